This is an optimization exercise on Yosys and OpenROAD, whose aim is small area, not a production implementation.
The RTL was checked by simulation tests, not by an equivalence proof against the original design.
Order is by start time. A run may have started before the one above it ended, and the first run may already hold edits.
Not every run is shown, and edits may drop behaviour that the tests do not exercise.
Power is estimated from default activity; no workload was simulated.

**flow/config.mk**
```make
export PLATFORM = sky130hd
export DESIGN_NAME = FIFO
export DESIGN_NICKNAME = FIFO
export VERILOG_FILES = /design/flow/design.v
export SDC_FILE = /design/flow/constraint.sdc
export NUM_CORES = 4
export LEC_CHECK = 0
export CAP_MARGIN = 20
export CORE_MARGIN = 2
export CORE_UTILIZATION = 40
export SLEW_MARGIN = 20
```
**flow/constraint.sdc**
```tcl
create_clock -name core_clock -period 5.0 [get_ports {clk}]
set_input_delay 1.0000 -clock core_clock [delete_from_list [all_inputs] [get_ports {clk}]]
set_output_delay 1.0000 -clock core_clock [all_outputs]
set_load 0.01 [all_outputs]
```
**flow/design.v**
```verilog
module FIFO (
    output reg [WIDTH-1:0] data_out,     
    output valid,                        
    output [$clog2(DEPTH)-1:0] count,    
    output reg overflow,                 
    output reg underflow,                
    output full,                         
    output near_full,                    
    output near_empty,                   
    output empty,                        
    input [WIDTH-1:0] data_in,           
    input clk,                           
    input wr_en,                         
    input rd_en,                         
    input rst                            
);
parameter WIDTH = 8;          
parameter DEPTH = 32;         
parameter near_e_depth = 2;   
parameter near_f_depth = 2;   
integer i;
reg [WIDTH-1:0] fifo[DEPTH-1:0];
reg [$clog2(DEPTH)-1:0] wr_pos;
reg [$clog2(DEPTH)-1:0] rd_pos;
assign count =      wr_pos - rd_pos;
assign empty =      (count == 0);
assign near_empty = (count <= near_e_depth) && !empty;
assign near_full =  (count >= (DEPTH-1 - near_f_depth)) && !full;
assign full =       (count == DEPTH-1);
assign valid =      (rd_en && !empty);
always @(posedge clk or negedge rst) begin
    if (!rst) begin
        wr_pos = 'b0; rd_pos = 'b0;
        for (i = 0; i < DEPTH; i = i + 1) 
            fifo[i] = 'b0;
        data_out = fifo[rd_pos];
        overflow = 1'b0; 
        underflow = 1'b0;
    end else begin
        if (wr_en && !full) begin
            fifo[wr_pos] = data_in;
            underflow = 1'b0;
            wr_pos = (wr_pos + 1);
        end else if (wr_en && full) 
            overflow = 1'b1;
        if (rd_en && !empty) begin
            data_out = fifo[rd_pos];
            overflow = 1'b0;
            rd_pos = (rd_pos + 1);
        end else if (rd_en && empty) begin
            underflow = 1'b1;
        end
    end
end
endmodule
```
**flow/run.sh**
```bash
#!/bin/bash
# synth_recipe.tcl (not shown) runs the flow's synth.tcl, then flattens the netlist and writes it again
# the make line also repeats each setting of config.mk as NAME=value (left out here)
make -C /OpenROAD-flow-scripts/flow DESIGN_CONFIG=/design/flow/config.mk WORK_HOME=/design/flow/orfs CLKGATE_MAP_FILE= SYNTH_SCRIPT=/design/flow/synth_recipe.tcl finish
```
==> results of run 1 <==
[routing by layer]
| layer | global-route usage (%) | wire, um | vias to the layer above |
|---|---|---|---|
| li1 | - | - | 4140 |
| met1 | 33.19 | 18390 | 4903 |
| met2 | 36.47 | 18630 | 316 |
| met3 | 3.799 | 2379 | 92 |
| met4 | 9.877 | 1701 | 0 |
| met5 | 0 | 0 | - |
[Yosys cell counts, types with 7 or more instances]
cell type  count  share of area, %
dfrtp_1      276                52
mux2_2       250                21
a22oi_1       64               3.6
nand2_1       61               1.7
nor2_1        59               1.7
clkbuf_1      44               1.2
a21oi_1       23              0.87
a32oi_1       23               1.5
inv_1         21              0.59
ha_1          16               1.5
nand4_1       16              0.75
o21ai_0       16              0.60
nor4_2        11               1.0
a221oi_1       9              0.59
a31oi_1        9              0.42
and4_1         9              0.59
buf_2          9              0.34
nand3_1        9              0.34
a22o_1         8              0.53
a32o_1         8              0.60
nand2b_1       8              0.38
xnor2_1        8              0.53
buf_1          7              0.20
nor4_1         7              0.33
o22ai_1        7              0.33
[stage by stage]
step / power [uW] / worst slack (ps) / cell area [um^2]
2_1_floorplan: 8371 / 699.9 / 13300
3_3_place_gp: 10610 / 586.6 / 14360
3_5_place_dp: 10690 / 532.1 / 14360
4_1_cts: 13140 / 430.0 / 15450
5_1_grt: 13890 / 222.8 / 15470
6_report: 13180 / 480.9 / 15470
[path summary, 6_finish.rpt]
kind	from	to	slack [ps]	cells after the start
worst max-delay path	wr_pos[0]$_DFFE_PN0N_	valid	480	11
worst min-delay path	rst	fifo[7][3]$_DFF_PN0_	340	1
worst max register to register	wr_pos[0]$_DFFE_PN0N_	data_out[2]$_DFFE_PN0P_	500	15
worst min register to register	fifo[31][1]$_DFF_PN0_	fifo[31][1]$_DFF_PN0_	490	2
max in group asynchronous	rst	fifo[16][3]$_DFF_PN0_	3400	3
min in group core_clock	fifo[31][1]$_DFF_PN0_	fifo[31][1]$_DFF_PN0_	490	2
[final cells by class]
class / count / area, um^2 / share of cell area, %
sequential: 276 / 6907 / 44.63
multi-input combinational: 710 / 6046 / 39.07
clock buffer: 37 / 848.3 / 5.482
timing repair buffer: 87 / 788.3 / 5.094
tap: 442 / 553.0 / 3.574
clock inverter: 21 / 246.5 / 1.593
inverter: 23 / 86.33 / 0.5579
[flip-flops by register name (all words and copies together), names as in the netlist]
register   flops
fifo         256
overflow       1
underflow      1
wr_pos         5
data_out       8
rd_pos         5
[report_power, final]
group / leakage, uW / switching [uW] / internal [uW]
sequential: 0.00325 / 338 / 3400
combinational: 0.00257 / 3910 / 3120
clock: 0.000546 / 953 / 1470
total: 0.00637 / 5200 / 7980
[logic make-up (layout without fill, tap and decap cells)]
| family | after synthesis | count (layout) | synth area share [%] |
|---|---|---|---|
| adder cells (fa/ha/maj) | 17 | 17 | 1.655 |
| buffers and inverters | 86 | 168 | 2.680 |
| multiplexers | 256 | 256 | 21.77 |
| XOR/XNOR | 11 | 11 | 0.7807 |
| AND/OR/NAND/NOR | 227 | 227 | 9.894 |
| flip-flops | 276 | 276 | 51.91 |
| AO/OA/AOI/OAI | 199 | 199 | 11.30 |
==> flow_metrics.py, run 1 <==
metrics = {
    "sta": {
        "whs_ps": 340.5,
        "max_freq_mhz": 221.3,
        "setup_tns_ps": 0,
        "finalHoldViolCount": 0,
        "skew_ps": 29.24,
        "finalCritPeriodShare_pct": 90.38,
        "tightest_slew_ps": 1164,
        "slew_headroom_pct": 22.09,
        "min_period_ps": 4519,
        "final_max_slew_viol_count": 0,
        "setup_violations": 0,
        "grt_setup_unrepaired": "no",
    },
    "critical_path": {
        "critical-path-top-delay-family": "buffers and inverters",
        "crit_chain": "inv_1 > ha_1 > inv_1 > fa_1 > a21o_1 > a21oi_2 > xor2_2 > nand3_1 > nor3_1 > nor2_1 > clkdlybuf4s50_1",
        "start_kind": "flop",
        "worstSetupPathType": "reg2out",
        "crit_top_cell": "inv_1",
        "crit_path_end_kind": "output pin",
        "cp_slowest_cell": "clkdlybuf4s50_1",
        "path_buf_inv": 3,
        "cp.required_ps": 4000,
        "arrival_ps": 3520,
        "critPathMaxStageDelay_ps": 520,
        "cp_max_fo": 4,
    },
    "detailed_routing": {
        "drt_wl_total_um": 41100,
        "first_iter_violations": 718,
        "routed_via_density": 5.922,
        "drtAntennaViolNets": 0,
        "drc": 0,
        "routedWlPerCell_um": 25.75,
        "drtPass1Iterations": 8,
        "vias": 9451,
    },
    "cts": {
        "cts_tree": "done",
        "htree_levels": 1,
        "clockRootBuffer": "clkbuf_16",
        "cts.sinks": 276,
        "cts-resized-gates": 0,
        "clk_latency_ps": 570,
        "clk_pin_slew_ps": 60,
        "cts_hold_buf": 0,
        "numCtsBuffers": 31,
        "clock_path_buffers": 3,
        "post_cts_buffers": 0,
    },
    "logic_synthesis": {
        "syn_inst": 1072,
        "syn_nets": 1101,
        "ys.flop_type": "dfrtp_1",
        "synth_cell_types": 78,
        "synth_area_per_cell_um2": 12.41,
        "syn_area_mm2": 0.01330,
        "synth_edf_count": 0,
        "yosys_warnings": 2,
        "yosysSeqAreaShare_pct": 51.91,
        "synth-seq-cells": 276,
        "async_flop_share_pct": 100.0,
    },
    "placed_design": {
        "detailed_place_hpwl_um": 27870,
        "placed_cells": 1537,
        "io_buffers": 31,
        "gp_congestion": 0.8900,
    },
    "floorplan": {
        "die_w_um": 186.4,
        "initial_core_util_pct": 40.79,
        "ioPinCount": 32,
        "dieArea_mm2": 0.03474,
        "die_h_um": 186.4,
        "core_mm2": 0.03262,
        "rows": 66,
    },
    "layout": {
        "nets": 1158,
        "fillers": 2933,
        "fin_util_pct": 47.44,
        "antennaDiodeCount": 0,
        "layout_commonest_cell": "dfrtp_1",
        "stdcell_count": 1596,
        "layout_common_cells": "276 x dfrtp_1, 250 x mux2_2, 64 x a22oi_1",
        "area.growth.synth_to_final_pct": 16.32,
        "drive_gt1_share_pct": 35.01,
    },
    "power_and_ir_drop": {
        "power_density_mw_per_mm2": 851.7,
        "vdd_drop_max_uv": 397.5,
        "power.leakage_uw": 0.006368,
    },
    "grt": {
        "grt.total_usage_pct": 23.63,
        "antenna_found_initial": 0,
        "grt_max_degree": 128,
        "grt_pass1_wl_um": 62630,
        "grt_overflow_total": 0,
        "grt_pass1_vias": 9714,
    },
    "flow_run": {
        "maxCapViolations": 0,
    },
    "outcome": {
        "outcome": "timing/DRC/antenna clean",
    },
    "worst_hold_path": {
        "min_path_type": "in2async",
    },
}
==> inputs of run 2 (changes only) <==
==> flow/design.v (replaced) <==
module FIFO (
    output [WIDTH-1:0] data_out,         
    output valid,                        
    output [$clog2(DEPTH)-1:0] count,    
    output reg overflow,                 
    output reg underflow,                
    output full,                         
    output near_full,                    
    output near_empty,                   
    output empty,                        
    input [WIDTH-1:0] data_in,           
    input clk,                           
    input wr_en,                         
    input rd_en,                         
    input rst                            
);
parameter WIDTH = 8;
parameter DEPTH = 32;
parameter near_e_depth = 2;
parameter near_f_depth = 2;
localparam AW = $clog2(DEPTH);
reg [WIDTH-1:0] mem [0:DEPTH-1];
reg [AW-1:0]    n;
assign count      = n;
assign empty      = (n == 0);
assign full       = (n == DEPTH-1);
assign near_empty = (n <= near_e_depth) && !empty;
assign near_full  = (n >= (DEPTH-1 - near_f_depth)) && !full;
assign valid      = rd_en && !empty;
wire wr_ok = wr_en && !full;
wire rd_ok = rd_en && !empty;
wire [DEPTH-1:0] sel = {{(DEPTH-1){1'b0}}, 1'b1} << n;
reg  [WIDTH-1:0] rd_word;
integer k;
always @(*) begin
    rd_word = 'b0;
    for (k = 0; k < DEPTH; k = k + 1)
        rd_word = rd_word | (mem[k] & {WIDTH{sel[k]}});
end
assign data_out = rd_word;
always @(posedge clk or negedge rst) begin
    if (!rst) begin
        n         <= 'b0;
        overflow  <= 1'b0;
        underflow <= 1'b0;
    end else begin
        if (wr_ok && !rd_ok)
            n <= n + 1'b1;
        else if (rd_ok && !wr_ok)
            n <= n - 1'b1;
        if (rd_ok)
            overflow <= 1'b0;
        else if (wr_en && full)
            overflow <= 1'b1;
        if (rd_en && empty)
            underflow <= 1'b1;
        else if (wr_ok)
            underflow <= 1'b0;
    end
end
always @(posedge clk or negedge rst) begin
    if (!rst)
        mem[0] <= 'b0;
    else if (wr_ok)
        mem[0] <= data_in;
end
genvar g;
generate
    for (g = 1; g < DEPTH; g = g + 1) begin : shift
        always @(posedge clk)
            if (wr_ok)
                mem[g] <= mem[g-1];
    end
endgenerate
endmodule
==> run 2 against run 1 <==
  * Sequential power decreased by 18%
  * Final cell count fell by 35%
  * Cell area fell by 22%
  * Non-clock buffer count fell by 32
  * Power shrank 46%
  * Largest cell class unchanged
  * Still clean
  * Synthesized area fell by 21%
  * Count of clock-buffer cells in the layout is 4 lower
  * Critical endpoint is now data_out[5]
  * Clock skew fell by 20 ps
  * Worst hold slack better by 110 ps
  * Die area fell by 21%
==> flow_metrics.py, run 2 <==
metrics = {
    "detailed_routing": {
        "first_iter_violations": 1036,
        "drc": 0,
        "drtAntennaViolNets": 0,
        "vias": 6470,
        "drt_wl_total_um": 28250,
        "routed_via_density": 6.215,
        "drtPass1Iterations": 7,
        "routedWlPerCell_um": 27.14,
    },
    "sta": {
        "finalCritPeriodShare_pct": 95.06,
        "max_freq_mhz": 210.4,
        "skew_ps": 8.922,
        "final_max_slew_viol_count": 0,
        "min_period_ps": 4753,
        "setup_violations": 0,
        "grt_setup_unrepaired": "no",
        "slew_headroom_pct": 22.50,
        "tightest_slew_ps": 1163,
        "finalHoldViolCount": 0,
    },
    "cts": {
        "clockRootBuffer": "clkbuf_16",
        "clk_pin_slew_ps": 60,
        "cts_tree": "done",
        "numCtsBuffers": 28,
        "htree_levels": 1,
        "clock_path_buffers": 3,
        "cts.sinks": 263,
        "post_cts_buffers": 0,
        "clk_latency_ps": 550,
        "cts_hold_buf": 0,
        "cts-resized-gates": 0,
    },
    "critical_path": {
        "cp.required_ps": 4000,
        "arrival_ps": 3750,
        "start_kind": "flop",
        "cp_max_fo": 19,
        "rrSetupSlack_ps": 1470,
        "r2r_start": "n[4]$_DFFE_PN0P_",
        "crit_path_end_kind": "output pin",
        "worstSetupPathType": "reg2out",
        "rr_endpoint": "n[4]$_DFFE_PN0P_",
        "reg2reg_depth": 12,
    },
    "layout": {
        "area.growth.synth_to_final_pct": 15.25,
        "fin_util_pct": 46.66,
        "layout_commonest_cell": "edfxtp_1",
        "nets": 703,
        "layout_common_cells": "248 x edfxtp_1, 31 x a22oi_1, 31 x clkdlybuf4s50_1",
        "drive_gt1_share_pct": 13.03,
        "largest_reg_flops": 256,
        "antennaDiodeCount": 0,
    },
    "power_and_ir_drop": {
        "vdd_drop_max_uv": 336.8,
        "power_density_mw_per_mm2": 587.8,
        "power.leakage_uw": 0.004109,
        "finalPower_uw": 7106,
    },
    "worst_hold_path": {
        "hold_start": "mem[18][2]$_DFFE_PP_",
        "min_to": "mem[19][2]$_DFFE_PP_",
        "min_path_cells": 0,
        "min_path_type": "reg2reg",
    },
    "placed_design": {
        "io_buffers": 31,
        "gp_congestion": 0.9297,
        "detailed_place_hpwl_um": 17790,
    },
    "logic_synthesis": {
        "synth_area_per_cell_um2": 16.31,
        "syn_inst": 643,
        "synth_edf_count": 248,
        "synth-seq-cells": 263,
        "yosys_warnings": 2,
        "synth_cell_types": 61,
        "ys.flop_type": "edfxtp_1",
        "syn_nets": 660,
        "yosysTopAreaCell": "edfxtp_1",
        "syn_area_mm2": 0.01049,
        "yosysSeqAreaShare_pct": 74.57,
        "yosysMostFrequentCell": "edfxtp_1",
        "synth_top_area_share_pct": 70.99,
        "async_flop_share_pct": 5.703,
        "synthTopCellsByCount": "248 x edfxtp_1, 31 x a22oi_1, 29 x nand3_1",
        "synth.area.top_cells": "edfxtp_1 71%, dfrtp_1 3.6%, a22oi_1 2.2%",
    },
    "grt": {
        "grt.total_usage_pct": 19.91,
        "grt_pass1_vias": 6419,
        "antenna_found_initial": 0,
        "grt_overflow_total": 0,
        "grt_pass1_wl_um": 41610,
        "grt_max_degree": 204,
    },
    "floorplan": {
        "rows": 59,
        "die_w_um": 165.9,
        "dieArea_mm2": 0.02754,
        "die_h_um": 165.9,
        "core_mm2": 0.02591,
        "ioPinCount": 32,
        "initial_core_util_pct": 40.48,
    },
    "outcome": {
        "outcome": "timing/DRC/antenna clean",
    },
    "flow_run": {
        "maxCapViolations": 0,
    },
}
[run 2: changes by cell type after synthesis, moves of 12 or more]
cell / previous run / this run
mux2i_1: 1 / 20
nor2_1: 59 / 17
a22oi_1: 64 / 31
dfrtp_1: 276 / 15
inv_1: 21 / 5
ha_1: 16 / 4
nand2_1: 61 / 25
a21oi_1: 23 / 5
mux2_2: 250 / 6
edfxtp_1: 0 / 248
clkbuf_1: 44 / 23
nand3_1: 9 / 29
[run 2: logic make-up after synthesis]
| kind of cell | Yosys count | share of synthesized area, % |
|---|---|---|
| DFF | 263 | 74.57 |
| muxes | 36 | 3.626 |
| adders and majority gates | 5 | 0.6680 |
| and+or+nand+nor | 160 | 8.755 |
| xor gates and xnor gates | 6 | 0.5010 |
| AOI/OAI and AO/OA | 125 | 9.685 |
| buffers and inverters | 48 | 2.195 |
[run 2: how the worst max path moves through the flow]
stage,start,end,slack (ps)
2_1_floorplan,n[0]$_DFFE_PN0P_,n[4]$_DFFE_PN0P_,-1510
3_3_place_gp,n[4]$_DFFE_PN0P_,data_out[5],1060
3_5_place_dp,n[4]$_DFFE_PN0P_,data_out[5],910
4_1_cts,n[4]$_DFFE_PN0P_,data_out[2],320
5_1_grt,n[4]$_DFFE_PN0P_,data_out[4],190
6_report,n[4]$_DFFE_PN0P_,data_out[5],250
[run 2: where the power goes]
part | switching [uW] | total, uW | internal [uW]
registers | 292 | 3050 | 2760
clock network | 848 | 1920 | 1070
logic | 1310 | 2130 | 829
[run 2: per-stage QoR]
step / hold WS [ps] / instances / area (um^2) / TNS, ps / setup slack (ps)
2_1_floorplan: 417.4 / 643 / 10550 / -96720 / -1509
3_3_place_gp: 425.2 / 991 / 11250 / 0 / 1061
3_5_place_dp: 425.3 / 991 / 11250 / 0 / 911.5
4_1_cts: 440.7 / 1041 / 12090 / 0 / 320.0
5_1_grt: 462.1 / 1041 / 12090 / 0 / 189.7
6_report: 446.0 / 1041 / 12090 / 0 / 246.8
[run 2: layer usage]
metal  share of wire, %  wire (um)  vias up  track usage (%)
li1                   -          -     2701                -
met1                 42      11730     3261            29.36
met2                 43      12100      431            28.56
met3                 11       3147       77            4.075
met4                4.5       1265        0            8.885
met5                  0          0        -                0
[run 2: area by class of cell]
| cell class | count | area (um^2) |
|---|---|---|
| Fill cell | 2215 | 13820 |
| Sequential cell | 263 | 7828 |
| Multi-Input combinational cell | 332 | 2481 |
| Clock buffer | 33 | 719.4 |
| Timing Repair Buffer | 55 | 503.0 |
| Tap cell | 335 | 419.2 |
| Clock inverter | 17 | 113.9 |
| Inverter | 6 | 26.28 |
[run 2: worst max-delay path, cell delays in order (launching register included)]
cell,delay [ps]
dfrtp_1,670
buf_4,340
nor3_2,590
and2_1,570
a22o_1,230
nor4_1,70
nand4b_1,170
clkdlybuf4s50_1,570
==> inputs of run 3 (changes only) <==
--- a/flow/design.v
+++ b/flow/design.v
@@ -32,10 +32,20 @@
 wire [DEPTH-1:0] sel = {{(DEPTH-1){1'b0}}, 1'b1} << n;
-reg  [WIDTH-1:0] rd_word;
-integer k;
-always @(*) begin
-    rd_word = 'b0;
-    for (k = 0; k < DEPTH; k = k + 1)
-        rd_word = rd_word | (mem[k] & {WIDTH{sel[k]}});
-end
-assign data_out = rd_word;
+genvar b, j;
+generate
+    for (b = 0; b < WIDTH; b = b + 1) begin : rd
+        wire [10:0] grp_n;
+        for (j = 0; j < 10; j = j + 1) begin : g3
+            FIFO_aoi222 u (
+                .a1(mem[3*j][b]),   .a2(sel[3*j]),
+                .b1(mem[3*j+1][b]), .b2(sel[3*j+1]),
+                .c1(mem[3*j+2][b]), .c2(sel[3*j+2]),
+                .y(grp_n[j]));
+        end
+        FIFO_aoi22 u30 (
+            .a1(mem[30][b]), .a2(sel[30]),
+            .b1(mem[31][b]), .b2(sel[31]),
+            .y(grp_n[10]));
+        assign data_out[b] = ~&grp_n;
+    end
+endgenerate
 always @(posedge clk or negedge rst) begin
@@ -75 +85,7 @@
 endmodule
+module FIFO_aoi222 (input a1, a2, b1, b2, c1, c2, output y);
+    assign y = ~((a1 & a2) | (b1 & b2) | (c1 & c2));
+endmodule
+module FIFO_aoi22 (input a1, a2, b1, b2, output y);
+    assign y = ~((a1 & a2) | (b1 & b2));
+endmodule
--- a/flow/config.mk
+++ b/flow/config.mk
@@ -11 +11,3 @@
 export SLEW_MARGIN = 20
+export SYNTH_HIERARCHICAL = 1
+export SYNTH_MINIMUM_KEEP_SIZE = 0
==> run 3 against run 2 <==
  * Final cell count down 16%
  * Register-to-register slack improved by 370 ps
  * Clock power hardly changed
  * First-iteration DRC count fell by 18%
  * Synthesized cell count shrank 25%
  * Sequential share of layout area up 5.8 points
  * Setup slack improved by 220 ps
  * Synthesized area decreased by 9.2%
  * Count of clock-buffer cells in the layout grew 4
  * Flip-flop and latch count unchanged
==> flow_metrics.py, run 3 <==
metrics = {
    "outcome": {
        "outcome": "timing/DRC/antenna clean",
    },
    "power_and_ir_drop": {
        "p_seq_share_pct": 47.9,
        "vdd_drop_max_uv": 182.0,
        "power.leakage_uw": 0.003628,
        "combPwrFrac_pct": 21.2,
        "p_int_uw": 4398,
        "power_switching_uw": 1726,
        "power_density_mw_per_mm2": 552.5,
        "clockPowerShare_pct": 30.9,
        "sw_frac_of_total_pct": 28.18,
    },
    "cts": {
        "numCtsBuffers": 28,
        "clockRootBuffer": "clkbuf_16",
        "cts_hold_buf": 0,
        "post_cts_buffers": 0,
        "cts.sinks": 263,
        "clk_latency_ps": 530,
        "cts-resized-gates": 0,
        "htree_levels": 1,
        "cts_tree": "done",
        "clk_pin_slew_ps": 60,
        "clock_path_buffers": 3,
    },
    "logic_synthesis": {
        "synth-seq-cells": 263,
        "async_flop_share_pct": 5.703,
        "ys.flop_type": "edfxtp_1",
        "syn_area_mm2": 0.009520,
        "yosysSeqAreaShare_pct": 82.17,
        "synth_edf_count": 248,
        "syn_inst": 482,
        "synth_cell_types": 31,
        "yosys_warnings": 9,
        "synthTopCellsByCount": "248 x edfxtp_1, 80 x a222oi_1, 46 x nor2_1",
        "synth_area_per_cell_um2": 19.75,
        "yosysTopAreaCell": "edfxtp_1",
        "synth_top_area_share_pct": 78.22,
        "syn_nets": 500,
        "synth.area.top_cells": "edfxtp_1 78%, a222oi_1 8.4%, dfrtp_1 3.9%",
        "yosysMostFrequentCell": "edfxtp_1",
    },
    "grt": {
        "grt_pass1_wl_um": 30770,
        "grt_max_degree": 191,
        "grt_overflow_total": 0,
        "grt_pass1_vias": 5313,
        "antenna_found_initial": 0,
        "grt.total_usage_pct": 15.92,
    },
    "placed_design": {
        "detailed_place_hpwl_um": 13040,
        "detailedPlace.worstSlack_ps": 998.8,
        "gp_congestion": 0.9070,
        "placedInstanceArea_mm2": 0.01025,
        "io_buffers": 31,
    },
    "layout": {
        "layout_common_cells": "248 x edfxtp_1, 80 x a222oi_1, 46 x nor2_1",
        "fillers": 1994,
        "multi_input_area_mm2": 0.001670,
        "fin_util_pct": 47.36,
        "layout_commonest_cell": "edfxtp_1",
        "largest_reg_flops": 256,
        "nets": 556,
        "drive_gt1_share_pct": 10.95,
        "fin_area_mm2": 0.01108,
        "antennaDiodeCount": 0,
        "register_area_mm2": 0.007823,
        "area.growth.synth_to_final_pct": 16.41,
    },
    "sta": {
        "skew_ps": 18.89,
        "tightest_slew_ps": 1029,
        "grt_setup_unrepaired": "no",
        "whs_ps": 441.3,
        "max_freq_mhz": 220.5,
        "min_period_ps": 4535,
        "finalCritPeriodShare_pct": 90.69,
        "setup_violations": 0,
        "slew_headroom_pct": 31.38,
        "fin_ws_ps": 465.3,
        "finalHoldViolCount": 0,
        "final_max_slew_viol_count": 0,
    },
    "critical_path": {
        "crit_path_end_kind": "output pin",
        "crit_chain": "inv_1 > nor2_1 > nand2_1 > nor2_1 > a22oi_2 > nand4_1 > nor2_1 > nand4_1 > clkdlybuf4s50_1",
        "critPathMaxStageDelay_ps": 810,
        "arrival_ps": 3530,
        "cp_slowest_cell": "nor2_1",
        "worstSetupPathType": "reg2out",
        "crit_top_cell": "nor2_1",
        "start_kind": "flop",
        "cp_max_fo": 8,
        "cp.required_ps": 4000,
    },
    "detailed_routing": {
        "drtPass1Iterations": 6,
        "routedWlPerCell_um": 22.62,
        "vias": 5220,
        "drtAntennaViolNets": 0,
        "drc": 0,
        "first_iter_violations": 854,
        "drt_wl_total_um": 19810,
        "routed_via_density": 5.959,
    },
    "floorplan": {
        "dieArea_mm2": 0.02505,
        "rows": 56,
        "initial_core_util_pct": 40.68,
        "core_mm2": 0.02340,
        "ioPinCount": 32,
        "die_w_um": 158.3,
        "die_h_um": 158.3,
    },
    "worst_hold_path": {
        "min_path_type": "reg2reg",
    },
    "flow_run": {
        "maxCapViolations": 0,
    },
}
run 3: changes by cell type after synthesis, sizes merged, moves of 19 or more:
cell,change
a222oi,+77
mux2i,-19
clkbuf,-20
a22oi,-23
a32o,-19
nand2,-19
nor2,+27
nand3,-27
run 3: cell families (layout without fill, tap and decap cells):
logic type / count (synthesis) / after routing / share of synthesized area (%)
AOI/OAI and AO/OA: 98 / 98 / 10.29
xor gates and xnor gates: 4 / 4 / 0.3681
adders and majority gates: 6 / 6 / 0.8674
buffers and inverters: 12 / 87 / 0.5913
DFF: 263 / 263 / 82.17
muxes: 9 / 9 / 1.051
and+or+nand+nor: 90 / 90 / 4.666
run 3: layout make-up:
cell class / instances / area share, %
clock inverter: 12 / 0.6774
multi-input combinational: 207 / 15.07
clock buffer: 37 / 6.819
tap: 319 / 3.601
sequential: 263 / 70.58
inverter: 5 / 0.2032
timing repair buffer: 33 / 3.048
run 3: routing by layer:
metal  global-route usage, %  wire length (um)  up-vias
met5                       0                 0        -
met4                   3.904               347        0
met3                   3.457              1701       31
met2                   25.63              9443      241
met1                   22.30              8319     2697
li1                        -                 -     2251
run 3: path summary, 6_finish.rpt:
check	from	cells past startpoint	slack [ps]	to
setup / recovery	n[1]$_DFFE_PN0P_	9	470	data_out[4]
hold / removal	mem[7][0]$_DFFE_PP_	0	440	mem[8][0]$_DFFE_PP_
setup reg to reg	n[3]$_DFFE_PN0P_	5	1840	mem[25][2]$_DFFE_PP_
hold reg to reg	mem[7][0]$_DFFE_PP_	0	440	mem[8][0]$_DFFE_PP_
max in group asynchronous	rst	1	3550	n[2]$_DFFE_PN0P_
min in group asynchronous	rst	1	940	mem[0][1]$_DFFE_PN0P_
run 3: stage by stage:
step | total power, uW | instances | setup TNS (ps)
after floorplan | 3674 | 482 | -83600
after global placement | 4213 | 827 | 0
after detailed placement | 4265 | 827 | 0
after CTS | 6177 | 876 | 0
after global routing | 6402 | 876 | 0
final | 6123 | 876 | 0
run 3: Yosys stat by module (local to each module, per instance):
module	times used	cell area, um^2	cells
FIFO_aoi222	80	10.01	1
FIFO	1	8620	394
FIFO_aoi22	8	12.51	1
run 3: power by group through the flow:
stage                     logic (uW)  clock network, uW  registers [uW]
after detailed placement        1290                  0            2970
after global placement          1260                  0            2950
after CTS                       1300               1940            2940
final                           1300               1890            2930
after global routing            1410               2020            2970
after floorplan                  737                  0            2940
run 3: worst max-delay path, delay by kind of cell (launching register included):
kind	cells	cell delay, ps
simple gates	6	1570
compound gates	1	220
flops	1	500
buf+inv	2	720
==> inputs of run 4 (changes only) <==
==> flow/flow/run.sh (new file) <==
#!/bin/bash
set -euo pipefail
export BUFFER_PORTS_ARGS="-buffer_cell sky130_fd_sc_hd__buf_1"
export CTS_ARGS="-sink_clustering_enable -repair_clock_nets -dont_use_dummy_load -buf_list {sky130_fd_sc_hd__clkbuf_8 sky130_fd_sc_hd__clkbuf_16} -sink_clustering_size 30 -sink_clustering_max_diameter 120"
bash standard.sh > standard.log 2>&1
==> flow/standard.sh (new file) <==
#!/bin/bash
# synth_recipe.tcl (not shown) runs the flow's synth.tcl, then flattens the netlist and writes it again
# the make line also repeats each setting of config.mk as NAME=value (left out here)
make -C /OpenROAD-flow-scripts/flow DESIGN_CONFIG=/design/flow/config.mk WORK_HOME=/design/flow/orfs CLKGATE_MAP_FILE= SYNTH_SCRIPT=/design/flow/synth_recipe.tcl "${@:-finish}"
removed: flow/run.sh
==> run 4 against run 3 <==
  * Worst hold slack improved by 1.7 ps
  * Still clean on timing, DRC and antenna
  * Sequential power barely moved
  * Routed wire length shrank 5.0%
  * Global-route usage decreased by 1.2 points
  * Cell area fell by 6.5%
==> flow_metrics.py, run 4 <==
metrics = {
    "placed_design": {
        "detailed_place_hpwl_um": 12720,
        "io_buffers": 31,
        "gp_congestion": 0.8495,
        "placed_cells": 827,
    },
    "layout": {
        "antennaDiodeCount": 0,
        "nets": 540,
        "stdcell_count": 839,
        "drive_gt1_share_pct": 7.692,
        "area.growth.synth_to_final_pct": 8.806,
        "layout_commonest_cell": "edfxtp_1",
        "largest_reg_flops": 256,
        "layout_common_cells": "248 x edfxtp_1, 80 x a222oi_1, 46 x nor2_1",
    },
    "floorplan": {
        "core_mm2": 0.02340,
        "dieArea_mm2": 0.02505,
        "rows": 56,
        "die_w_um": 158.3,
        "initial_core_util_pct": 40.68,
        "die_h_um": 158.3,
        "ioPinCount": 32,
    },
    "cts": {
        "numCtsBuffers": 12,
        "clk_pin_slew_ps": 110,
        "cts_tree": "done",
        "htree_levels": 1,
        "clk_latency_ps": 480,
        "cts.sinks": 263,
        "clockRootBuffer": "clkbuf_16",
        "post_cts_buffers": 0,
        "clock_path_buffers": 3,
        "cts_hold_buf": 0,
        "cts-resized-gates": 0,
    },
    "logic_synthesis": {
        "yosysMostFrequentCell": "edfxtp_1",
        "yosys_warnings": 9,
        "ys.flop_type": "edfxtp_1",
        "synth_area_per_cell_um2": 19.75,
        "synth_edf_count": 248,
        "synth-seq-cells": 263,
        "synth_top_area_share_pct": 78.22,
        "syn_area_mm2": 0.009520,
        "synthTopCellsByCount": "248 x edfxtp_1, 80 x a222oi_1, 46 x nor2_1",
        "async_flop_share_pct": 5.703,
        "syn_nets": 500,
        "yosysTopAreaCell": "edfxtp_1",
        "syn_inst": 482,
        "synth.area.top_cells": "edfxtp_1 78%, a222oi_1 8.4%, dfrtp_1 3.9%",
        "synth_cell_types": 31,
        "yosysSeqAreaShare_pct": 82.17,
    },
    "grt": {
        "antenna_found_initial": 0,
        "grt.busiest_layer": "met2",
        "grt_use_met3_pct": 2.831,
        "met1_usage_pct": 21.73,
        "grt_pass1_vias": 4848,
        "grt.total_usage_pct": 14.73,
        "use_met2_pct": 23.48,
        "grt_pass1_wl_um": 28280,
        "grt_overflow_total": 0,
        "grt_max_degree": 188,
    },
    "sta": {
        "final_max_slew_viol_count": 0,
        "whs_ps": 443.0,
        "min_period_ps": 4200,
        "slew_headroom_pct": 33.01,
        "max_freq_mhz": 238.1,
        "finalHoldViolCount": 0,
        "skew_ps": 25.76,
        "finalCritPeriodShare_pct": 84.00,
        "tightest_slew_ps": 1005,
        "setup_violations": 0,
        "grt_setup_unrepaired": "no",
    },
    "critical_path": {
        "arrival_ps": 3200,
        "cp_slowest_cell": "dfrtp_1",
        "cp_max_fo": 14,
        "start_kind": "flop",
        "worstSetupPathType": "reg2out",
        "crit_path_end_kind": "output pin",
        "rrSetupSlack_ps": 1830,
        "critPathMaxStageDelay_ps": 680,
        "crit_chain": "or3_1 > nor2_1 > a222oi_1 > nand4_1 > nor2_1 > nand4_1 > buf_1",
        "cp.required_ps": 4000,
    },
    "worst_hold_path": {
        "min_path_type": "reg2reg",
    },
    "detailed_routing": {
        "drc": 0,
        "routed_via_density": 5.977,
        "drt_wl_total_um": 18820,
        "first_iter_violations": 944,
        "routedWlPerCell_um": 22.43,
        "vias": 5015,
        "drtAntennaViolNets": 0,
        "drtPass1Iterations": 6,
    },
    "outcome": {
        "outcome": "timing/DRC/antenna clean",
    },
    "power_and_ir_drop": {
        "vdd_drop_max_uv": 187.1,
        "power.leakage_uw": 0.003290,
        "power_density_mw_per_mm2": 492.4,
    },
    "flow_run": {
        "maxCapViolations": 0,
    },
}
==> run 4: cell counts after synthesis <==
No cell type changed its count.
==> run 4: Yosys stat by module (local to each module, per instance) <==
module,cells inside,copies in the design
FIFO_aoi222,1,80
FIFO_aoi22,1,8
FIFO,394,1
==> run 4: report_power, final <==
group	switching (uW)	internal (uW)	total (uW)
clock	621	436	1060
combinational	742	371	1110
sequential	184	2750	2930
==> run 4: cells by family after synthesis <==
kind of cell | after synthesis | synth area share [%]
adders and majority gates | 6 | 0.8674
muxes | 9 | 1.051
and+or+nand+nor | 90 | 4.666
buffers and inverters | 12 | 0.5913
DFF | 263 | 82.17
AOI/OAI and AO/OA | 98 | 10.29
xor gates and xnor gates | 4 | 0.3681
==> run 4: metal layers <==
metal  wire [um]  part of all wire [%]
met5           0                     0
met4         175                  0.93
met3        1464                   7.8
met2        9145                    49
met1        8035                    43
==> run 4: critical path: cells and delay by family, from the launching register on <==
kind / cells / cell delay, ps
AOI/OAI and AO/OA: 1 / 650
buffers and inverters: 1 / 170
DFF: 1 / 680
and+or+nand+nor: 5 / 1230
==> run 4: final timing paths <==
check                      depth (start not counted)                 start                    end
hold reg to reg                                    0  mem[21][0]$_DFFE_PP_   mem[22][0]$_DFFE_PP_
hold / removal                                     0  mem[21][0]$_DFFE_PP_   mem[22][0]$_DFFE_PP_
setup reg to reg                                   5      n[3]$_DFFE_PN0P_   mem[27][1]$_DFFE_PP_
max in group asynchronous                          1                   rst       n[0]$_DFFE_PN0P_
min in group asynchronous                          1                   rst  mem[0][2]$_DFFE_PN0P_
setup / recovery                                   7      n[2]$_DFFE_PN0P_            data_out[4]
==> run 4: area by class of cell <==
class	count	area, um^2
inverters	5	22.52
multi-input cells	207	1670
clock buffers	12	300.3
well taps	319	399.1
fillers	2054	13040
flip-flops and latches	263	7823
repair buffers	33	143.9
==> run 4: per-stage QoR <==
stage | util, % | TNS, ps | setup WS (ps) | power, uW | area [um^2]
floorplan | - | -83600 | -1629 | 3674 | 9563
finish | 44.26 | 0 | 800.0 | 5100 | 10360
detailed placement | 42.98 | 0 | 1444 | 4079 | 10060
global placement | 42.98 | 0 | 1496 | 4037 | 10060
global route | 44.26 | 0 | 713.5 | 5324 | 10360
CTS | 44.26 | 0 | 916.6 | 5127 | 10360
==> inputs of run 5 (changes only) <==
==> flow/flow/run.sh (replaced) <==
#!/bin/bash
set -euo pipefail
export BUFFER_PORTS_ARGS="-buffer_cell sky130_fd_sc_hd__buf_1"
export CTS_ARGS="-sink_clustering_enable -repair_clock_nets -dont_use_dummy_load -buf_list {sky130_fd_sc_hd__clkbuf_4 sky130_fd_sc_hd__clkbuf_8} -sink_clustering_size 20 -sink_clustering_max_diameter 80"
bash standard.sh > standard.log 2>&1
==> run 5 against run 4 <==
  * Final cell count is 0.60% higher
  * Flip-flop and latch count is the same
  * Synthesized cell count stayed put
  * Worst hold slack got worse by 58 ps
  * Setup slack better by 63 ps
  * First-iteration DRC count fell by 14%
  * Via count is 0.46% higher
  * Non-clock buffer count is the same
  * Cell area is 0.64% lower
  * Synthesized area stayed put
==> flow_metrics.py, run 5 <==
metrics = {
    "sta": {
        "setup_violations": 0,
        "grt_setup_unrepaired": "no",
        "final_max_slew_viol_count": 0,
        "finalCritPeriodShare_pct": 82.75,
        "skew_ps": 57.13,
        "max_freq_mhz": 241.7,
        "finalHoldViolCount": 0,
        "min_period_ps": 4137,
        "fin_ws_ps": 862.5,
        "tightest_slew_ps": 1066,
        "slew_headroom_pct": 28.94,
    },
    "grt": {
        "grt_overflow_total": 0,
        "grt_pass1_vias": 4915,
        "antenna_found_initial": 0,
        "grt_pass1_wl_um": 28420,
        "grt.total_usage_pct": 14.88,
        "grt_max_degree": 188,
    },
    "worst_hold_path": {
        "min_path_type": "reg2reg",
        "min_to": "mem[8][1]$_DFFE_PP_",
        "hold_start": "mem[7][1]$_DFFE_PP_",
        "min_path_cells": 0,
    },
    "critical_path": {
        "worstSetupPathType": "reg2out",
        "reg2reg_depth": 5,
        "arrival_ps": 3140,
        "r2r_start": "n[3]$_DFFE_PN0P_",
        "cp.required_ps": 4000,
        "rr_endpoint": "mem[27][7]$_DFFE_PP_",
        "cp_max_fo": 8,
        "crit_path_end_kind": "output pin",
        "start_kind": "flop",
        "rrSetupSlack_ps": 1810,
        "startpoint": "n[1]$_DFFE_PN0P_",
    },
    "detailed_routing": {
        "routed_via_density": 5.969,
        "first_iter_violations": 814,
        "drt_wl_total_um": 18950,
        "drc": 0,
        "drtPass1Iterations": 6,
        "drtAntennaViolNets": 0,
        "routedWlPerCell_um": 22.46,
        "vias": 5038,
    },
    "placed_design": {
        "detailedPlace.worstSlack_ps": 1444,
        "gp_congestion": 0.8495,
        "io_buffers": 31,
        "detailed_place_hpwl_um": 12720,
        "placed_cells": 827,
    },
    "cts": {
        "cts_hold_buf": 0,
        "cts-resized-gates": 0,
        "cts_tree": "done",
        "cts.sinks": 263,
        "post_cts_buffers": 0,
        "htree_levels": 1,
        "clockRootBuffer": "clkbuf_8",
        "clk_latency_ps": 520,
        "clk_pin_slew_ps": 120,
        "clock_path_buffers": 3,
        "numCtsBuffers": 17,
    },
    "floorplan": {
        "die_h_um": 158.3,
        "core_mm2": 0.02340,
        "die_w_um": 158.3,
        "rows": 56,
        "dieArea_mm2": 0.02505,
        "ioPinCount": 32,
        "initial_core_util_pct": 40.68,
    },
    "logic_synthesis": {
        "yosys_warnings": 9,
        "ys.flop_type": "edfxtp_1",
        "yosysSeqAreaShare_pct": 82.17,
        "synth_top_area_share_pct": 78.22,
        "async_flop_share_pct": 5.703,
        "synth_edf_count": 248,
        "synth-seq-cells": 263,
        "yosysTopAreaCell": "edfxtp_1",
        "synth.area.top_cells": "edfxtp_1 78%, a222oi_1 8.4%, dfrtp_1 3.9%",
        "syn_inst": 482,
        "syn_area_mm2": 0.009520,
        "synthTopCellsByCount": "248 x edfxtp_1, 80 x a222oi_1, 46 x nor2_1",
        "syn_nets": 500,
        "yosysMostFrequentCell": "edfxtp_1",
        "synth_area_per_cell_um2": 19.75,
        "synth_cell_types": 31,
    },
    "layout": {
        "nets": 545,
        "area.growth.synth_to_final_pct": 8.109,
        "drive_gt1_share_pct": 8.571,
        "layout_commonest_cell": "edfxtp_1",
        "largest_reg_flops": 256,
        "antennaDiodeCount": 0,
        "layout_common_cells": "248 x edfxtp_1, 80 x a222oi_1, 46 x nor2_1",
        "stdcell_count": 844,
        "fillers": 2071,
    },
    "power_and_ir_drop": {
        "combPwrFrac_pct": 22.4,
        "vdd_drop_max_uv": 171.7,
        "p_seq_share_pct": 58.9,
        "power_density_mw_per_mm2": 483.2,
        "clockPowerShare_pct": 18.7,
        "power_switching_uw": 1546,
        "sw_frac_of_total_pct": 31.09,
        "p_int_uw": 3427,
        "power.leakage_uw": 0.003265,
    },
    "outcome": {
        "outcome": "timing/DRC/antenna clean",
    },
    "flow_run": {
        "maxCapViolations": 0,
    },
}
==> run 5: cell counts after synthesis <==
No cell type changed its count.
==> run 5: kinds of logic (layout without fill, tap and decap cells) <==
family | count (synthesis) | in the layout | share of synthesized area, %
muxes | 9 | 9 | 1.051
buffers and inverters | 12 | 55 | 0.5913
and+or+nand+nor | 90 | 90 | 4.666
AOI/OAI and AO/OA | 98 | 98 | 10.29
adders and majority gates | 6 | 6 | 0.8674
xor gates and xnor gates | 4 | 4 | 0.3681
DFF | 263 | 263 | 82.17
==> run 5: worst max path at each step <==
stage / endpoint / slack, ps
2_1_floorplan: n[4]$_DFFE_PN0P_ / -1630
3_3_place_gp: data_out[4] / 1500
3_5_place_dp: data_out[1] / 1440
4_1_cts: data_out[1] / 830
5_1_grt: data_out[1] / 630
6_report: data_out[6] / 860
==> run 5: stage by stage <==
stage	utilization, %	instance area, um^2	hold WS, ps	setup TNS, ps	power (uW)
global route	43.98	10290	386.7	0	5201
finish	43.98	10290	385.3	0	4973
global placement	42.98	10060	432.5	0	4037
detailed placement	42.98	10060	435.4	0	4079
CTS	43.98	10290	382.9	0	5004
floorplan	-	9563	426.0	-83600	3674
==> run 5: power groups by stage <==
stage | combinational, uW | clock [uW] | sequential, uW
after floorplan | 737 | 0 | 2940
after global placement | 1090 | 0 | 2950
after detailed placement | 1110 | 0 | 2970
after CTS | 1110 | 965 | 2930
after global routing | 1200 | 1040 | 2960
final | 1120 | 929 | 2930
==> run 5: Yosys stat by module (local to each module, per instance) <==
module	copies in the design	cell area [um^2]	cells inside	flip-flops and latches
FIFO_aoi22	8	12.51	1	0
FIFO	1	8620	394	263
FIFO_aoi222	80	10.01	1	0
==> run 5: area by class of cell <==
type | count | area (um^2) | share of cell area (%)
multi-input combinational | 207 | 1670 | 16.23
sequential | 263 | 7823 | 76.00
inverter | 5 | 22.52 | 0.2188
timing repair buffer | 33 | 143.9 | 1.398
tap | 319 | 399.1 | 3.878
clock buffer | 17 | 234.0 | 2.273
==> run 5: worst max-delay path, cell delays in order, from the launching register on <==
cell and delay, ps:
dfrtp_1 520, inv_1 180, or3_1 530, nor2_1 540, a222oi_1 290, nand4_1 200, nor2_1 70, nand4_1 100
buf_1 170
==> run 5: per-layer routing <==
metal	share of wire (%)	GRT usage [%]	up-vias
li1	-	-	2198
met1	43	21.69	2611
met2	48	23.50	212
met3	8.0	3.348	17
met4	0.96	2.445	0
met5	0	0	-
==> inputs of run 6 (changes only) <==
--- a/flow/config.mk
+++ b/flow/config.mk
@@ -9,3 +9,4 @@
 export CORE_MARGIN = 2
-export CORE_UTILIZATION = 40
+export CORE_UTILIZATION = 65
+export PLACE_DENSITY = 0.75
 export SLEW_MARGIN = 20
==> run 6 against run 5 <==
  * Power shrank 0.93%
  * Critical path type unchanged
  * Routed wire length down 4.7%
  * Still clean on timing, DRC and antenna
  * Sequential power is essentially flat
  * Critical path depth is 1 lower
  * Worst hold slack improved by 14 ps
  * Via count up 1.3%
  * Count of clock-buffer cells in the layout unchanged
  * Final cell count down 16%
  * Sequential share of layout area increased by 1.3 points
  * Setup slack gained 41 ps
  * Clock skew grew 1.5 ps
==> flow_metrics.py, run 6 <==
metrics = {
    "sta": {
        "grt_setup_unrepaired": "no",
        "max_freq_mhz": 244.1,
        "tightest_slew_ps": 1070,
        "slew_headroom_pct": 28.65,
        "setup_violations": 0,
        "skew_ps": 58.65,
        "finalCritPeriodShare_pct": 81.92,
        "finalHoldViolCount": 0,
        "min_period_ps": 4096,
        "final_max_slew_viol_count": 0,
        "fin_ws_ps": 903.9,
    },
    "layout": {
        "fin_util_pct": 70.19,
        "drive_gt1_share_pct": 8.571,
        "antennaDiodeCount": 0,
        "largest_reg_flops": 256,
        "layout_common_cells": "248 x edfxtp_1, 80 x a222oi_1, 46 x nor2_1",
        "area.growth.synth_to_final_pct": 6.335,
        "layout_commonest_cell": "edfxtp_1",
        "fillers": 891,
        "nets": 545,
        "fin_area_mm2": 0.01012,
        "stdcell_count": 709,
    },
    "grt": {
        "grt_overflow_total": 0,
        "grt_pass1_wl_um": 27880,
        "antenna_found_initial": 0,
        "grt.total_usage_pct": 22.90,
        "grt_max_degree": 192,
        "grt_pass1_vias": 4857,
    },
    "logic_synthesis": {
        "synthTopCellsByCount": "248 x edfxtp_1, 80 x a222oi_1, 46 x nor2_1",
        "ys.flop_type": "edfxtp_1",
        "synth-seq-cells": 263,
        "synth_area_per_cell_um2": 19.75,
        "syn_inst": 482,
        "yosysSeqAreaShare_pct": 82.17,
        "synth_cell_types": 31,
        "syn_nets": 500,
        "synth_edf_count": 248,
        "yosys_warnings": 9,
        "async_flop_share_pct": 5.703,
        "yosysTopAreaCell": "edfxtp_1",
        "synth_top_area_share_pct": 78.22,
        "synth.area.top_cells": "edfxtp_1 78%, a222oi_1 8.4%, dfrtp_1 3.9%",
        "yosysMostFrequentCell": "edfxtp_1",
        "syn_area_mm2": 0.009520,
    },
    "floorplan": {
        "die_w_um": 125.0,
        "core_mm2": 0.01442,
        "initial_core_util_pct": 66.00,
        "dieArea_mm2": 0.01563,
        "ioPinCount": 32,
        "die_h_um": 125.0,
        "rows": 44,
    },
    "cts": {
        "htree_levels": 1,
        "clockRootBuffer": "clkbuf_8",
        "cts_hold_buf": 0,
        "post_cts_buffers": 0,
        "cts.sinks": 263,
        "clk_pin_slew_ps": 110,
        "clock_path_buffers": 3,
        "numCtsBuffers": 17,
        "clk_latency_ps": 520,
        "cts-resized-gates": 0,
        "cts_tree": "done",
    },
    "detailed_routing": {
        "drt_wl_total_um": 18060,
        "first_iter_violations": 965,
        "routed_via_density": 7.196,
        "routedWlPerCell_um": 25.48,
        "drtAntennaViolNets": 0,
        "vias": 5102,
        "drc": 0,
        "drtPass1Iterations": 7,
    },
    "critical_path": {
        "cp_slowest_cell": "dfrtp_1",
        "start_kind": "flop",
        "path_buf_inv": 1,
        "worstSetupPathType": "reg2out",
        "cp.depth": 7,
        "rrSetupSlack_ps": 1850,
        "arrival_ps": 3100,
        "cp_max_fo": 14,
        "crit_path_end_kind": "output pin",
        "reg2reg_depth": 5,
        "cp.required_ps": 4000,
        "critPathMaxStageDelay_ps": 660,
        "crit_chain": "or3_1 > nor2_1 > a222oi_1 > nand4_1 > nor2_1 > nand4_1 > buf_1",
        "critical-path-top-delay-family": "simple AND/OR/NAND/NOR gates",
        "rr_endpoint": "mem[12][3]$_DFFE_PP_",
        "r2r_start": "n[3]$_DFFE_PN0P_",
    },
    "outcome": {
        "outcome": "timing/DRC/antenna clean",
    },
    "placed_design": {
        "placed_cells": 692,
        "placedInstanceArea_mm2": 0.009889,
        "detailedPlace.worstSlack_ps": 1517,
        "io_buffers": 31,
        "gp_congestion": 0.8993,
        "detailed_place_hpwl_um": 12020,
    },
    "worst_hold_path": {
        "min_to": "mem[3][2]$_DFFE_PP_",
        "hold_start": "mem[2][2]$_DFFE_PP_",
        "min_path_type": "reg2reg",
        "min_path_cells": 0,
    },
    "flow_run": {
        "maxCapViolations": 0,
    },
    "power_and_ir_drop": {
        "vdd_drop_max_uv": 303.0,
        "power.leakage_uw": 0.003265,
        "power_density_mw_per_mm2": 486.7,
    },
}
[run 6: power breakdown]
| part | internal [uW] | total (uW) | switching, uW | leakage [uW] |
|---|---|---|---|---|
| Sequential | 2750 | 2930 | 186 | 0.00260 |
| Combinational | 371 | 1090 | 722 | 0.000538 |
| Clock | 309 | 901 | 592 | 0.000122 |
[run 6: final cells by class]
type | count | area, um^2 | share of cell area [%]
Timing Repair Buffer | 33 | 143.9 | 1.421
Inverter | 5 | 22.52 | 0.2225
Sequential cell | 263 | 7823 | 77.27
Tap cell | 184 | 230.2 | 2.274
Multi-Input combinational cell | 207 | 1670 | 16.50
Clock buffer | 17 | 234.0 | 2.311
[run 6: metal layers]
metal	track usage [%]	vias to the layer above	wire (um)
met3	4.493	25	1751
met1	34.68	2589	7298
met4	5.229	0	267
met2	35.71	292	8746
met5	0	-	0
li1	-	2196	-
[run 6: worst max path at each step]
stage / from / end / slack, ps
after CTS: n[2]$_DFFE_PN0P_ / data_out[0] / 930
after detailed placement: n[2]$_DFFE_PN0P_ / data_out[0] / 1520
after global routing: n[2]$_DFFE_PN0P_ / data_out[1] / 740
after global placement: n[2]$_DFFE_PN0P_ / data_out[7] / 1610
after floorplan: wr_en / n[4]$_DFFE_PN0P_ / -1630
final: n[2]$_DFFE_PN0P_ / data_out[0] / 900
[run 6: cells by family after synthesis]
family | Yosys count | synth area share (%)
flip-flops | 263 | 82.17
AO/OA/AOI/OAI | 98 | 10.29
buffers and inverters | 12 | 0.5913
XOR/XNOR | 4 | 0.3681
adder cells (fa/ha/maj) | 6 | 0.8674
AND/OR/NAND/NOR | 90 | 4.666
multiplexers | 9 | 1.051
[run 6: Yosys stat by module (local to each module, per instance)]
module       area (um^2)  cells inside  copies in the design  flops+latches
FIFO_aoi222        10.01             1                    80              0
FIFO                8620           394                     1            263
FIFO_aoi22         12.51             1                     8              0
[run 6: worst reg2reg max path: stages (launching register included)]
cell        delay, ps
dfrtp_1           480
nand2_1           430
o21ai_4           210
clkinvlp_4        120
buf_4             570
buf_12            700
[run 6: metrics by stage]
step / setup TNS (ps) / hold slack [ps] / power (uW)
after floorplan: -83600 / 426.0 / 3674
after global placement: 0 / 430.0 / 4000
after detailed placement: 0 / 433.7 / 4053
after CTS: 0 / 398.6 / 4944
after global routing: 0 / 408.6 / 5146
final: 0 / 399.1 / 4927
==> inputs of run 7 (changes only) <==
--- a/flow/config.mk
+++ b/flow/config.mk
@@ -9,4 +9,4 @@
 export CORE_MARGIN = 2
-export CORE_UTILIZATION = 65
-export PLACE_DENSITY = 0.75
+export CORE_UTILIZATION = 75
+export PLACE_DENSITY = 0.85
 export SLEW_MARGIN = 20
==> run 7 against run 6 <==
  * Sequential power barely moved
  * Flip-flop and latch count did not move
  * Synthesized cell count did not move
  * Setup slack improved by 61 ps
  * Core utilization rose by 11 points
  * Via count rose by 1.0%
  * Critical path depth rose by 1
  * Final cell count fell by 1.7%
  * Largest power group unchanged
  * First-iteration DRC count rose by 4.4%
  * Clock power fell by 0.6%
  * Still clean on timing, DRC and antenna
==> flow_metrics.py, run 7 <==
metrics = {
    "outcome": {
        "outcome": "timing/DRC/antenna clean",
    },
    "cts": {
        "post_cts_buffers": 0,
        "htree_levels": 1,
        "numCtsBuffers": 17,
        "clock_path_buffers": 3,
        "cts_tree": "done",
        "cts_hold_buf": 0,
        "cts.sinks": 263,
        "cts-resized-gates": 0,
        "clk_pin_slew_ps": 110,
        "clk_latency_ps": 520,
        "clockRootBuffer": "clkbuf_8",
    },
    "sta": {
        "min_period_ps": 4035,
        "skew_ps": 76.82,
        "tightest_slew_ps": 939.5,
        "grt_setup_unrepaired": "no",
        "setup_violations": 0,
        "setup_tns_ps": 0,
        "finalCritPeriodShare_pct": 80.70,
        "max_freq_mhz": 247.8,
        "finalHoldViolCount": 0,
        "final_max_slew_viol_count": 0,
        "slew_headroom_pct": 37.37,
    },
    "floorplan": {
        "core_mm2": 0.01252,
        "die_h_um": 116.7,
        "ioPinCount": 32,
        "dieArea_mm2": 0.01361,
        "die_w_um": 116.7,
        "rows": 41,
        "initial_core_util_pct": 76.06,
    },
    "logic_synthesis": {
        "synth-seq-cells": 263,
        "synth_area_per_cell_um2": 19.75,
        "synth.area.top_cells": "edfxtp_1 78%, a222oi_1 8.4%, dfrtp_1 3.9%",
        "syn_inst": 482,
        "async_flop_share_pct": 5.703,
        "syn_area_mm2": 0.009520,
        "synth_cell_types": 31,
        "synth_edf_count": 248,
        "yosysSeqAreaShare_pct": 82.17,
        "yosys_warnings": 9,
        "ys.flop_type": "edfxtp_1",
        "synth_top_area_share_pct": 78.22,
        "yosysTopAreaCell": "edfxtp_1",
        "synthTopCellsByCount": "248 x edfxtp_1, 80 x a222oi_1, 46 x nor2_1",
        "syn_nets": 500,
        "yosysMostFrequentCell": "edfxtp_1",
    },
    "grt": {
        "grt_pass1_wl_um": 27630,
        "grt_pass1_vias": 4942,
        "antenna_found_initial": 0,
        "grt_max_degree": 187,
        "grt.total_usage_pct": 27.45,
        "grt_overflow_total": 0,
    },
    "power_and_ir_drop": {
        "power.leakage_uw": 0.003265,
        "vdd_drop_max_uv": 334.5,
        "power_density_mw_per_mm2": 486.5,
        "finalPower_uw": 4918,
    },
    "layout": {
        "antennaDiodeCount": 0,
        "nets": 545,
        "layout_common_cells": "248 x edfxtp_1, 80 x a222oi_1, 46 x nor2_1",
        "area.growth.synth_to_final_pct": 6.176,
        "multi_input_area_mm2": 0.001670,
        "largest_reg_flops": 256,
        "layout_commonest_cell": "edfxtp_1",
        "fillers": 642,
        "fin_area_mm2": 0.01011,
        "register_area_mm2": 0.007823,
        "drive_gt1_share_pct": 8.571,
    },
    "detailed_routing": {
        "first_iter_violations": 1007,
        "drtPass1Iterations": 9,
        "routed_via_density": 7.395,
        "drt_wl_total_um": 17890,
        "drtAntennaViolNets": 0,
        "routedWlPerCell_um": 25.66,
        "vias": 5154,
        "drc": 0,
    },
    "placed_design": {
        "placedInstanceArea_mm2": 0.009874,
        "detailed_place_hpwl_um": 11930,
        "io_buffers": 31,
        "gp_congestion": 0.9281,
    },
    "flow_run": {
        "maxCapViolations": 0,
    },
    "critical_path": {
        "cp.required_ps": 4000,
        "arrival_ps": 3030,
        "cp_max_fo": 8,
        "worstSetupPathType": "reg2out",
        "start_kind": "flop",
        "crit_path_end_kind": "output pin",
    },
    "worst_hold_path": {
        "min_path_type": "reg2reg",
    },
}
[run 7: final timing paths]
check | start | slack [ps] | cells after the start | to
worst max-delay path | n[1]$_DFFE_PN0P_ | 970 | 8 | data_out[1]
worst min-delay path | mem[9][3]$_DFFE_PP_ | 450 | 0 | mem[10][3]$_DFFE_PP_
worst max register to register | n[3]$_DFFE_PN0P_ | 1940 | 5 | mem[31][1]$_DFFE_PP_
worst min register to register | mem[9][3]$_DFFE_PP_ | 450 | 0 | mem[10][3]$_DFFE_PP_
max in group asynchronous | rst | 3820 | 1 | n[2]$_DFFE_PN0P_
min in group asynchronous | rst | 570 | 1 | mem[0][2]$_DFFE_PN0P_
[run 7: area by class of cell]
type                       count  area share, %
clock buffer                  17          2.315
inverter                       5         0.2228
multi-input combinational    207          16.52
sequential                   263          77.39
tap                          172          2.129
timing repair buffer          33          1.423
[run 7: cells by family (layout without fill, tap and decap cells)]
family,Yosys count,in the layout,synth area share (%)
flip-flops,263,263,82.17
multiplexers,9,9,1.051
AND/OR/NAND/NOR,90,90,4.666
AO/OA/AOI/OAI,98,98,10.29
adder cells (fa/ha/maj),6,6,0.8674
buffers and inverters,12,55,0.5913
XOR/XNOR,4,4,0.3681
[run 7: per-layer routing]
metal	part of all wire, %	global-route usage (%)	up-vias
li1	-	-	2202
met1	39	39.48	2564
met2	48	42.48	354
met3	11	7.940	34
met4	2.1	7.765	0
met5	0	0	-
[run 7: worst max-delay path: stages, from the launching register on]
cell and delay (ps):
dfrtp_1 500, inv_1 170, or3_1 520, nor2_1 590
a222oi_1 160, nand4_1 220, nor2_1 90, nand4_1 110
buf_1 160
[run 7: modules after synthesis, one instance, submodules excluded]
module | area [um^2] | flops+latches | copies in the design
FIFO | 8620 | 263 | 1
FIFO_aoi22 | 12.51 | 0 | 8
FIFO_aoi222 | 10.01 | 0 | 80
[run 7: power by group]
| group | total (uW) | leakage, uW | switching [uW] | internal, uW |
|---|---|---|---|---|
| sequential | 2930 | 0.00260 | 186 | 2750 |
| combinational | 1090 | 0.000538 | 719 | 370 |
| clock | 896 | 0.000122 | 587 | 309 |
| total | 4920 | 0.00326 | 1490 | 3430 |
[run 7: stage by stage]
step                instances  worst slack [ps]  util (%)  hold WS (ps)
floorplan                 482             -1629         -         426.0
global placement          680              1647     78.89         429.5
detailed placement        680              1535     78.89         432.0
CTS                       697              1001     80.76         459.4
global route              697             746.5     80.76         468.1
finish                    697             965.1     80.76         453.0
==> inputs of run 8 (changes only) <==
--- a/flow/design.v
+++ b/flow/design.v
@@ -23,2 +23,3 @@
 reg [AW-1:0]    n;
+reg             none_read;
 assign count      = n;
@@ -31,3 +32,42 @@
 wire rd_ok = rd_en && !empty;
-wire [DEPTH-1:0] sel = {{(DEPTH-1){1'b0}}, 1'b1} << n;
+wire cnt_up = wr_ok && !rd_ok;
+wire cnt_dn = rd_ok && !wr_ok;
+reg [AW-1:0] n_tgl;
+integer t;
+always @(*)
+    for (t = 0; t < AW; t = t + 1)
+        n_tgl[t] = (cnt_up && &(n | ({AW{1'b1}} << t))) ||
+                   (cnt_dn && ~|(n & ~({AW{1'b1}} << t)));
+always @(posedge clk or negedge rst) begin
+    if (!rst) begin
+        n         <= 'b0;
+        overflow  <= 1'b0;
+        underflow <= 1'b0;
+        none_read <= 1'b1;
+    end else begin
+        n <= n ^ n_tgl;
+        if (rd_ok)
+            overflow <= 1'b0;
+        else if (wr_en && full)
+            overflow <= 1'b1;
+        if (rd_en && empty)
+            underflow <= 1'b1;
+        else if (wr_ok)
+            underflow <= 1'b0;
+        if (rd_ok)
+            none_read <= 1'b0;
+    end
+end
+always @(posedge clk)
+    if (wr_ok)
+        mem[0] <= data_in;
+genvar g;
+generate
+    for (g = 1; g < DEPTH; g = g + 1) begin : shift
+        always @(posedge clk)
+            if (wr_ok)
+                mem[g] <= mem[g-1];
+    end
+endgenerate
+wire [DEPTH-1:0] sel = {{(DEPTH-1){1'b0}}, !none_read} << n;
 genvar b, j;
@@ -50,36 +90,2 @@
 endgenerate
-always @(posedge clk or negedge rst) begin
-    if (!rst) begin
-        n         <= 'b0;
-        overflow  <= 1'b0;
-        underflow <= 1'b0;
-    end else begin
-        if (wr_ok && !rd_ok)
-            n <= n + 1'b1;
-        else if (rd_ok && !wr_ok)
-            n <= n - 1'b1;
-        if (rd_ok)
-            overflow <= 1'b0;
-        else if (wr_en && full)
-            overflow <= 1'b1;
-        if (rd_en && empty)
-            underflow <= 1'b1;
-        else if (wr_ok)
-            underflow <= 1'b0;
-    end
-end
-always @(posedge clk or negedge rst) begin
-    if (!rst)
-        mem[0] <= 'b0;
-    else if (wr_ok)
-        mem[0] <= data_in;
-end
-genvar g;
-generate
-    for (g = 1; g < DEPTH; g = g + 1) begin : shift
-        always @(posedge clk)
-            if (wr_ok)
-                mem[g] <= mem[g-1];
-    end
-endgenerate
 endmodule
--- a/flow/config.mk
+++ b/flow/config.mk
@@ -9,4 +9,4 @@
 export CORE_MARGIN = 2
-export CORE_UTILIZATION = 75
-export PLACE_DENSITY = 0.85
+export CORE_UTILIZATION = 65
+export PLACE_DENSITY = 0.75
 export SLEW_MARGIN = 20
==> run 8 against run 7 <==
  * Clock skew down 11 ps
  * Cell area decreased by 0.48%
  * Flip-flop and latch count grew 1
  * Routed wire length up 0.26%
  * Still clean
  * Global-route usage shrank 4.4 points
  * Highest routed layer unchanged
  * Power is 0.42% lower
  * Core utilization is 11 points lower
==> flow_metrics.py, run 8 <==
metrics = {
    "placed_design": {
        "io_buffers": 31,
        "detailed_place_hpwl_um": 12140,
        "gp_congestion": 0.8293,
        "detailedPlace.worstSlack_ps": 1355,
        "placedInstanceArea_mm2": 0.009826,
    },
    "power_and_ir_drop": {
        "combPwrFrac_pct": 20.8,
        "p_int_uw": 3415,
        "vdd_drop_max_uv": 263.7,
        "power_switching_uw": 1483,
        "finalPower_uw": 4897,
        "sw_frac_of_total_pct": 30.27,
        "power_density_mw_per_mm2": 486.8,
        "power.leakage_uw": 0.003217,
        "p_seq_share_pct": 60.7,
        "clockPowerShare_pct": 18.5,
    },
    "grt": {
        "antenna_found_initial": 0,
        "grt_max_degree": 129,
        "grt.total_usage_pct": 23.02,
        "grt_pass1_vias": 4907,
        "grt_pass1_wl_um": 27880,
        "grt_overflow_total": 0,
    },
    "logic_synthesis": {
        "yosysMostFrequentCell": "edfxtp_1",
        "synth_cell_types": 32,
        "yosysSeqAreaShare_pct": 83.44,
        "synth-seq-cells": 264,
        "syn_nets": 483,
        "synth_edf_count": 256,
        "synth_top_area_share_pct": 81.31,
        "yosys_warnings": 9,
        "synth_area_per_cell_um2": 20.16,
        "synth.area.top_cells": "edfxtp_1 81%, a222oi_1 8.5%, dfrtp_1 1.9%",
        "syn_area_mm2": 0.009454,
        "synthTopCellsByCount": "256 x edfxtp_1, 80 x a222oi_1, 45 x nor2_1",
        "ys.flop_type": "edfxtp_1",
        "yosysTopAreaCell": "edfxtp_1",
        "async_flop_share_pct": 3.030,
        "syn_inst": 469,
    },
    "floorplan": {
        "dieArea_mm2": 0.01553,
        "die_h_um": 124.6,
        "ioPinCount": 32,
        "rows": 44,
        "initial_core_util_pct": 65.80,
        "core_mm2": 0.01437,
        "die_w_um": 124.6,
    },
    "cts": {
        "cts_hold_buf": 0,
        "clk_pin_slew_ps": 110,
        "post_cts_buffers": 0,
        "cts_tree": "done",
        "clockRootBuffer": "clkbuf_8",
        "clk_latency_ps": 520,
        "numCtsBuffers": 17,
        "cts.sinks": 264,
        "htree_levels": 1,
        "clock_path_buffers": 3,
        "cts-resized-gates": 0,
    },
    "detailed_routing": {
        "drtAntennaViolNets": 0,
        "drt_wl_total_um": 17930,
        "drtPass1Iterations": 9,
        "routed_via_density": 7.248,
        "first_iter_violations": 983,
        "routedWlPerCell_um": 25.69,
        "vias": 5059,
        "drc": 0,
    },
    "outcome": {
        "outcome": "timing/DRC/antenna clean",
    },
    "layout": {
        "layout_commonest_cell": "edfxtp_1",
        "layout_common_cells": "256 x edfxtp_1, 80 x a222oi_1, 45 x nor2_1",
        "antennaDiodeCount": 0,
        "drive_gt1_share_pct": 8.366,
        "fin_area_mm2": 0.01006,
        "nets": 530,
        "fin_util_pct": 70.01,
        "largest_reg_flops": 256,
        "area.growth.synth_to_final_pct": 6.405,
        "fillers": 876,
    },
    "sta": {
        "slew_headroom_pct": 41.24,
        "final_max_slew_viol_count": 0,
        "tightest_slew_ps": 878.1,
        "fin_ws_ps": 748.3,
        "finalCritPeriodShare_pct": 85.03,
        "grt_setup_unrepaired": "no",
        "finalHoldViolCount": 0,
        "setup_violations": 0,
        "min_period_ps": 4252,
        "skew_ps": 66.00,
        "max_freq_mhz": 235.2,
        "whs_ps": 392.2,
    },
    "critical_path": {
        "start_kind": "flop",
        "crit_path_end_kind": "output pin",
        "worstSetupPathType": "reg2out",
        "arrival_ps": 3250,
        "cp_max_fo": 13,
        "cp.required_ps": 4000,
    },
    "worst_hold_path": {
        "min_path_type": "reg2reg",
    },
    "flow_run": {
        "maxCapViolations": 0,
    },
}
## run 8: layout make-up
class | count | area, um^2 | area share, %
Tap cell | 184 | 230.2 | 2.289
Inverter | 3 | 15.01 | 0.1493
Sequential cell | 264 | 7889 | 78.42
Timing Repair Buffer | 36 | 166.4 | 1.654
Multi-Input combinational cell | 194 | 1525 | 15.16
Clock buffer | 17 | 234.0 | 2.326
## run 8: stage by stage
step / TNS [ps] / cells
after floorplan: -82730 / 469
after global placement: 0 / 681
after detailed placement: 0 / 681
after CTS: 0 / 698
after global routing: 0 / 698
final: 0 / 698
## run 8: path summary, 6_finish.rpt
path                                startpoint               endpoint  slack [ps]  depth (start not counted)
setup reg to reg                n[2]$_DFF_PN0_         n[3]$_DFF_PN0_        2120                          7
hold / removal             mem[7][7]$_DFFE_PN_    mem[8][7]$_DFFE_PN_         390                          0
max in group asynchronous                  rst  none_read$_DFFE_PN1P_        4170                          1
hold reg to reg            mem[7][7]$_DFFE_PN_    mem[8][7]$_DFFE_PN_         390                          0
min in group asynchronous                  rst  underflow$_DFFE_PN0P_         400                          1
setup / recovery                n[0]$_DFF_PN0_            data_out[7]         750                          8
## run 8: cells by family (layout without fill, tap and decap cells)
logic type | count (synthesis) | in the layout | share of synthesized area [%]
DFF | 264 | 264 | 83.44
AOI/OAI and AO/OA | 93 | 93 | 10.05
and+or+nand+nor | 91 | 91 | 4.831
buffers and inverters | 11 | 56 | 0.6485
xor gates and xnor gates | 6 | 6 | 0.5560
adders and majority gates | 2 | 2 | 0.2646
muxes | 2 | 2 | 0.2118
## run 8: Yosys stat by module (local to each module, per instance)
module / copies in the design / cell area [um^2] / cells inside
FIFO: 1 / 8553 / 381
FIFO_aoi22: 8 / 12.51 / 1
FIFO_aoi222: 80 / 10.01 / 1
## run 8: power by group through the flow
stage	Combinational (uW)	Sequential, uW	Clock (uW)
after floorplan	718	2940	0
after global placement	972	2990	0
after detailed placement	1000	3020	0
after CTS	1010	2970	931
after global routing	1100	3010	998
final	1020	2970	906
## run 8: per-layer routing
metal / vias up / global-route usage [%] / share of wire (%)
met3: 21 / 3.393 / 7.5
met5: - / 0 / 0
met2: 265 / 36.35 / 49
met1: 2615 / 35.33 / 42
li1: 2158 / - / -
met4: 0 / 4.825 / 1.6
## run 8: worst max-delay path, cell delays in order, from the launching register on
cell      delay, ps
dfrtp_1         680
nand2_1         240
or2_2           430
nor2_1          560
a222oi_1        310
nand4_1         210
nor2_1           80
nand4_1          90
buf_1           160
==> inputs of run 9 (changes only) <==
==> flow/flow/run.sh (replaced) <==
#!/bin/bash
set -euo pipefail
export BUFFER_PORTS_ARGS="-buffer_cell sky130_fd_sc_hd__buf_1"
export CTS_ARGS="-sink_clustering_enable -repair_clock_nets -dont_use_dummy_load -buf_list {sky130_fd_sc_hd__clkbuf_8} -sink_clustering_size 16 -sink_clustering_max_diameter 60"
bash standard.sh > standard.log 2>&1
==> run 9 against run 8 <==
  * Count of clock-buffer cells in the layout grew 3
  * Maximum frequency increased by 0.91%
  * Clock power up 7.8%
  * Synthesized area unchanged
  * Sequential power about the same
  * Sequential share of layout area down 0.32 points
  * First-iteration DRC count grew 1.7%
  * Critical endpoint unchanged
  * Largest cell class unchanged
==> flow_metrics.py, run 9 <==
metrics = {
    "logic_synthesis": {
        "synth_cell_types": 32,
        "yosys_warnings": 9,
        "synth.area.top_cells": "edfxtp_1 81%, a222oi_1 8.5%, dfrtp_1 1.9%",
        "syn_nets": 483,
        "async_flop_share_pct": 3.030,
        "synth_area_per_cell_um2": 20.16,
        "ys.flop_type": "edfxtp_1",
        "syn_inst": 469,
        "yosysTopAreaCell": "edfxtp_1",
        "yosysSeqAreaShare_pct": 83.44,
        "syn_area_mm2": 0.009454,
        "synthTopCellsByCount": "256 x edfxtp_1, 80 x a222oi_1, 45 x nor2_1",
        "synth_edf_count": 256,
        "synth-seq-cells": 264,
        "yosysMostFrequentCell": "edfxtp_1",
        "synth_top_area_share_pct": 81.31,
    },
    "outcome": {
        "outcome": "timing/DRC/antenna clean",
    },
    "grt": {
        "use_met2_pct": 36.35,
        "grt.busiest_layer": "met2",
        "grt_max_degree": 129,
        "grt_pass1_vias": 4911,
        "grt_pass1_wl_um": 27970,
        "grt_use_met3_pct": 3.565,
        "met1_usage_pct": 35.54,
        "grt.total_usage_pct": 23.04,
        "grt_overflow_total": 0,
        "antenna_found_initial": 0,
    },
    "power_and_ir_drop": {
        "vdd_drop_max_uv": 283.8,
        "finalPower_uw": 4966,
        "p_seq_share_pct": 59.9,
        "combPwrFrac_pct": 20.4,
        "power_switching_uw": 1499,
        "clockPowerShare_pct": 19.7,
        "power_density_mw_per_mm2": 491.7,
        "power.leakage_uw": 0.003239,
        "p_int_uw": 3467,
        "sw_frac_of_total_pct": 30.19,
    },
    "sta": {
        "finalCritPeriodShare_pct": 84.27,
        "final_max_slew_viol_count": 0,
        "finalHoldViolCount": 0,
        "skew_ps": 48.33,
        "setup_violations": 0,
        "whs_ps": 417.8,
        "tightest_slew_ps": 858.5,
        "grt_setup_unrepaired": "no",
        "min_period_ps": 4214,
        "max_freq_mhz": 237.3,
        "slew_headroom_pct": 42.56,
    },
    "worst_hold_path": {
        "min_path_type": "in2async",
    },
    "cts": {
        "cts_hold_buf": 0,
        "clockRootBuffer": "clkbuf_8",
        "clk_latency_ps": 520,
        "htree_levels": 1,
        "cts-resized-gates": 0,
        "cts.sinks": 264,
        "cts_tree": "done",
        "post_cts_buffers": 0,
        "numCtsBuffers": 20,
        "clock_path_buffers": 3,
        "clk_pin_slew_ps": 90,
    },
    "detailed_routing": {
        "drc": 0,
        "vias": 5101,
        "routedWlPerCell_um": 25.58,
        "drtAntennaViolNets": 0,
        "drtPass1Iterations": 12,
        "first_iter_violations": 1000,
        "drt_wl_total_um": 17930,
        "routed_via_density": 7.277,
    },
    "critical_path": {
        "crit_chain": "nand2_1 > or2_2 > nor2_1 > a222oi_1 > nand4_1 > nor2_1 > nand4_1 > buf_1",
        "start_kind": "flop",
        "critPathMaxStageDelay_ps": 670,
        "cp_slowest_cell": "dfrtp_1",
        "arrival_ps": 3210,
        "crit_path_end_kind": "output pin",
        "worstSetupPathType": "reg2out",
        "critical-path-top-delay-family": "simple AND/OR/NAND/NOR gates",
        "path_buf_inv": 1,
        "cp.required_ps": 4000,
        "cp_max_fo": 13,
    },
    "floorplan": {
        "dieArea_mm2": 0.01553,
        "die_w_um": 124.6,
        "rows": 44,
        "initial_core_util_pct": 65.80,
        "ioPinCount": 32,
        "die_h_um": 124.6,
        "core_mm2": 0.01437,
    },
    "layout": {
        "layout_common_cells": "256 x edfxtp_1, 80 x a222oi_1, 45 x nor2_1",
        "drive_gt1_share_pct": 8.897,
        "multi_input_area_mm2": 0.001525,
        "largest_reg_flops": 256,
        "fillers": 873,
        "register_area_mm2": 0.007889,
        "nets": 533,
        "fin_util_pct": 70.30,
        "area.growth.synth_to_final_pct": 6.842,
        "layout_commonest_cell": "edfxtp_1",
        "antennaDiodeCount": 0,
    },
    "placed_design": {
        "io_buffers": 31,
        "gp_congestion": 0.8293,
        "detailed_place_hpwl_um": 12140,
    },
    "flow_run": {
        "maxCapViolations": 0,
    },
}
## run 9: cell types whose count changed in the layout (fill, tap and decap cells not counted)
cell	before	now
clkbuf_8	17	20
## run 9: metrics by stage
| step | setup slack, ps | cells | instance area (um^2) | setup TNS (ps) |
|---|---|---|---|---|
| CTS | 795.5 | 701 | 10100 | 0 |
| finish | 786.5 | 701 | 10100 | 0 |
| floorplan | -803.4 | 469 | 9479 | -82730 |
| global placement | 1468 | 681 | 9826 | 0 |
| detailed placement | 1355 | 681 | 9826 | 0 |
| global route | 627.2 | 701 | 10100 | 0 |
## run 9: power groups by stage
stage / Sequential, uW / Combinational, uW / Clock [uW]
4_1_cts: 2970 / 1010 / 998
5_1_grt: 3010 / 1100 / 1070
6_report: 2970 / 1020 / 977
3_3_place_gp: 2990 / 972 / 0
2_1_floorplan: 2940 / 718 / 0
3_5_place_dp: 3020 / 1000 / 0
## run 9: per-module statistics from Yosys (local to each module, per instance)
module / cell area [um^2] / flops+latches / times used
FIFO: 8553 / 264 / 1
FIFO_aoi22: 12.51 / 0 / 8
FIFO_aoi222: 10.01 / 0 / 80
## run 9: cells by family (layout without fill, tap and decap cells)
| group | after synthesis | in the layout | share of synthesized area (%) |
|---|---|---|---|
| adder cells (fa/ha/maj) | 2 | 2 | 0.2646 |
| multiplexers | 2 | 2 | 0.2118 |
| AND/OR/NAND/NOR | 91 | 91 | 4.831 |
| flip-flops | 264 | 264 | 83.44 |
| XOR/XNOR | 6 | 6 | 0.5560 |
| buffers and inverters | 11 | 59 | 0.6485 |
| AO/OA/AOI/OAI | 93 | 93 | 10.05 |
## run 9: final timing paths
path	startpoint	end	slack (ps)	cells after the start
worst min-delay path	rst	n[3]$_DFF_PN0_	420	1
worst max register to register	n[0]$_DFF_PN0_	n[3]$_DFF_PN0_	2150	7
worst max-delay path	n[0]$_DFF_PN0_	data_out[7]	790	8
min in group core_clock	mem[8][7]$_DFFE_PN_	mem[9][7]$_DFFE_PN_	440	0
max in group asynchronous	rst	none_read$_DFFE_PN1P_	4210	1
worst min register to register	mem[8][7]$_DFFE_PN_	mem[9][7]$_DFFE_PN_	440	0
## run 9: layout make-up
class,count,share of cell area [%]
flip-flops and latches,264,78.10
inverters,3,0.1486
repair buffers,36,1.647
well taps,184,2.279
clock buffers,20,2.725
multi-input cells,194,15.10
## run 9: per-layer routing
metal	part of all wire, %	wire length (um)
met1	42	7503
met2	48	8674
met3	8.3	1491
met4	1.5	263
met5	0	0
==> inputs of run 10 (changes only) <==
==> flow/flow/run.sh (replaced) <==
#!/bin/bash
set -euo pipefail
export BUFFER_PORTS_ARGS="-buffer_cell sky130_fd_sc_hd__buf_1"
export CTS_ARGS="-sink_clustering_enable -repair_clock_nets -dont_use_dummy_load -buf_list {sky130_fd_sc_hd__clkbuf_16} -sink_clustering_size 36 -sink_clustering_max_diameter 80"
bash standard.sh > standard.log 2>&1
==> run 10 against run 9 <==
  * Setup slack improved by 33 ps
  * Maximum frequency increased by 0.79%
  * Still clean on timing, DRC and antenna
  * Count of clock-buffer cells in the layout decreased by 8
  * Cell area increased by 0.25%
  * Core utilization increased by 0.17 points
  * Largest cell class unchanged
  * Clock power increased by 5%
  * First-iteration DRC count increased by 6.2%
==> flow_metrics.py, run 10 <==
metrics = {
    "power_and_ir_drop": {
        "power.leakage_uw": 0.003243,
        "p_seq_share_pct": 59.2,
        "combPwrFrac_pct": 20.3,
        "vdd_drop_max_uv": 275.7,
        "power_density_mw_per_mm2": 495.8,
        "power_switching_uw": 1480,
        "clockPowerShare_pct": 20.5,
        "p_int_uw": 3541,
        "finalPower_uw": 5021,
        "sw_frac_of_total_pct": 29.48,
    },
    "worst_hold_path": {
        "min_to": "mem[6][4]$_DFFE_PN_",
        "min_path_cells": 0,
        "min_path_type": "reg2reg",
        "hold_start": "mem[5][4]$_DFFE_PN_",
    },
    "layout": {
        "layout_common_cells": "256 x edfxtp_1, 80 x a222oi_1, 45 x nor2_1",
        "stdcell_count": 693,
        "largest_reg_flops": 256,
        "fillers": 870,
        "layout_commonest_cell": "edfxtp_1",
        "multi_input_area_mm2": 0.001525,
        "drive_gt1_share_pct": 7.466,
        "area.growth.synth_to_final_pct": 7.107,
        "nets": 525,
        "register_area_mm2": 0.007889,
        "antennaDiodeCount": 0,
    },
    "sta": {
        "slew_headroom_pct": 42.70,
        "grt_setup_unrepaired": "no",
        "min_period_ps": 4181,
        "final_max_slew_viol_count": 0,
        "finalHoldViolCount": 0,
        "setup_violations": 0,
        "tightest_slew_ps": 856.4,
        "max_freq_mhz": 239.2,
        "skew_ps": 61.96,
        "finalCritPeriodShare_pct": 83.61,
        "setup_tns_ps": 0,
    },
    "logic_synthesis": {
        "syn_area_mm2": 0.009454,
        "synth_compound_area_share_pct": 10.04,
        "synth_xor_xnor_area_share_pct": 0.5558,
        "yosysMostFrequentCell": "edfxtp_1",
        "synth_cell_types": 32,
        "synth.area.top_cells": "edfxtp_1 81%, a222oi_1 8.5%, dfrtp_1 1.9%",
        "synthSimpleGateAreaFrac_pct": 4.831,
        "synth_top_area_share_pct": 81.31,
        "synth_area_per_cell_um2": 20.16,
        "syn_nets": 483,
        "ys.flop_type": "edfxtp_1",
        "synthTopCellsByCount": "256 x edfxtp_1, 80 x a222oi_1, 45 x nor2_1",
        "async_flop_share_pct": 3.030,
        "synth-seq-cells": 264,
        "yosys.area_share.adder_pct": 0.2647,
        "yosys_warnings": 9,
        "syn_inst": 469,
        "yosysTopAreaCell": "edfxtp_1",
        "synth_edf_count": 256,
        "synthMuxAreaShare_pct": 0.2118,
        "synth_top_family_by_area": "compound AO/OA/AOI/OAI gates",
        "yosysSeqAreaShare_pct": 83.44,
    },
    "cts": {
        "clk_latency_ps": 490,
        "clock_path_buffers": 3,
        "cts-resized-gates": 0,
        "post_cts_buffers": 0,
        "clk_pin_slew_ps": 120,
        "cts.sinks": 264,
        "clockRootBuffer": "clkbuf_16",
        "cts_hold_buf": 0,
        "htree_levels": 1,
        "numCtsBuffers": 12,
        "cts_tree": "done",
    },
    "floorplan": {
        "initial_core_util_pct": 65.80,
        "rows": 44,
        "dieArea_mm2": 0.01553,
        "die_w_um": 124.6,
        "core_mm2": 0.01437,
        "ioPinCount": 32,
        "die_h_um": 124.6,
    },
    "detailed_routing": {
        "drtPass1Iterations": 9,
        "routed_via_density": 7.206,
        "drtAntennaViolNets": 0,
        "vias": 4994,
        "first_iter_violations": 1062,
        "routedWlPerCell_um": 25.61,
        "drc": 0,
        "drt_wl_total_um": 17750,
    },
    "grt": {
        "grt_pass1_vias": 4833,
        "met1_usage_pct": 35.31,
        "grt.total_usage_pct": 22.69,
        "grt_max_degree": 129,
        "grt.busiest_layer": "met2",
        "use_met2_pct": 36.35,
        "grt_pass1_wl_um": 27610,
        "grt_overflow_total": 0,
        "grt_use_met3_pct": 3.007,
        "antenna_found_initial": 0,
    },
    "placed_design": {
        "io_buffers": 31,
        "placed_cells": 681,
        "gp_congestion": 0.8293,
        "detailed_place_hpwl_um": 12140,
    },
    "critical_path": {
        "r2r_start": "n[0]$_DFF_PN0_",
        "cp.required_ps": 4000,
        "rr_endpoint": "n[3]$_DFF_PN0_",
        "rrSetupSlack_ps": 2140,
        "reg2reg_depth": 7,
        "worstSetupPathType": "reg2out",
        "start_kind": "flop",
        "arrival_ps": 3180,
        "crit_path_end_kind": "output pin",
        "cp_max_fo": 13,
    },
    "flow_run": {
        "maxCapViolations": 0,
    },
    "outcome": {
        "outcome": "timing/DRC/antenna clean",
    },
}
-- run 10: worst max-delay path, cell delays in order (launching register included) --
cell and delay, ps:
dfrtp_1 660, nand2_1 230, or2_2 430, nor2_1 600
a222oi_1 280, nand4_1 210, nor2_1 70, nand4_1 100
buf_1 160
-- run 10: power groups by stage --
| stage | clock network, uW | registers (uW) | logic, uW |
|---|---|---|---|
| 2_1_floorplan | 0 | 2940 | 718 |
| 3_3_place_gp | 0 | 2990 | 972 |
| 3_5_place_dp | 0 | 3020 | 1000 |
| 4_1_cts | 1050 | 2970 | 1010 |
| 5_1_grt | 1120 | 3010 | 1100 |
| 6_report | 1030 | 2970 | 1020 |
-- run 10: worst max path at each step --
stage              startpoint        endpoint  slack (ps)  depth (start not counted)
2_1_floorplan           wr_en  n[4]$_DFF_PN0_        -800                          6
3_3_place_gp   n[0]$_DFF_PN0_     data_out[1]        1470                          8
3_5_place_dp   n[0]$_DFF_PN0_     data_out[7]        1350                          8
4_1_cts        n[0]$_DFF_PN0_     data_out[7]         880                          8
5_1_grt        n[0]$_DFF_PN0_     data_out[7]         700                          8
6_report       n[0]$_DFF_PN0_     data_out[1]         820                          8
-- run 10: cell type report --
cell class,count,share of cell area (%)
repair buffers,36,1.643
clock buffers,12,2.966
well taps,184,2.274
inverters,3,0.1483
multi-input cells,194,15.06
flip-flops and latches,264,77.91
-- run 10: through the flow --
stage          setup WS (ps)  hold WS [ps]  util, %  instance area [um^2]
2_1_floorplan         -803.4         426.0        -                  9479
3_3_place_gp            1468         431.1    68.38                  9826
3_5_place_dp            1355         432.8    68.38                  9826
4_1_cts                875.1         395.0    70.47                 10130
5_1_grt                697.1         394.2    70.47                 10130
6_report               819.5         395.4    70.47                 10130
-- run 10: per-module statistics from Yosys (local to each module, per instance) --
module       flops+latches  cell area [um^2]  times used  cells inside
FIFO_aoi222              0             10.01          80             1
FIFO_aoi22               0             12.51           8             1
FIFO                   264              8553           1           381
-- run 10: cells by family (layout without fill, tap and decap cells) --
family | Yosys count | count (layout)
fa+ha+maj | 2 | 2
mux | 2 | 2
simple gates | 91 | 91
buf+inv | 11 | 51
flops | 264 | 264
compound gates | 93 | 93
xor+xnor | 6 | 6
-- run 10: per-layer routing --
metal / part of all wire (%) / up-vias
met3: 7.2 / 14
met1: 42 / 2600
met2: 50 / 227
met5: 0 / -
met4: 0.85 / 0
li1: - / 2153
==> inputs of run 11 (changes only) <==
==> flow/flow/run.sh (replaced) <==
#!/bin/bash
# The standard layout, with three changes that only shrink the cells:
#  - ports are buffered with buf_1,
#  - the clock tree uses clkbuf_4/clkbuf_8 in clusters of 20 sinks and no
#    dummy loads,
#  - after placement, gates that synthesis upsized are sized back down where
#    timing allows (downsize.tcl), then slew/cap are repaired as usual.
# make's output goes to standard_*.log here and each tool's full log to
# orfs/logs; downsize.tcl's output goes to downsize.log.
set -euo pipefail
export BUFFER_PORTS_ARGS="-buffer_cell sky130_fd_sc_hd__buf_1"
export CTS_ARGS="-sink_clustering_enable -repair_clock_nets -dont_use_dummy_load -buf_list {sky130_fd_sc_hd__clkbuf_8} -sink_clustering_size 20 -sink_clustering_max_diameter 40"
bash standard.sh place > standard_place.log 2>&1
R=orfs/results/${FLOW_PLATFORM:-sky130hd}/FIFO/base
openroad -no_init -exit flow/downsize.tcl -log downsize_tool.log > downsize.log 2>&1 || true
bash standard.sh > standard_finish.log 2>&1
==> flow/flow/downsize.tcl (new file) <==
set P $::env(FLOW_HOME)/platforms/sky130hd
set R orfs/results/sky130hd/FIFO/base
read_lef $P/lef/sky130_fd_sc_hd.tlef
read_lef $P/lef/sky130_fd_sc_hd_merged.lef
read_liberty $P/lib/sky130_fd_sc_hd__tt_025C_1v80.lib
read_db $R/3_place.odb
read_sdc $R/3_place.sdc
source $P/setRC.tcl
set_dont_use [concat [get_lib_cells sky130_fd_sc_hd__probe*] [get_lib_cells sky130_fd_sc_hd__lpflow_*]]
estimate_parasitics -placement
puts "area before [rsz::design_area]"
report_worst_slack -max
# Size every combinational gate down to its smallest drive of the same
# function; repair_design and repair_timing below size back up what needs it.
set n_swapped 0
foreach inst [get_cells *] {
  set m [get_property $inst ref_name]
  if {![regexp {^(sky130_fd_sc_hd__[a-z0-9]+)_([0-9]+)$} $m -> base sz]} { continue }
  if {[regexp {df|dl|clk|tap|fill|decap|conb|probe|lpflow} $base]} { continue }
  foreach s {0 1} {
    if {$s >= $sz} { break }
    set lc [get_lib_cells -quiet ${base}_$s]
    if {[llength $lc]} {
      replace_cell $inst $lc
      incr n_swapped
      break
    }
  }
}
puts "swapped $n_swapped"
estimate_parasitics -placement
repair_design -slew_margin 20 -cap_margin 20 -verbose
repair_timing -setup -verbose
puts "area after [rsz::design_area]"
report_worst_slack -max
detailed_placement
check_placement
write_db $R/3_place.odb
==> run 11 against run 10 <==
  * Register-to-register slack worse by 670 ps
  * Critical path type unchanged
  * Still clean
  * Synthesized cell count stayed put
  * Power is 0.65% higher
  * Highest routed layer unchanged
  * Clock power is 5% higher
  * Core utilization is 0.39 points higher
==> flow_metrics.py, run 11 <==
metrics = {
    "logic_synthesis": {
        "synthTopCellsByCount": "256 x edfxtp_1, 80 x a222oi_1, 45 x nor2_1",
        "yosysTopAreaCell": "edfxtp_1",
        "yosysMostFrequentCell": "edfxtp_1",
        "syn_nets": 483,
        "synth_cell_types": 32,
        "ys.flop_type": "edfxtp_1",
        "yosysSeqAreaShare_pct": 83.44,
        "async_flop_share_pct": 3.030,
        "synth-seq-cells": 264,
        "yosys_warnings": 9,
        "syn_inst": 469,
        "synth_edf_count": 256,
        "synth_top_area_share_pct": 81.31,
        "syn_area_mm2": 0.009454,
        "synth.area.top_cells": "edfxtp_1 81%, a222oi_1 8.5%, dfrtp_1 1.9%",
        "synth_area_per_cell_um2": 20.16,
    },
    "floorplan": {
        "ioPinCount": 32,
        "die_w_um": 124.6,
        "dieArea_mm2": 0.01553,
        "initial_core_util_pct": 65.80,
        "rows": 44,
        "die_h_um": 124.6,
        "core_mm2": 0.01437,
    },
    "critical_path": {
        "start_kind": "flop",
        "reg2reg_depth": 5,
        "rr_endpoint": "mem[28][0]$_DFFE_PN_",
        "crit_path_end_kind": "output pin",
        "critPathMaxStageDelay_ps": 530,
        "cp_slowest_cell": "dfrtp_1",
        "worstSetupPathType": "reg2out",
        "arrival_ps": 3220,
        "rrSetupSlack_ps": 1470,
        "cp_max_fo": 13,
        "crit_chain": "nand2_1 > or2_0 > nor2_1 > a222oi_1 > nand4_1 > nor2_1 > nand4_1 > buf_1",
        "cp.required_ps": 4000,
        "r2r_start": "n[2]$_DFF_PN0_",
    },
    "detailed_routing": {
        "drc": 0,
        "routedWlPerCell_um": 24.95,
        "first_iter_violations": 978,
        "drt_wl_total_um": 17770,
        "drtPass1Iterations": 8,
        "vias": 5130,
        "drtAntennaViolNets": 0,
        "routed_via_density": 7.205,
    },
    "grt": {
        "grt_pass1_vias": 4983,
        "antenna_found_initial": 0,
        "grt_pass1_wl_um": 27830,
        "grt_overflow_total": 0,
        "grt_max_degree": 58,
        "grt.total_usage_pct": 22.92,
    },
    "cts": {
        "cts.sinks": 264,
        "clockRootBuffer": "clkbuf_8",
        "clk_pin_slew_ps": 90,
        "cts_hold_buf": 0,
        "numCtsBuffers": 26,
        "htree_levels": 1,
        "cts-resized-gates": 0,
        "clk_latency_ps": 560,
        "clock_path_buffers": 3,
        "post_cts_buffers": 0,
        "cts_tree": "done",
    },
    "sta": {
        "final_max_slew_viol_count": 0,
        "fin_ws_ps": 783.4,
        "max_freq_mhz": 237.2,
        "grt_setup_unrepaired": "no",
        "setup_violations": 0,
        "finalCritPeriodShare_pct": 84.33,
        "tightest_slew_ps": 743.7,
        "slew_headroom_pct": 50.32,
        "skew_ps": 79.50,
        "finalHoldViolCount": 0,
        "min_period_ps": 4217,
    },
    "flow_run": {
        "maxCapViolations": 0,
    },
    "power_and_ir_drop": {
        "power_density_mw_per_mm2": 496.3,
        "power.leakage_uw": 0.003305,
        "vdd_drop_max_uv": 283.8,
    },
    "layout": {
        "layout_commonest_cell": "edfxtp_1",
        "area.growth.synth_to_final_pct": 7.703,
        "antennaDiodeCount": 0,
        "nets": 544,
        "fillers": 855,
        "fin_util_pct": 70.86,
        "layout_common_cells": "256 x edfxtp_1, 80 x a222oi_1, 45 x nor2_1",
        "largest_reg_flops": 256,
        "drive_gt1_share_pct": 7.008,
    },
    "worst_hold_path": {
        "min_path_type": "in2async",
    },
    "outcome": {
        "outcome": "timing/DRC/antenna clean",
    },
    "placed_design": {
        "io_buffers": 31,
        "detailedPlace.worstSlack_ps": 1355,
        "detailed_place_hpwl_um": 12140,
        "gp_congestion": 0.8293,
    },
}
==> run 11: cell counts after synthesis <==
Identical to the previous run, type by type.
==> run 11: worst max-delay path by stage <==
stage                   start             end  slack, ps  cells past startpoint
6_report       n[0]$_DFF_PN0_     data_out[0]        780                      8
5_1_grt        n[0]$_DFF_PN0_     data_out[3]        580                      8
4_1_cts        n[0]$_DFF_PN0_     data_out[0]        830                      8
3_5_place_dp   n[0]$_DFF_PN0_     data_out[7]       1350                      8
3_3_place_gp   n[0]$_DFF_PN0_     data_out[1]       1470                      8
2_1_floorplan           wr_en  n[4]$_DFF_PN0_       -800                      6
==> run 11: worst max-delay path: cells and delay by family (launching register included) <==
kind,cells,cell delay [ps]
AOI/OAI and AO/OA,1,480
buffers and inverters,1,160
DFF,1,530
and+or+nand+nor,6,1530
==> run 11: routing by layer <==
layer	up-vias	global-route usage [%]	wire (um)
li1	2189	-	-
met1	2652	34.70	7232
met2	260	36.45	8714
met3	29	3.007	1505
met4	0	5.882	314
met5	-	0	0
==> run 11: area by class of cell <==
cell class                      count  area [um^2]  area share, %
Sequential cell                   264         7889          77.48
Multi-Input combinational cell    194         1440          14.14
Clock buffer                       26        357.8          3.514
Timing Repair Buffer               41        250.2          2.458
Tap cell                          184        230.2          2.261
Inverter                            3        15.01         0.1475
==> run 11: Yosys stat by module, one instance, submodules excluded <==
module       flops+latches  cells inside  area (um^2)
FIFO                   264           381         8553
FIFO_aoi22               0             1        12.51
FIFO_aoi222              0             1        10.01
==> run 11: per-stage QoR <==
step	hold WS (ps)	cell area [um^2]	instances	power, uW	setup TNS [ps]
floorplan	426.0	9479	469	3659	-82730
CTS	386.7	10180	712	5064	0
global placement	431.1	9826	681	3961	0
global route	413.1	10180	712	5267	0
detailed placement	432.8	9826	681	4020	0
finish	390.2	10180	712	5054	0
==> run 11: report_power, final <==
group          switching (uW)  leakage, uW  total, uW  internal [uW]
clock network             620     0.000187       1080            462
registers                 194      0.00260       2960           2770
logic                     673     0.000520       1010            337
total                    1490      0.00331       5050           3570
==> run 11: cells by family after synthesis <==
logic type	after synthesis	share of synthesized area, %
mux	2	0.2118
buf+inv	11	0.6485
xor+xnor	6	0.5560
compound gates	93	10.05
fa+ha+maj	2	0.2646
flops	264	83.44
simple gates	91	4.831
==> inputs of run 12 (changes only) <==
--- a/flow/flow/run.sh
+++ b/flow/flow/run.sh
@@ -11,3 +11,3 @@
 export BUFFER_PORTS_ARGS="-buffer_cell sky130_fd_sc_hd__buf_1"
-export CTS_ARGS="-sink_clustering_enable -repair_clock_nets -dont_use_dummy_load -buf_list {sky130_fd_sc_hd__clkbuf_8} -sink_clustering_size 20 -sink_clustering_max_diameter 40"
+export CTS_ARGS="-sink_clustering_enable -repair_clock_nets -dont_use_dummy_load -buf_list {sky130_fd_sc_hd__clkbuf_8} -sink_clustering_size 16 -sink_clustering_max_diameter 60"
 bash standard.sh place > standard_place.log 2>&1
==> run 12 against run 11 <==
  * Maximum frequency is essentially flat
  * Register-to-register slack got worse by 60 ps
  * Global-route usage is essentially flat
  * Non-clock buffer count stayed put
  * Via count down 1.2%
  * Sequential share of layout area rose by 0.63 points
  * Routed wire length up 0.35%
  * Final cell count down 0.84%
  * Flip-flop and latch count did not move
  * Critical path type unchanged
  * Largest power group unchanged
==> flow_metrics.py, run 12 <==
metrics = {
    "critical_path": {
        "path_buf_inv": 1,
        "start_kind": "flop",
        "critPathMaxStageDelay_ps": 550,
        "cp_max_fo": 13,
        "cp_slowest_cell": "a222oi_1",
        "crit_path_end_kind": "output pin",
        "cp.required_ps": 4000,
        "arrival_ps": 3210,
        "crit_chain": "nand2_1 > or2_0 > nor2_1 > a222oi_1 > nand4_1 > nor2_1 > nand4_1 > buf_1",
        "critical-path-top-delay-family": "simple AND/OR/NAND/NOR gates",
        "worstSetupPathType": "reg2out",
    },
    "cts": {
        "cts_hold_buf": 0,
        "clk_pin_slew_ps": 100,
        "htree_levels": 1,
        "cts.sinks": 264,
        "numCtsBuffers": 20,
        "clockRootBuffer": "clkbuf_8",
        "clk_latency_ps": 510,
        "clock_path_buffers": 3,
        "cts-resized-gates": 0,
        "post_cts_buffers": 0,
        "cts_tree": "done",
    },
    "layout": {
        "area.growth.synth_to_final_pct": 6.829,
        "largest_reg_flops": 256,
        "nets": 538,
        "layout_commonest_cell": "edfxtp_1",
        "fillers": 864,
        "multi_input_area_mm2": 0.001440,
        "antennaDiodeCount": 0,
        "register_area_mm2": 0.007889,
        "drive_gt1_share_pct": 5.939,
        "layout_common_cells": "256 x edfxtp_1, 80 x a222oi_1, 45 x nor2_1",
        "fin_util_pct": 70.29,
    },
    "power_and_ir_drop": {
        "vdd_drop_max_uv": 325.3,
        "power.leakage_uw": 0.003262,
        "power_density_mw_per_mm2": 488.2,
    },
    "logic_synthesis": {
        "yosysSeqAreaShare_pct": 83.44,
        "synth.area.top_cells": "edfxtp_1 81%, a222oi_1 8.5%, dfrtp_1 1.9%",
        "yosysMostFrequentCell": "edfxtp_1",
        "synth-seq-cells": 264,
        "syn_area_mm2": 0.009454,
        "yosys_warnings": 9,
        "syn_nets": 483,
        "async_flop_share_pct": 3.030,
        "syn_inst": 469,
        "synth_area_per_cell_um2": 20.16,
        "synth_cell_types": 32,
        "synth_top_area_share_pct": 81.31,
        "synth_edf_count": 256,
        "ys.flop_type": "edfxtp_1",
        "synthTopCellsByCount": "256 x edfxtp_1, 80 x a222oi_1, 45 x nor2_1",
        "yosysTopAreaCell": "edfxtp_1",
    },
    "detailed_routing": {
        "routed_via_density": 7.176,
        "routedWlPerCell_um": 25.25,
        "drtPass1Iterations": 7,
        "drtAntennaViolNets": 0,
        "first_iter_violations": 938,
        "vias": 5066,
        "drc": 0,
        "drt_wl_total_um": 17830,
    },
    "sta": {
        "max_freq_mhz": 237.4,
        "min_period_ps": 4213,
        "finalCritPeriodShare_pct": 84.25,
        "finalHoldViolCount": 0,
        "fin_ws_ps": 787.4,
        "grt_setup_unrepaired": "no",
        "tightest_slew_ps": 754.6,
        "setup_tns_ps": 0,
        "final_max_slew_viol_count": 0,
        "slew_headroom_pct": 49.59,
        "skew_ps": 37.42,
        "setup_violations": 0,
    },
    "floorplan": {
        "ioPinCount": 32,
        "core_mm2": 0.01437,
        "dieArea_mm2": 0.01553,
        "die_w_um": 124.6,
        "initial_core_util_pct": 65.80,
        "die_h_um": 124.6,
        "rows": 44,
    },
    "grt": {
        "antenna_found_initial": 0,
        "grt.total_usage_pct": 22.91,
        "grt_overflow_total": 0,
        "grt_pass1_wl_um": 27730,
        "grt_max_degree": 58,
        "grt_pass1_vias": 4880,
    },
    "outcome": {
        "outcome": "timing/DRC/antenna clean",
    },
    "worst_hold_path": {
        "min_path_type": "in2async",
    },
    "flow_run": {
        "maxCapViolations": 0,
    },
    "placed_design": {
        "gp_congestion": 0.8293,
        "detailedPlace.worstSlack_ps": 1355,
        "detailed_place_hpwl_um": 12140,
        "io_buffers": 31,
    },
}
==> run 12: cell counts after synthesis <==
No cell type changed its count.
==> run 12: kinds of logic (layout without fill, tap and decap cells) <==
family,Yosys count,count (layout),synth area share (%)
simple gates,91,91,4.831
compound gates,93,93,10.05
flops,264,264,83.44
fa+ha+maj,2,2,0.2646
xor+xnor,6,6,0.5560
buf+inv,11,64,0.6485
mux,2,2,0.2118
==> run 12: per-stage QoR <==
step	hold slack (ps)	std cells	cell area [um^2]	power [uW]
3_5_place_dp	432.8	681	9826	4020
2_1_floorplan	426.0	469	9479	3659
3_3_place_gp	431.1	681	9826	3961
5_1_grt	412.8	706	10100	5138
6_report	400.9	706	10100	4931
4_1_cts	406.3	706	10100	4930
==> run 12: modules after synthesis, one instance, submodules excluded <==
module / flip-flops and latches / times used / cells inside / area, um^2
FIFO: 264 / 1 / 381 / 8553
FIFO_aoi22: 0 / 8 / 1 / 12.51
FIFO_aoi222: 0 / 80 / 1 / 10.01
==> run 12: worst paths after layout <==
kind / slack (ps) / end / startpoint / cells past startpoint
hold / removal: 400 / n[3]$_DFF_PN0_ / rst / 1
max in group asynchronous: 4260 / none_read$_DFFE_PN1P_ / rst / 1
setup / recovery: 790 / data_out[7] / n[0]$_DFF_PN0_ / 8
hold reg to reg: 410 / mem[5][7]$_DFFE_PN_ / mem[4][7]$_DFFE_PN_ / 0
min in group core_clock: 410 / mem[5][7]$_DFFE_PN_ / mem[4][7]$_DFFE_PN_ / 0
setup reg to reg: 1410 / mem[28][6]$_DFFE_PN_ / n[2]$_DFF_PN0_ / 5
==> run 12: final cells by class <==
class,count,area share (%)
sequential,264,78.11
multi-input combinational,194,14.26
clock buffer,20,2.725
timing repair buffer,41,2.478
tap,184,2.279
inverter,3,0.1487
==> run 12: routing by layer <==
layer	vias to the layer above	part of all wire [%]	track usage, %
met2	272	49	36.35
li1	2178	-	-
met4	0	1.6	4.693
met1	2583	41	35.07
met3	33	8.5	3.351
met5	-	0	0
==> run 12: where the power goes <==
part / switching (uW) / internal [uW]
Clock: 604 / 361
Sequential: 194 / 2770
Combinational: 670 / 337
==> inputs of run 13 (changes only) <==
--- a/flow/flow/run.sh
+++ b/flow/flow/run.sh
@@ -13,3 +13,3 @@
 bash standard.sh place > standard_place.log 2>&1
-R=orfs/results/${FLOW_PLATFORM:-sky130hd}/FIFO/base
+
 openroad -no_init -exit flow/downsize.tcl -log downsize_tool.log > downsize.log 2>&1 || true
==> flow/flow/downsize.tcl (replaced) <==
# Runs between the standard placement and clock-tree synthesis.
# Synthesis and the floorplan's timing repair (which works from wire-load
# models) leave some gates and buffers larger than the placed design needs.
# Size each combinational gate and buffer down to the smallest drive of the
# same function that keeps setup slack and slews comfortable, then let
# repair_design / repair_timing fix anything that is left.
set P $::env(FLOW_HOME)/platforms/sky130hd
set R orfs/results/sky130hd/FIFO/base
read_lef $P/lef/sky130_fd_sc_hd.tlef
read_lef $P/lef/sky130_fd_sc_hd_merged.lef
read_liberty $P/lib/sky130_fd_sc_hd__tt_025C_1v80.lib
read_db $R/3_place.odb
read_sdc $R/3_place.sdc
source $P/setRC.tcl
set_dont_use [concat [get_lib_cells sky130_fd_sc_hd__probe*] [get_lib_cells sky130_fd_sc_hd__lpflow_*]]
estimate_parasitics -placement
puts "area before [expr {[rsz::design_area] * 1e12}]"
report_worst_slack -max

set slew_cap 0.75e-9
set slack_floor 0.4e-9

proc ok_now {inst} {
  global slew_cap slack_floor
  estimate_parasitics -placement
  if {[sta::max_slew_violation_count] > 0} { return 0 }
  if {[sta::max_capacitance_violation_count] > 0} { return 0 }
  if {[sta::worst_slack_cmd max] < $slack_floor} { return 0 }
  foreach p [get_pins -of_objects $inst -filter "direction==output"] {
    if {[get_property $p slew_max] > $slew_cap * 1e9} { return 0 }
  }
  return 1
}
puts "slack [sta::worst_slack_cmd max] slew viol [sta::max_slew_violation_count]"

proc lib_area {lc} { return [get_property $lc area] }

set cands {}
foreach inst [get_cells *] {
  set m [get_property $inst ref_name]
  if {![regexp {^(sky130_fd_sc_hd__[a-z0-9]+)_([0-9]+)$} $m -> base sz]} { continue }
  if {[regexp {df|dl|clk|tap|fill|decap|conb|probe|lpflow} $base]} { continue }
  lappend cands [list [lib_area [get_lib_cells $m]] $inst $base $m]
}
set saved 0.0
foreach c [lsort -real -decreasing -index 0 $cands] {
  lassign $c a inst base m
  set smaller {}
  foreach lc [get_lib_cells ${base}_*] {
    if {![regexp "^${base}_\[0-9\]+\$" [get_name $lc]]} { continue }
    set la [lib_area $lc]
    if {$la < $a} { lappend smaller [list $la $lc] }
  }
  foreach s [lsort -real -increasing -index 0 $smaller] {
    lassign $s la lc
    replace_cell $inst $lc
    if {[ok_now $inst]} {
      set saved [expr {$saved + $a - $la}]
      puts "downsized [get_full_name $inst] $m -> [get_name $lc]"
      break
    }
    replace_cell $inst [get_lib_cells $m]
  }
}
estimate_parasitics -placement
puts "saved $saved"
repair_design -slew_margin 20 -cap_margin 20 -verbose
repair_timing -setup -verbose
puts "area after [expr {[rsz::design_area] * 1e12}]"
report_worst_slack -max
detailed_placement
check_placement
write_db $R/3_place.odb
==> run 13 against run 12 <==
  * Sequential share of layout area grew 0.72 points
  * First-iteration DRC count grew 0.11%
  * Combinational power is essentially flat
  * Routed wire length shrank 0.27%
  * Final cell count shrank 0.71%
  * Clock skew grew 2.9 ps
  * Setup slack gained 100 ps
  * Highest routed layer unchanged
==> flow_metrics.py, run 13 <==
metrics = {
    "logic_synthesis": {
        "synth_edf_count": 256,
        "syn_nets": 483,
        "ys.flop_type": "edfxtp_1",
        "synth-seq-cells": 264,
        "yosysMostFrequentCell": "edfxtp_1",
        "synthTopCellsByCount": "256 x edfxtp_1, 80 x a222oi_1, 45 x nor2_1",
        "syn_inst": 469,
        "synth_area_per_cell_um2": 20.16,
        "synth_top_area_share_pct": 81.31,
        "synth_cell_types": 32,
        "syn_area_mm2": 0.009454,
        "synth.area.top_cells": "edfxtp_1 81%, a222oi_1 8.5%, dfrtp_1 1.9%",
        "yosysSeqAreaShare_pct": 83.44,
        "async_flop_share_pct": 3.030,
        "yosys_warnings": 9,
        "yosysTopAreaCell": "edfxtp_1",
    },
    "sta": {
        "max_freq_mhz": 243.3,
        "grt_setup_unrepaired": "no",
        "tightest_slew_ps": 764.2,
        "slew_headroom_pct": 48.95,
        "setup_violations": 0,
        "final_max_slew_viol_count": 0,
        "skew_ps": 40.30,
        "finalCritPeriodShare_pct": 82.21,
        "finalHoldViolCount": 0,
        "setup_tns_ps": 0,
        "min_period_ps": 4111,
    },
    "cts": {
        "numCtsBuffers": 20,
        "cts_tree": "done",
        "cts-resized-gates": 0,
        "post_cts_buffers": 0,
        "clk_pin_slew_ps": 100,
        "cts.sinks": 264,
        "cts_hold_buf": 0,
        "clock_path_buffers": 3,
        "htree_levels": 1,
        "clockRootBuffer": "clkbuf_8",
        "clk_latency_ps": 500,
    },
    "layout": {
        "fillers": 879,
        "fin_util_pct": 69.64,
        "largest_reg_flops": 256,
        "fin_area_mm2": 0.01001,
        "drive_gt1_share_pct": 5.996,
        "area.growth.synth_to_final_pct": 5.850,
        "nets": 533,
        "layout_common_cells": "256 x edfxtp_1, 80 x a222oi_1, 45 x nor2_1",
        "layout_commonest_cell": "edfxtp_1",
        "multi_input_area_mm2": 0.001440,
        "register_area_mm2": 0.007889,
        "antennaDiodeCount": 0,
    },
    "floorplan": {
        "die_h_um": 124.6,
        "ioPinCount": 32,
        "dieArea_mm2": 0.01553,
        "initial_core_util_pct": 65.80,
        "rows": 44,
        "die_w_um": 124.6,
        "core_mm2": 0.01437,
    },
    "detailed_routing": {
        "drtAntennaViolNets": 0,
        "drc": 0,
        "routedWlPerCell_um": 25.37,
        "first_iter_violations": 939,
        "drt_wl_total_um": 17780,
        "drtPass1Iterations": 6,
        "vias": 5066,
        "routed_via_density": 7.227,
    },
    "critical_path": {
        "arrival_ps": 3110,
        "r2r_start": "n[2]$_DFF_PN0_",
        "cp_slowest_cell": "dfrtp_1",
        "reg2reg_depth": 7,
        "rrSetupSlack_ps": 1520,
        "crit_chain": "nand2_1 > or2_2 > nor2_1 > a222oi_1 > nand4_1 > nor2_1 > nand4_1 > buf_1",
        "critical-path-top-delay-family": "simple AND/OR/NAND/NOR gates",
        "cp_max_fo": 13,
        "cp.required_ps": 4000,
        "critPathMaxStageDelay_ps": 620,
        "start_kind": "flop",
        "path_buf_inv": 1,
        "worstSetupPathType": "reg2out",
        "rr_endpoint": "n[3]$_DFF_PN0_",
        "crit_path_end_kind": "output pin",
    },
    "power_and_ir_drop": {
        "clockPowerShare_pct": 19.4,
        "p_seq_share_pct": 60.3,
        "p_int_uw": 3455,
        "power.leakage_uw": 0.003220,
        "power_density_mw_per_mm2": 491.2,
        "sw_frac_of_total_pct": 29.71,
        "combPwrFrac_pct": 20.3,
        "vdd_drop_max_uv": 393.3,
        "power_switching_uw": 1460,
    },
    "placed_design": {
        "detailed_place_hpwl_um": 12140,
        "gp_congestion": 0.8293,
        "io_buffers": 31,
        "placedInstanceArea_mm2": 0.009826,
    },
    "grt": {
        "grt.total_usage_pct": 22.68,
        "grt_overflow_total": 0,
        "grt_pass1_wl_um": 27560,
        "antenna_found_initial": 0,
        "grt_pass1_vias": 4870,
        "grt_max_degree": 129,
    },
    "worst_hold_path": {
        "min_path_type": "in2async",
    },
    "outcome": {
        "outcome": "timing/DRC/antenna clean",
    },
    "flow_run": {
        "maxCapViolations": 0,
    },
}
run 13: cell counts after synthesis:
Identical to the previous run, type by type.
run 13: worst register-to-register path, cell delays in order (launching register included):
cell        delay [ps]
dfrtp_1            580
nand3_1            390
o21ai_0            620
clkinvlp_4         830
ha_1               520
nand3_1            140
mux2i_1            120
xor2_1             160
run 13: worst max path at each step:
| stage | start | endpoint | slack [ps] | cells after the start |
|---|---|---|---|---|
| CTS | n[0]$_DFF_PN0_ | data_out[7] | 950 | 8 |
| global placement | n[0]$_DFF_PN0_ | data_out[1] | 1470 | 8 |
| global route | n[0]$_DFF_PN0_ | data_out[7] | 750 | 8 |
| finish | n[0]$_DFF_PN0_ | data_out[7] | 890 | 8 |
| detailed placement | n[0]$_DFF_PN0_ | data_out[7] | 1350 | 8 |
| floorplan | wr_en | n[4]$_DFF_PN0_ | -800 | 6 |
run 13: area by class of cell:
cell class	count	area share, %
Tap cell	184	2.301
Timing Repair Buffer	36	1.575
Clock buffer	20	2.751
Inverter	3	0.1500
Sequential cell	264	78.83
Multi-Input combinational cell	194	14.39
run 13: cells by family after synthesis:
logic type,Yosys count,synth area share (%)
multiplexers,2,0.2118
AND/OR/NAND/NOR,91,4.831
buffers and inverters,11,0.6485
adder cells (fa/ha/maj),2,0.2646
XOR/XNOR,6,0.5560
flip-flops,264,83.44
AO/OA/AOI/OAI,93,10.05
run 13: Yosys stat by module (local to each module, per instance):
module | copies in the design | cells | flip-flops and latches
FIFO_aoi222 | 80 | 1 | 0
FIFO | 1 | 381 | 264
FIFO_aoi22 | 8 | 1 | 0
run 13: routing by layer:
layer	global-route usage, %	vias to the layer above	wire length [um]
li1	-	2166	-
met1	34.99	2612	7477
met2	36.00	263	8662
met3	3.007	25	1418
met4	4.494	0	223
met5	0	-	0
run 13: per-stage QoR:
step	hold slack [ps]	total power, uW	instances	setup WS (ps)
floorplan	426.0	3659	469	-803.4
global placement	431.1	3961	681	1468
detailed placement	432.8	4020	681	1355
CTS	409.7	4916	701	946.1
global route	413.1	5122	701	754.2
finish	405.8	4915	701	889.4
run 13: power by group through the flow:
stage	registers, uW	logic [uW]	clock network, uW
floorplan	2940	718	0
global placement	2990	972	0
detailed placement	3020	1000	0
CTS	2960	985	972
global route	3000	1080	1050
finish	2960	996	956
==> inputs of run 14 (changes only) <==
--- a/flow/flow/run.sh
+++ b/flow/flow/run.sh
@@ -11,3 +11,3 @@
 export BUFFER_PORTS_ARGS="-buffer_cell sky130_fd_sc_hd__buf_1"
-export CTS_ARGS="-sink_clustering_enable -repair_clock_nets -dont_use_dummy_load -buf_list {sky130_fd_sc_hd__clkbuf_8} -sink_clustering_size 16 -sink_clustering_max_diameter 60"
+export CTS_ARGS="-sink_clustering_enable -repair_clock_nets -dont_use_dummy_load -buf_list {sky130_fd_sc_hd__clkbuf_8} -sink_clustering_size 20 -sink_clustering_max_diameter 60"
 bash standard.sh place > standard_place.log 2>&1
--- a/flow/config.mk
+++ b/flow/config.mk
@@ -9,4 +9,4 @@
 export CORE_MARGIN = 2
-export CORE_UTILIZATION = 65
-export PLACE_DENSITY = 0.75
+export CORE_UTILIZATION = 80
+export PLACE_DENSITY = 0.9
 export SLEW_MARGIN = 20
==> run 14 against run 13 <==
  * Die area down 18%
  * Flip-flop and latch count unchanged
  * Cell area down 1.0%
  * Critical endpoint is now data_out[0]
  * Highest routed layer unchanged
==> flow_metrics.py, run 14 <==
metrics = {
    "logic_synthesis": {
        "yosys_warnings": 9,
        "synth.area.top_cells": "edfxtp_1 81%, a222oi_1 8.5%, dfrtp_1 1.9%",
        "yosysMostFrequentCell": "edfxtp_1",
        "ys.flop_type": "edfxtp_1",
        "async_flop_share_pct": 3.030,
        "synth-seq-cells": 264,
        "synth_top_area_share_pct": 81.31,
        "yosysSeqAreaShare_pct": 83.44,
        "syn_area_mm2": 0.009454,
        "syn_nets": 483,
        "synth_area_per_cell_um2": 20.16,
        "syn_inst": 469,
        "synth_cell_types": 32,
        "yosysTopAreaCell": "edfxtp_1",
        "synthTopCellsByCount": "256 x edfxtp_1, 80 x a222oi_1, 45 x nor2_1",
        "synth_edf_count": 256,
    },
    "floorplan": {
        "dieArea_mm2": 0.01270,
        "initial_core_util_pct": 82.44,
        "ioPinCount": 32,
        "rows": 39,
        "die_w_um": 112.7,
        "die_h_um": 112.7,
        "core_mm2": 0.01147,
    },
    "layout": {
        "drive_gt1_share_pct": 5.263,
        "antennaDiodeCount": 0,
        "layout_common_cells": "256 x edfxtp_1, 80 x a222oi_1, 45 x nor2_1",
        "area.growth.synth_to_final_pct": 4.791,
        "layout_commonest_cell": "edfxtp_1",
        "nets": 529,
        "largest_reg_flops": 256,
        "stdcell_count": 656,
    },
    "placed_design": {
        "gp_congestion": 0.9062,
        "detailed_place_hpwl_um": 12860,
        "detailedPlace.worstSlack_ps": 1334,
        "placed_cells": 639,
        "io_buffers": 31,
    },
    "sta": {
        "setup_violations": 0,
        "max_freq_mhz": 244.3,
        "final_max_slew_viol_count": 0,
        "slew_headroom_pct": 41.65,
        "skew_ps": 34.13,
        "tightest_slew_ps": 875.2,
        "grt_setup_unrepaired": "no",
        "finalHoldViolCount": 0,
        "finalCritPeriodShare_pct": 81.85,
        "min_period_ps": 4093,
        "fin_ws_ps": 907.3,
    },
    "critical_path": {
        "cp_max_fo": 13,
        "worstSetupPathType": "reg2out",
        "cp_slowest_cell": "dfrtp_1",
        "start_kind": "flop",
        "critical-path-top-delay-family": "simple AND/OR/NAND/NOR gates",
        "cp.depth": 8,
        "rrSetupSlack_ps": 1430,
        "critPathMaxStageDelay_ps": 610,
        "crit_path_end_kind": "output pin",
        "crit_chain": "nand2_1 > or2_2 > nor2_1 > a222oi_1 > nand4_1 > nor2_1 > nand4_1 > buf_1",
        "cp.required_ps": 4000,
        "reg2reg_depth": 4,
        "arrival_ps": 3090,
        "path_buf_inv": 1,
    },
    "cts": {
        "cts_hold_buf": 0,
        "cts-resized-gates": 0,
        "numCtsBuffers": 17,
        "post_cts_buffers": 0,
        "clk_latency_ps": 510,
        "cts.sinks": 264,
        "cts_tree": "done",
        "clockRootBuffer": "clkbuf_8",
        "htree_levels": 1,
        "clk_pin_slew_ps": 110,
        "clock_path_buffers": 3,
    },
    "power_and_ir_drop": {
        "power.leakage_uw": 0.003194,
        "sw_frac_of_total_pct": 30.05,
        "p_int_uw": 3404,
        "power_density_mw_per_mm2": 491.2,
        "combPwrFrac_pct": 21.0,
        "power_switching_uw": 1462,
        "p_seq_share_pct": 61.1,
        "finalPower_uw": 4867,
        "clockPowerShare_pct": 17.9,
        "vdd_drop_max_uv": 417.2,
    },
    "outcome": {
        "outcome": "timing/DRC/antenna clean",
    },
    "grt": {
        "grt_overflow_total": 0,
        "grt_pass1_vias": 4951,
        "met1_usage_pct": 43.01,
        "grt_max_degree": 166,
        "antenna_found_initial": 0,
        "use_met2_pct": 49.06,
        "grt.busiest_layer": "met2",
        "grt_pass1_wl_um": 28680,
        "grt_use_met3_pct": 5.731,
        "grt.total_usage_pct": 29.96,
    },
    "worst_hold_path": {
        "min_path_type": "in2async",
    },
    "detailed_routing": {
        "first_iter_violations": 1310,
        "drt_wl_total_um": 18720,
        "drtAntennaViolNets": 0,
        "vias": 5244,
        "drtPass1Iterations": 8,
        "routedWlPerCell_um": 28.54,
        "routed_via_density": 7.994,
        "drc": 0,
    },
    "flow_run": {
        "maxCapViolations": 0,
    },
}
==> run 14: changes by cell type in the layout (fill, tap and decap cells not counted) <==
cell	previous run	this run
clkbuf_8	20	17
buf_4	1	0
==> run 14: power by group through the flow <==
stage | clock (uW) | combinational [uW] | sequential (uW)
5_1_grt | 941 | 1080 | 3010
2_1_floorplan | 0 | 718 | 2940
3_3_place_gp | 0 | 947 | 2990
6_report | 871 | 1020 | 2980
3_5_place_dp | 0 | 1020 | 3030
4_1_cts | 878 | 999 | 2970
==> run 14: modules after synthesis (local to each module, per instance) <==
module,cells inside,cell area [um^2],copies in the design,flops+latches
FIFO,381,8553,1,264
FIFO_aoi22,1,12.51,8,0
FIFO_aoi222,1,10.01,80,0
==> run 14: layer usage <==
metal | share of wire [%] | vias to the layer above
li1 | - | 2156
met1 | 36 | 2599
met2 | 50 | 443
met3 | 12 | 46
met4 | 2.5 | 0
met5 | 0 | -
==> run 14: layout make-up <==
type	instances	area (um^2)
Sequential cell	264	7889
Timing Repair Buffer	35	150.1
Tap cell	143	178.9
Clock buffer	17	234.0
Fill cell	467	1560
Multi-Input combinational cell	194	1440
Inverter	3	15.01
==> run 14: kinds of logic (layout without fill, tap and decap cells) <==
| kind of cell | count (synthesis) | in the layout | synth area share [%] |
|---|---|---|---|
| DFF | 264 | 264 | 83.44 |
| buffers and inverters | 11 | 55 | 0.6485 |
| xor gates and xnor gates | 6 | 6 | 0.5560 |
| and+or+nand+nor | 91 | 91 | 4.831 |
| adders and majority gates | 2 | 2 | 0.2646 |
| AOI/OAI and AO/OA | 93 | 93 | 10.05 |
| muxes | 2 | 2 | 0.2118 |
==> run 14: final timing paths <==
path	from	end
min in group core_clock	mem[6][5]$_DFFE_PN_	mem[7][5]$_DFFE_PN_
worst min register to register	mem[6][5]$_DFFE_PN_	mem[7][5]$_DFFE_PN_
worst max register to register	n[2]$_DFF_PN0_	mem[18][7]$_DFFE_PN_
worst min-delay path	rst	n[3]$_DFF_PN0_
worst max-delay path	n[0]$_DFF_PN0_	data_out[0]
max in group asynchronous	rst	none_read$_DFFE_PN1P_
==> run 14: per-stage QoR <==
stage                     area [um^2]  TNS (ps)  hold WS, ps  utilization, %
after CTS                        9907         0        403.2           86.39
after global routing             9907         0        425.2           86.39
after global placement           9767         0        429.1           85.17
after floorplan                  9479    -82730        426.0               -
after detailed placement         9767         0        432.1           85.17
final                            9907         0        392.4           86.39
==> inputs of run 15 (changes only) <==
--- a/flow/config.mk
+++ b/flow/config.mk
@@ -9,4 +9,4 @@
 export CORE_MARGIN = 2
-export CORE_UTILIZATION = 80
-export PLACE_DENSITY = 0.9
+export CORE_UTILIZATION = 85
+export PLACE_DENSITY = 0.92
 export SLEW_MARGIN = 20
==> run 15 against run 14 <==
  * The flow now stops in detailed placement
  * Synthesized area is the same
  * Synthesized cell count is the same
==> flow_metrics.py, run 15 <==
metrics = {
    "outcome": {
        "stop_stage": "detailed placement",
        "outcome": "stopped before the end",
        "stop_error": "[ERROR DPL-0033] detailed placement checks failed during check placement.",
    },
    "logic_synthesis": {
        "synth_area_per_cell_um2": 20.16,
        "yosysMostFrequentCell": "edfxtp_1",
        "syn_nets": 483,
        "synth.area.top_cells": "edfxtp_1 81%, a222oi_1 8.5%, dfrtp_1 1.9%",
        "synth_edf_count": 256,
        "yosysTopAreaCell": "edfxtp_1",
        "ys.flop_type": "edfxtp_1",
        "syn_area_mm2": 0.009454,
        "async_flop_share_pct": 3.030,
        "synth_cell_types": 32,
        "yosys_warnings": 9,
        "synth-seq-cells": 264,
        "synthTopCellsByCount": "256 x edfxtp_1, 80 x a222oi_1, 45 x nor2_1",
        "syn_inst": 469,
        "synth_top_area_share_pct": 81.31,
        "yosysSeqAreaShare_pct": 83.44,
    },
    "placed_design": {
        "io_buffers": 31,
        "gp_congestion": 0.8803,
        "detailed_place_hpwl_um": 16500,
    },
    "floorplan": {
        "die_w_um": 109.5,
        "rows": 38,
        "initial_core_util_pct": 87.21,
        "die_h_um": 109.5,
        "ioPinCount": 32,
    },
}
[run 15: cell counts after synthesis]
No cell type changed its count.
[run 15: metrics by stage]
stage | total power, uW | hold WS (ps) | instances | setup WS (ps) | area, um^2
floorplan | 3659 | 426.0 | 469 | -803.4 | 9479
global placement | 3943 | 429.6 | 636 | 1496 | 9763
[run 15: worst max path at each step]
stage / start / to / slack, ps / cells past startpoint
floorplan: wr_en / n[4]$_DFF_PN0_ / -800 / 6
global placement: n[0]$_DFF_PN0_ / data_out[7] / 1500 / 8
[run 15: logic make-up after synthesis]
logic type | count (synthesis) | share of synthesized area (%)
flip-flops | 264 | 83.44
AO/OA/AOI/OAI | 93 | 10.05
AND/OR/NAND/NOR | 91 | 4.831
buffers and inverters | 11 | 0.6485
XOR/XNOR | 6 | 0.5560
multiplexers | 2 | 0.2118
adder cells (fa/ha/maj) | 2 | 0.2646
[run 15: power groups by stage]
stage	clock, uW	combinational, uW	sequential, uW
after global placement	0	955	2990
after floorplan	0	718	2940
[run 15: modules after synthesis (local to each module, per instance)]
module       cell area [um^2]  cells inside  flip-flops and latches  copies in the design
FIFO                     8553           381                     264                     1
FIFO_aoi222             10.01             1                       0                    80
FIFO_aoi22              12.51             1                       0                     8
==> inputs of run 16 (changes only) <==
--- a/flow/flow/run.sh
+++ b/flow/flow/run.sh
@@ -11,3 +11,3 @@
 export BUFFER_PORTS_ARGS="-buffer_cell sky130_fd_sc_hd__buf_1"
-export CTS_ARGS="-sink_clustering_enable -repair_clock_nets -dont_use_dummy_load -buf_list {sky130_fd_sc_hd__clkbuf_8} -sink_clustering_size 20 -sink_clustering_max_diameter 60"
+export CTS_ARGS="-sink_clustering_enable -repair_clock_nets -dont_use_dummy_load -buf_list {sky130_fd_sc_hd__clkbuf_8} -sink_clustering_size 18 -sink_clustering_max_diameter 50"
 bash standard.sh place > standard_place.log 2>&1
--- a/flow/config.mk
+++ b/flow/config.mk
@@ -9,4 +9,4 @@
 export CORE_MARGIN = 2
-export CORE_UTILIZATION = 85
-export PLACE_DENSITY = 0.92
+export CORE_UTILIZATION = 80
+export PLACE_DENSITY = 0.9
 export SLEW_MARGIN = 20
==> run 16 against run 15 <==
  * Now clean on timing, DRC and antenna
  * Synthesized cell count unchanged
  * Synthesized area unchanged
==> flow_metrics.py, run 16 <==
metrics = {
    "outcome": {
        "outcome": "timing/DRC/antenna clean",
    },
    "floorplan": {
        "core_mm2": 0.01147,
        "dieArea_mm2": 0.01270,
        "rows": 39,
        "ioPinCount": 32,
        "die_h_um": 112.7,
        "initial_core_util_pct": 82.44,
        "die_w_um": 112.7,
    },
    "logic_synthesis": {
        "yosysTopAreaCell": "edfxtp_1",
        "synth_edf_count": 256,
        "synth_cell_types": 32,
        "synth_area_per_cell_um2": 20.16,
        "synth.area.top_cells": "edfxtp_1 81%, a222oi_1 8.5%, dfrtp_1 1.9%",
        "syn_inst": 469,
        "async_flop_share_pct": 3.030,
        "ys.flop_type": "edfxtp_1",
        "synth-seq-cells": 264,
        "syn_area_mm2": 0.009454,
        "yosys_warnings": 9,
        "synthTopCellsByCount": "256 x edfxtp_1, 80 x a222oi_1, 45 x nor2_1",
        "yosysMostFrequentCell": "edfxtp_1",
        "yosysSeqAreaShare_pct": 83.44,
        "synth_top_area_share_pct": 81.31,
        "syn_nets": 483,
    },
    "detailed_routing": {
        "topRoutingLayerUsed": "met4",
        "vias": 5273,
        "wl_met3_um": 2205,
        "drt_wl_total_um": 18860,
        "wl_met1_um": 6737,
        "routedWlPerCell_um": 28.67,
        "routed_via_density": 8.014,
        "first_iter_violations": 1255,
        "dr_wl_met2_um": 9530,
        "drtAntennaViolNets": 0,
        "drtPass1Iterations": 9,
        "drc": 0,
    },
    "layout": {
        "area.growth.synth_to_final_pct": 5.082,
        "nets": 531,
        "largest_reg_flops": 256,
        "layout_commonest_cell": "edfxtp_1",
        "drive_gt1_share_pct": 5.631,
        "layout_common_cells": "256 x edfxtp_1, 80 x a222oi_1, 45 x nor2_1",
        "antennaDiodeCount": 0,
        "fin_area_mm2": 0.009935,
    },
    "power_and_ir_drop": {
        "power_switching_uw": 1480,
        "p_seq_share_pct": 60.5,
        "vdd_drop_max_uv": 439.8,
        "p_int_uw": 3439,
        "power.leakage_uw": 0.003208,
        "sw_frac_of_total_pct": 30.09,
        "power_density_mw_per_mm2": 495.1,
        "clockPowerShare_pct": 18.7,
        "finalPower_uw": 4919,
        "combPwrFrac_pct": 20.8,
    },
    "critical_path": {
        "critPathMaxStageDelay_ps": 620,
        "crit_top_cell": "nor2_1",
        "crit_path_end_kind": "output pin",
        "worstSetupPathType": "reg2out",
        "cp_slowest_cell": "dfrtp_1",
        "path_buf_inv": 1,
        "crit_chain": "nor2_1 > nand2_1 > nor2_1 > a222oi_1 > nand4_1 > nor2_1 > nand4_1 > buf_1",
        "arrival_ps": 3100,
        "start_kind": "flop",
        "critical-path-top-delay-family": "simple AND/OR/NAND/NOR gates",
        "cp.required_ps": 4000,
        "cp_max_fo": 13,
    },
    "placed_design": {
        "detailed_place_hpwl_um": 12860,
        "placedInstanceArea_mm2": 0.009767,
        "detailedPlace.worstSlack_ps": 1334,
        "io_buffers": 31,
        "gp_congestion": 0.9062,
    },
    "grt": {
        "grt_overflow_total": 0,
        "grt.total_usage_pct": 30.06,
        "grt_pass1_wl_um": 28790,
        "grt_max_degree": 166,
        "grt_pass1_vias": 5058,
        "antenna_found_initial": 0,
    },
    "cts": {
        "cts_hold_buf": 0,
        "clk_latency_ps": 500,
        "post_cts_buffers": 0,
        "cts-resized-gates": 0,
        "clock_path_buffers": 3,
        "clockRootBuffer": "clkbuf_8",
        "cts_tree": "done",
        "cts.sinks": 264,
        "clk_pin_slew_ps": 100,
        "numCtsBuffers": 19,
        "htree_levels": 1,
    },
    "sta": {
        "grt_setup_unrepaired": "no",
        "fin_ws_ps": 904.5,
        "finalHoldViolCount": 0,
        "max_freq_mhz": 244.2,
        "final_max_slew_viol_count": 0,
        "skew_ps": 39.34,
        "setup_violations": 0,
        "whs_ps": 408.9,
        "tightest_slew_ps": 825.4,
        "slew_headroom_pct": 44.77,
        "finalCritPeriodShare_pct": 81.91,
        "min_period_ps": 4095,
    },
    "flow_run": {
        "maxCapViolations": 0,
    },
    "worst_hold_path": {
        "min_path_type": "reg2reg",
    },
}
==> run 16: cells by family (layout without fill, tap and decap cells) <==
logic type / count (synthesis) / after routing / share of synthesized area, %
flops: 264 / 264 / 83.44
compound gates: 93 / 93 / 10.05
simple gates: 91 / 91 / 4.831
buf+inv: 11 / 57 / 0.6485
xor+xnor: 6 / 6 / 0.5560
fa+ha+maj: 2 / 2 / 0.2646
mux: 2 / 2 / 0.2118
==> run 16: final timing paths <==
check,start,to,slack (ps),cells past startpoint
hold reg to reg,mem[8][2]$_DFFE_PN_,mem[9][2]$_DFFE_PN_,410,0
setup / recovery,n[0]$_DFF_PN0_,data_out[5],900,8
min in group asynchronous,rst,n[3]$_DFF_PN0_,420,1
max in group asynchronous,rst,none_read$_DFFE_PN1P_,4210,1
setup reg to reg,n[2]$_DFF_PN0_,n[4]$_DFF_PN0_,1440,7
hold / removal,mem[8][2]$_DFFE_PN_,mem[9][2]$_DFFE_PN_,410,0
==> run 16: power by group through the flow <==
| stage | sequential (uW) | combinational, uW | clock (uW) |
|---|---|---|---|
| 6_report | 2980 | 1020 | 917 |
| 5_1_grt | 3010 | 1090 | 992 |
| 4_1_cts | 2970 | 1000 | 920 |
| 3_5_place_dp | 3030 | 1020 | 0 |
| 3_3_place_gp | 2990 | 947 | 0 |
| 2_1_floorplan | 2940 | 718 | 0 |
==> run 16: cell type report <==
cell class | count | area (um^2)
multi-input cells | 194 | 1440
repair buffers | 35 | 150.1
inverters | 3 | 15.01
well taps | 143 | 178.9
flip-flops and latches | 264 | 7889
fillers | 455 | 1533
clock buffers | 19 | 261.5
==> run 16: stage by stage <==
stage	util (%)	TNS [ps]	instances
5_1_grt	86.63	0	658
6_report	86.63	0	658
2_1_floorplan	-	-82730	469
3_3_place_gp	85.17	0	639
4_1_cts	86.63	0	658
3_5_place_dp	85.17	0	639
==> run 16: per-layer routing <==
| layer | GRT usage [%] | vias up |
|---|---|---|
| li1 | - | 2165 |
| met5 | 0 | - |
| met1 | 42.74 | 2624 |
| met2 | 49.50 | 443 |
| met4 | 8.374 | 0 |
| met3 | 6.160 | 41 |
==> run 16: per-module statistics from Yosys (local to each module, per instance) <==
| module | flops+latches | area, um^2 | copies in the design | cells inside |
|---|---|---|---|---|
| FIFO_aoi22 | 0 | 12.51 | 8 | 1 |
| FIFO | 264 | 8553 | 1 | 381 |
| FIFO_aoi222 | 0 | 10.01 | 80 | 1 |
==> inputs of run 17 (changes only) <==
--- a/flow/flow/run.sh
+++ b/flow/flow/run.sh
@@ -11,3 +11,3 @@
 export BUFFER_PORTS_ARGS="-buffer_cell sky130_fd_sc_hd__buf_1"
-export CTS_ARGS="-sink_clustering_enable -repair_clock_nets -dont_use_dummy_load -buf_list {sky130_fd_sc_hd__clkbuf_8} -sink_clustering_size 18 -sink_clustering_max_diameter 50"
+export CTS_ARGS="-sink_clustering_enable -repair_clock_nets -dont_use_dummy_load -buf_list {sky130_fd_sc_hd__clkbuf_8} -sink_clustering_size 16 -sink_clustering_max_diameter 60"
 bash standard.sh place > standard_place.log 2>&1
==> run 17 against run 16 <==
  * Critical path depth did not move
  * Maximum frequency fell by 1.8%
  * Clock power rose by 2.7%
  * Setup slack got worse by 73 ps
  * Combinational power barely moved
  * Routed wire length rose by 2.3%
  * Cell area rose by 0.14%
  * Clock skew fell by 1.4 ps
  * Register-to-register slack improved by 50 ps
  * Power rose by 0.74%
  * Core utilization rose by 0.12 points
  * Largest cell class unchanged
==> flow_metrics.py, run 17 <==
metrics = {
    "logic_synthesis": {
        "syn_area_mm2": 0.009454,
        "yosysMostFrequentCell": "edfxtp_1",
        "synthTopCellsByCount": "256 x edfxtp_1, 80 x a222oi_1, 45 x nor2_1",
        "yosysTopAreaCell": "edfxtp_1",
        "synth_cell_types": 32,
        "syn_nets": 483,
        "synth_area_per_cell_um2": 20.16,
        "synth_top_area_share_pct": 81.31,
        "synth-seq-cells": 264,
        "synth_edf_count": 256,
        "async_flop_share_pct": 3.030,
        "yosysSeqAreaShare_pct": 83.44,
        "yosys_warnings": 9,
        "syn_inst": 469,
        "ys.flop_type": "edfxtp_1",
        "synth.area.top_cells": "edfxtp_1 81%, a222oi_1 8.5%, dfrtp_1 1.9%",
    },
    "cts": {
        "clk_latency_ps": 500,
        "clk_pin_slew_ps": 100,
        "cts_hold_buf": 0,
        "post_cts_buffers": 0,
        "numCtsBuffers": 20,
        "cts_tree": "done",
        "cts-resized-gates": 0,
        "clockRootBuffer": "clkbuf_8",
        "htree_levels": 1,
        "cts.sinks": 264,
        "clock_path_buffers": 3,
    },
    "grt": {
        "grt_pass1_wl_um": 29120,
        "antenna_found_initial": 0,
        "grt_overflow_total": 0,
        "grt.total_usage_pct": 30.30,
        "grt_pass1_vias": 5041,
        "grt_max_degree": 166,
    },
    "sta": {
        "grt_setup_unrepaired": "no",
        "min_period_ps": 4169,
        "whs_ps": 405.7,
        "finalCritPeriodShare_pct": 83.38,
        "tightest_slew_ps": 815.8,
        "setup_violations": 0,
        "final_max_slew_viol_count": 0,
        "slew_headroom_pct": 45.61,
        "finalHoldViolCount": 0,
        "max_freq_mhz": 239.9,
        "skew_ps": 37.92,
    },
    "critical_path": {
        "cp_max_fo": 13,
        "rr_endpoint": "n[3]$_DFF_PN0_",
        "path_buf_inv": 1,
        "start_kind": "flop",
        "cp.depth": 8,
        "reg2reg_depth": 7,
        "crit_top_cell": "nor2_1",
        "r2r_start": "n[2]$_DFF_PN0_",
        "critical-path-top-delay-family": "simple AND/OR/NAND/NOR gates",
        "cp.required_ps": 4000,
        "cp_slowest_cell": "a222oi_1",
        "endpoint": "data_out[2]",
        "startpoint": "n[0]$_DFF_PN0_",
        "worstSetupPathType": "reg2out",
        "arrival_ps": 3170,
        "crit_path_end_kind": "output pin",
        "rrSetupSlack_ps": 1490,
        "critPathMaxStageDelay_ps": 620,
        "crit_chain": "nor2_1 > nand2_1 > nor2_1 > a222oi_1 > nand4_1 > nor2_1 > nand4_1 > buf_1",
    },
    "floorplan": {
        "die_w_um": 112.7,
        "die_h_um": 112.7,
        "ioPinCount": 32,
        "core_mm2": 0.01147,
        "dieArea_mm2": 0.01270,
        "initial_core_util_pct": 82.44,
        "rows": 39,
    },
    "detailed_routing": {
        "topRoutingLayerUsed": "met4",
        "wl_met3_um": 2521,
        "routed_via_density": 8.120,
        "dr_wl_met2_um": 9688,
        "vias": 5351,
        "drc": 0,
        "wl_met1_um": 6567,
        "first_iter_violations": 1295,
        "drtPass1Iterations": 11,
        "routedWlPerCell_um": 29.29,
        "drt_wl_total_um": 19300,
        "drtAntennaViolNets": 0,
    },
    "power_and_ir_drop": {
        "power.leakage_uw": 0.003216,
        "power_density_mw_per_mm2": 498.1,
        "vdd_drop_max_uv": 397.3,
    },
    "layout": {
        "layout_common_cells": "256 x edfxtp_1, 80 x a222oi_1, 45 x nor2_1",
        "antennaDiodeCount": 0,
        "drive_gt1_share_pct": 5.814,
        "area.growth.synth_to_final_pct": 5.228,
        "fin_util_pct": 86.75,
        "nets": 532,
        "largest_reg_flops": 256,
        "layout_commonest_cell": "edfxtp_1",
    },
    "outcome": {
        "outcome": "timing/DRC/antenna clean",
    },
    "placed_design": {
        "detailed_place_hpwl_um": 12860,
        "io_buffers": 31,
        "gp_congestion": 0.9062,
    },
    "worst_hold_path": {
        "min_path_type": "in2async",
    },
    "flow_run": {
        "maxCapViolations": 0,
    },
}
==> run 17: cell counts after synthesis <==
No cell type changed its count.
==> run 17: cells by family after synthesis <==
logic type / share of synthesized area (%)
AO/OA/AOI/OAI: 10.05
flip-flops: 83.44
multiplexers: 0.2118
AND/OR/NAND/NOR: 4.831
adder cells (fa/ha/maj): 0.2646
XOR/XNOR: 0.5560
buffers and inverters: 0.6485
==> run 17: report_power, final <==
group          internal (uW)  switching, uW  leakage, uW
clock                    360            582     0.000144
sequential              2770            210      0.00260
combinational            326            707     0.000474
==> run 17: worst min path at each step <==
stage                         startpoint  cells past startpoint  slack [ps]              endpoint
finish                               rst                      1         410        n[3]$_DFF_PN0_
global route                         rst                      1         440        n[3]$_DFF_PN0_
CTS                                  rst                      1         410        n[3]$_DFF_PN0_
detailed placement   mem[6][3]$_DFFE_PN_                      0         430   mem[7][3]$_DFFE_PN_
global placement    mem[15][3]$_DFFE_PN_                      0         430  mem[16][3]$_DFFE_PN_
floorplan            mem[9][0]$_DFFE_PN_                      0         430  mem[10][0]$_DFFE_PN_
==> run 17: final cells by class <==
class	count	area (um^2)
timing repair buffer	35	150.1
clock buffer	20	275.3
inverter	3	15.01
fill	449	1519
tap	143	178.9
multi-input combinational	194	1440
sequential	264	7889
==> run 17: routing by layer <==
layer | vias to the layer above | GRT usage, %
li1 | 2168 | -
met1 | 2618 | 43.17
met2 | 506 | 50.42
met3 | 59 | 5.999
met4 | 0 | 7.480
met5 | - | 0
==> run 17: per-stage QoR <==
stage          worst slack (ps)  power (uW)  area [um^2]  cells  setup TNS, ps
2_1_floorplan            -803.4        3659         9479    469         -82730
3_3_place_gp               1563        3935         9767    639              0
3_5_place_dp               1334        4043         9767    639              0
4_1_cts                   987.6        4925         9948    659              0
5_1_grt                   818.4        5103         9948    659              0
6_report                  831.0        4955         9948    659              0
==> run 17: Yosys stat by module (local to each module, per instance) <==
module | area [um^2] | times used
FIFO | 8553 | 1
FIFO_aoi22 | 12.51 | 8
FIFO_aoi222 | 10.01 | 80
==> inputs of run 18 (changes only) <==
--- a/flow/flow/run.sh
+++ b/flow/flow/run.sh
@@ -11,3 +11,3 @@
 export BUFFER_PORTS_ARGS="-buffer_cell sky130_fd_sc_hd__buf_1"
-export CTS_ARGS="-sink_clustering_enable -repair_clock_nets -dont_use_dummy_load -buf_list {sky130_fd_sc_hd__clkbuf_8} -sink_clustering_size 16 -sink_clustering_max_diameter 60"
+export CTS_ARGS="-sink_clustering_enable -repair_clock_nets -dont_use_dummy_load -buf_list {sky130_fd_sc_hd__clkbuf_4 sky130_fd_sc_hd__clkbuf_8} -sink_clustering_size 12 -sink_clustering_max_diameter 50"
 bash standard.sh place > standard_place.log 2>&1
==> run 18 against run 17 <==
  * Final cell count up 0.76%
  * Clock power up 11%
  * First-iteration DRC count down 12%
  * Sequential share of layout area down 0.54 points
  * Combinational power about the same
  * Maximum frequency up 0.90%
  * Count of clock-buffer cells in the layout up 5
  * Sequential power about the same
  * Flip-flop and latch count unchanged
  * Die area unchanged
  * Global-route usage about the same
  * Non-clock buffer count unchanged
  * Largest power group unchanged
==> flow_metrics.py, run 18 <==
metrics = {
    "outcome": {
        "outcome": "timing/DRC/antenna clean",
    },
    "layout": {
        "area.growth.synth_to_final_pct": 5.955,
        "layout_commonest_cell": "edfxtp_1",
        "fillers": 430,
        "largest_reg_flops": 256,
        "register_area_mm2": 0.007889,
        "layout_common_cells": "256 x edfxtp_1, 80 x a222oi_1, 45 x nor2_1",
        "nets": 537,
        "antennaDiodeCount": 0,
        "fin_area_mm2": 0.01002,
        "multi_input_area_mm2": 0.001440,
        "drive_gt1_share_pct": 6.718,
    },
    "critical_path": {
        "crit_chain": "nand2_1 > or2_2 > nor2_1 > a222oi_1 > nand4_1 > nor2_1 > nand4_1 > buf_1",
        "worstSetupPathType": "reg2out",
        "cp.required_ps": 4000,
        "cp_slowest_cell": "dfrtp_1",
        "crit_path_end_kind": "output pin",
        "cp_max_fo": 13,
        "critPathMaxStageDelay_ps": 610,
        "reg2reg_depth": 7,
        "start_kind": "flop",
        "arrival_ps": 3130,
    },
    "placed_design": {
        "io_buffers": 31,
        "gp_congestion": 0.9062,
        "detailed_place_hpwl_um": 12860,
        "placedInstanceArea_mm2": 0.009767,
    },
    "floorplan": {
        "ioPinCount": 32,
        "die_h_um": 112.7,
        "dieArea_mm2": 0.01270,
        "core_mm2": 0.01147,
        "die_w_um": 112.7,
        "initial_core_util_pct": 82.44,
        "rows": 39,
    },
    "power_and_ir_drop": {
        "p_int_uw": 3543,
        "power_switching_uw": 1525,
        "power.leakage_uw": 0.003251,
        "vdd_drop_max_uv": 366.1,
        "clockPowerShare_pct": 20.8,
        "sw_frac_of_total_pct": 30.09,
        "p_seq_share_pct": 58.8,
        "combPwrFrac_pct": 20.3,
        "power_density_mw_per_mm2": 505.9,
    },
    "cts": {
        "cts_tree": "done",
        "htree_levels": 1,
        "cts-resized-gates": 0,
        "post_cts_buffers": 0,
        "clockRootBuffer": "clkbuf_8",
        "cts.sinks": 264,
        "cts_hold_buf": 0,
        "clk_latency_ps": 520,
        "clock_path_buffers": 3,
        "numCtsBuffers": 25,
        "clk_pin_slew_ps": 90,
    },
    "detailed_routing": {
        "drtAntennaViolNets": 0,
        "routed_via_density": 7.991,
        "first_iter_violations": 1134,
        "drtPass1Iterations": 9,
        "drc": 0,
        "routedWlPerCell_um": 28.93,
        "drt_wl_total_um": 19210,
        "vias": 5306,
    },
    "logic_synthesis": {
        "yosysSeqAreaShare_pct": 83.44,
        "syn_nets": 483,
        "synth_edf_count": 256,
        "ys.flop_type": "edfxtp_1",
        "synth-seq-cells": 264,
        "synth_area_per_cell_um2": 20.16,
        "yosys_warnings": 9,
        "synth_cell_types": 32,
        "syn_inst": 469,
        "synth_top_area_share_pct": 81.31,
        "yosysMostFrequentCell": "edfxtp_1",
        "syn_area_mm2": 0.009454,
        "async_flop_share_pct": 3.030,
        "yosysTopAreaCell": "edfxtp_1",
        "synth.area.top_cells": "edfxtp_1 81%, a222oi_1 8.5%, dfrtp_1 1.9%",
        "synthTopCellsByCount": "256 x edfxtp_1, 80 x a222oi_1, 45 x nor2_1",
    },
    "flow_run": {
        "maxCapViolations": 0,
    },
    "grt": {
        "antenna_found_initial": 0,
        "grt_pass1_vias": 5107,
        "grt_overflow_total": 0,
        "grt_max_degree": 166,
        "grt_pass1_wl_um": 29060,
        "grt.total_usage_pct": 30.35,
    },
    "sta": {
        "max_freq_mhz": 242.0,
        "setup_tns_ps": 0,
        "skew_ps": 14.47,
        "slew_headroom_pct": 44.97,
        "finalCritPeriodShare_pct": 82.63,
        "tightest_slew_ps": 825.5,
        "grt_setup_unrepaired": "no",
        "min_period_ps": 4132,
        "setup_violations": 0,
        "finalHoldViolCount": 0,
        "final_max_slew_viol_count": 0,
    },
    "worst_hold_path": {
        "min_path_type": "in2async",
    },
}
[run 18: changes by cell type in the layout (fill, tap and decap cells not counted), sizes merged]
cell | before | now
clkbuf | 20 | 25
[run 18: logic make-up after synthesis]
kind of cell | share of synthesized area [%]
mux | 0.2118
flops | 83.44
compound gates | 10.05
buf+inv | 0.6485
xor+xnor | 0.5560
fa+ha+maj | 0.2646
simple gates | 4.831
[run 18: power groups by stage]
stage	sequential, uW	combinational [uW]	clock, uW
after floorplan	2940	718	0
after global placement	2990	947	0
after detailed placement	3030	1020	0
after CTS	2970	1000	1060
after global routing	3010	1080	1130
final	2980	1030	1050
[run 18: metrics by stage]
step	instances	total power [uW]	worst slack, ps	hold WS [ps]	utilization, %
2_1_floorplan	469	3659	-803.4	426.0	-
3_3_place_gp	639	3935	1563	429.1	85.17
3_5_place_dp	639	4043	1334	432.1	85.17
4_1_cts	664	5036	948.5	389.9	87.35
5_1_grt	664	5218	768.9	417.7	87.35
6_report	664	5068	868.3	385.3	87.35
[run 18: cell type report]
| type | instances | area share, % |
|---|---|---|
| clock buffers | 25 | 3.435 |
| multi-input cells | 194 | 14.38 |
| well taps | 143 | 1.786 |
| inverters | 3 | 0.1499 |
| repair buffers | 35 | 1.499 |
| flip-flops and latches | 264 | 78.75 |
[run 18: path summary, 6_finish.rpt]
check | endpoint | slack (ps) | startpoint
worst min-delay path | n[3]$_DFF_PN0_ | 390 | rst
max in group asynchronous | none_read$_DFFE_PN1P_ | 4260 | rst
worst max-delay path | data_out[0] | 870 | n[0]$_DFF_PN0_
worst max register to register | n[3]$_DFF_PN0_ | 1410 | n[2]$_DFF_PN0_
worst min register to register | mem[22][1]$_DFFE_PN_ | 450 | mem[21][1]$_DFFE_PN_
min in group core_clock | mem[22][1]$_DFFE_PN_ | 450 | mem[21][1]$_DFFE_PN_
[run 18: worst max-delay path, delay by kind of cell, from the launching register on]
kind	cells	cell delay [ps]
compound gates	1	300
flops	1	610
simple gates	6	1550
buf+inv	1	160
[run 18: metal layers]
metal	GRT usage (%)	vias up	share of wire (%)
li1	-	2174	-
met1	42.65	2623	36
met2	49.38	445	49
met3	6.749	64	12
met4	9.756	0	2.7
met5	0	-	0
[run 18: Yosys stat by module (local to each module, per instance)]
module / cell area (um^2) / flip-flops and latches
FIFO_aoi22: 12.51 / 0
FIFO: 8553 / 264
FIFO_aoi222: 10.01 / 0
==> inputs of run 19 (changes only) <==
--- a/flow/flow/run.sh
+++ b/flow/flow/run.sh
@@ -11,3 +11,3 @@
 export BUFFER_PORTS_ARGS="-buffer_cell sky130_fd_sc_hd__buf_1"
-export CTS_ARGS="-sink_clustering_enable -repair_clock_nets -dont_use_dummy_load -buf_list {sky130_fd_sc_hd__clkbuf_4 sky130_fd_sc_hd__clkbuf_8} -sink_clustering_size 12 -sink_clustering_max_diameter 50"
+export CTS_ARGS="-sink_clustering_enable -repair_clock_nets -dont_use_dummy_load -buf_list {sky130_fd_sc_hd__clkbuf_8} -sink_clustering_size 22 -sink_clustering_max_diameter 45"
 bash standard.sh place > standard_place.log 2>&1
==> run 19 against run 18 <==
  * Cell area down 0.96%
  * Final cell count down 1.1%
  * Largest cell class unchanged
  * Register-to-register slack worse by 80 ps
  * Global-route usage down 0.11 points
  * Still clean on timing, DRC and antenna
  * Sequential share of layout area up 0.76 points
  * Sequential power about the same
  * Highest routed layer unchanged
  * Clock skew up 23 ps
  * Maximum frequency up 1.1%
  * Via count up 0.36%
  * Count of clock-buffer cells in the layout down 7
==> flow_metrics.py, run 19 <==
metrics = {
    "power_and_ir_drop": {
        "power.leakage_uw": 0.003201,
        "power_density_mw_per_mm2": 493.2,
        "vdd_drop_max_uv": 386.6,
    },
    "layout": {
        "antennaDiodeCount": 0,
        "layout_commonest_cell": "edfxtp_1",
        "register_area_mm2": 0.007889,
        "drive_gt1_share_pct": 5.447,
        "multi_input_area_mm2": 0.001440,
        "fin_util_pct": 86.51,
        "nets": 530,
        "layout_common_cells": "256 x edfxtp_1, 80 x a222oi_1, 45 x nor2_1",
        "largest_reg_flops": 256,
        "area.growth.synth_to_final_pct": 4.936,
        "fillers": 467,
    },
    "sta": {
        "finalHoldViolCount": 0,
        "tightest_slew_ps": 910.4,
        "finalCritPeriodShare_pct": 81.70,
        "max_freq_mhz": 244.8,
        "setup_violations": 0,
        "min_period_ps": 4085,
        "skew_ps": 37.56,
        "slew_headroom_pct": 39.30,
        "final_max_slew_viol_count": 0,
        "whs_ps": 414.3,
        "setup_tns_ps": 0,
        "grt_setup_unrepaired": "no",
    },
    "detailed_routing": {
        "routedWlPerCell_um": 28.74,
        "drtAntennaViolNets": 0,
        "drc": 0,
        "drt_wl_total_um": 18880,
        "first_iter_violations": 1297,
        "vias": 5325,
        "drtPass1Iterations": 12,
        "routed_via_density": 8.105,
    },
    "logic_synthesis": {
        "synth_top_family_by_area": "compound AO/OA/AOI/OAI gates",
        "synth-seq-cells": 264,
        "ys.flop_type": "edfxtp_1",
        "synth_compound_area_share_pct": 10.04,
        "synth_edf_count": 256,
        "syn_area_mm2": 0.009454,
        "synthMuxAreaShare_pct": 0.2118,
        "synth.area.top_cells": "edfxtp_1 81%, a222oi_1 8.5%, dfrtp_1 1.9%",
        "syn_nets": 483,
        "async_flop_share_pct": 3.030,
        "syn_inst": 469,
        "synth_area_per_cell_um2": 20.16,
        "synth_cell_types": 32,
        "synth_xor_xnor_area_share_pct": 0.5558,
        "yosys.area_share.adder_pct": 0.2647,
        "yosysSeqAreaShare_pct": 83.44,
        "yosysTopAreaCell": "edfxtp_1",
        "synthSimpleGateAreaFrac_pct": 4.831,
        "yosys_warnings": 9,
        "synthTopCellsByCount": "256 x edfxtp_1, 80 x a222oi_1, 45 x nor2_1",
        "yosysMostFrequentCell": "edfxtp_1",
        "synth_top_area_share_pct": 81.31,
    },
    "cts": {
        "clk_pin_slew_ps": 100,
        "cts_tree": "done",
        "clockRootBuffer": "clkbuf_8",
        "clock_path_buffers": 3,
        "cts-resized-gates": 0,
        "numCtsBuffers": 18,
        "cts.sinks": 264,
        "clk_latency_ps": 510,
        "post_cts_buffers": 0,
        "cts_hold_buf": 0,
        "htree_levels": 1,
    },
    "critical_path": {
        "crit_chain": "or3_1 > nor4_1 > buf_1 > a222oi_1 > nand4_1 > nor2_1 > nand4_1 > buf_1",
        "crit_path_end_kind": "output pin",
        "cp_max_fo": 12,
        "cp_slowest_cell": "a222oi_1",
        "critical-path-top-delay-family": "simple AND/OR/NAND/NOR gates",
        "path_buf_inv": 2,
        "start_kind": "flop",
        "critPathMaxStageDelay_ps": 590,
        "cp.required_ps": 4000,
        "worstSetupPathType": "reg2out",
        "arrival_ps": 3080,
    },
    "grt": {
        "grt_max_degree": 166,
        "grt_pass1_wl_um": 28920,
        "grt.total_usage_pct": 30.24,
        "grt_pass1_vias": 4989,
        "grt_overflow_total": 0,
        "antenna_found_initial": 0,
    },
    "flow_run": {
        "maxCapViolations": 0,
    },
    "floorplan": {
        "dieArea_mm2": 0.01270,
        "ioPinCount": 32,
        "core_mm2": 0.01147,
        "die_h_um": 112.7,
        "rows": 39,
        "initial_core_util_pct": 82.44,
        "die_w_um": 112.7,
    },
    "placed_design": {
        "io_buffers": 31,
        "detailed_place_hpwl_um": 12860,
        "gp_congestion": 0.9062,
    },
    "outcome": {
        "outcome": "timing/DRC/antenna clean",
    },
    "worst_hold_path": {
        "min_path_type": "in2async",
    },
}
run 19: cell counts after synthesis:
Identical to the previous run, type by type.
run 19: through the flow:
step	power [uW]	std cells	instance area (um^2)	worst slack (ps)
finish	4893	657	9921	915.1
global route	5053	657	9921	766.9
CTS	4872	657	9921	964.6
detailed placement	4043	639	9767	1334
global placement	3935	639	9767	1563
floorplan	3659	469	9479	-803.4
run 19: report_power, final:
group	switching, uW	internal (uW)
combinational	692	325
clock	567	326
sequential	211	2770
total	1470	3420
run 19: layout make-up:
type                    instances  share of cell area, %
flip-flops and latches        264                  79.52
clock buffers                  18                  2.497
repair buffers                 35                  1.513
inverters                       3                 0.1513
multi-input cells             194                  14.52
well taps                     143                  1.804
run 19: worst paths after layout:
path	from	to	depth (start not counted)	slack [ps]
hold / removal	rst	n[1]$_DFF_PN0_	1	410
max in group asynchronous	rst	none_read$_DFFE_PN1P_	1	4250
setup / recovery	n[2]$_DFF_PN0_	data_out[5]	8	920
setup reg to reg	n[2]$_DFF_PN0_	mem[29][6]$_DFFE_PN_	4	1330
min in group core_clock	mem[24][4]$_DFFE_PN_	mem[25][4]$_DFFE_PN_	0	440
hold reg to reg	mem[24][4]$_DFFE_PN_	mem[25][4]$_DFFE_PN_	0	440
run 19: metal layers:
metal	part of all wire [%]	vias to the layer above	wire (um)	global-route usage, %
met5	0	-	0	0
met4	3.3	0	615	8.618
met3	11	67	2098	5.035
met2	50	495	9452	50.18
met1	36	2598	6715	43.37
li1	-	2165	-	-
run 19: cells by family (layout without fill, tap and decap cells):
| logic type | after synthesis | in the layout |
|---|---|---|
| AOI/OAI and AO/OA | 93 | 93 |
| adders and majority gates | 2 | 2 |
| and+or+nand+nor | 91 | 91 |
| DFF | 264 | 264 |
| xor gates and xnor gates | 6 | 6 |
| buffers and inverters | 11 | 56 |
| muxes | 2 | 2 |
run 19: modules after synthesis (local to each module, per instance):
module,cell area (um^2),flops+latches,copies in the design,cells
FIFO_aoi222,10.01,0,80,1
FIFO_aoi22,12.51,0,8,1
FIFO,8553,264,1,381
run 19: worst reg2reg max path: stages (launching register included):
cell and delay (ps):
dfrtp_1 580, nand3_1 410, o21ai_0 700, clkinvlp_4 840, buf_12 500
==> inputs of run 20 (changes only) <==
==> flow/flow/run.sh (replaced) <==
#!/bin/bash
# The standard layout (standard.sh), with changes that only shrink cells:
#  - ports are buffered with buf_1 instead of clkdlybuf4s50_1,
#  - the clock tree is built from clkbuf_8 in clusters of at most 18 sinks
#    within 50 um, without dummy loads,
#  - after placement, gates that synthesis or the floorplan's wire-load
#    timing repair upsized are sized back down where timing allows
#    (downsize.tcl); repair_design / repair_timing then run as usual.
# make's output goes to standard_*.log here and each tool's full log to
# orfs/logs; downsize.tcl's output goes to downsize.log.
set -euo pipefail
export BUFFER_PORTS_ARGS="-buffer_cell sky130_fd_sc_hd__buf_1"
export CTS_ARGS="-sink_clustering_enable -repair_clock_nets -dont_use_dummy_load -buf_list {sky130_fd_sc_hd__clkbuf_8} -sink_clustering_size 18 -sink_clustering_max_diameter 50"
bash standard.sh place > standard_place.log 2>&1
openroad -no_init -exit flow/downsize.tcl > downsize.log 2>&1 || true
bash standard.sh > standard_finish.log 2>&1
==> run 20 against run 19 <==
  * Still clean
  * Register-to-register slack better by 110 ps
  * Routed wire length hardly changed
  * Die area stayed put
  * Sequential share of layout area is 0.11 points lower
  * Core utilization is 0.12 points higher
  * Count of clock-buffer cells in the layout is 1 higher
  * Global-route usage is 0.17 points lower
  * Combinational power hardly changed
  * Critical endpoint unchanged
  * Highest routed layer unchanged
==> flow_metrics.py, run 20 <==
metrics = {
    "critical_path": {
        "crit_chain": "nor2_1 > nand2_1 > nor2_1 > a222oi_1 > nand4_1 > nor2_1 > nand4_1 > buf_1",
        "reg2reg_depth": 7,
        "rrSetupSlack_ps": 1440,
        "cp_slowest_cell": "dfrtp_1",
        "path_buf_inv": 1,
        "crit_path_end_kind": "output pin",
        "rr_endpoint": "n[4]$_DFF_PN0_",
        "critical-path-top-delay-family": "simple AND/OR/NAND/NOR gates",
        "critPathMaxStageDelay_ps": 620,
        "crit_top_cell": "nor2_1",
        "start_kind": "flop",
        "cp.required_ps": 4000,
        "r2r_start": "n[2]$_DFF_PN0_",
        "cp_max_fo": 13,
        "worstSetupPathType": "reg2out",
        "arrival_ps": 3100,
    },
    "logic_synthesis": {
        "ys.flop_type": "edfxtp_1",
        "syn_nets": 483,
        "synth.area.top_cells": "edfxtp_1 81%, a222oi_1 8.5%, dfrtp_1 1.9%",
        "yosysTopAreaCell": "edfxtp_1",
        "async_flop_share_pct": 3.030,
        "synth_area_per_cell_um2": 20.16,
        "synth-seq-cells": 264,
        "synth_top_area_share_pct": 81.31,
        "yosysMostFrequentCell": "edfxtp_1",
        "syn_inst": 469,
        "yosysSeqAreaShare_pct": 83.44,
        "synth_edf_count": 256,
        "syn_area_mm2": 0.009454,
        "synth_cell_types": 32,
        "yosys_warnings": 9,
        "synthTopCellsByCount": "256 x edfxtp_1, 80 x a222oi_1, 45 x nor2_1",
    },
    "detailed_routing": {
        "routed_via_density": 8.014,
        "drtAntennaViolNets": 0,
        "routedWlPerCell_um": 28.67,
        "drt_wl_total_um": 18860,
        "drtPass1Iterations": 9,
        "first_iter_violations": 1255,
        "vias": 5273,
        "drc": 0,
    },
    "layout": {
        "layout_common_cells": "256 x edfxtp_1, 80 x a222oi_1, 45 x nor2_1",
        "drive_gt1_share_pct": 5.631,
        "fillers": 455,
        "largest_reg_flops": 256,
        "multi_input_area_mm2": 0.001440,
        "fin_util_pct": 86.63,
        "antennaDiodeCount": 0,
        "stdcell_count": 658,
        "layout_commonest_cell": "edfxtp_1",
        "register_area_mm2": 0.007889,
        "area.growth.synth_to_final_pct": 5.082,
        "nets": 531,
    },
    "placed_design": {
        "detailedPlace.worstSlack_ps": 1334,
        "gp_congestion": 0.9062,
        "detailed_place_hpwl_um": 12860,
        "placed_cells": 639,
        "io_buffers": 31,
    },
    "grt": {
        "antenna_found_initial": 0,
        "grt_pass1_wl_um": 28790,
        "grt_overflow_total": 0,
        "grt.total_usage_pct": 30.06,
        "grt_pass1_vias": 5058,
        "grt_max_degree": 166,
    },
    "floorplan": {
        "rows": 39,
        "dieArea_mm2": 0.01270,
        "initial_core_util_pct": 82.44,
        "die_w_um": 112.7,
        "core_mm2": 0.01147,
        "die_h_um": 112.7,
        "ioPinCount": 32,
    },
    "sta": {
        "finalCritPeriodShare_pct": 81.91,
        "skew_ps": 39.34,
        "slew_headroom_pct": 44.77,
        "setup_violations": 0,
        "fin_ws_ps": 904.5,
        "grt_setup_unrepaired": "no",
        "finalHoldViolCount": 0,
        "max_freq_mhz": 244.2,
        "min_period_ps": 4095,
        "final_max_slew_viol_count": 0,
        "tightest_slew_ps": 825.4,
    },
    "worst_hold_path": {
        "min_to": "mem[9][2]$_DFFE_PN_",
        "hold_start": "mem[8][2]$_DFFE_PN_",
        "min_path_cells": 0,
        "min_path_type": "reg2reg",
    },
    "power_and_ir_drop": {
        "power.leakage_uw": 0.003208,
        "combPwrFrac_pct": 20.8,
        "p_seq_share_pct": 60.5,
        "p_int_uw": 3439,
        "power_density_mw_per_mm2": 495.1,
        "vdd_drop_max_uv": 439.8,
        "clockPowerShare_pct": 18.7,
        "power_switching_uw": 1480,
        "sw_frac_of_total_pct": 30.09,
    },
    "cts": {
        "cts_hold_buf": 0,
        "clockRootBuffer": "clkbuf_8",
        "numCtsBuffers": 19,
        "cts.sinks": 264,
        "post_cts_buffers": 0,
        "cts_tree": "done",
        "htree_levels": 1,
        "cts-resized-gates": 0,
        "clk_pin_slew_ps": 100,
        "clock_path_buffers": 3,
        "clk_latency_ps": 500,
    },
    "outcome": {
        "outcome": "timing/DRC/antenna clean",
    },
    "flow_run": {
        "maxCapViolations": 0,
    },
}
[run 20: kinds of logic (layout without fill, tap and decap cells)]
kind of cell,Yosys count,in the layout,share of synthesized area (%)
mux,2,2,0.2118
buf+inv,11,57,0.6485
simple gates,91,91,4.831
flops,264,264,83.44
compound gates,93,93,10.05
xor+xnor,6,6,0.5560
fa+ha+maj,2,2,0.2646
[run 20: power by group through the flow]
| stage | combinational, uW | sequential, uW | clock (uW) |
|---|---|---|---|
| 2_1_floorplan | 718 | 2940 | 0 |
| 3_3_place_gp | 947 | 2990 | 0 |
| 3_5_place_dp | 1020 | 3030 | 0 |
| 4_1_cts | 1000 | 2970 | 920 |
| 5_1_grt | 1090 | 3010 | 992 |
| 6_report | 1020 | 2980 | 917 |
[run 20: per-module statistics from Yosys, one instance, submodules excluded]
| module | cell area, um^2 | cells | flops+latches |
|---|---|---|---|
| FIFO | 8553 | 381 | 264 |
| FIFO_aoi222 | 10.01 | 1 | 0 |
| FIFO_aoi22 | 12.51 | 1 | 0 |
[run 20: through the flow]
step | area [um^2] | TNS (ps) | hold slack, ps | power, uW
after floorplan | 9479 | -82730 | 426.0 | 3659
after global placement | 9767 | 0 | 429.1 | 3935
after detailed placement | 9767 | 0 | 432.1 | 4043
after CTS | 9935 | 0 | 401.0 | 4894
after global routing | 9935 | 0 | 404.4 | 5084
final | 9935 | 0 | 408.9 | 4919
[run 20: worst max path at each step]
| stage | from | end | slack (ps) | cells after the start |
|---|---|---|---|---|
| finish | n[0]$_DFF_PN0_ | data_out[5] | 900 | 8 |
| global route | n[2]$_DFF_PN0_ | data_out[1] | 750 | 8 |
| CTS | n[2]$_DFF_PN0_ | data_out[2] | 960 | 8 |
| detailed placement | n[0]$_DFF_PN0_ | data_out[0] | 1330 | 8 |
| floorplan | wr_en | n[4]$_DFF_PN0_ | -800 | 6 |
| global placement | n[0]$_DFF_PN0_ | data_out[6] | 1560 | 8 |
[run 20: layout make-up]
type	instances	area share [%]
sequential	264	79.41
multi-input combinational	194	14.50
clock buffer	19	2.632
tap	143	1.801
timing repair buffer	35	1.511
inverter	3	0.1511
[run 20: per-layer routing]
metal	vias up	GRT usage [%]	routed length, um
met3	41	6.160	2205
met1	2624	42.74	6737
li1	2165	-	-
met4	0	8.374	390
met5	-	0	0
met2	443	49.50	9530
==> inputs of run 21 (changes only) <==
--- a/flow/flow/run.sh
+++ b/flow/flow/run.sh
@@ -12,3 +12,3 @@
 export BUFFER_PORTS_ARGS="-buffer_cell sky130_fd_sc_hd__buf_1"
-export CTS_ARGS="-sink_clustering_enable -repair_clock_nets -dont_use_dummy_load -buf_list {sky130_fd_sc_hd__clkbuf_8} -sink_clustering_size 18 -sink_clustering_max_diameter 50"
+export CTS_ARGS="-sink_clustering_enable -repair_clock_nets -dont_use_dummy_load -buf_list {sky130_fd_sc_hd__clkbuf_8} -sink_clustering_size 20 -sink_clustering_max_diameter 50"
 bash standard.sh place > standard_place.log 2>&1
==> run 21 against run 20 <==
  * Routed wire length rose by 0.45%
  * Via count fell by 0.61%
  * Critical endpoint is now data_out[0]
  * Die area did not move
==> flow_metrics.py, run 21 <==
metrics = {
    "outcome": {
        "outcome": "timing/DRC/antenna clean",
    },
    "critical_path": {
        "cp_slowest_cell": "dfrtp_1",
        "worstSetupPathType": "reg2out",
        "critical-path-top-delay-family": "simple AND/OR/NAND/NOR gates",
        "critPathMaxStageDelay_ps": 610,
        "cp_max_fo": 12,
        "crit_path_end_kind": "output pin",
        "start_kind": "flop",
        "arrival_ps": 3110,
        "path_buf_inv": 1,
        "crit_chain": "nand2_1 > or2_2 > nor2_1 > a222oi_1 > nand4_1 > nor2_1 > nand4_1 > buf_1",
        "cp.required_ps": 4000,
    },
    "cts": {
        "clk_latency_ps": 520,
        "cts-resized-gates": 0,
        "clockRootBuffer": "clkbuf_8",
        "cts_hold_buf": 0,
        "clock_path_buffers": 3,
        "cts.sinks": 264,
        "clk_pin_slew_ps": 100,
        "htree_levels": 1,
        "cts_tree": "done",
        "numCtsBuffers": 17,
        "post_cts_buffers": 0,
    },
    "detailed_routing": {
        "routedWlPerCell_um": 28.89,
        "routed_via_density": 7.989,
        "drtPass1Iterations": 7,
        "first_iter_violations": 1318,
        "drc": 0,
        "drt_wl_total_um": 18950,
        "drtAntennaViolNets": 0,
        "vias": 5241,
    },
    "floorplan": {
        "die_h_um": 112.7,
        "die_w_um": 112.7,
        "initial_core_util_pct": 82.44,
        "dieArea_mm2": 0.01270,
        "ioPinCount": 32,
        "core_mm2": 0.01147,
        "rows": 39,
    },
    "power_and_ir_drop": {
        "power.leakage_uw": 0.003194,
        "power_switching_uw": 1480,
        "vdd_drop_max_uv": 384.5,
        "finalPower_uw": 4884,
        "combPwrFrac_pct": 21.0,
        "sw_frac_of_total_pct": 30.30,
        "power_density_mw_per_mm2": 493.0,
        "p_seq_share_pct": 61.0,
        "p_int_uw": 3404,
        "clockPowerShare_pct": 18.0,
    },
    "logic_synthesis": {
        "synth-seq-cells": 264,
        "ys.flop_type": "edfxtp_1",
        "yosysSeqAreaShare_pct": 83.44,
        "synth_top_area_share_pct": 81.31,
        "yosysTopAreaCell": "edfxtp_1",
        "synth_area_per_cell_um2": 20.16,
        "yosys_warnings": 9,
        "synthTopCellsByCount": "256 x edfxtp_1, 80 x a222oi_1, 45 x nor2_1",
        "async_flop_share_pct": 3.030,
        "syn_nets": 483,
        "synth_edf_count": 256,
        "yosysMostFrequentCell": "edfxtp_1",
        "synth_cell_types": 32,
        "syn_inst": 469,
        "syn_area_mm2": 0.009454,
        "synth.area.top_cells": "edfxtp_1 81%, a222oi_1 8.5%, dfrtp_1 1.9%",
    },
    "layout": {
        "layout_commonest_cell": "edfxtp_1",
        "layout_common_cells": "256 x edfxtp_1, 80 x a222oi_1, 45 x nor2_1",
        "fin_util_pct": 86.39,
        "fillers": 458,
        "antennaDiodeCount": 0,
        "area.growth.synth_to_final_pct": 4.791,
        "nets": 529,
        "drive_gt1_share_pct": 5.263,
        "largest_reg_flops": 256,
    },
    "sta": {
        "final_max_slew_viol_count": 0,
        "grt_setup_unrepaired": "no",
        "setup_violations": 0,
        "skew_ps": 27.33,
        "min_period_ps": 4106,
        "max_freq_mhz": 243.6,
        "finalHoldViolCount": 0,
        "tightest_slew_ps": 820.2,
        "whs_ps": 406.7,
        "slew_headroom_pct": 45.32,
        "finalCritPeriodShare_pct": 82.12,
    },
    "grt": {
        "antenna_found_initial": 0,
        "grt_pass1_wl_um": 29060,
        "grt_pass1_vias": 5019,
        "grt_max_degree": 166,
        "grt.total_usage_pct": 30.44,
        "grt_overflow_total": 0,
    },
    "placed_design": {
        "io_buffers": 31,
        "detailed_place_hpwl_um": 12860,
        "gp_congestion": 0.9062,
    },
    "flow_run": {
        "maxCapViolations": 0,
    },
    "worst_hold_path": {
        "min_path_type": "in2async",
    },
}
==> run 21: logic make-up after synthesis <==
logic type / count (synthesis) / synth area share [%]
flip-flops: 264 / 83.44
AO/OA/AOI/OAI: 93 / 10.05
AND/OR/NAND/NOR: 91 / 4.831
buffers and inverters: 11 / 0.6485
XOR/XNOR: 6 / 0.5560
multiplexers: 2 / 0.2118
adder cells (fa/ha/maj): 2 / 0.2646
==> run 21: layer usage <==
layer / GRT usage, % / vias to the layer above / share of wire (%)
met5: 0 / - / 0
met4: 8.374 / 0 / 2.2
met3: 5.999 / 54 / 12
met2: 50.46 / 439 / 50
met1: 43.14 / 2576 / 35
li1: - / 2172 / -
==> run 21: path summary, 6_finish.rpt <==
kind / start / to / slack, ps / cells past startpoint
max: n[1]$_DFF_PN0_ / data_out[0] / 890 / 8
min: rst / n[1]$_DFF_PN0_ / 410 / 1
max reg2reg: n[2]$_DFF_PN0_ / n[3]$_DFF_PN0_ / 1470 / 7
min reg2reg: mem[3][1]$_DFFE_PN_ / mem[4][1]$_DFFE_PN_ / 450 / 0
max in group asynchronous: rst / none_read$_DFFE_PN1P_ / 4250 / 1
min in group core_clock: mem[3][1]$_DFFE_PN_ / mem[4][1]$_DFFE_PN_ / 450 / 0
==> run 21: cell type report <==
cell class | instances | area (um^2) | area share [%]
clock buffers | 17 | 234.0 | 2.362
inverters | 3 | 15.01 | 0.1516
multi-input cells | 194 | 1440 | 14.54
flip-flops and latches | 264 | 7889 | 79.63
well taps | 143 | 178.9 | 1.806
repair buffers | 35 | 150.1 | 1.516
==> run 21: through the flow <==
| step | instance area [um^2] | setup slack, ps | TNS [ps] | instances |
|---|---|---|---|---|
| 2_1_floorplan | 9479 | -803.4 | -82730 | 469 |
| 3_3_place_gp | 9767 | 1563 | 0 | 639 |
| 3_5_place_dp | 9767 | 1334 | 0 | 639 |
| 4_1_cts | 9907 | 933.7 | 0 | 656 |
| 5_1_grt | 9907 | 752.5 | 0 | 656 |
| 6_report | 9907 | 894.2 | 0 | 656 |
==> run 21: per-module statistics from Yosys, one instance, submodules excluded <==
module	times used	cells inside	flops+latches	area, um^2
FIFO	1	381	264	8553
FIFO_aoi22	8	1	0	12.51
FIFO_aoi222	80	1	0	10.01
==> run 21: power groups by stage <==
stage / combinational, uW / sequential [uW] / clock (uW)
after global routing: 1090 / 3010 / 950
after global placement: 947 / 2990 / 0
after CTS: 1010 / 2970 / 883
final: 1030 / 2980 / 878
after floorplan: 718 / 2940 / 0
after detailed placement: 1020 / 3030 / 0
==> run 21: worst reg2reg max path: cells and delay by family (launching register included) <==
| family | cells | cell delay (ps) |
|---|---|---|
| xor gates and xnor gates | 1 | 160 |
| buffers and inverters | 1 | 820 |
| and+or+nand+nor | 2 | 550 |
| adders and majority gates | 1 | 510 |
| DFF | 1 | 580 |
| muxes | 1 | 120 |
| AOI/OAI and AO/OA | 1 | 650 |
==> inputs of run 22 (changes only) <==
--- a/flow/flow/run.sh
+++ b/flow/flow/run.sh
@@ -12,3 +12,3 @@
 export BUFFER_PORTS_ARGS="-buffer_cell sky130_fd_sc_hd__buf_1"
-export CTS_ARGS="-sink_clustering_enable -repair_clock_nets -dont_use_dummy_load -buf_list {sky130_fd_sc_hd__clkbuf_8} -sink_clustering_size 20 -sink_clustering_max_diameter 50"
+export CTS_ARGS="-sink_clustering_enable -repair_clock_nets -dont_use_dummy_load -buf_list {sky130_fd_sc_hd__clkbuf_8} -sink_clustering_size 19 -sink_clustering_max_diameter 60"
 bash standard.sh place > standard_place.log 2>&1
==> run 22 against run 21 <==
  * Still clean
  * Sequential power barely moved
  * Register-to-register slack about the same
  * Via count increased by 0.74%
  * First-iteration DRC count decreased by 13%
  * Count of clock-buffer cells in the layout unchanged
  * Synthesized cell count unchanged
  * Critical path type unchanged
  * Critical endpoint is now data_out[5]
  * Largest cell class unchanged
==> flow_metrics.py, run 22 <==
metrics = {
    "outcome": {
        "outcome": "timing/DRC/antenna clean",
    },
    "logic_synthesis": {
        "ys.flop_type": "edfxtp_1",
        "synth_cell_types": 32,
        "synth_area_per_cell_um2": 20.16,
        "synthTopCellsByCount": "256 x edfxtp_1, 80 x a222oi_1, 45 x nor2_1",
        "async_flop_share_pct": 3.030,
        "yosysMostFrequentCell": "edfxtp_1",
        "synth-seq-cells": 264,
        "synth_edf_count": 256,
        "synth_top_area_share_pct": 81.31,
        "syn_area_mm2": 0.009454,
        "synth.area.top_cells": "edfxtp_1 81%, a222oi_1 8.5%, dfrtp_1 1.9%",
        "yosysSeqAreaShare_pct": 83.44,
        "yosysTopAreaCell": "edfxtp_1",
        "syn_nets": 483,
        "syn_inst": 469,
        "yosys_warnings": 9,
    },
    "critical_path": {
        "cp_slowest_cell": "a222oi_1",
        "cp.required_ps": 4000,
        "worstSetupPathType": "reg2out",
        "critical-path-top-delay-family": "simple AND/OR/NAND/NOR gates",
        "cp_max_fo": 12,
        "path_buf_inv": 2,
        "start_kind": "flop",
        "crit_chain": "or3_1 > nor4_1 > buf_1 > a222oi_1 > nand4_1 > nor2_1 > nand4_1 > buf_1",
        "critPathMaxStageDelay_ps": 600,
        "arrival_ps": 3120,
        "crit_path_end_kind": "output pin",
    },
    "floorplan": {
        "dieArea_mm2": 0.01270,
        "die_h_um": 112.7,
        "die_w_um": 112.7,
        "ioPinCount": 32,
        "initial_core_util_pct": 82.44,
        "rows": 39,
        "core_mm2": 0.01147,
    },
    "cts": {
        "htree_levels": 1,
        "numCtsBuffers": 17,
        "clockRootBuffer": "clkbuf_8",
        "post_cts_buffers": 0,
        "clk_pin_slew_ps": 100,
        "cts.sinks": 264,
        "cts_hold_buf": 0,
        "cts-resized-gates": 0,
        "clk_latency_ps": 500,
        "cts_tree": "done",
        "clock_path_buffers": 3,
    },
    "placed_design": {
        "gp_congestion": 0.9062,
        "io_buffers": 31,
        "placed_cells": 639,
        "detailed_place_hpwl_um": 12860,
        "detailedPlace.worstSlack_ps": 1334,
    },
    "layout": {
        "register_area_mm2": 0.007889,
        "stdcell_count": 656,
        "multi_input_area_mm2": 0.001440,
        "largest_reg_flops": 256,
        "drive_gt1_share_pct": 5.263,
        "fin_util_pct": 86.39,
        "fillers": 462,
        "layout_commonest_cell": "edfxtp_1",
        "antennaDiodeCount": 0,
        "layout_common_cells": "256 x edfxtp_1, 80 x a222oi_1, 45 x nor2_1",
        "nets": 529,
        "area.growth.synth_to_final_pct": 4.791,
    },
    "sta": {
        "setup_tns_ps": 0,
        "max_freq_mhz": 242.4,
        "finalHoldViolCount": 0,
        "finalCritPeriodShare_pct": 82.50,
        "whs_ps": 418.1,
        "slew_headroom_pct": 43.51,
        "tightest_slew_ps": 847.3,
        "fin_ws_ps": 875.0,
        "setup_violations": 0,
        "grt_setup_unrepaired": "no",
        "min_period_ps": 4125,
        "skew_ps": 8.192,
        "final_max_slew_viol_count": 0,
    },
    "power_and_ir_drop": {
        "clockPowerShare_pct": 17.8,
        "combPwrFrac_pct": 21.1,
        "power_density_mw_per_mm2": 491.9,
        "p_int_uw": 3404,
        "power.leakage_uw": 0.003194,
        "power_switching_uw": 1469,
        "sw_frac_of_total_pct": 30.14,
        "p_seq_share_pct": 61.1,
        "vdd_drop_max_uv": 392.7,
    },
    "detailed_routing": {
        "wl_met1_um": 6926,
        "topRoutingLayerUsed": "met4",
        "first_iter_violations": 1152,
        "drtPass1Iterations": 9,
        "wl_met3_um": 1947,
        "dr_wl_met2_um": 9517,
        "routedWlPerCell_um": 28.69,
        "vias": 5280,
        "routed_via_density": 8.049,
        "drtAntennaViolNets": 0,
        "drc": 0,
        "drt_wl_total_um": 18820,
    },
    "grt": {
        "grt_overflow_total": 0,
        "grt_max_degree": 166,
        "grt.total_usage_pct": 30.06,
        "grt_pass1_vias": 4972,
        "grt_pass1_wl_um": 28870,
        "antenna_found_initial": 0,
    },
    "worst_hold_path": {
        "min_path_type": "in2async",
    },
    "flow_run": {
        "maxCapViolations": 0,
    },
}
-- run 22: cell counts after synthesis --
Identical to the previous run, type by type.
-- run 22: power groups by stage --
stage	Combinational, uW	Clock (uW)	Sequential, uW
2_1_floorplan	718	0	2940
3_3_place_gp	947	0	2990
3_5_place_dp	1020	0	3030
4_1_cts	1010	878	2970
5_1_grt	1090	939	3010
6_report	1030	868	2980
-- run 22: cell families (layout without fill, tap and decap cells) --
family	count (synthesis)	in the layout	share of synthesized area, %
DFF	264	264	83.44
xor gates and xnor gates	6	6	0.5560
AOI/OAI and AO/OA	93	93	10.05
and+or+nand+nor	91	91	4.831
buffers and inverters	11	55	0.6485
adders and majority gates	2	2	0.2646
muxes	2	2	0.2118
-- run 22: layout make-up --
cell class                 instances  share of cell area [%]
clock buffer                      17                   2.362
tap                              143                   1.806
timing repair buffer              35                   1.516
multi-input combinational        194                   14.54
sequential                       264                   79.63
inverter                           3                  0.1516
-- run 22: routing by layer --
layer / up-vias / global-route usage, %
met4: 0 / 7.724
met2: 437 / 50.06
met1: 2625 / 43.04
li1: 2161 / -
met3: 57 / 5.410
met5: - / 0
-- run 22: worst paths after layout --
kind,from,to,slack [ps],depth (start not counted)
setup reg to reg,n[2]$_DFF_PN0_,n[3]$_DFF_PN0_,1480,7
hold / removal,rst,n[3]$_DFF_PN0_,420,1
hold reg to reg,mem[21][1]$_DFFE_PN_,mem[22][1]$_DFFE_PN_,460,0
setup / recovery,n[2]$_DFF_PN0_,data_out[5],880,8
min in group core_clock,mem[21][1]$_DFFE_PN_,mem[22][1]$_DFFE_PN_,460,0
max in group asynchronous,rst,none_read$_DFFE_PN1P_,4240,1
-- run 22: metrics by stage --
step	cell area (um^2)	power, uW
after floorplan	9479	3659
after global placement	9767	3935
after detailed placement	9767	4043
after CTS	9907	4857
after global routing	9907	5035
final	9907	4873
-- run 22: modules after synthesis, one instance, submodules excluded --
module / times used / flip-flops and latches / cell area (um^2) / cells
FIFO: 1 / 264 / 8553 / 381
FIFO_aoi22: 8 / 0 / 12.51 / 1
FIFO_aoi222: 80 / 0 / 10.01 / 1
-- run 22: worst reg2reg max path, delay by kind of cell (launching register included) --
family	cells	cell delay, ps
and+or+nand+nor	2	550
muxes	1	120
DFF	1	590
xor gates and xnor gates	1	160
AOI/OAI and AO/OA	1	670
adders and majority gates	1	500
buffers and inverters	1	810
==> inputs of run 23 (changes only) <==
--- a/flow/flow/run.sh
+++ b/flow/flow/run.sh
@@ -3,4 +3,4 @@
 #  - ports are buffered with buf_1 instead of clkdlybuf4s50_1,
-#  - the clock tree is built from clkbuf_8 in clusters of at most 18 sinks
-#    within 50 um, without dummy loads,
+#  - the clock tree is built from clkbuf_8 in clusters of at most 19 sinks
+#    within 60 um, without dummy loads,
 #  - after placement, gates that synthesis or the floorplan's wire-load
==> run 23 against run 22 <==
  * Still clean
  * Largest power group unchanged
  * Global-route usage did not move
  * Flip-flop and latch count did not move
  * Cell area did not move
  * Worst hold slack did not move
  * Via count did not move
  * Combinational power barely moved
  * Routed wire length did not move
  * Register-to-register slack barely moved
  * Clock skew did not move
  * Setup slack did not move
==> flow_metrics.py, run 23 <==
metrics = {
    "sta": {
        "finalCritPeriodShare_pct": 82.50,
        "grt_setup_unrepaired": "no",
        "slew_headroom_pct": 43.51,
        "min_period_ps": 4125,
        "setup_violations": 0,
        "final_max_slew_viol_count": 0,
        "skew_ps": 8.192,
        "setup_tns_ps": 0,
        "tightest_slew_ps": 847.3,
        "fin_ws_ps": 875.0,
        "finalHoldViolCount": 0,
        "max_freq_mhz": 242.4,
    },
    "floorplan": {
        "dieArea_mm2": 0.01270,
        "die_h_um": 112.7,
        "die_w_um": 112.7,
        "initial_core_util_pct": 82.44,
        "rows": 39,
        "ioPinCount": 32,
        "core_mm2": 0.01147,
    },
    "cts": {
        "cts_hold_buf": 0,
        "cts-resized-gates": 0,
        "cts_tree": "done",
        "cts.sinks": 264,
        "clk_latency_ps": 500,
        "clk_pin_slew_ps": 100,
        "post_cts_buffers": 0,
        "clock_path_buffers": 3,
        "numCtsBuffers": 17,
        "clockRootBuffer": "clkbuf_8",
        "htree_levels": 1,
    },
    "layout": {
        "layout_commonest_cell": "edfxtp_1",
        "area.growth.synth_to_final_pct": 4.791,
        "antennaDiodeCount": 0,
        "fin_util_pct": 86.39,
        "fin_area_mm2": 0.009907,
        "drive_gt1_share_pct": 5.263,
        "fillers": 462,
        "layout_common_cells": "256 x edfxtp_1, 80 x a222oi_1, 45 x nor2_1",
        "nets": 529,
        "largest_reg_flops": 256,
    },
    "critical_path": {
        "cp.required_ps": 4000,
        "crit_path_end_kind": "output pin",
        "crit_chain": "or3_1 > nor4_1 > buf_1 > a222oi_1 > nand4_1 > nor2_1 > nand4_1 > buf_1",
        "worstSetupPathType": "reg2out",
        "arrival_ps": 3120,
        "critical-path-top-delay-family": "simple AND/OR/NAND/NOR gates",
        "cp_max_fo": 12,
        "start_kind": "flop",
        "path_buf_inv": 2,
        "cp_slowest_cell": "a222oi_1",
        "critPathMaxStageDelay_ps": 600,
    },
    "logic_synthesis": {
        "yosysMostFrequentCell": "edfxtp_1",
        "synth_area_per_cell_um2": 20.16,
        "yosysSeqAreaShare_pct": 83.44,
        "syn_nets": 483,
        "synth-seq-cells": 264,
        "synth_top_area_share_pct": 81.31,
        "yosysTopAreaCell": "edfxtp_1",
        "syn_inst": 469,
        "async_flop_share_pct": 3.030,
        "yosys_warnings": 9,
        "synth_cell_types": 32,
        "synth_edf_count": 256,
        "syn_area_mm2": 0.009454,
        "synthTopCellsByCount": "256 x edfxtp_1, 80 x a222oi_1, 45 x nor2_1",
        "ys.flop_type": "edfxtp_1",
        "synth.area.top_cells": "edfxtp_1 81%, a222oi_1 8.5%, dfrtp_1 1.9%",
    },
    "power_and_ir_drop": {
        "p_seq_share_pct": 61.1,
        "vdd_drop_max_uv": 392.7,
        "power_density_mw_per_mm2": 491.9,
        "power_switching_uw": 1469,
        "combPwrFrac_pct": 21.1,
        "clockPowerShare_pct": 17.8,
        "sw_frac_of_total_pct": 30.14,
        "p_int_uw": 3404,
        "power.leakage_uw": 0.003194,
    },
    "placed_design": {
        "placedInstanceArea_mm2": 0.009767,
        "detailed_place_hpwl_um": 12860,
        "io_buffers": 31,
        "detailedPlace.worstSlack_ps": 1334,
        "gp_congestion": 0.9062,
    },
    "detailed_routing": {
        "wl_met1_um": 6926,
        "dr_wl_met2_um": 9517,
        "topRoutingLayerUsed": "met4",
        "routedWlPerCell_um": 28.69,
        "drtAntennaViolNets": 0,
        "drc": 0,
        "routed_via_density": 8.049,
        "drt_wl_total_um": 18820,
        "vias": 5280,
        "drtPass1Iterations": 9,
        "wl_met3_um": 1947,
        "first_iter_violations": 1152,
    },
    "grt": {
        "grt.total_usage_pct": 30.06,
        "grt_pass1_wl_um": 28870,
        "grt_max_degree": 166,
        "antenna_found_initial": 0,
        "grt_pass1_vias": 4972,
        "grt_overflow_total": 0,
    },
    "outcome": {
        "outcome": "timing/DRC/antenna clean",
    },
    "flow_run": {
        "maxCapViolations": 0,
    },
    "worst_hold_path": {
        "min_path_type": "in2async",
    },
}
==> run 23: power by group through the flow <==
stage	clock network (uW)	registers (uW)	logic, uW
3_5_place_dp	0	3030	1020
2_1_floorplan	0	2940	718
4_1_cts	878	2970	1010
6_report	868	2980	1030
3_3_place_gp	0	2990	947
5_1_grt	939	3010	1090
==> run 23: cells by family after synthesis <==
| family | after synthesis | synth area share [%] |
|---|---|---|
| DFF | 264 | 83.44 |
| AOI/OAI and AO/OA | 93 | 10.05 |
| and+or+nand+nor | 91 | 4.831 |
| buffers and inverters | 11 | 0.6485 |
| xor gates and xnor gates | 6 | 0.5560 |
| muxes | 2 | 0.2118 |
| adders and majority gates | 2 | 0.2646 |
==> run 23: worst reg2reg max path, stage by stage, from the launching register on <==
cell,delay (ps)
dfrtp_1,590
nand3_1,400
o21ai_0,670
clkinvlp_4,810
ha_1,500
nand3_1,150
mux2i_1,120
xor2_1,160
==> run 23: modules after synthesis, one instance, submodules excluded <==
module / cell area (um^2) / flops+latches / cells inside
FIFO_aoi222: 10.01 / 0 / 1
FIFO: 8553 / 264 / 381
FIFO_aoi22: 12.51 / 0 / 1
==> run 23: path summary, 6_finish.rpt <==
path                                 startpoint                     to  slack [ps]  cells past startpoint
setup / recovery                 n[2]$_DFF_PN0_            data_out[5]         880                      8
min in group core_clock    mem[21][1]$_DFFE_PN_   mem[22][1]$_DFFE_PN_         460                      0
max in group asynchronous                   rst  none_read$_DFFE_PN1P_        4240                      1
hold / removal                              rst         n[3]$_DFF_PN0_         420                      1
hold reg to reg            mem[21][1]$_DFFE_PN_   mem[22][1]$_DFFE_PN_         460                      0
setup reg to reg                 n[2]$_DFF_PN0_         n[3]$_DFF_PN0_        1480                      7
==> run 23: cell type report <==
cell class	count	area, um^2	area share (%)
flip-flops and latches	264	7889	79.63
multi-input cells	194	1440	14.54
clock buffers	17	234.0	2.362
well taps	143	178.9	1.806
repair buffers	35	150.1	1.516
inverters	3	15.01	0.1516
==> run 23: metrics by stage <==
| step | instances | hold slack, ps | power (uW) |
|---|---|---|---|
| after global routing | 656 | 434.2 | 5035 |
| after floorplan | 469 | 426.0 | 3659 |
| after CTS | 656 | 403.9 | 4857 |
| final | 656 | 418.1 | 4873 |
| after global placement | 639 | 429.1 | 3935 |
| after detailed placement | 639 | 432.1 | 4043 |
==> run 23: per-layer routing <==
layer	up-vias	global-route usage, %
li1	2161	-
met1	2625	43.04
met2	437	50.06
met3	57	5.410
met4	0	7.724
met5	-	0
==> inputs of run 24 (changes only) <==
--- a/flow/flow/run.sh
+++ b/flow/flow/run.sh
@@ -12,3 +12,3 @@
 export BUFFER_PORTS_ARGS="-buffer_cell sky130_fd_sc_hd__buf_1"
-export CTS_ARGS="-sink_clustering_enable -repair_clock_nets -dont_use_dummy_load -buf_list {sky130_fd_sc_hd__clkbuf_8} -sink_clustering_size 19 -sink_clustering_max_diameter 60"
+export CTS_ARGS="-sink_clustering_enable -repair_clock_nets -dont_use_dummy_load -buf_list {sky130_fd_sc_hd__clkbuf_8} -sink_clustering_size 22 -sink_clustering_max_diameter 70"
 bash standard.sh place > standard_place.log 2>&1
==> run 24 against run 23 <==
  * Power shrank 1.1%
  * Critical path depth is the same
  * Largest power group unchanged
  * Flip-flop and latch count is the same
  * Highest routed layer unchanged
  * Cell area shrank 0.28%
  * First-iteration DRC count grew 13%
  * Combinational power is essentially flat
  * Die area is the same
  * Via count shrank 1.4%
  * Core utilization shrank 0.24 points
  * Sequential share of layout area grew 0.22 points
  * Critical path type unchanged
  * Clock power shrank 4.8%
  * Clock skew grew 5.2 ps
==> flow_metrics.py, run 24 <==
metrics = {
    "sta": {
        "setup_tns_ps": 0,
        "finalHoldViolCount": 0,
        "fin_ws_ps": 888.3,
        "finalCritPeriodShare_pct": 82.23,
        "whs_ps": 403.3,
        "skew_ps": 13.39,
        "grt_setup_unrepaired": "no",
        "tightest_slew_ps": 822.3,
        "final_max_slew_viol_count": 0,
        "slew_headroom_pct": 45.18,
        "min_period_ps": 4112,
        "setup_violations": 0,
        "max_freq_mhz": 243.2,
    },
    "detailed_routing": {
        "routedWlPerCell_um": 28.21,
        "drt_wl_total_um": 18450,
        "vias": 5204,
        "drc": 0,
        "drtAntennaViolNets": 0,
        "routed_via_density": 7.957,
        "first_iter_violations": 1302,
        "drtPass1Iterations": 9,
    },
    "logic_synthesis": {
        "synth-seq-cells": 264,
        "syn_inst": 469,
        "syn_area_mm2": 0.009454,
        "async_flop_share_pct": 3.030,
        "syn_nets": 483,
        "synth_edf_count": 256,
        "synth_cell_types": 32,
        "synth_area_per_cell_um2": 20.16,
        "synthTopCellsByCount": "256 x edfxtp_1, 80 x a222oi_1, 45 x nor2_1",
        "ys.flop_type": "edfxtp_1",
        "yosysSeqAreaShare_pct": 83.44,
        "synth.area.top_cells": "edfxtp_1 81%, a222oi_1 8.5%, dfrtp_1 1.9%",
        "yosysTopAreaCell": "edfxtp_1",
        "synth_top_area_share_pct": 81.31,
        "yosys_warnings": 9,
        "yosysMostFrequentCell": "edfxtp_1",
    },
    "placed_design": {
        "io_buffers": 31,
        "detailedPlace.worstSlack_ps": 1334,
        "placed_cells": 639,
        "detailed_place_hpwl_um": 12860,
        "gp_congestion": 0.9062,
    },
    "cts": {
        "clockRootBuffer": "clkbuf_8",
        "cts_tree": "done",
        "htree_levels": 1,
        "cts-resized-gates": 0,
        "numCtsBuffers": 15,
        "cts.sinks": 264,
        "post_cts_buffers": 0,
        "clk_pin_slew_ps": 120,
        "clock_path_buffers": 3,
        "clk_latency_ps": 500,
        "cts_hold_buf": 0,
    },
    "grt": {
        "antenna_found_initial": 0,
        "grt.total_usage_pct": 29.32,
        "grt_pass1_wl_um": 28260,
        "grt_pass1_vias": 4965,
        "grt_max_degree": 166,
        "grt_overflow_total": 0,
    },
    "flow_run": {
        "maxCapViolations": 0,
    },
    "floorplan": {
        "die_w_um": 112.7,
        "rows": 39,
        "ioPinCount": 32,
        "initial_core_util_pct": 82.44,
        "core_mm2": 0.01147,
        "dieArea_mm2": 0.01270,
        "die_h_um": 112.7,
    },
    "critical_path": {
        "crit_path_end_kind": "output pin",
        "rrSetupSlack_ps": 1460,
        "arrival_ps": 3110,
        "worstSetupPathType": "reg2out",
        "cp_max_fo": 13,
        "rr_endpoint": "n[4]$_DFF_PN0_",
        "start_kind": "flop",
        "reg2reg_depth": 7,
        "r2r_start": "n[2]$_DFF_PN0_",
        "cp.required_ps": 4000,
    },
    "power_and_ir_drop": {
        "power_density_mw_per_mm2": 487.7,
        "vdd_drop_max_uv": 451.9,
        "power.leakage_uw": 0.003180,
    },
    "layout": {
        "antennaDiodeCount": 0,
        "area.growth.synth_to_final_pct": 4.500,
        "drive_gt1_share_pct": 4.892,
        "nets": 527,
        "stdcell_count": 654,
        "layout_common_cells": "256 x edfxtp_1, 80 x a222oi_1, 45 x nor2_1",
        "fin_util_pct": 86.15,
        "layout_commonest_cell": "edfxtp_1",
        "fillers": 468,
        "largest_reg_flops": 256,
    },
    "worst_hold_path": {
        "min_path_type": "in2async",
    },
    "outcome": {
        "outcome": "timing/DRC/antenna clean",
    },
}
==> run 24: cell counts after synthesis <==
Identical to the previous run, type by type.
==> run 24: Yosys stat by module, one instance, submodules excluded <==
| module | area (um^2) | cells inside | copies in the design | flip-flops and latches |
|---|---|---|---|---|
| FIFO | 8553 | 381 | 1 | 264 |
| FIFO_aoi22 | 12.51 | 1 | 8 | 0 |
| FIFO_aoi222 | 10.01 | 1 | 80 | 0 |
==> run 24: per-stage QoR <==
stage | power (uW) | area, um^2
floorplan | 3659 | 9479
global placement | 3935 | 9767
detailed placement | 4043 | 9767
CTS | 4805 | 9879
global route | 4984 | 9879
finish | 4818 | 9879
==> run 24: worst max-delay path by stage <==
stage | startpoint | endpoint | slack [ps] | cells past startpoint
2_1_floorplan | wr_en | n[4]$_DFF_PN0_ | -800 | 6
3_3_place_gp | n[0]$_DFF_PN0_ | data_out[6] | 1560 | 8
3_5_place_dp | n[0]$_DFF_PN0_ | data_out[0] | 1330 | 8
4_1_cts | n[2]$_DFF_PN0_ | data_out[1] | 930 | 8
5_1_grt | n[2]$_DFF_PN0_ | data_out[1] | 730 | 8
6_report | n[0]$_DFF_PN0_ | data_out[0] | 890 | 8
==> run 24: cell type report <==
class | instances | area [um^2] | share of cell area [%]
clock buffers | 15 | 206.4 | 2.090
inverters | 3 | 15.01 | 0.1520
multi-input cells | 194 | 1440 | 14.58
flip-flops and latches | 264 | 7889 | 79.85
well taps | 143 | 178.9 | 1.811
repair buffers | 35 | 150.1 | 1.520
==> run 24: critical path: stages (launching register included) <==
cell,delay (ps)
dfrtp_1,630
nand2_1,180
or2_2,400
nor2_1,560
a222oi_1,300
nand4_1,200
nor2_1,90
nand4_1,100
buf_1,160
==> run 24: report_power, final <==
group	switching [uW]	internal [uW]
logic	691	325
registers	206	2770
clock network	552	274
total	1450	3370
==> run 24: cells by family (layout without fill, tap and decap cells) <==
| group | after synthesis | after routing | share of synthesized area (%) |
|---|---|---|---|
| fa+ha+maj | 2 | 2 | 0.2646 |
| buf+inv | 11 | 53 | 0.6485 |
| flops | 264 | 264 | 83.44 |
| mux | 2 | 2 | 0.2118 |
| compound gates | 93 | 93 | 10.05 |
| xor+xnor | 6 | 6 | 0.5560 |
| simple gates | 91 | 91 | 4.831 |
==> run 24: routing by layer <==
| metal | GRT usage [%] | part of all wire, % | up-vias |
|---|---|---|---|
| met5 | 0 | 0 | - |
| met4 | 7.724 | 1.9 | 0 |
| met3 | 5.892 | 12 | 43 |
| met2 | 48.18 | 50 | 428 |
| met1 | 42.06 | 35 | 2579 |
| li1 | - | - | 2154 |
==> inputs of run 25 (changes only) <==
--- a/flow/flow/run.sh
+++ b/flow/flow/run.sh
@@ -12,3 +12,3 @@
 export BUFFER_PORTS_ARGS="-buffer_cell sky130_fd_sc_hd__buf_1"
-export CTS_ARGS="-sink_clustering_enable -repair_clock_nets -dont_use_dummy_load -buf_list {sky130_fd_sc_hd__clkbuf_8} -sink_clustering_size 22 -sink_clustering_max_diameter 70"
+export CTS_ARGS="-sink_clustering_enable -repair_clock_nets -dont_use_dummy_load -buf_list {sky130_fd_sc_hd__clkbuf_16} -sink_clustering_size 40 -sink_clustering_max_diameter 60"
 bash standard.sh place > standard_place.log 2>&1
==> run 25 against run 24 <==
  * Core utilization grew 0.82 points
  * Setup slack gained 26 ps
  * Synthesized cell count is the same
  * Sequential power is essentially flat
  * Power grew 3.9%
  * Flip-flop and latch count is the same
  * Final cell count shrank 0.46%
  * Combinational power is essentially flat
  * Largest cell class unchanged
  * Register-to-register slack is essentially flat
  * Sequential share of layout area shrank 0.75 points
  * Maximum frequency grew 0.63%
==> flow_metrics.py, run 25 <==
metrics = {
    "sta": {
        "tightest_slew_ps": 852.5,
        "grt_setup_unrepaired": "no",
        "finalHoldViolCount": 0,
        "min_period_ps": 4086,
        "final_max_slew_viol_count": 0,
        "whs_ps": 430.9,
        "slew_headroom_pct": 43.16,
        "setup_violations": 0,
        "finalCritPeriodShare_pct": 81.72,
        "skew_ps": 30.31,
        "max_freq_mhz": 244.8,
    },
    "cts": {
        "cts_hold_buf": 0,
        "clk_latency_ps": 470,
        "clock_path_buffers": 3,
        "clockRootBuffer": "clkbuf_16",
        "numCtsBuffers": 12,
        "cts_tree": "done",
        "cts.sinks": 264,
        "htree_levels": 1,
        "clk_pin_slew_ps": 120,
        "post_cts_buffers": 0,
        "cts-resized-gates": 0,
    },
    "critical_path": {
        "cp_slowest_cell": "dfrtp_1",
        "critical-path-top-delay-family": "simple AND/OR/NAND/NOR gates",
        "crit_chain": "nor2_1 > nand2_1 > nor2_1 > a222oi_1 > nand4_1 > nor2_1 > nand4_1 > buf_1",
        "rrSetupSlack_ps": 1460,
        "path_buf_inv": 1,
        "reg2reg_depth": 4,
        "crit_top_cell": "nor2_1",
        "cp_max_fo": 13,
        "start_kind": "flop",
        "cp.depth": 8,
        "rr_endpoint": "mem[29][7]$_DFFE_PN_",
        "arrival_ps": 3090,
        "worstSetupPathType": "reg2out",
        "critPathMaxStageDelay_ps": 600,
        "crit_path_end_kind": "output pin",
        "r2r_start": "n[2]$_DFF_PN0_",
        "cp.required_ps": 4000,
    },
    "layout": {
        "nets": 524,
        "antennaDiodeCount": 0,
        "layout_common_cells": "256 x edfxtp_1, 80 x a222oi_1, 45 x nor2_1",
        "fin_util_pct": 86.97,
        "largest_reg_flops": 256,
        "layout_commonest_cell": "edfxtp_1",
        "area.growth.synth_to_final_pct": 5.492,
        "fillers": 445,
        "register_area_mm2": 0.007889,
        "multi_input_area_mm2": 0.001440,
        "drive_gt1_share_pct": 4.331,
        "stdcell_count": 651,
    },
    "detailed_routing": {
        "drc": 0,
        "drtAntennaViolNets": 0,
        "routed_via_density": 8.066,
        "drtPass1Iterations": 7,
        "first_iter_violations": 1211,
        "drt_wl_total_um": 19020,
        "routedWlPerCell_um": 29.22,
        "vias": 5251,
    },
    "logic_synthesis": {
        "syn_inst": 469,
        "yosys_warnings": 9,
        "synth_compound_area_share_pct": 10.04,
        "synth.area.top_cells": "edfxtp_1 81%, a222oi_1 8.5%, dfrtp_1 1.9%",
        "yosysTopAreaCell": "edfxtp_1",
        "syn_area_mm2": 0.009454,
        "synth_edf_count": 256,
        "synth-seq-cells": 264,
        "async_flop_share_pct": 3.030,
        "ys.flop_type": "edfxtp_1",
        "synth_xor_xnor_area_share_pct": 0.5558,
        "synth_top_family_by_area": "compound AO/OA/AOI/OAI gates",
        "synthTopCellsByCount": "256 x edfxtp_1, 80 x a222oi_1, 45 x nor2_1",
        "yosysMostFrequentCell": "edfxtp_1",
        "synthMuxAreaShare_pct": 0.2118,
        "syn_nets": 483,
        "synth_area_per_cell_um2": 20.16,
        "synth_cell_types": 32,
        "synth_top_area_share_pct": 81.31,
        "yosysSeqAreaShare_pct": 83.44,
        "yosys.area_share.adder_pct": 0.2647,
        "synthSimpleGateAreaFrac_pct": 4.831,
    },
    "power_and_ir_drop": {
        "power.leakage_uw": 0.003220,
        "power_density_mw_per_mm2": 501.7,
        "vdd_drop_max_uv": 455.3,
        "finalPower_uw": 5004,
    },
    "grt": {
        "antenna_found_initial": 0,
        "grt_pass1_vias": 5061,
        "grt_pass1_wl_um": 29040,
        "use_met2_pct": 50.78,
        "grt.total_usage_pct": 30.23,
        "met1_usage_pct": 42.03,
        "grt.busiest_layer": "met2",
        "grt_max_degree": 166,
        "grt_overflow_total": 0,
        "grt_use_met3_pct": 6.535,
    },
    "placed_design": {
        "detailed_place_hpwl_um": 12860,
        "io_buffers": 31,
        "gp_congestion": 0.9062,
        "placed_cells": 639,
    },
    "floorplan": {
        "ioPinCount": 32,
        "initial_core_util_pct": 82.44,
        "rows": 39,
        "core_mm2": 0.01147,
        "die_w_um": 112.7,
        "dieArea_mm2": 0.01270,
        "die_h_um": 112.7,
    },
    "worst_hold_path": {
        "min_path_type": "reg2reg",
        "min_to": "mem[15][1]$_DFFE_PN_",
        "hold_start": "mem[14][1]$_DFFE_PN_",
        "min_path_cells": 0,
    },
    "outcome": {
        "outcome": "timing/DRC/antenna clean",
    },
    "flow_run": {
        "maxCapViolations": 0,
    },
}
[run 25: cell counts after synthesis]
No cell type changed its count.
[run 25: cell families after synthesis]
family                   count (synthesis)
AO/OA/AOI/OAI                           93
XOR/XNOR                                 6
adder cells (fa/ha/maj)                  2
buffers and inverters                   11
flip-flops                             264
multiplexers                             2
AND/OR/NAND/NOR                         91
[run 25: per-stage QoR]
step                area, um^2  setup WS (ps)  setup TNS (ps)
global placement          9767           1563               0
floorplan                 9479         -803.4          -82730
detailed placement        9767           1334               0
global route              9973          772.1               0
CTS                       9973          975.8               0
finish                    9973          914.2               0
[run 25: worst max path at each step]
stage / from / to / slack (ps)
after global placement: n[0]$_DFF_PN0_ / data_out[6] / 1560
after global routing: n[2]$_DFF_PN0_ / data_out[4] / 770
after floorplan: wr_en / n[4]$_DFF_PN0_ / -800
after CTS: n[0]$_DFF_PN0_ / data_out[0] / 980
after detailed placement: n[0]$_DFF_PN0_ / data_out[0] / 1330
final: n[0]$_DFF_PN0_ / data_out[2] / 910
[run 25: report_power, final]
group / leakage, uW / switching [uW] / internal (uW) / total (uW)
clock network: 0.000148 / 561 / 434 / 996
logic: 0.000474 / 704 / 325 / 1030
registers: 0.00260 / 208 / 2770 / 2980
[run 25: Yosys stat by module (local to each module, per instance)]
module	times used	cell area, um^2
FIFO_aoi222	80	10.01
FIFO	1	8553
FIFO_aoi22	8	12.51
[run 25: cell type report]
class	count	area share, %
multi-input cells	194	14.44
well taps	143	1.794
inverters	3	0.1505
flip-flops and latches	264	79.10
repair buffers	35	1.505
clock buffers	12	3.011
[run 25: metal layers]
| layer | vias to the layer above | part of all wire, % |
|---|---|---|
| li1 | 2157 | - |
| met1 | 2604 | 35 |
| met2 | 434 | 51 |
| met3 | 56 | 11 |
| met4 | 0 | 2.5 |
| met5 | - | 0 |
==> inputs of run 26 (changes only) <==
--- a/flow/flow/run.sh
+++ b/flow/flow/run.sh
@@ -12,3 +12,3 @@
 export BUFFER_PORTS_ARGS="-buffer_cell sky130_fd_sc_hd__buf_1"
-export CTS_ARGS="-sink_clustering_enable -repair_clock_nets -dont_use_dummy_load -buf_list {sky130_fd_sc_hd__clkbuf_16} -sink_clustering_size 40 -sink_clustering_max_diameter 60"
+export CTS_ARGS="-sink_clustering_enable -repair_clock_nets -dont_use_dummy_load -buf_list {sky130_fd_sc_hd__clkbuf_8 sky130_fd_sc_hd__clkbuf_16} -sink_clustering_buffer sky130_fd_sc_hd__clkbuf_16 -sink_clustering_size 40 -sink_clustering_max_diameter 60"
 bash standard.sh place > standard_place.log 2>&1
==> run 26 against run 25 <==
  * Core utilization unchanged
  * Synthesized cell count unchanged
  * Combinational power about the same
  * Maximum frequency unchanged
  * Clock skew stayed put
  * Flip-flop and latch count did not move
  * Setup slack unchanged
  * Critical path type unchanged
  * Critical endpoint unchanged
  * Largest power group unchanged
==> flow_metrics.py, run 26 <==
metrics = {
    "cts": {
        "clk_pin_slew_ps": 120,
        "cts_tree": "done",
        "cts_hold_buf": 0,
        "numCtsBuffers": 12,
        "cts.sinks": 264,
        "htree_levels": 1,
        "post_cts_buffers": 0,
        "clk_latency_ps": 470,
        "cts-resized-gates": 0,
        "clockRootBuffer": "clkbuf_16",
        "clock_path_buffers": 3,
    },
    "sta": {
        "setup_tns_ps": 0,
        "fin_ws_ps": 914.2,
        "finalCritPeriodShare_pct": 81.72,
        "slew_headroom_pct": 43.16,
        "finalHoldViolCount": 0,
        "final_max_slew_viol_count": 0,
        "skew_ps": 30.31,
        "setup_violations": 0,
        "min_period_ps": 4086,
        "grt_setup_unrepaired": "no",
        "tightest_slew_ps": 852.5,
        "max_freq_mhz": 244.8,
    },
    "logic_synthesis": {
        "async_flop_share_pct": 3.030,
        "syn_nets": 483,
        "synth_compound_area_share_pct": 10.04,
        "synth_cell_types": 32,
        "synth_top_area_share_pct": 81.31,
        "synth_xor_xnor_area_share_pct": 0.5558,
        "yosys.area_share.adder_pct": 0.2647,
        "syn_inst": 469,
        "synth.area.top_cells": "edfxtp_1 81%, a222oi_1 8.5%, dfrtp_1 1.9%",
        "synthTopCellsByCount": "256 x edfxtp_1, 80 x a222oi_1, 45 x nor2_1",
        "yosysSeqAreaShare_pct": 83.44,
        "yosysMostFrequentCell": "edfxtp_1",
        "synth_edf_count": 256,
        "synth-seq-cells": 264,
        "synthSimpleGateAreaFrac_pct": 4.831,
        "yosys_warnings": 9,
        "ys.flop_type": "edfxtp_1",
        "synthMuxAreaShare_pct": 0.2118,
        "synth_top_family_by_area": "compound AO/OA/AOI/OAI gates",
        "yosysTopAreaCell": "edfxtp_1",
        "synth_area_per_cell_um2": 20.16,
        "syn_area_mm2": 0.009454,
    },
    "placed_design": {
        "detailedPlace.worstSlack_ps": 1334,
        "placed_cells": 639,
        "gp_congestion": 0.9062,
        "io_buffers": 31,
        "placedInstanceArea_mm2": 0.009767,
        "detailed_place_hpwl_um": 12860,
    },
    "critical_path": {
        "rrSetupSlack_ps": 1460,
        "arrival_ps": 3090,
        "worstSetupPathType": "reg2out",
        "cp.required_ps": 4000,
        "r2r_start": "n[2]$_DFF_PN0_",
        "cp_max_fo": 13,
        "rr_endpoint": "mem[29][7]$_DFFE_PN_",
        "crit_path_end_kind": "output pin",
        "reg2reg_depth": 4,
        "start_kind": "flop",
    },
    "layout": {
        "antennaDiodeCount": 0,
        "drive_gt1_share_pct": 4.331,
        "stdcell_count": 651,
        "fillers": 445,
        "layout_commonest_cell": "edfxtp_1",
        "area.growth.synth_to_final_pct": 5.492,
        "nets": 524,
        "layout_common_cells": "256 x edfxtp_1, 80 x a222oi_1, 45 x nor2_1",
        "largest_reg_flops": 256,
        "fin_area_mm2": 0.009973,
    },
    "power_and_ir_drop": {
        "power.leakage_uw": 0.003220,
        "vdd_drop_max_uv": 455.3,
        "power_density_mw_per_mm2": 501.7,
    },
    "floorplan": {
        "core_mm2": 0.01147,
        "rows": 39,
        "die_h_um": 112.7,
        "ioPinCount": 32,
        "dieArea_mm2": 0.01270,
        "die_w_um": 112.7,
        "initial_core_util_pct": 82.44,
    },
    "grt": {
        "grt_pass1_wl_um": 29040,
        "antenna_found_initial": 0,
        "grt_overflow_total": 0,
        "grt_pass1_vias": 5061,
        "grt_max_degree": 166,
        "grt.total_usage_pct": 30.23,
    },
    "worst_hold_path": {
        "min_path_type": "reg2reg",
        "min_to": "mem[15][1]$_DFFE_PN_",
        "hold_start": "mem[14][1]$_DFFE_PN_",
        "min_path_cells": 0,
    },
    "detailed_routing": {
        "drt_wl_total_um": 19020,
        "routed_via_density": 8.066,
        "vias": 5251,
        "drtAntennaViolNets": 0,
        "routedWlPerCell_um": 29.22,
        "drc": 0,
        "drtPass1Iterations": 7,
        "first_iter_violations": 1211,
    },
    "flow_run": {
        "maxCapViolations": 0,
    },
    "outcome": {
        "outcome": "timing/DRC/antenna clean",
    },
}
-- run 26: cell counts after synthesis --
Identical to the previous run, type by type.
-- run 26: layout make-up --
class	count	area (um^2)	share of cell area, %
inverter	3	15.01	0.1505
sequential	264	7889	79.10
tap	143	178.9	1.794
clock buffer	12	300.3	3.011
timing repair buffer	35	150.1	1.505
multi-input combinational	194	1440	14.44
-- run 26: per-layer routing --
layer / wire length, um / vias to the layer above / global-route usage [%]
met5: 0 / - / 0
met4: 481 / 0 / 7.642
met3: 2155 / 56 / 6.535
met2: 9644 / 434 / 50.78
met1: 6739 / 2604 / 42.03
li1: - / 2157 / -
-- run 26: how the worst max path moves through the flow --
stage                              start              to  cells past startpoint
final                     n[0]$_DFF_PN0_     data_out[2]                      8
after global routing      n[2]$_DFF_PN0_     data_out[4]                      8
after CTS                 n[0]$_DFF_PN0_     data_out[0]                      8
after detailed placement  n[0]$_DFF_PN0_     data_out[0]                      8
after global placement    n[0]$_DFF_PN0_     data_out[6]                      8
after floorplan                    wr_en  n[4]$_DFF_PN0_                      6
-- run 26: modules after synthesis (local to each module, per instance) --
module	cells inside	cell area, um^2
FIFO_aoi22	1	12.51
FIFO_aoi222	1	10.01
FIFO	381	8553
-- run 26: through the flow --
| step | hold slack, ps | total power, uW | utilization, % |
|---|---|---|---|
| 2_1_floorplan | 426.0 | 3659 | - |
| 3_3_place_gp | 429.1 | 3935 | 85.17 |
| 3_5_place_dp | 432.1 | 4043 | 85.17 |
| 4_1_cts | 433.6 | 4992 | 86.97 |
| 5_1_grt | 434.2 | 5163 | 86.97 |
| 6_report | 430.9 | 5004 | 86.97 |
-- run 26: logic make-up after synthesis --
family,Yosys count
AOI/OAI and AO/OA,93
xor gates and xnor gates,6
adders and majority gates,2
buffers and inverters,11
DFF,264
muxes,2
and+or+nand+nor,91
-- run 26: where the power goes --
group	switching [uW]	total, uW	leakage, uW	internal, uW
registers	208	2980	0.00260	2770
logic	704	1030	0.000474	325
clock network	561	996	0.000148	434
total	1470	5000	0.00322	3530
-- run 26: worst max-delay path, cell delays in order, from the launching register on --
cell,delay [ps]
dfrtp_1,600
nor2_1,80
nand2_1,340
nor2_1,290
a222oi_1,570
nand4_1,200
nor2_1,250
nand4_1,140
buf_1,160

[separate check: timing with driven ports]
The results above use ideal ports. As a check the final layouts listed here were re-extracted and re-timed, cells and wires unchanged.
Step 1 assumes that a clkbuf_16 drives the clock port and a buf_2 every other input.
Step 2, shift: input delay + t, output delay - t, t = (earliest + latest rising clock arrival at the registers) / 2. This alone moves slack from input paths to output paths.
Slacks: no drivers / after step 1 / after step 2; pairs: no drivers / after step 1.
| run | t (ns) | setup WS [ns] | worst hold slack (ns) | clock arrival spread, ns |
|---|---|---|---|---|
| run 1 | 0.607 | 0.481 / 0.430 / 0.496 | 0.340 / 0.339 / 0.489 | 0.030 / 0.029 |
| run 2 | 0.589 | 0.247 / 0.204 / 0.793 | 0.446 / 0.446 / 0.446 | 0.011 / 0.011 |
| run 3 | 0.564 | 0.465 / 0.424 / 0.988 | 0.441 / 0.441 / 0.441 | 0.020 / 0.019 |
| run 4 | 0.512 | 0.800 / 0.759 / 1.270 | 0.443 / 0.443 / 0.443 | 0.033 / 0.033 |
| run 5 | 0.533 | 0.863 / 0.824 / 1.357 | 0.385 / 0.385 / 0.385 | 0.060 / 0.059 |
| run 6 | 0.524 | 0.904 / 0.871 / 1.394 | 0.399 / 0.399 / 0.399 | 0.066 / 0.065 |
| run 7 | 0.516 | 0.965 / 0.930 / 1.445 | 0.453 / 0.453 / 0.453 | 0.077 / 0.077 |
| run 8 | 0.521 | 0.748 / 0.710 / 1.231 | 0.392 / 0.391 / 0.392 | 0.067 / 0.066 |
| run 9 | 0.530 | 0.786 / 0.749 / 1.278 | 0.418 / 0.409 / 0.443 | 0.049 / 0.049 |
| run 10 | 0.496 | 0.819 / 0.778 / 1.274 | 0.395 / 0.395 / 0.395 | 0.062 / 0.062 |
| run 11 | 0.558 | 0.783 / 0.748 / 1.306 | 0.390 / 0.384 / 0.398 | 0.080 / 0.080 |
| run 12 | 0.532 | 0.787 / 0.753 / 1.284 | 0.401 / 0.394 / 0.412 | 0.050 / 0.051 |
| run 13 | 0.526 | 0.889 / 0.854 / 1.381 | 0.406 / 0.403 / 0.406 | 0.057 / 0.057 |
| run 14 | 0.534 | 0.907 / 0.870 / 1.404 | 0.392 / 0.379 / 0.433 | 0.034 / 0.034 |
| run 16 | 0.524 | 0.905 / 0.867 / 1.390 | 0.409 / 0.403 / 0.409 | 0.053 / 0.053 |
| run 17 | 0.519 | 0.831 / 0.797 / 1.316 | 0.406 / 0.395 / 0.436 | 0.038 / 0.038 |
| run 18 | 0.554 | 0.868 / 0.831 / 1.385 | 0.385 / 0.371 / 0.453 | 0.014 / 0.015 |
| run 19 | 0.528 | 0.915 / 0.877 / 1.331 | 0.414 / 0.400 / 0.436 | 0.039 / 0.038 |
| run 20 | 0.524 | 0.905 / 0.867 / 1.390 | 0.409 / 0.403 / 0.409 | 0.053 / 0.053 |
| run 21 | 0.542 | 0.894 / 0.854 / 1.396 | 0.407 / 0.392 / 0.450 | 0.027 / 0.027 |
| run 22 | 0.530 | 0.875 / 0.838 / 1.367 | 0.418 / 0.405 / 0.460 | 0.013 / 0.013 |
| run 23 | 0.530 | 0.875 / 0.838 / 1.367 | 0.418 / 0.405 / 0.460 | 0.013 / 0.013 |
| run 24 | 0.521 | 0.888 / 0.856 / 1.377 | 0.403 / 0.395 / 0.459 | 0.013 / 0.014 |
| run 25 | 0.496 | 0.914 / 0.875 / 1.371 | 0.431 / 0.421 / 0.431 | 0.032 / 0.033 |
| run 26 | 0.496 | 0.914 / 0.875 / 1.371 | 0.431 / 0.421 / 0.431 | 0.032 / 0.033 |
After both steps every run listed still meets setup and hold.
